This design comes from an exercise in tuning for small area and a short achievable clock period on the open sky130 flow, not from production work. Where RTL was checked, it was by simulation tests only, not by an equivalence proof against the original. Runs are listed by start time; runs that overlapped did not see each other's results, and the first one shown may already differ from the original design. Some runs may be left out. An edit can pass the tests and still lose a function that they never use. Only the layout flow was run in runs 2, 5, 9, 14, 16, 21 and 22; the RTL was not checked for function there.

===== design/flow/design.v =====
module a_s(op_a, op_m, as, outp);
   parameter        NBITS = 6;
   input [NBITS:0]  op_a;
   input [NBITS:0]  op_m;
   input            as;
   output [NBITS:0] outp;
   reg [NBITS:0]    outp;
   always @(as or op_a or op_m)
   begin: adder_subt
      if (as == 1'b1)
         outp <= op_a + op_m;
      else
         outp <= op_a - op_m;
   end
endmodule
module div_nr_wsticky(A, B, Q, sticky);
   parameter             NBITS = 6;
   parameter             PBITS = 8;
   input [NBITS-1:0]     A;
   input [NBITS-1:0]     B;
   output [PBITS-1:0]    Q;
   output                sticky;
   parameter [NBITS-1:0] ZEROS = 0;
   reg [NBITS:0]         YY_in[0:PBITS];
   reg [PBITS-1:0]       QQ_in[0:PBITS];
   reg [NBITS:0]         m_cablesIn[0:PBITS];
   wire [NBITS:0]        m_cablesOut[0:PBITS];
   wire [PBITS:0]        a_or_s;
   wire [PBITS-1:0]      QQ;
   wire [NBITS-1:0]      YY;
   wire [NBITS-1:0]      XX;
   assign XX = A;
   assign YY = B;
   assign Q = QQ;
   assign a_or_s[0] = 1'b0;
   always @(*) m_cablesIn[0] <= {1'b0, XX};
   always @(*) YY_in[0] <= {1'b0, YY};
   generate
      begin : xhdl0
         genvar                I;
         for (I = 0; I <= PBITS - 1; I = I + 1)
         begin : divisor
            a_s #(NBITS) int_mod(.op_a(m_cablesIn[I]), .op_m(YY_in[I]), .as(a_or_s[I]), .outp(m_cablesOut[I]));
         end
      end
   endgenerate
   generate
      begin : xhdl1
         genvar                I;
         for (I = 0; I <= PBITS - 1; I = I + 1)
         begin : conex
            assign a_or_s[I + 1] = m_cablesOut[I][NBITS];
            always @(*) m_cablesIn[I + 1] <= {m_cablesOut[I][NBITS - 1:0], 1'b0};
            always @(*) YY_in[I + 1] <= YY_in[I];
            always @(*) QQ_in[I + 1][I] <= a_or_s[I + 1];
            if (I > 0)
            begin : rest
               always @(*) QQ_in[I + 1][I - 1:0] <= QQ_in[I][I - 1:0];
            end
         end
      end
   endgenerate
   generate
      begin : xhdl2
         genvar                I;
         for (I = 0; I <= PBITS - 1; I = I + 1)
         begin : quotient
            assign QQ[I] = (~QQ_in[PBITS][PBITS - 1 - I]);
         end
      end
   endgenerate
   assign sticky = (m_cablesOut[PBITS - 1] == ZEROS) ? 1'b0 : 
                   1'b1;
endmodule
module FP_div(FP_A, FP_B, clk, ce, FP_Z);
   parameter         K = 32;
   parameter         P = 24;
   parameter         E = 8;
   input [K-1:0]     FP_A;
   input [K-1:0]     FP_B;
   input             clk;
   input             ce;
   output [K-1:0]    FP_Z;
   reg [K-1:0]       FP_Z;
   parameter [K-1:0] ZEROS = 1'b0;
   parameter [K-1:0] ONES = 32'hffffffff;
   parameter [E-1:0] BIAS = {1'b0, ONES[E - 2:0]};
   parameter         PBITS = P + 3;
   reg [K-1:0]       A_int;
   reg [K-1:0]       B_int;
   reg [K-1:0]       FP_Z_int;
   wire [E-1:0]      exp_A;
   wire [E-1:0]      exp_B;
   wire [P-1:0]      frac_A;
   wire [P-1:0]      frac_B;
   wire              sign_A;
   wire              sign_B;
   wire              expA_FF;
   wire              expB_FF;
   wire              expA_Z;
   wire              expB_Z;
   wire              fracA_Z;
   wire              fracB_Z;
   wire [E:0]        exp_noBIAS;
   wire [E:0]        exp_Biased;
   wire [E:0]        exp_Biased_Norm;
   wire              isNaN_A;
   wire              isNaN_B;
   wire              isInf_A;
   wire              isInf_B;
   wire              isZero_A;
   wire              isZero_B;
   wire              isNaN;
   wire              isInf;
   wire              isZero;
   wire              sign;
   wire [PBITS-1:0]  frac_div;
   wire [PBITS-1:0]  frac_div_shifted;
   wire [PBITS-2:0]  fr_sh;
   wire [P-2:0]      frac_final;
   wire              underflow;
   wire              overflow;
   wire [E-1:0]      exp_final;
   wire              sticky_bit;
   wire              div_by_zero;
   always @(posedge clk)
      begin
         if (ce == 1'b1)
         begin
            A_int <= FP_A;
            B_int <= FP_B;
         end
      end
   assign sign_A = A_int[K - 1];
   assign sign_B = B_int[K - 1];
   assign exp_A = A_int[K - 2:K - E - 1];
   assign exp_B = B_int[K - 2:K - E - 1];
   assign frac_A = {1'b1, A_int[P - 2:0]};
   assign frac_B = {1'b1, B_int[P - 2:0]};
   assign expA_FF = (A_int[K - 2:K - E - 1] == ONES[K - 2:K - E - 1]) ? 1'b1 : 
                    1'b0;
   assign expB_FF = (B_int[K - 2:K - E - 1] == ONES[K - 2:K - E - 1]) ? 1'b1 : 
                    1'b0;
   assign expA_Z = (A_int[K - 2:K - E - 1] == ZEROS[K - 2:K - E - 1]) ? 1'b1 : 
                   1'b0;
   assign expB_Z = (B_int[K - 2:K - E - 1] == ZEROS[K - 2:K - E - 1]) ? 1'b1 : 
                   1'b0;
   assign fracA_Z = (A_int[P - 2:0] == ZEROS[P - 2:0]) ? 1'b1 : 
                    1'b0;
   assign fracB_Z = (B_int[P - 2:0] == ZEROS[P - 2:0]) ? 1'b1 : 
                    1'b0;
   assign isNaN_A = expA_FF & ((~fracA_Z));
   assign isNaN_B = expB_FF & ((~fracB_Z));
   assign isInf_A = expA_FF;
   assign isInf_B = expB_FF;
   assign isZero_A = expA_Z & fracA_Z;
   assign isZero_B = expB_Z & fracB_Z;
   assign div_by_zero = expB_Z;
   assign isNaN = isNaN_A | isNaN_B;
   assign isInf = isInf_A | isInf_B | div_by_zero;
   assign isZero = isZero_A & (~isZero_B);
   assign exp_noBIAS = ({1'b0, exp_A}) - ({1'b0, exp_B});
   assign exp_Biased = exp_noBIAS + ({1'b0, BIAS});
   assign sign = sign_A ^ sign_B;
   div_nr_wsticky #(P,PBITS) a_div(.A(frac_A), .B(frac_B), .Q(frac_div), .sticky(sticky_bit));
   assign frac_div_shifted = (frac_div[PBITS - 1] == 1'b0) ? {frac_div[PBITS - 2:0], 1'b0} : 
                             frac_div;
   assign exp_Biased_Norm = (frac_div[PBITS - 1] == 1'b0) ? exp_Biased - 1 : 
                            exp_Biased;
   assign exp_final = exp_Biased_Norm[E - 1:0];
   assign overflow = (((exp_Biased_Norm[E:E - 1] == 2'b10) | (exp_Biased_Norm[E:0] == {1'b0, ONES[E - 1:0]}))) ? 1'b1 : 
                     1'b0;
   assign underflow = (((exp_Biased_Norm[E:E - 1] == 2'b11) | (exp_Biased_Norm[E - 1:0] == ZEROS[E - 1:0]))) ? 1'b1 : 
                      1'b0;
   assign fr_sh = frac_div_shifted[PBITS - 2:0];
   assign frac_final = ((fr_sh[2] == 1'b1 & (sticky_bit == 1'b1 | fr_sh[0] == 1'b1 | fr_sh[1] == 1'b1))) ? fr_sh[PBITS - 2:PBITS - P] + 1 : 
                       (((sticky_bit == 1'b1) & (fr_sh[2:0] == 3'b100) & (fr_sh[3] == 1'b1))) ? fr_sh[PBITS - 2:PBITS - P] + 1 : 
                       fr_sh[PBITS - 2:PBITS - P];
   always @(sign or isNaN or isInf or isZero or exp_final or frac_final or underflow or overflow)
   begin: packing
      FP_Z_int[K - 1] <= sign;
      if (isNaN == 1'b1)
      begin
         FP_Z_int[K - 2:P - 1] <= ONES[E - 1:0];
         FP_Z_int[P - 2:0] <= {1'b1, ZEROS[P - 3:0]};
      end
      else if ((isInf == 1'b1) | (overflow == 1'b1))
      begin
         FP_Z_int[K - 2:P - 1] <= ONES[E - 1:0];
         FP_Z_int[P - 2:0] <= ZEROS[P - 2:0];
      end
      else if ((isZero == 1'b1) | (underflow == 1'b1))
      begin
         FP_Z_int[K - 2:P - 1] <= ZEROS[E - 1:0];
         FP_Z_int[P - 2:0] <= ZEROS[P - 2:0];
      end
      else
      begin
         FP_Z_int[K - 2:P - 1] <= exp_final;
         FP_Z_int[P - 2:0] <= frac_final;
      end
   end
   always @(posedge clk)
   begin: final_reg
      begin
         if (ce == 1'b1)
            FP_Z <= FP_Z_int;
      end
   end
endmodule

===== design/flow/run.sh =====
#!/bin/bash
# synth_recipe.tcl (not shown) runs the flow's synth.tcl, then flattens the netlist and writes it again
# the make line also repeats each setting of config.mk as NAME=value (left out here)
make -C /OpenROAD-flow-scripts/flow DESIGN_CONFIG=/design/flow/config.mk WORK_HOME=/design/flow/orfs CLKGATE_MAP_FILE= SYNTH_SCRIPT=/design/flow/synth_recipe.tcl finish

===== design/flow/config.mk =====
export PLATFORM = sky130hd
export DESIGN_NAME = FP_div
export DESIGN_NICKNAME = FP_div
export VERILOG_FILES = /design/flow/design.v
export SDC_FILE = /design/flow/constraint.sdc
export NUM_CORES = 4
export LEC_CHECK = 0
export CAP_MARGIN = 20
export CORE_MARGIN = 2
export CORE_UTILIZATION = 45
export PLACE_DENSITY = 0.6
export SLEW_MARGIN = 20

===== design/flow/constraint.sdc =====
create_clock -name core_clock -period 80.0 [get_ports {clk}]
set_input_delay 16.0000 -clock core_clock [delete_from_list [all_inputs] [get_ports {clk}]]
set_output_delay 16.0000 -clock core_clock [all_outputs]
set_load 0.01 [all_outputs]

==> results.py, run 1 <==
metrics = {
    "timing": {
        "finClkSkew_ns": 0.0317,
        "rsz0062_at_grt": "no",
        "final-hold-violation-count": 0,
        "slew_headroom_pct": 24.2,
        "setup_violations": 0,
        "fin_crit_ns": 68.63,
        "tightest_slew_ns": 1.14,
        "fmax_ghz": 0.0146,
        "fin_hold_ws_ns": 0.574,
        "finalCritPeriodShare_pct": 85.8,
        "fin_tns_setup_ns": 0,
        "slew_viol_final": 0,
    },
    "global_route": {
        "gr-total-overflow": 0,
        "grt_pass1_vias": 46800,
        "grt_max_degree": 55,
        "gr-usage-all-layers_pct": 27.4,
        "grt_pass1_wl_um": 257000,
        "antenna_found_initial": 8,
    },
    "detailed_routing": {
        "wl_um": 164000,
        "vias": 49100,
        "drt_first_pass_iters": 5,
        "first_iter_violations": 3444,
        "drcViolationCount": 0,
        "wl_per_cell_um": 19.3,
        "vias_per_cell": 5.79,
        "ant_nets": 0,
    },
    "synth": {
        "synth_compound_area_share_pct": 25.5,
        "synthMuxAreaShare_pct": 5.95,
        "synth_cell_types": 107,
        "yosys_register_bits": 96,
        "synth_xor_area_share_pct": 12.3,
        "seq_area_frac_synth_pct": 5.67,
        "synth_fa_ha_area_share_pct": 28.1,
        "syn_area_sq_um": 50900,
        "synth-warning-count": 9,
        "synth-main-ff-cell": "edfxtp_1",
        "avgSynthCellArea_sq_um": 7.37,
        "synth-simple-area-share_pct": 18.3,
        "synth-edff-count": 96,
        "ys_async_sr_fraction_pct": 0,
        "synthCells": 6906,
        "synth_top_family_by_area": "adder cells",
    },
    "finish": {
        "nNetsFinal": 8164,
        "final_cells": 8479,
        "layout_commonest_cell": "nor2_1",
        "fin_util_pct": 48.4,
        "area_growth_pct": 6.84,
        "final_layout_size_suffix_gt1_share_pct": 3.55,
        "layout_common_cells": "nor2_1 (1241), ha_1 (1100), a21oi_1 (793)",
    },
    "clocking": {
        "tritoncts": "built",
        "cts-resized-gates": 0,
        "cts_setup_buffers": 0,
        "cts_sinks": 96,
        "clockBufferDepth": 2,
        "clk_pin_slew_ns": 0.09,
        "cts-root-buf": "clkbuf_16",
        "htreeDepth": 3,
        "clk_latency_ns": 0.42,
        "holdBufCountCts": 0,
        "numCtsBuffers": 9,
    },
    "placed_design": {
        "gp_congestion": 0.932,
        "io_buffer_count": 97,
        "dpl.hpwl_um": 128000,
        "dp.cells": 8461,
    },
    "worst_setup_path": {
        "crit_type": "reg -> reg",
        "crit_slowest_cell": "a2111oi_0",
        "cp_data_arrival_time_ns": 68.89,
        "max_stage_delay_ns": 0.69,
        "required_ns": 80.26,
        "cp_max_fo": 42,
        "crit_path_end_kind": "flip-flop",
        "startpoint_type": "flip-flop",
        "cpMostUsedCell": "a21oi_1",
    },
    "floorplanning": {
        "io_pins": 98,
        "die_area_sq_um": 116000,
        "fp.dieH_um": 340,
        "start_util_pct": 45.3,
        "fp.dieW_um": 340,
        "coreArea_sq_um": 112000,
        "rows": 123,
    },
    "job": {
        "maxCapViolCount": 0,
    },
    "hold_path": {
        "min_path_type": "reg -> reg",
    },
    "status": {
        "status": "complete, no violations",
    },
}
## state kept, by name, summed over array words and instances, names as in the netlist
signal and cells:
B_int 32, FP_Z 32, A_int 32
## worst paths after layout
check | from | end | slack [ns] | depth (start not counted)
max | B_int[10] | FP_Z[16] | 11.37 | 367
max reg2reg | B_int[10] | FP_Z[16] | 11.37 | 367
min | A_int[31] | FP_Z[31] | 0.57 | 1
min reg2reg | A_int[31] | FP_Z[31] | 0.57 | 1
## cells by family after synthesis
family | Yosys count
xor gates and xnor gates | 693
DFF | 96
muxes | 288
buffers and inverters | 520
adders and majority gates | 1126
AOI/OAI and AO/OA | 2064
and+or+nand+nor | 2119
## layer usage
layer / track usage (%) / share of wire (%) / up-vias
met5: 0 / 0.0079 / -
met4: 7.52 / 2.8 / 2
met3: 3.03 / 5.4 / 217
met2: 46.6 / 46 / 1265
met1: 36.5 / 46 / 23000
li1: - / - / 24600
## per-stage QoR
step	worst slack, ns	area, sq um
2_1_floorplan	19.08	50900
3_3_place_gp	12.83	54000
3_5_place_dp	12.43	54000
4_1_cts	12.02	54300
5_1_grt	5.50	54300
6_report	11.37	54400
## cells in the mapped netlist (16+ instances only)
library cell     n  share of area [%]
or2_2           20               0.25
o21bai_1       312                4.6
a211oi_1        34               0.50
clkbuf_1        79               0.58
o21a_1          22               0.32
o22ai_1         26               0.32
edfxtp_1        96                5.7
nand3b_1        33               0.49
o211ai_1        20               0.30
nor3_1          90               0.89
nand2b_1       116                1.4
a21oi_1        794                7.8
buf_2           26               0.26
o31ai_1         32               0.47
nand4_1         18               0.22
fa_1            26                1.0
buf_1           21               0.15
a21o_1         260                3.8
buf_4           23               0.34
a221o_1         16               0.31
nor2b_1         69               0.85
nand3_1         55               0.54
and2_1          25               0.31
nor4_1          38               0.47
a221oi_1        23               0.40
nand2_1        320                2.4
ha_1          1100                 27
inv_1          360                2.7
mux2i_1        265                5.2
o21ai_0        332                3.3
a31oi_1         22               0.27
o21ba_2         16               0.31
or3_1           21               0.26
xor2_1         110                1.9
nor2_1        1243                9.2
xnor2_1        564                9.7
## cell type report
cell class	count	area (sq um)
Fill cell	11400	58000
Multi-Input combinational cell	6290	46100
Tap cell	1500	1880
Antenna cell	2	5.00
Clock inverter	7	95.1
Timing Repair Buffer	212	1840
Clock buffer	9	225
Sequential cell	96	2880
Inverter	363	1360
## worst max-delay path: cells and delay by family, from the launching register on
family | cells | cell delay, ns
buf+inv | 16 | 5.87
simple gates | 112 | 13.25
fa+ha+maj | 14 | 4.85
xor+xnor | 21 | 4.84
compound gates | 196 | 36.63
mux | 8 | 2.14
flops | 1 | 0.37
Power of run 1 is left out: the tool's default activity adds up to more than one toggle a clock period on the data nets, which glitch-free logic cannot reach.
==> inputs of run 2 (changes only) <==
==> design/flow/design.v (replaced) <==
module a_s(s_in, c_in, y, s_out, c_out, qp2, qp1, qn1, qn2);
   input  [26:0] s_in;
   input  [26:0] c_in;
   input  [22:0] y;
   output [26:0] s_out;
   output [26:0] c_out;
   output        qp2, qp1, qn1, qn2;
   wire [6:0] est = s_in[26:20] + c_in[26:20];
   div_nr_wsticky qds(.yt(y[22:20]), .est(est), .q({qp2, qp1, qn1, qn2}));
   wire [28:0] d1 = {3'b000, 1'b1, y, 2'b00};
   wire [28:0] d2 = {2'b00, 1'b1, y, 3'b000};
   wire [28:0] m = ({29{qp1}} & ~d1) | ({29{qp2}} & ~d2) | ({29{qn1}} & d1) | ({29{qn2}} & d2);
   wire [28:0] a = {s_in, 2'b00};
   wire [28:0] b = {c_in, 1'b0, qp1 | qp2};
   wire [28:0] sum = a ^ b ^ m;
   wire [28:0] cy  = (a & b) | (a & m) | (b & m);
   assign s_out = sum[26:0];
   assign c_out = {cy[25:0], 1'b0};
endmodule
module div_nr_wsticky(yt, est, q);
   input  [2:0] yt;
   input  [6:0] est;
   output reg [3:0] q;
   always @(*) begin
      case ({yt, est})
         10'd0: q = 4'b0000;
         10'd1: q = 4'b0000;
         10'd2: q = 4'b0000;
         10'd3: q = 4'b0000;
         10'd4: q = 4'b0100;
         10'd5: q = 4'b0100;
         10'd6: q = 4'b0100;
         10'd7: q = 4'b0100;
         10'd8: q = 4'b0100;
         10'd9: q = 4'b0100;
         10'd10: q = 4'b0100;
         10'd11: q = 4'b0100;
         10'd12: q = 4'b1000;
         10'd13: q = 4'b1000;
         10'd14: q = 4'b1000;
         10'd15: q = 4'b1000;
         10'd16: q = 4'b1000;
         10'd17: q = 4'b1000;
         10'd18: q = 4'b1000;
         10'd19: q = 4'b1000;
         10'd20: q = 4'b1000;
         10'd21: q = 4'b1000;
         10'd22: q = 4'b1000;
         10'd23: q = 4'b1000;
         10'd24: q = 4'b1000;
         10'd25: q = 4'b1000;
         10'd26: q = 4'b1000;
         10'd27: q = 4'b1000;
         10'd28: q = 4'b1000;
         10'd29: q = 4'b1000;
         10'd30: q = 4'b1000;
         10'd31: q = 4'b1000;
         10'd32: q = 4'b1000;
         10'd33: q = 4'b1000;
         10'd34: q = 4'b1000;
         10'd35: q = 4'b1000;
         10'd36: q = 4'b1000;
         10'd37: q = 4'b1000;
         10'd38: q = 4'b1000;
         10'd39: q = 4'b1000;
         10'd40: q = 4'b1000;
         10'd41: q = 4'b1000;
         10'd42: q = 4'b1000;
         10'd43: q = 4'b1000;
         10'd44: q = 4'b1000;
         10'd45: q = 4'b1000;
         10'd46: q = 4'b1000;
         10'd47: q = 4'b1000;
         10'd48: q = 4'b1000;
         10'd49: q = 4'b1000;
         10'd50: q = 4'b1000;
         10'd51: q = 4'b1000;
         10'd52: q = 4'b1000;
         10'd53: q = 4'b1000;
         10'd54: q = 4'b1000;
         10'd55: q = 4'b1000;
         10'd56: q = 4'b1000;
         10'd57: q = 4'b1000;
         10'd58: q = 4'b1000;
         10'd59: q = 4'b1000;
         10'd60: q = 4'b1000;
         10'd61: q = 4'b1000;
         10'd62: q = 4'b1000;
         10'd63: q = 4'b1000;
         10'd64: q = 4'b0001;
         10'd65: q = 4'b0001;
         10'd66: q = 4'b0001;
         10'd67: q = 4'b0001;
         10'd68: q = 4'b0001;
         10'd69: q = 4'b0001;
         10'd70: q = 4'b0001;
         10'd71: q = 4'b0001;
         10'd72: q = 4'b0001;
         10'd73: q = 4'b0001;
         10'd74: q = 4'b0001;
         10'd75: q = 4'b0001;
         10'd76: q = 4'b0001;
         10'd77: q = 4'b0001;
         10'd78: q = 4'b0001;
         10'd79: q = 4'b0001;
         10'd80: q = 4'b0001;
         10'd81: q = 4'b0001;
         10'd82: q = 4'b0001;
         10'd83: q = 4'b0001;
         10'd84: q = 4'b0001;
         10'd85: q = 4'b0001;
         10'd86: q = 4'b0001;
         10'd87: q = 4'b0001;
         10'd88: q = 4'b0001;
         10'd89: q = 4'b0001;
         10'd90: q = 4'b0001;
         10'd91: q = 4'b0001;
         10'd92: q = 4'b0001;
         10'd93: q = 4'b0001;
         10'd94: q = 4'b0001;
         10'd95: q = 4'b0001;
         10'd96: q = 4'b0001;
         10'd97: q = 4'b0001;
         10'd98: q = 4'b0001;
         10'd99: q = 4'b0001;
         10'd100: q = 4'b0001;
         10'd101: q = 4'b0001;
         10'd102: q = 4'b0001;
         10'd103: q = 4'b0001;
         10'd104: q = 4'b0001;
         10'd105: q = 4'b0001;
         10'd106: q = 4'b0001;
         10'd107: q = 4'b0001;
         10'd108: q = 4'b0001;
         10'd109: q = 4'b0001;
         10'd110: q = 4'b0001;
         10'd111: q = 4'b0001;
         10'd112: q = 4'b0001;
         10'd113: q = 4'b0001;
         10'd114: q = 4'b0001;
         10'd115: q = 4'b0010;
         10'd116: q = 4'b0010;
         10'd117: q = 4'b0010;
         10'd118: q = 4'b0010;
         10'd119: q = 4'b0010;
         10'd120: q = 4'b0010;
         10'd121: q = 4'b0010;
         10'd122: q = 4'b0010;
         10'd123: q = 4'b0010;
         10'd124: q = 4'b0000;
         10'd125: q = 4'b0000;
         10'd126: q = 4'b0000;
         10'd127: q = 4'b0000;
         10'd128: q = 4'b0000;
         10'd129: q = 4'b0000;
         10'd130: q = 4'b0000;
         10'd131: q = 4'b0000;
         10'd132: q = 4'b0100;
         10'd133: q = 4'b0100;
         10'd134: q = 4'b0100;
         10'd135: q = 4'b0100;
         10'd136: q = 4'b0100;
         10'd137: q = 4'b0100;
         10'd138: q = 4'b0100;
         10'd139: q = 4'b0100;
         10'd140: q = 4'b0100;
         10'd141: q = 4'b0100;
         10'd142: q = 4'b1000;
         10'd143: q = 4'b1000;
         10'd144: q = 4'b1000;
         10'd145: q = 4'b1000;
         10'd146: q = 4'b1000;
         10'd147: q = 4'b1000;
         10'd148: q = 4'b1000;
         10'd149: q = 4'b1000;
         10'd150: q = 4'b1000;
         10'd151: q = 4'b1000;
         10'd152: q = 4'b1000;
         10'd153: q = 4'b1000;
         10'd154: q = 4'b1000;
         10'd155: q = 4'b1000;
         10'd156: q = 4'b1000;
         10'd157: q = 4'b1000;
         10'd158: q = 4'b1000;
         10'd159: q = 4'b1000;
         10'd160: q = 4'b1000;
         10'd161: q = 4'b1000;
         10'd162: q = 4'b1000;
         10'd163: q = 4'b1000;
         10'd164: q = 4'b1000;
         10'd165: q = 4'b1000;
         10'd166: q = 4'b1000;
         10'd167: q = 4'b1000;
         10'd168: q = 4'b1000;
         10'd169: q = 4'b1000;
         10'd170: q = 4'b1000;
         10'd171: q = 4'b1000;
         10'd172: q = 4'b1000;
         10'd173: q = 4'b1000;
         10'd174: q = 4'b1000;
         10'd175: q = 4'b1000;
         10'd176: q = 4'b1000;
         10'd177: q = 4'b1000;
         10'd178: q = 4'b1000;
         10'd179: q = 4'b1000;
         10'd180: q = 4'b1000;
         10'd181: q = 4'b1000;
         10'd182: q = 4'b1000;
         10'd183: q = 4'b1000;
         10'd184: q = 4'b1000;
         10'd185: q = 4'b1000;
         10'd186: q = 4'b1000;
         10'd187: q = 4'b1000;
         10'd188: q = 4'b1000;
         10'd189: q = 4'b1000;
         10'd190: q = 4'b1000;
         10'd191: q = 4'b1000;
         10'd192: q = 4'b0001;
         10'd193: q = 4'b0001;
         10'd194: q = 4'b0001;
         10'd195: q = 4'b0001;
         10'd196: q = 4'b0001;
         10'd197: q = 4'b0001;
         10'd198: q = 4'b0001;
         10'd199: q = 4'b0001;
         10'd200: q = 4'b0001;
         10'd201: q = 4'b0001;
         10'd202: q = 4'b0001;
         10'd203: q = 4'b0001;
         10'd204: q = 4'b0001;
         10'd205: q = 4'b0001;
         10'd206: q = 4'b0001;
         10'd207: q = 4'b0001;
         10'd208: q = 4'b0001;
         10'd209: q = 4'b0001;
         10'd210: q = 4'b0001;
         10'd211: q = 4'b0001;
         10'd212: q = 4'b0001;
         10'd213: q = 4'b0001;
         10'd214: q = 4'b0001;
         10'd215: q = 4'b0001;
         10'd216: q = 4'b0001;
         10'd217: q = 4'b0001;
         10'd218: q = 4'b0001;
         10'd219: q = 4'b0001;
         10'd220: q = 4'b0001;
         10'd221: q = 4'b0001;
         10'd222: q = 4'b0001;
         10'd223: q = 4'b0001;
         10'd224: q = 4'b0001;
         10'd225: q = 4'b0001;
         10'd226: q = 4'b0001;
         10'd227: q = 4'b0001;
         10'd228: q = 4'b0001;
         10'd229: q = 4'b0001;
         10'd230: q = 4'b0001;
         10'd231: q = 4'b0001;
         10'd232: q = 4'b0001;
         10'd233: q = 4'b0001;
         10'd234: q = 4'b0001;
         10'd235: q = 4'b0001;
         10'd236: q = 4'b0001;
         10'd237: q = 4'b0001;
         10'd238: q = 4'b0001;
         10'd239: q = 4'b0001;
         10'd240: q = 4'b0001;
         10'd241: q = 4'b0010;
         10'd242: q = 4'b0010;
         10'd243: q = 4'b0010;
         10'd244: q = 4'b0010;
         10'd245: q = 4'b0010;
         10'd246: q = 4'b0010;
         10'd247: q = 4'b0010;
         10'd248: q = 4'b0010;
         10'd249: q = 4'b0010;
         10'd250: q = 4'b0000;
         10'd251: q = 4'b0000;
         10'd252: q = 4'b0000;
         10'd253: q = 4'b0000;
         10'd254: q = 4'b0000;
         10'd255: q = 4'b0000;
         10'd256: q = 4'b0000;
         10'd257: q = 4'b0000;
         10'd258: q = 4'b0000;
         10'd259: q = 4'b0000;
         10'd260: q = 4'b0100;
         10'd261: q = 4'b0100;
         10'd262: q = 4'b0100;
         10'd263: q = 4'b0100;
         10'd264: q = 4'b0100;
         10'd265: q = 4'b0100;
         10'd266: q = 4'b0100;
         10'd267: q = 4'b0100;
         10'd268: q = 4'b0100;
         10'd269: q = 4'b0100;
         10'd270: q = 4'b0100;
         10'd271: q = 4'b1000;
         10'd272: q = 4'b1000;
         10'd273: q = 4'b1000;
         10'd274: q = 4'b1000;
         10'd275: q = 4'b1000;
         10'd276: q = 4'b1000;
         10'd277: q = 4'b1000;
         10'd278: q = 4'b1000;
         10'd279: q = 4'b1000;
         10'd280: q = 4'b1000;
         10'd281: q = 4'b1000;
         10'd282: q = 4'b1000;
         10'd283: q = 4'b1000;
         10'd284: q = 4'b1000;
         10'd285: q = 4'b1000;
         10'd286: q = 4'b1000;
         10'd287: q = 4'b1000;
         10'd288: q = 4'b1000;
         10'd289: q = 4'b1000;
         10'd290: q = 4'b1000;
         10'd291: q = 4'b1000;
         10'd292: q = 4'b1000;
         10'd293: q = 4'b1000;
         10'd294: q = 4'b1000;
         10'd295: q = 4'b1000;
         10'd296: q = 4'b1000;
         10'd297: q = 4'b1000;
         10'd298: q = 4'b1000;
         10'd299: q = 4'b1000;
         10'd300: q = 4'b1000;
         10'd301: q = 4'b1000;
         10'd302: q = 4'b1000;
         10'd303: q = 4'b1000;
         10'd304: q = 4'b1000;
         10'd305: q = 4'b1000;
         10'd306: q = 4'b1000;
         10'd307: q = 4'b1000;
         10'd308: q = 4'b1000;
         10'd309: q = 4'b1000;
         10'd310: q = 4'b1000;
         10'd311: q = 4'b1000;
         10'd312: q = 4'b1000;
         10'd313: q = 4'b1000;
         10'd314: q = 4'b1000;
         10'd315: q = 4'b1000;
         10'd316: q = 4'b1000;
         10'd317: q = 4'b1000;
         10'd318: q = 4'b1000;
         10'd319: q = 4'b1000;
         10'd320: q = 4'b0001;
         10'd321: q = 4'b0001;
         10'd322: q = 4'b0001;
         10'd323: q = 4'b0001;
         10'd324: q = 4'b0001;
         10'd325: q = 4'b0001;
         10'd326: q = 4'b0001;
         10'd327: q = 4'b0001;
         10'd328: q = 4'b0001;
         10'd329: q = 4'b0001;
         10'd330: q = 4'b0001;
         10'd331: q = 4'b0001;
         10'd332: q = 4'b0001;
         10'd333: q = 4'b0001;
         10'd334: q = 4'b0001;
         10'd335: q = 4'b0001;
         10'd336: q = 4'b0001;
         10'd337: q = 4'b0001;
         10'd338: q = 4'b0001;
         10'd339: q = 4'b0001;
         10'd340: q = 4'b0001;
         10'd341: q = 4'b0001;
         10'd342: q = 4'b0001;
         10'd343: q = 4'b0001;
         10'd344: q = 4'b0001;
         10'd345: q = 4'b0001;
         10'd346: q = 4'b0001;
         10'd347: q = 4'b0001;
         10'd348: q = 4'b0001;
         10'd349: q = 4'b0001;
         10'd350: q = 4'b0001;
         10'd351: q = 4'b0001;
         10'd352: q = 4'b0001;
         10'd353: q = 4'b0001;
         10'd354: q = 4'b0001;
         10'd355: q = 4'b0001;
         10'd356: q = 4'b0001;
         10'd357: q = 4'b0001;
         10'd358: q = 4'b0001;
         10'd359: q = 4'b0001;
         10'd360: q = 4'b0001;
         10'd361: q = 4'b0001;
         10'd362: q = 4'b0001;
         10'd363: q = 4'b0001;
         10'd364: q = 4'b0001;
         10'd365: q = 4'b0001;
         10'd366: q = 4'b0001;
         10'd367: q = 4'b0001;
         10'd368: q = 4'b0010;
         10'd369: q = 4'b0010;
         10'd370: q = 4'b0010;
         10'd371: q = 4'b0010;
         10'd372: q = 4'b0010;
         10'd373: q = 4'b0010;
         10'd374: q = 4'b0010;
         10'd375: q = 4'b0010;
         10'd376: q = 4'b0010;
         10'd377: q = 4'b0010;
         10'd378: q = 4'b0000;
         10'd379: q = 4'b0000;
         10'd380: q = 4'b0000;
         10'd381: q = 4'b0000;
         10'd382: q = 4'b0000;
         10'd383: q = 4'b0000;
         10'd384: q = 4'b0000;
         10'd385: q = 4'b0000;
         10'd386: q = 4'b0000;
         10'd387: q = 4'b0000;
         10'd388: q = 4'b0100;
         10'd389: q = 4'b0100;
         10'd390: q = 4'b0100;
         10'd391: q = 4'b0100;
         10'd392: q = 4'b0100;
         10'd393: q = 4'b0100;
         10'd394: q = 4'b0100;
         10'd395: q = 4'b0100;
         10'd396: q = 4'b0100;
         10'd397: q = 4'b0100;
         10'd398: q = 4'b0100;
         10'd399: q = 4'b0100;
         10'd400: q = 4'b1000;
         10'd401: q = 4'b1000;
         10'd402: q = 4'b1000;
         10'd403: q = 4'b1000;
         10'd404: q = 4'b1000;
         10'd405: q = 4'b1000;
         10'd406: q = 4'b1000;
         10'd407: q = 4'b1000;
         10'd408: q = 4'b1000;
         10'd409: q = 4'b1000;
         10'd410: q = 4'b1000;
         10'd411: q = 4'b1000;
         10'd412: q = 4'b1000;
         10'd413: q = 4'b1000;
         10'd414: q = 4'b1000;
         10'd415: q = 4'b1000;
         10'd416: q = 4'b1000;
         10'd417: q = 4'b1000;
         10'd418: q = 4'b1000;
         10'd419: q = 4'b1000;
         10'd420: q = 4'b1000;
         10'd421: q = 4'b1000;
         10'd422: q = 4'b1000;
         10'd423: q = 4'b1000;
         10'd424: q = 4'b1000;
         10'd425: q = 4'b1000;
         10'd426: q = 4'b1000;
         10'd427: q = 4'b1000;
         10'd428: q = 4'b1000;
         10'd429: q = 4'b1000;
         10'd430: q = 4'b1000;
         10'd431: q = 4'b1000;
         10'd432: q = 4'b1000;
         10'd433: q = 4'b1000;
         10'd434: q = 4'b1000;
         10'd435: q = 4'b1000;
         10'd436: q = 4'b1000;
         10'd437: q = 4'b1000;
         10'd438: q = 4'b1000;
         10'd439: q = 4'b1000;
         10'd440: q = 4'b1000;
         10'd441: q = 4'b1000;
         10'd442: q = 4'b1000;
         10'd443: q = 4'b1000;
         10'd444: q = 4'b1000;
         10'd445: q = 4'b1000;
         10'd446: q = 4'b1000;
         10'd447: q = 4'b1000;
         10'd448: q = 4'b0001;
         10'd449: q = 4'b0001;
         10'd450: q = 4'b0001;
         10'd451: q = 4'b0001;
         10'd452: q = 4'b0001;
         10'd453: q = 4'b0001;
         10'd454: q = 4'b0001;
         10'd455: q = 4'b0001;
         10'd456: q = 4'b0001;
         10'd457: q = 4'b0001;
         10'd458: q = 4'b0001;
         10'd459: q = 4'b0001;
         10'd460: q = 4'b0001;
         10'd461: q = 4'b0001;
         10'd462: q = 4'b0001;
         10'd463: q = 4'b0001;
         10'd464: q = 4'b0001;
         10'd465: q = 4'b0001;
         10'd466: q = 4'b0001;
         10'd467: q = 4'b0001;
         10'd468: q = 4'b0001;
         10'd469: q = 4'b0001;
         10'd470: q = 4'b0001;
         10'd471: q = 4'b0001;
         10'd472: q = 4'b0001;
         10'd473: q = 4'b0001;
         10'd474: q = 4'b0001;
         10'd475: q = 4'b0001;
         10'd476: q = 4'b0001;
         10'd477: q = 4'b0001;
         10'd478: q = 4'b0001;
         10'd479: q = 4'b0001;
         10'd480: q = 4'b0001;
         10'd481: q = 4'b0001;
         10'd482: q = 4'b0001;
         10'd483: q = 4'b0001;
         10'd484: q = 4'b0001;
         10'd485: q = 4'b0001;
         10'd486: q = 4'b0001;
         10'd487: q = 4'b0001;
         10'd488: q = 4'b0001;
         10'd489: q = 4'b0001;
         10'd490: q = 4'b0001;
         10'd491: q = 4'b0001;
         10'd492: q = 4'b0001;
         10'd493: q = 4'b0001;
         10'd494: q = 4'b0010;
         10'd495: q = 4'b0010;
         10'd496: q = 4'b0010;
         10'd497: q = 4'b0010;
         10'd498: q = 4'b0010;
         10'd499: q = 4'b0010;
         10'd500: q = 4'b0010;
         10'd501: q = 4'b0010;
         10'd502: q = 4'b0010;
         10'd503: q = 4'b0010;
         10'd504: q = 4'b0010;
         10'd505: q = 4'b0010;
         10'd506: q = 4'b0000;
         10'd507: q = 4'b0000;
         10'd508: q = 4'b0000;
         10'd509: q = 4'b0000;
         10'd510: q = 4'b0000;
         10'd511: q = 4'b0000;
         10'd512: q = 4'b0000;
         10'd513: q = 4'b0000;
         10'd514: q = 4'b0000;
         10'd515: q = 4'b0000;
         10'd516: q = 4'b0000;
         10'd517: q = 4'b0000;
         10'd518: q = 4'b0100;
         10'd519: q = 4'b0100;
         10'd520: q = 4'b0100;
         10'd521: q = 4'b0100;
         10'd522: q = 4'b0100;
         10'd523: q = 4'b0100;
         10'd524: q = 4'b0100;
         10'd525: q = 4'b0100;
         10'd526: q = 4'b0100;
         10'd527: q = 4'b0100;
         10'd528: q = 4'b0100;
         10'd529: q = 4'b0100;
         10'd530: q = 4'b1000;
         10'd531: q = 4'b1000;
         10'd532: q = 4'b1000;
         10'd533: q = 4'b1000;
         10'd534: q = 4'b1000;
         10'd535: q = 4'b1000;
         10'd536: q = 4'b1000;
         10'd537: q = 4'b1000;
         10'd538: q = 4'b1000;
         10'd539: q = 4'b1000;
         10'd540: q = 4'b1000;
         10'd541: q = 4'b1000;
         10'd542: q = 4'b1000;
         10'd543: q = 4'b1000;
         10'd544: q = 4'b1000;
         10'd545: q = 4'b1000;
         10'd546: q = 4'b1000;
         10'd547: q = 4'b1000;
         10'd548: q = 4'b1000;
         10'd549: q = 4'b1000;
         10'd550: q = 4'b1000;
         10'd551: q = 4'b1000;
         10'd552: q = 4'b1000;
         10'd553: q = 4'b1000;
         10'd554: q = 4'b1000;
         10'd555: q = 4'b1000;
         10'd556: q = 4'b1000;
         10'd557: q = 4'b1000;
         10'd558: q = 4'b1000;
         10'd559: q = 4'b1000;
         10'd560: q = 4'b1000;
         10'd561: q = 4'b1000;
         10'd562: q = 4'b1000;
         10'd563: q = 4'b1000;
         10'd564: q = 4'b1000;
         10'd565: q = 4'b1000;
         10'd566: q = 4'b1000;
         10'd567: q = 4'b1000;
         10'd568: q = 4'b1000;
         10'd569: q = 4'b1000;
         10'd570: q = 4'b1000;
         10'd571: q = 4'b1000;
         10'd572: q = 4'b1000;
         10'd573: q = 4'b1000;
         10'd574: q = 4'b1000;
         10'd575: q = 4'b1000;
         10'd576: q = 4'b0001;
         10'd577: q = 4'b0001;
         10'd578: q = 4'b0001;
         10'd579: q = 4'b0001;
         10'd580: q = 4'b0001;
         10'd581: q = 4'b0001;
         10'd582: q = 4'b0001;
         10'd583: q = 4'b0001;
         10'd584: q = 4'b0001;
         10'd585: q = 4'b0001;
         10'd586: q = 4'b0001;
         10'd587: q = 4'b0001;
         10'd588: q = 4'b0001;
         10'd589: q = 4'b0001;
         10'd590: q = 4'b0001;
         10'd591: q = 4'b0001;
         10'd592: q = 4'b0001;
         10'd593: q = 4'b0001;
         10'd594: q = 4'b0001;
         10'd595: q = 4'b0001;
         10'd596: q = 4'b0001;
         10'd597: q = 4'b0001;
         10'd598: q = 4'b0001;
         10'd599: q = 4'b0001;
         10'd600: q = 4'b0001;
         10'd601: q = 4'b0001;
         10'd602: q = 4'b0001;
         10'd603: q = 4'b0001;
         10'd604: q = 4'b0001;
         10'd605: q = 4'b0001;
         10'd606: q = 4'b0001;
         10'd607: q = 4'b0001;
         10'd608: q = 4'b0001;
         10'd609: q = 4'b0001;
         10'd610: q = 4'b0001;
         10'd611: q = 4'b0001;
         10'd612: q = 4'b0001;
         10'd613: q = 4'b0001;
         10'd614: q = 4'b0001;
         10'd615: q = 4'b0001;
         10'd616: q = 4'b0001;
         10'd617: q = 4'b0001;
         10'd618: q = 4'b0001;
         10'd619: q = 4'b0001;
         10'd620: q = 4'b0010;
         10'd621: q = 4'b0010;
         10'd622: q = 4'b0010;
         10'd623: q = 4'b0010;
         10'd624: q = 4'b0010;
         10'd625: q = 4'b0010;
         10'd626: q = 4'b0010;
         10'd627: q = 4'b0010;
         10'd628: q = 4'b0010;
         10'd629: q = 4'b0010;
         10'd630: q = 4'b0010;
         10'd631: q = 4'b0010;
         10'd632: q = 4'b0000;
         10'd633: q = 4'b0000;
         10'd634: q = 4'b0000;
         10'd635: q = 4'b0000;
         10'd636: q = 4'b0000;
         10'd637: q = 4'b0000;
         10'd638: q = 4'b0000;
         10'd639: q = 4'b0000;
         10'd640: q = 4'b0000;
         10'd641: q = 4'b0000;
         10'd642: q = 4'b0000;
         10'd643: q = 4'b0000;
         10'd644: q = 4'b0000;
         10'd645: q = 4'b0000;
         10'd646: q = 4'b0100;
         10'd647: q = 4'b0100;
         10'd648: q = 4'b0100;
         10'd649: q = 4'b0100;
         10'd650: q = 4'b0100;
         10'd651: q = 4'b0100;
         10'd652: q = 4'b0100;
         10'd653: q = 4'b0100;
         10'd654: q = 4'b0100;
         10'd655: q = 4'b0100;
         10'd656: q = 4'b0100;
         10'd657: q = 4'b0100;
         10'd658: q = 4'b0100;
         10'd659: q = 4'b0100;
         10'd660: q = 4'b1000;
         10'd661: q = 4'b1000;
         10'd662: q = 4'b1000;
         10'd663: q = 4'b1000;
         10'd664: q = 4'b1000;
         10'd665: q = 4'b1000;
         10'd666: q = 4'b1000;
         10'd667: q = 4'b1000;
         10'd668: q = 4'b1000;
         10'd669: q = 4'b1000;
         10'd670: q = 4'b1000;
         10'd671: q = 4'b1000;
         10'd672: q = 4'b1000;
         10'd673: q = 4'b1000;
         10'd674: q = 4'b1000;
         10'd675: q = 4'b1000;
         10'd676: q = 4'b1000;
         10'd677: q = 4'b1000;
         10'd678: q = 4'b1000;
         10'd679: q = 4'b1000;
         10'd680: q = 4'b1000;
         10'd681: q = 4'b1000;
         10'd682: q = 4'b1000;
         10'd683: q = 4'b1000;
         10'd684: q = 4'b1000;
         10'd685: q = 4'b1000;
         10'd686: q = 4'b1000;
         10'd687: q = 4'b1000;
         10'd688: q = 4'b1000;
         10'd689: q = 4'b1000;
         10'd690: q = 4'b1000;
         10'd691: q = 4'b1000;
         10'd692: q = 4'b1000;
         10'd693: q = 4'b1000;
         10'd694: q = 4'b1000;
         10'd695: q = 4'b1000;
         10'd696: q = 4'b1000;
         10'd697: q = 4'b1000;
         10'd698: q = 4'b1000;
         10'd699: q = 4'b1000;
         10'd700: q = 4'b1000;
         10'd701: q = 4'b1000;
         10'd702: q = 4'b1000;
         10'd703: q = 4'b1000;
         10'd704: q = 4'b0001;
         10'd705: q = 4'b0001;
         10'd706: q = 4'b0001;
         10'd707: q = 4'b0001;
         10'd708: q = 4'b0001;
         10'd709: q = 4'b0001;
         10'd710: q = 4'b0001;
         10'd711: q = 4'b0001;
         10'd712: q = 4'b0001;
         10'd713: q = 4'b0001;
         10'd714: q = 4'b0001;
         10'd715: q = 4'b0001;
         10'd716: q = 4'b0001;
         10'd717: q = 4'b0001;
         10'd718: q = 4'b0001;
         10'd719: q = 4'b0001;
         10'd720: q = 4'b0001;
         10'd721: q = 4'b0001;
         10'd722: q = 4'b0001;
         10'd723: q = 4'b0001;
         10'd724: q = 4'b0001;
         10'd725: q = 4'b0001;
         10'd726: q = 4'b0001;
         10'd727: q = 4'b0001;
         10'd728: q = 4'b0001;
         10'd729: q = 4'b0001;
         10'd730: q = 4'b0001;
         10'd731: q = 4'b0001;
         10'd732: q = 4'b0001;
         10'd733: q = 4'b0001;
         10'd734: q = 4'b0001;
         10'd735: q = 4'b0001;
         10'd736: q = 4'b0001;
         10'd737: q = 4'b0001;
         10'd738: q = 4'b0001;
         10'd739: q = 4'b0001;
         10'd740: q = 4'b0001;
         10'd741: q = 4'b0001;
         10'd742: q = 4'b0001;
         10'd743: q = 4'b0001;
         10'd744: q = 4'b0001;
         10'd745: q = 4'b0001;
         10'd746: q = 4'b0001;
         10'd747: q = 4'b0001;
         10'd748: q = 4'b0010;
         10'd749: q = 4'b0010;
         10'd750: q = 4'b0010;
         10'd751: q = 4'b0010;
         10'd752: q = 4'b0010;
         10'd753: q = 4'b0010;
         10'd754: q = 4'b0010;
         10'd755: q = 4'b0010;
         10'd756: q = 4'b0010;
         10'd757: q = 4'b0010;
         10'd758: q = 4'b0010;
         10'd759: q = 4'b0010;
         10'd760: q = 4'b0000;
         10'd761: q = 4'b0000;
         10'd762: q = 4'b0000;
         10'd763: q = 4'b0000;
         10'd764: q = 4'b0000;
         10'd765: q = 4'b0000;
         10'd766: q = 4'b0000;
         10'd767: q = 4'b0000;
         10'd768: q = 4'b0000;
         10'd769: q = 4'b0000;
         10'd770: q = 4'b0000;
         10'd771: q = 4'b0000;
         10'd772: q = 4'b0000;
         10'd773: q = 4'b0000;
         10'd774: q = 4'b0000;
         10'd775: q = 4'b0000;
         10'd776: q = 4'b0100;
         10'd777: q = 4'b0100;
         10'd778: q = 4'b0100;
         10'd779: q = 4'b0100;
         10'd780: q = 4'b0100;
         10'd781: q = 4'b0100;
         10'd782: q = 4'b0100;
         10'd783: q = 4'b0100;
         10'd784: q = 4'b0100;
         10'd785: q = 4'b0100;
         10'd786: q = 4'b0100;
         10'd787: q = 4'b0100;
         10'd788: q = 4'b1000;
         10'd789: q = 4'b1000;
         10'd790: q = 4'b1000;
         10'd791: q = 4'b1000;
         10'd792: q = 4'b1000;
         10'd793: q = 4'b1000;
         10'd794: q = 4'b1000;
         10'd795: q = 4'b1000;
         10'd796: q = 4'b1000;
         10'd797: q = 4'b1000;
         10'd798: q = 4'b1000;
         10'd799: q = 4'b1000;
         10'd800: q = 4'b1000;
         10'd801: q = 4'b1000;
         10'd802: q = 4'b1000;
         10'd803: q = 4'b1000;
         10'd804: q = 4'b1000;
         10'd805: q = 4'b1000;
         10'd806: q = 4'b1000;
         10'd807: q = 4'b1000;
         10'd808: q = 4'b1000;
         10'd809: q = 4'b1000;
         10'd810: q = 4'b1000;
         10'd811: q = 4'b1000;
         10'd812: q = 4'b1000;
         10'd813: q = 4'b1000;
         10'd814: q = 4'b1000;
         10'd815: q = 4'b1000;
         10'd816: q = 4'b1000;
         10'd817: q = 4'b1000;
         10'd818: q = 4'b1000;
         10'd819: q = 4'b1000;
         10'd820: q = 4'b1000;
         10'd821: q = 4'b1000;
         10'd822: q = 4'b1000;
         10'd823: q = 4'b1000;
         10'd824: q = 4'b1000;
         10'd825: q = 4'b1000;
         10'd826: q = 4'b1000;
         10'd827: q = 4'b1000;
         10'd828: q = 4'b1000;
         10'd829: q = 4'b1000;
         10'd830: q = 4'b1000;
         10'd831: q = 4'b1000;
         10'd832: q = 4'b0001;
         10'd833: q = 4'b0001;
         10'd834: q = 4'b0001;
         10'd835: q = 4'b0001;
         10'd836: q = 4'b0001;
         10'd837: q = 4'b0001;
         10'd838: q = 4'b0001;
         10'd839: q = 4'b0001;
         10'd840: q = 4'b0001;
         10'd841: q = 4'b0001;
         10'd842: q = 4'b0001;
         10'd843: q = 4'b0001;
         10'd844: q = 4'b0001;
         10'd845: q = 4'b0001;
         10'd846: q = 4'b0001;
         10'd847: q = 4'b0001;
         10'd848: q = 4'b0001;
         10'd849: q = 4'b0001;
         10'd850: q = 4'b0001;
         10'd851: q = 4'b0001;
         10'd852: q = 4'b0001;
         10'd853: q = 4'b0001;
         10'd854: q = 4'b0001;
         10'd855: q = 4'b0001;
         10'd856: q = 4'b0001;
         10'd857: q = 4'b0001;
         10'd858: q = 4'b0001;
         10'd859: q = 4'b0001;
         10'd860: q = 4'b0001;
         10'd861: q = 4'b0001;
         10'd862: q = 4'b0001;
         10'd863: q = 4'b0001;
         10'd864: q = 4'b0001;
         10'd865: q = 4'b0001;
         10'd866: q = 4'b0001;
         10'd867: q = 4'b0001;
         10'd868: q = 4'b0001;
         10'd869: q = 4'b0001;
         10'd870: q = 4'b0001;
         10'd871: q = 4'b0001;
         10'd872: q = 4'b0001;
         10'd873: q = 4'b0001;
         10'd874: q = 4'b0010;
         10'd875: q = 4'b0010;
         10'd876: q = 4'b0010;
         10'd877: q = 4'b0010;
         10'd878: q = 4'b0010;
         10'd879: q = 4'b0010;
         10'd880: q = 4'b0010;
         10'd881: q = 4'b0010;
         10'd882: q = 4'b0010;
         10'd883: q = 4'b0010;
         10'd884: q = 4'b0010;
         10'd885: q = 4'b0010;
         10'd886: q = 4'b0010;
         10'd887: q = 4'b0010;
         10'd888: q = 4'b0000;
         10'd889: q = 4'b0000;
         10'd890: q = 4'b0000;
         10'd891: q = 4'b0000;
         10'd892: q = 4'b0000;
         10'd893: q = 4'b0000;
         10'd894: q = 4'b0000;
         10'd895: q = 4'b0000;
         10'd896: q = 4'b0000;
         10'd897: q = 4'b0000;
         10'd898: q = 4'b0000;
         10'd899: q = 4'b0000;
         10'd900: q = 4'b0000;
         10'd901: q = 4'b0000;
         10'd902: q = 4'b0000;
         10'd903: q = 4'b0000;
         10'd904: q = 4'b0100;
         10'd905: q = 4'b0100;
         10'd906: q = 4'b0100;
         10'd907: q = 4'b0100;
         10'd908: q = 4'b0100;
         10'd909: q = 4'b0100;
         10'd910: q = 4'b0100;
         10'd911: q = 4'b0100;
         10'd912: q = 4'b0100;
         10'd913: q = 4'b0100;
         10'd914: q = 4'b0100;
         10'd915: q = 4'b0100;
         10'd916: q = 4'b0100;
         10'd917: q = 4'b0100;
         10'd918: q = 4'b0100;
         10'd919: q = 4'b0100;
         10'd920: q = 4'b1000;
         10'd921: q = 4'b1000;
         10'd922: q = 4'b1000;
         10'd923: q = 4'b1000;
         10'd924: q = 4'b1000;
         10'd925: q = 4'b1000;
         10'd926: q = 4'b1000;
         10'd927: q = 4'b1000;
         10'd928: q = 4'b1000;
         10'd929: q = 4'b1000;
         10'd930: q = 4'b1000;
         10'd931: q = 4'b1000;
         10'd932: q = 4'b1000;
         10'd933: q = 4'b1000;
         10'd934: q = 4'b1000;
         10'd935: q = 4'b1000;
         10'd936: q = 4'b1000;
         10'd937: q = 4'b1000;
         10'd938: q = 4'b1000;
         10'd939: q = 4'b1000;
         10'd940: q = 4'b1000;
         10'd941: q = 4'b1000;
         10'd942: q = 4'b1000;
         10'd943: q = 4'b1000;
         10'd944: q = 4'b1000;
         10'd945: q = 4'b1000;
         10'd946: q = 4'b1000;
         10'd947: q = 4'b1000;
         10'd948: q = 4'b1000;
         10'd949: q = 4'b1000;
         10'd950: q = 4'b1000;
         10'd951: q = 4'b1000;
         10'd952: q = 4'b1000;
         10'd953: q = 4'b1000;
         10'd954: q = 4'b1000;
         10'd955: q = 4'b1000;
         10'd956: q = 4'b1000;
         10'd957: q = 4'b1000;
         10'd958: q = 4'b1000;
         10'd959: q = 4'b1000;
         10'd960: q = 4'b0001;
         10'd961: q = 4'b0001;
         10'd962: q = 4'b0001;
         10'd963: q = 4'b0001;
         10'd964: q = 4'b0001;
         10'd965: q = 4'b0001;
         10'd966: q = 4'b0001;
         10'd967: q = 4'b0001;
         10'd968: q = 4'b0001;
         10'd969: q = 4'b0001;
         10'd970: q = 4'b0001;
         10'd971: q = 4'b0001;
         10'd972: q = 4'b0001;
         10'd973: q = 4'b0001;
         10'd974: q = 4'b0001;
         10'd975: q = 4'b0001;
         10'd976: q = 4'b0001;
         10'd977: q = 4'b0001;
         10'd978: q = 4'b0001;
         10'd979: q = 4'b0001;
         10'd980: q = 4'b0001;
         10'd981: q = 4'b0001;
         10'd982: q = 4'b0001;
         10'd983: q = 4'b0001;
         10'd984: q = 4'b0001;
         10'd985: q = 4'b0001;
         10'd986: q = 4'b0001;
         10'd987: q = 4'b0001;
         10'd988: q = 4'b0001;
         10'd989: q = 4'b0001;
         10'd990: q = 4'b0001;
         10'd991: q = 4'b0001;
         10'd992: q = 4'b0001;
         10'd993: q = 4'b0001;
         10'd994: q = 4'b0001;
         10'd995: q = 4'b0001;
         10'd996: q = 4'b0001;
         10'd997: q = 4'b0001;
         10'd998: q = 4'b0001;
         10'd999: q = 4'b0001;
         10'd1000: q = 4'b0010;
         10'd1001: q = 4'b0010;
         10'd1002: q = 4'b0010;
         10'd1003: q = 4'b0010;
         10'd1004: q = 4'b0010;
         10'd1005: q = 4'b0010;
         10'd1006: q = 4'b0010;
         10'd1007: q = 4'b0010;
         10'd1008: q = 4'b0010;
         10'd1009: q = 4'b0010;
         10'd1010: q = 4'b0010;
         10'd1011: q = 4'b0010;
         10'd1012: q = 4'b0010;
         10'd1013: q = 4'b0010;
         10'd1014: q = 4'b0010;
         10'd1015: q = 4'b0010;
         10'd1016: q = 4'b0000;
         10'd1017: q = 4'b0000;
         10'd1018: q = 4'b0000;
         10'd1019: q = 4'b0000;
         10'd1020: q = 4'b0000;
         10'd1021: q = 4'b0000;
         10'd1022: q = 4'b0000;
         10'd1023: q = 4'b0000;
         default: q = 4'b0000;
      endcase
   end
endmodule
module FP_div(FP_A, FP_B, clk, ce, FP_Z);
   parameter K = 5;
   input  [31:0] FP_A;
   input  [31:0] FP_B;
   input         clk;
   input         ce;
   output [31:0] FP_Z;
   reg    [31:0] FP_Z;
   wire [7:0] ea = FP_A[30:23];
   wire [7:0] eb = FP_B[30:23];
   wire fa_z = (FP_A[22:0] == 23'd0);
   wire fb_z = (FP_B[22:0] == 23'd0);
   wire nan1  = (&ea & ~fa_z) | (&eb & ~fb_z);
   wire inf1  = (&ea) | (&eb) | (eb == 8'd0);
   wire zero1 = (ea == 8'd0) & fa_z;
   wire hi = (FP_A[22:0] >= FP_B[22:0]);
   wire [8:0] en = {1'b0, ea} - {1'b0, eb} + 9'd126 + {8'd0, hi};
   wire ovf = (en[8:7] == 2'b10) | (en == 9'd255);
   wire unf = (en[8:7] == 2'b11) | (en[7:0] == 8'd0);
   wire [1:0] cls1 = nan1 ? 2'd3 : (inf1 | ovf) ? 2'd2 : (zero1 | unf) ? 2'd1 : 2'd0;
   wire [26:0] s1 [0:K];
   wire [26:0] c1 [0:K];
   wire [K-1:0] p2_1, p1_1, n1_1, n2_1;
   assign s1[0] = hi ? {3'b000, 1'b1, FP_A[22:0]} : {2'b00, 1'b1, FP_A[22:0], 1'b0};
   assign c1[0] = 27'd0;
   genvar i;
   generate
      for (i = 0; i < K; i = i + 1) begin : st1
         a_s row(.s_in(s1[i]), .c_in(c1[i]), .y(FP_B[22:0]),
                 .s_out(s1[i+1]), .c_out(c1[i+1]),
                 .qp2(p2_1[K-1-i]), .qp1(p1_1[K-1-i]), .qn1(n1_1[K-1-i]), .qn2(n2_1[K-1-i]));
      end
   endgenerate
   reg [26:0]  s_r, c_r;
   reg [22:0]  y_r;
   reg [K-1:0] p2_r, p1_r, n1_r, n2_r;
   reg [1:0]   cls_r;
   reg         sign_r;
   reg [7:0]   exp_r;
   always @(posedge clk) begin
      if (ce) begin
         s_r <= s1[K];
         c_r <= c1[K];
         y_r <= FP_B[22:0];
         p2_r <= p2_1;
         p1_r <= p1_1;
         n1_r <= n1_1;
         n2_r <= n2_1;
         cls_r <= cls1;
         sign_r <= FP_A[31] ^ FP_B[31];
         exp_r <= en[7:0];
      end
   end
   wire [26:0] s2 [0:13-K];
   wire [26:0] c2 [0:13-K];
   wire [12-K:0] p2_2, p1_2, n1_2, n2_2;
   assign s2[0] = s_r;
   assign c2[0] = c_r;
   generate
      for (i = 0; i < 13 - K; i = i + 1) begin : st2
         a_s row(.s_in(s2[i]), .c_in(c2[i]), .y(y_r),
                 .s_out(s2[i+1]), .c_out(c2[i+1]),
                 .qp2(p2_2[12-K-i]), .qp1(p1_2[12-K-i]), .qn1(n1_2[12-K-i]), .qn2(n2_2[12-K-i]));
      end
   endgenerate
   wire [12:0] p2 = {p2_r, p2_2}, p1 = {p1_r, p1_2}, n1 = {n1_r, n1_2}, n2 = {n2_r, n2_2};
   wire [25:0] qp, qn;
   generate
      for (i = 0; i < 13; i = i + 1) begin : dig
         assign qp[2*i+1:2*i] = {p2[i], p1[i]};
         assign qn[2*i+1:2*i] = {n2[i], n1[i]};
      end
   endgenerate
   wire [26:0] w = s2[13-K] + c2[13-K];
   wire [25:0] f = qp - qn - {25'd0, w[26]};
   wire [22:0] man = f[23:1] + {22'd0, f[0]};
   reg [30:0] z;
   always @(*) begin
      case (cls_r)
         2'd3: z = {8'hff, 23'h400000};
         2'd2: z = {8'hff, 23'd0};
         2'd1: z = 31'd0;
         default: z = {exp_r, man};
      endcase
   end
   always @(posedge clk)
      if (ce)
         FP_Z <= {sign_r, z};
endmodule
==> run 2 against run 1 <==
Worst setup slack better by 29 ns. Maximum frequency is 74% higher. Final area is 41% lower. Clock-buffer cell count is 8 higher. Non-clock buffer count is 30 lower. Sequential cell count is 35 higher. Global-route usage is 0.56 points higher. Core utilization is 0.48 points higher. Die area is 41% lower. Still clean on timing, DRC and antenna. Clock skew is 0.017 ns lower. Cell count is 44% lower.
==> results.py, run 2 <==
metrics = {
    "status": {
        "status": "complete, no violations",
    },
    "placed_design": {
        "io_buffer_count": 97,
        "dpl.hpwl_um": 74600,
        "gp_congestion": 0.944,
        "placedInstanceArea_sq_um": 31500,
    },
    "worst_setup_path": {
        "crit_start": "s_r[20]",
        "rrSetupSlack_ns": 40.54,
        "crit_path_end_kind": "flip-flop",
        "cp_data_arrival_time_ns": 39.66,
        "reg2reg_from": "s_r[20]",
        "crit_end": "FP_Z[22]",
        "startpoint_type": "flip-flop",
        "r2r_cells": 158,
        "crit_type": "reg -> reg",
        "timing.rr.end": "FP_Z[22]",
        "max_stage_delay_ns": 0.83,
        "cp_max_fo": 25,
        "cpMostUsedCell": "nor2_1",
        "required_ns": 80.20,
        "crit_slowest_cell": "xnor2_1",
    },
    "synth": {
        "seq_area_frac_synth_pct": 13.2,
        "synth_xor_area_share_pct": 4.06,
        "syn_area_sq_um": 29900,
        "ys_async_sr_fraction_pct": 0,
        "synthMuxAreaShare_pct": 1.52,
        "avgSynthCellArea_sq_um": 7.60,
        "synth_top_area_cell": "fa_1",
        "synth_most_common_cell": "nor2_1",
        "synth-warning-count": 2,
        "synth_top_family_by_area": "adder cells",
        "synthTopCellsByCount": "nor2_1 (469), inv_1 (435), nand2_1 (428)",
        "synth-edff-count": 131,
        "synth_top_area_share_pct": 17.2,
        "synth.area.top_cells": "fa_1 (17%), edfxtp_1 (13%), ha_1 (11%)",
        "synth-simple-area-share_pct": 16.9,
        "yosys_register_bits": 131,
        "synth_compound_area_share_pct": 26.7,
        "synth-main-ff-cell": "edfxtp_1",
        "synth_fa_ha_area_share_pct": 28.2,
        "synthCells": 3935,
        "synth_cell_types": 104,
    },
    "timing": {
        "slew_headroom_pct": 24.7,
        "fin_crit_ns": 39.46,
        "setup_violations": 0,
        "tightest_slew_ns": 1.13,
        "finClkSkew_ns": 0.0143,
        "fin_tns_setup_ns": 0,
        "final-hold-violation-count": 0,
        "rsz0062_at_grt": "no",
        "fin_hold_ws_ns": 0.428,
        "finalCritPeriodShare_pct": 49.3,
        "slew_viol_final": 0,
        "fmax_ghz": 0.0253,
    },
    "floorplanning": {
        "start_util_pct": 45.5,
        "die_area_sq_um": 68500,
        "rows": 94,
        "fp.dieW_um": 262,
        "io_pins": 98,
        "fp.dieH_um": 262,
        "coreArea_sq_um": 65700,
    },
    "detailed_routing": {
        "wl_um": 95900,
        "first_iter_violations": 3162,
        "drt_first_pass_iters": 6,
        "vias": 28100,
        "wl_per_cell_um": 20.3,
        "ant_nets": 0,
        "vias_per_cell": 5.95,
        "drcViolationCount": 0,
    },
    "clocking": {
        "cts-root-buf": "clkbuf_16",
        "holdBufCountCts": 0,
        "tritoncts": "built",
        "cts_sinks": 131,
        "numCtsBuffers": 17,
        "cts_setup_buffers": 0,
        "clockBufferDepth": 2,
        "clk_latency_ns": 0.47,
        "clk_pin_slew_ns": 0.08,
        "cts-resized-gates": 0,
        "htreeDepth": 4,
    },
    "finish": {
        "final_cell_area_sq_um": 32100,
        "largest_reg_flops": 32,
        "reg_top3": "FP_Z (32), s_r (26)",
        "area_growth_pct": 7.40,
        "diodes": 0,
        "layout_commonest_cell": "nor2_1",
        "multi_input_area_sq_um": 23200,
        "regMostFlops": "FP_Z",
        "final_layout_size_suffix_gt1_share_pct": 4.96,
        "nNetsFinal": 4423,
        "num-fill-cells": 6472,
        "layout_common_cells": "nor2_1 (469), inv_1 (435), nand2_1 (428)",
        "seq_area_sq_um": 3930,
    },
    "global_route": {
        "grt_pass1_wl_um": 151000,
        "gr-total-overflow": 0,
        "antenna_found_initial": 2,
        "gr-usage-all-layers_pct": 27.9,
        "grt_pass1_vias": 26500,
        "grt_max_degree": 68,
    },
    "hold_path": {
        "min_path_type": "reg -> reg",
        "min_path_cells": 0,
    },
    "job": {
        "maxCapViolCount": 0,
    },
}
[run 2: per-stage QoR]
stage | setup WS [ns] | cells | util, %
after floorplan | 45.08 | 3935 | -
after global placement | 41.89 | 4685 | 47.9
after detailed placement | 41.05 | 4685 | 47.9
after CTS | 40.98 | 4717 | 48.9
after global routing | 37.15 | 4717 | 48.9
final | 40.54 | 4717 | 48.9
[run 2: how the worst min path moves through the flow]
stage | start | to | slack [ns]
2_1_floorplan | sign_r | FP_Z[31] | 0.40
3_3_place_gp | sign_r | FP_Z[31] | 0.40
3_5_place_dp | sign_r | FP_Z[31] | 0.42
4_1_cts | sign_r | FP_Z[31] | 0.43
5_1_grt | sign_r | FP_Z[31] | 0.44
6_report | sign_r | FP_Z[31] | 0.43
[run 2: cell type report]
type | count | area share (%)
clock buffers | 17 | 1.32
clock inverters | 15 | 0.565
inverters | 449 | 5.25
multi-input cells | 3059 | 72.3
flip-flops and latches | 131 | 12.2
well taps | 864 | 3.37
repair buffers | 182 | 5.00
[run 2: critical path: cells and delay by family, from the launching register on]
kind            cells  cell delay (ns)
simple gates       42             8.31
flops               1             0.38
buf+inv            15             2.51
fa+ha+maj          32            12.30
xor+xnor            9             2.80
compound gates     60            12.84
[run 2: logic make-up (layout without fill, tap and decap cells)]
kind of cell    Yosys count  count (layout)
flops                   131             131
compound gates         1180            1180
simple gates           1180            1180
other cells               2               2
fa+ha+maj               520             520
mux                      44              44
buf+inv                 745             663
xor+xnor                133             133
[run 2: metal layers]
layer  vias up  part of all wire (%)  track usage (%)  wire (um)
li1      13500                     -                -          -
met1     13300                    43             37.1      41600
met2      1091                    47             47.1      45300
met3       149                   5.7             2.99       5480
met4         0                   3.6             10.2       3480
met5         -                     0                0          0
Power of run 2 is left out for the same reason.
==> inputs of run 3 (changes only) <==
--- a/design/flow/design.v
+++ b/design/flow/design.v
@@ -1126,6 +1126,7 @@
    endgenerate
    wire [26:0] w = s2[13-K] + c2[13-K];
-   wire [25:0] f = qp - qn - {25'd0, w[26]};
-   wire [22:0] man = f[23:1] + {22'd0, f[0]};
+   wire [25:0] q0 = qp - qn;
+   wire [25:0] q1 = qp - qn + 26'd1;
+   wire [22:0] man = w[26] ? q0[23:1] : q1[23:1];
    reg [30:0] z;
    always @(*) begin
--- a/design/flow/config.mk
+++ b/design/flow/config.mk
@@ -6,4 +6,5 @@
 export NUM_CORES = 4
 export LEC_CHECK = 0
+export ABC_AREA = 1
 export CAP_MARGIN = 20
 export CORE_MARGIN = 2
==> run 3 against run 2 <==
Non-clock buffer count down 48. Still clean. Critical path depth down 64. First-iteration DRC count up 4.5%. Core utilization up 0.087 points. Register-to-register slack better by 3.2 ns. Area after synthesis down 5.4%. Synthesized cell count down 2.3%. Global-route usage up 1.6 points.
==> results.py, run 3 <==
metrics = {
    "status": {
        "status": "complete, no violations",
    },
    "worst_setup_path": {
        "required_ns": 80.30,
        "crit_slowest_cell": "clkdlybuf4s50_1",
        "cp_max_fo": 43,
        "cp_data_arrival_time_ns": 38.18,
        "crit_type": "in -> reg",
        "startpoint_type": "input pin",
        "crit_path_end_kind": "flip-flop",
        "rrSetupSlack_ns": 43.76,
        "max_stage_delay_ns": 0.97,
    },
    "finish": {
        "regMostFlops": "FP_Z",
        "fin_util_pct": 48.9,
        "final_cell_area_sq_um": 30300,
        "largest_reg_flops": 32,
        "layout_commonest_cell": "nand2_1",
        "seq_area_sq_um": 3930,
        "reg_top3": "FP_Z (32), s_r (26)",
        "area_growth_pct": 7.11,
        "layout_common_cells": "nand2_1 (657), inv_1 (586), o21ai_0 (275)",
        "multi_input_area_sq_um": 21100,
        "final_layout_size_suffix_gt1_share_pct": 3.86,
        "num-fill-cells": 6357,
        "nNetsFinal": 4331,
    },
    "synth": {
        "seq_area_frac_synth_pct": 13.9,
        "synthCells": 3846,
        "synthTopCellsByCount": "nand2_1 (658), inv_1 (588), o21ai_0 (275)",
        "synth.area.top_cells": "fa_1 (18%), edfxtp_1 (14%), ha_1 (11%)",
        "synth_cell_types": 65,
        "synth-warning-count": 2,
        "synth-edff-count": 131,
        "synth_most_common_cell": "nand2_1",
        "ys_async_sr_fraction_pct": 0,
        "yosys_register_bits": 131,
        "synth_top_area_cell": "fa_1",
        "synth-main-ff-cell": "edfxtp_1",
        "synth_top_area_share_pct": 18.1,
        "avgSynthCellArea_sq_um": 7.36,
        "syn_area_sq_um": 28300,
    },
    "timing": {
        "finClkSkew_ns": 0.0213,
        "rsz0062_at_grt": "no",
        "setup_violations": 0,
        "finalCritPeriodShare_pct": 47.4,
        "fmax_ghz": 0.0264,
        "slew_headroom_pct": 19.1,
        "fin_crit_ns": 37.88,
        "tightest_slew_ns": 1.21,
        "layout_setup_ws_ns": 42.12,
        "slew_viol_final": 0,
        "fin_tns_setup_ns": 0,
        "final-hold-violation-count": 0,
    },
    "placed_design": {
        "gp_congestion": 0.970,
        "dpl.hpwl_um": 76000,
        "placedInstanceArea_sq_um": 29700,
        "io_buffer_count": 97,
        "place_ws_ns": 41.73,
    },
    "hold_path": {
        "min_path_type": "reg -> reg",
    },
    "detailed_routing": {
        "wl_per_cell_um": 21.0,
        "highest_layer": "met4",
        "vias_per_cell": 6.10,
        "vias": 28200,
        "met1_length_um": 39900,
        "first_iter_violations": 3303,
        "wl_um": 96800,
        "drt_first_pass_iters": 6,
        "dr_wl_met2_um": 44800,
        "drcViolationCount": 0,
        "wl_met3_um": 7020,
        "ant_nets": 0,
    },
    "floorplanning": {
        "die_area_sq_um": 64900,
        "rows": 91,
        "io_pins": 98,
        "fp.dieW_um": 255,
        "coreArea_sq_um": 61900,
        "start_util_pct": 45.7,
        "fp.dieH_um": 255,
    },
    "clocking": {
        "cts-root-buf": "clkbuf_16",
        "holdBufCountCts": 0,
        "clk_pin_slew_ns": 0.07,
        "htreeDepth": 4,
        "cts_sinks": 131,
        "clk_latency_ns": 0.44,
        "tritoncts": "built",
        "cts-resized-gates": 0,
        "cts_setup_buffers": 0,
        "clockBufferDepth": 2,
        "numCtsBuffers": 17,
    },
    "global_route": {
        "antenna_found_initial": 1,
        "grt_pass1_vias": 26600,
        "gr-total-overflow": 0,
        "gr-usage-all-layers_pct": 29.6,
        "grt_pass1_wl_um": 151000,
        "grt_max_degree": 81,
    },
    "job": {
        "maxCapViolCount": 0,
    },
}
run 3: final cells by class:
class / count / share of cell area [%]
Inverter: 630 / 7.80
Timing Repair Buffer: 134 / 4.11
Clock buffer: 17 / 1.40
Tap cell: 837 / 3.45
Sequential cell: 131 / 13.0
Antenna cell: 1 / 0.00825
Clock inverter: 15 / 0.598
Multi-Input combinational cell: 2855 / 69.6
run 3: layer usage:
| layer | vias up | GRT usage, % |
|---|---|---|
| li1 | 13200 | - |
| met1 | 13400 | 38.5 |
| met2 | 1324 | 48.8 |
| met3 | 244 | 3.39 |
| met4 | 0 | 14.7 |
| met5 | - | 0 |
run 3: worst paths after layout:
check | from | end | depth (start not counted)
setup reg to reg | y_r[21] | FP_Z[20] | 148
hold reg to reg | sign_r | FP_Z[31] | 0
hold / removal | sign_r | FP_Z[31] | 0
setup / recovery | FP_B[16] | s_r[8] | 94
run 3: worst max-delay path, delay by kind of cell:
kind                     cells  cell delay, ns
AND/OR/NAND/NOR             29            3.84
AO/OA/AOI/OAI               33            7.59
buffers and inverters       18            4.99
adder cells (fa/ha/maj)     10            4.03
XOR/XNOR                     4            1.70
run 3: kinds of logic after synthesis:
group | Yosys count | share of synthesized area [%]
xor gates and xnor gates | 105 | 3.30
buffers and inverters | 860 | 11.5
and+or+nand+nor | 1180 | 18.2
AOI/OAI and AO/OA | 1072 | 24.3
other | 2 | 0.0265
DFF | 131 | 13.9
adders and majority gates | 496 | 28.7
run 3: stage by stage:
stage | instances | hold WS, ns
2_1_floorplan | 3846 | 0.400
3_3_place_gp | 4587 | 0.402
3_5_place_dp | 4587 | 0.405
4_1_cts | 4619 | 0.421
5_1_grt | 4620 | 0.441
6_report | 4620 | 0.419
Power of run 3 is left out for the same reason.
==> inputs of run 4 (changes only) <==
--- a/design/flow/config.mk
+++ b/design/flow/config.mk
@@ -9,5 +9,5 @@
 export CAP_MARGIN = 20
 export CORE_MARGIN = 2
-export CORE_UTILIZATION = 45
-export PLACE_DENSITY = 0.6
+export CORE_UTILIZATION = 60
+export PLACE_DENSITY = 0.75
 export SLEW_MARGIN = 20
==> run 4 against run 3 <==
Area after synthesis did not move. Hold slack improved by 0.025 ns. Synthesized cell count did not move. Non-clock buffer count fell by 4. Sequential share of layout area rose by 0.14 points. Register-to-register slack got worse by 0.83 ns. Highest routed layer unchanged.
==> results.py, run 4 <==
metrics = {
    "clocking": {
        "numCtsBuffers": 17,
        "htreeDepth": 4,
        "clk_latency_ns": 0.44,
        "cts_sinks": 131,
        "cts_setup_buffers": 0,
        "cts-resized-gates": 0,
        "cts-root-buf": "clkbuf_16",
        "clk_pin_slew_ns": 0.07,
        "clockBufferDepth": 2,
        "holdBufCountCts": 0,
        "tritoncts": "built",
    },
    "finish": {
        "final_cells": 4385,
        "layout_commonest_cell": "nand2_1",
        "regMostFlops": "FP_Z",
        "final_cell_area_sq_um": 30000,
        "largest_reg_flops": 32,
        "nNetsFinal": 4327,
        "diodes": 0,
        "area_growth_pct": 5.94,
        "final_layout_size_suffix_gt1_share_pct": 3.68,
        "layout_common_cells": "nand2_1 (658), inv_1 (586), o21ai_0 (275)",
        "reg_top3": "FP_Z (32), s_r (26)",
    },
    "hold_path": {
        "min_path_type": "reg -> reg",
    },
    "floorplanning": {
        "fp.dieH_um": 221,
        "io_pins": 98,
        "fp.dieW_um": 221,
        "start_util_pct": 60.8,
        "rows": 79,
        "coreArea_sq_um": 46600,
        "die_area_sq_um": 48900,
    },
    "worst_setup_path": {
        "cp_max_fo": 43,
        "crit_slowest_cell": "clkdlybuf4s50_1",
        "cpMostUsedCell": "nand2_1",
        "startpoint_type": "input pin",
        "crit_start": "FP_B[19]",
        "max_stage_delay_ns": 0.93,
        "cp_data_arrival_time_ns": 39.37,
        "required_ns": 80.29,
        "crit_type": "in -> reg",
        "r2r_cells": 154,
        "reg2reg_from": "s_r[20]",
        "crit_path_end_kind": "flip-flop",
        "crit_end": "s_r[7]",
        "timing.rr.end": "FP_Z[21]",
        "rrSetupSlack_ns": 42.93,
    },
    "synth": {
        "synth-edff-count": 131,
        "synth_top_area_share_pct": 18.1,
        "synth_most_common_cell": "nand2_1",
        "yosys_register_bits": 131,
        "ys_async_sr_fraction_pct": 0,
        "synth.area.top_cells": "fa_1 (18%), edfxtp_1 (14%), ha_1 (11%)",
        "synth-warning-count": 2,
        "synthCells": 3846,
        "syn_area_sq_um": 28300,
        "avgSynthCellArea_sq_um": 7.36,
        "synthTopCellsByCount": "nand2_1 (658), inv_1 (588), o21ai_0 (275)",
        "synth-main-ff-cell": "edfxtp_1",
        "seq_area_frac_synth_pct": 13.9,
        "synth_top_area_cell": "fa_1",
        "synth_cell_types": 65,
    },
    "timing": {
        "fin_hold_ws_ns": 0.445,
        "rsz0062_at_grt": "no",
        "finClkSkew_ns": 0.0220,
        "fmax_ghz": 0.0256,
        "fin_tns_setup_ns": 0,
        "tightest_slew_ns": 1.09,
        "slew_headroom_pct": 27.5,
        "finalCritPeriodShare_pct": 48.9,
        "fin_crit_ns": 39.08,
        "slew_viol_final": 0,
        "setup_violations": 0,
        "final-hold-violation-count": 0,
    },
    "detailed_routing": {
        "ant_nets": 0,
        "vias_per_cell": 6.69,
        "drt_first_pass_iters": 7,
        "vias": 29400,
        "wl_per_cell_um": 21.7,
        "drcViolationCount": 0,
        "wl_um": 95300,
        "first_iter_violations": 3573,
    },
    "global_route": {
        "grt_pass1_vias": 28100,
        "grt_max_degree": 89,
        "gr-total-overflow": 0,
        "grt_pass1_wl_um": 151000,
        "gr-usage-all-layers_pct": 37.9,
        "antenna_found_initial": 0,
    },
    "status": {
        "status": "complete, no violations",
    },
    "placed_design": {
        "dp.cells": 4353,
        "gp_congestion": 1.05,
        "io_buffer_count": 97,
        "placedInstanceArea_sq_um": 29400,
        "dpl.hpwl_um": 73700,
    },
    "job": {
        "maxCapViolCount": 0,
    },
}
## run 4: cell counts after synthesis
Identical to the previous run, type by type.
## run 4: kinds of logic after synthesis
logic type	synth area share, %
AOI/OAI and AO/OA	24.3
xor gates and xnor gates	3.30
adders and majority gates	28.7
buffers and inverters	11.5
DFF	13.9
other	0.0265
and+or+nand+nor	18.2
## run 4: through the flow
step / utilization, % / worst slack [ns]
floorplan: - / 46.94
global placement: 63.1 / 41.58
detailed placement: 63.1 / 41.20
CTS: 64.4 / 41.57
global route: 64.4 / 39.45
finish: 64.4 / 40.92
## run 4: worst min-delay path by stage
stage | startpoint | to | slack [ns] | cells after the start
finish | sign_r | FP_Z[31] | 0.44 | 0
floorplan | sign_r | FP_Z[31] | 0.40 | 0
global route | sign_r | FP_Z[31] | 0.46 | 0
detailed placement | sign_r | FP_Z[31] | 0.43 | 0
global placement | sign_r | FP_Z[31] | 0.40 | 0
CTS | sign_r | FP_Z[31] | 0.45 | 0
## run 4: cell type report
type                    count  area (sq um)
clock buffers              17           425
clock inverters            15           173
fillers                  4101         16600
inverters                 630          2360
multi-input cells        2855         21100
flip-flops and latches    131          3930
well taps                 607           759
repair buffers            130          1220
## run 4: critical path: cells and delay by family
kind,cells,cell delay [ns]
XOR/XNOR,3,1.53
AO/OA/AOI/OAI,28,7.26
AND/OR/NAND/NOR,30,4.07
adder cells (fa/ha/maj),11,4.37
buffers and inverters,21,6.08
## run 4: routing by layer
layer,vias up,GRT usage (%),wire [um]
li1,13200,-,-
met1,13800,47.8,36200
met2,1941,62.2,43600
met3,397,5.03,8990
met4,0,23.0,6570
met5,-,0,0
Power of run 4 is left out for the same reason.
==> inputs of run 5 (changes only) <==
--- a/design/flow/design.v
+++ b/design/flow/design.v
@@ -1053,5 +1053,5 @@
 endmodule
 module FP_div(FP_A, FP_B, clk, ce, FP_Z);
-   parameter K = 5;
+   parameter K = 1;
    input  [31:0] FP_A;
    input  [31:0] FP_B;
@@ -1060,29 +1060,12 @@
    output [31:0] FP_Z;
    reg    [31:0] FP_Z;
-   wire [7:0] ea = FP_A[30:23];
-   wire [7:0] eb = FP_B[30:23];
-   wire fa_z = (FP_A[22:0] == 23'd0);
-   wire fb_z = (FP_B[22:0] == 23'd0);
-   wire nan1  = (&ea & ~fa_z) | (&eb & ~fb_z);
-   wire inf1  = (&ea) | (&eb) | (eb == 8'd0);
-   wire zero1 = (ea == 8'd0) & fa_z;
-   wire hi = (FP_A[22:0] >= FP_B[22:0]);
-   wire [8:0] en = {1'b0, ea} - {1'b0, eb} + 9'd126 + {8'd0, hi};
-   wire ovf = (en[8:7] == 2'b10) | (en == 9'd255);
-   wire unf = (en[8:7] == 2'b11) | (en[7:0] == 8'd0);
-   wire [1:0] cls1 = nan1 ? 2'd3 : (inf1 | ovf) ? 2'd2 : (zero1 | unf) ? 2'd1 : 2'd0;
-   wire [26:0] s1 [0:K];
-   wire [26:0] c1 [0:K];
+   wire [26:0]  s1, c1;
    wire [K-1:0] p2_1, p1_1, n1_1, n2_1;
-   assign s1[0] = hi ? {3'b000, 1'b1, FP_A[22:0]} : {2'b00, 1'b1, FP_A[22:0], 1'b0};
-   assign c1[0] = 27'd0;
-   genvar i;
-   generate
-      for (i = 0; i < K; i = i + 1) begin : st1
-         a_s row(.s_in(s1[i]), .c_in(c1[i]), .y(FP_B[22:0]),
-                 .s_out(s1[i+1]), .c_out(c1[i+1]),
-                 .qp2(p2_1[K-1-i]), .qp1(p1_1[K-1-i]), .qn1(n1_1[K-1-i]), .qn2(n2_1[K-1-i]));
-      end
-   endgenerate
+   wire [1:0]   cls1;
+   wire         sign1;
+   wire [7:0]   exp1;
+   fp_div_s1 #(K) st1(.FP_A(FP_A), .FP_B(FP_B), .s(s1), .c(c1),
+                      .p2(p2_1), .p1(p1_1), .n1(n1_1), .n2(n2_1),
+                      .cls(cls1), .sign(sign1), .expo(exp1));
    reg [26:0]  s_r, c_r;
    reg [22:0]  y_r;
@@ -1093,6 +1076,6 @@
    always @(posedge clk) begin
       if (ce) begin
-         s_r <= s1[K];
-         c_r <= c1[K];
+         s_r <= s1;
+         c_r <= c1;
          y_r <= FP_B[22:0];
          p2_r <= p2_1;
@@ -1101,43 +1084,96 @@
          n2_r <= n2_1;
          cls_r <= cls1;
-         sign_r <= FP_A[31] ^ FP_B[31];
-         exp_r <= en[7:0];
+         sign_r <= sign1;
+         exp_r <= exp1;
       end
    end
-   wire [26:0] s2 [0:13-K];
-   wire [26:0] c2 [0:13-K];
+   wire [31:0] z;
+   fp_div_s2 #(K) st2(.s(s_r), .c(c_r), .y(y_r), .p2(p2_r), .p1(p1_r), .n1(n1_r), .n2(n2_r),
+                      .cls(cls_r), .sign(sign_r), .expo(exp_r), .z(z));
+   always @(posedge clk)
+      if (ce)
+         FP_Z <= z;
+endmodule
+module fp_div_s1(FP_A, FP_B, s, c, p2, p1, n1, n2, cls, sign, expo);
+   parameter K = 1;
+   input  [31:0]  FP_A;
+   input  [31:0]  FP_B;
+   output [26:0]  s, c;
+   output [K-1:0] p2, p1, n1, n2;
+   output [1:0]   cls;
+   output         sign;
+   output [7:0]   expo;
+   wire [7:0] ea = FP_A[30:23];
+   wire [7:0] eb = FP_B[30:23];
+   wire fa_z = (FP_A[22:0] == 23'd0);
+   wire fb_z = (FP_B[22:0] == 23'd0);
+   wire nan1  = (&ea & ~fa_z) | (&eb & ~fb_z);
+   wire inf1  = (&ea) | (&eb) | (eb == 8'd0);
+   wire zero1 = (ea == 8'd0) & fa_z;
+   wire hi = (FP_A[22:0] >= FP_B[22:0]);
+   wire [8:0] en = {1'b0, ea} - {1'b0, eb} + 9'd126 + {8'd0, hi};
+   wire ovf = (en[8:7] == 2'b10) | (en == 9'd255);
+   wire unf = (en[8:7] == 2'b11) | (en[7:0] == 8'd0);
+   assign cls = nan1 ? 2'd3 : (inf1 | ovf) ? 2'd2 : (zero1 | unf) ? 2'd1 : 2'd0;
+   assign sign = FP_A[31] ^ FP_B[31];
+   assign expo = en[7:0];
+   wire [26:0] sr [0:K];
+   wire [26:0] cr [0:K];
+   assign sr[0] = hi ? {3'b000, 1'b1, FP_A[22:0]} : {2'b00, 1'b1, FP_A[22:0], 1'b0};
+   assign cr[0] = 27'd0;
+   genvar i;
+   generate
+      for (i = 0; i < K; i = i + 1) begin : row
+         a_s r(.s_in(sr[i]), .c_in(cr[i]), .y(FP_B[22:0]),
+               .s_out(sr[i+1]), .c_out(cr[i+1]),
+               .qp2(p2[K-1-i]), .qp1(p1[K-1-i]), .qn1(n1[K-1-i]), .qn2(n2[K-1-i]));
+      end
+   endgenerate
+   assign s = sr[K];
+   assign c = cr[K];
+endmodule
+module fp_div_s2(s, c, y, p2, p1, n1, n2, cls, sign, expo, z);
+   parameter K = 1;
+   input  [26:0]  s, c;
+   input  [22:0]  y;
+   input  [K-1:0] p2, p1, n1, n2;
+   input  [1:0]   cls;
+   input          sign;
+   input  [7:0]   expo;
+   output [31:0]  z;
+   wire [26:0] sr [0:13-K];
+   wire [26:0] cr [0:13-K];
    wire [12-K:0] p2_2, p1_2, n1_2, n2_2;
-   assign s2[0] = s_r;
-   assign c2[0] = c_r;
+   assign sr[0] = s;
+   assign cr[0] = c;
+   genvar i;
    generate
-      for (i = 0; i < 13 - K; i = i + 1) begin : st2
-         a_s row(.s_in(s2[i]), .c_in(c2[i]), .y(y_r),
-                 .s_out(s2[i+1]), .c_out(c2[i+1]),
-                 .qp2(p2_2[12-K-i]), .qp1(p1_2[12-K-i]), .qn1(n1_2[12-K-i]), .qn2(n2_2[12-K-i]));
+      for (i = 0; i < 13 - K; i = i + 1) begin : row
+         a_s r(.s_in(sr[i]), .c_in(cr[i]), .y(y),
+               .s_out(sr[i+1]), .c_out(cr[i+1]),
+               .qp2(p2_2[12-K-i]), .qp1(p1_2[12-K-i]), .qn1(n1_2[12-K-i]), .qn2(n2_2[12-K-i]));
       end
    endgenerate
-   wire [12:0] p2 = {p2_r, p2_2}, p1 = {p1_r, p1_2}, n1 = {n1_r, n1_2}, n2 = {n2_r, n2_2};
+   wire [12:0] a2 = {p2, p2_2}, a1 = {p1, p1_2}, b1 = {n1, n1_2}, b2 = {n2, n2_2};
    wire [25:0] qp, qn;
    generate
       for (i = 0; i < 13; i = i + 1) begin : dig
-         assign qp[2*i+1:2*i] = {p2[i], p1[i]};
-         assign qn[2*i+1:2*i] = {n2[i], n1[i]};
+         assign qp[2*i+1:2*i] = {a2[i], a1[i]};
+         assign qn[2*i+1:2*i] = {b2[i], b1[i]};
       end
    endgenerate
-   wire [26:0] w = s2[13-K] + c2[13-K];
+   wire [26:0] w = sr[13-K] + cr[13-K];
    wire [25:0] q0 = qp - qn;
    wire [25:0] q1 = qp - qn + 26'd1;
    wire [22:0] man = w[26] ? q0[23:1] : q1[23:1];
-   reg [30:0] z;
+   reg [30:0] zz;
    always @(*) begin
-      case (cls_r)
-         2'd3: z = {8'hff, 23'h400000};
-         2'd2: z = {8'hff, 23'd0};
-         2'd1: z = 31'd0;
-         default: z = {exp_r, man};
+      case (cls)
+         2'd3: zz = {8'hff, 23'h400000};
+         2'd2: zz = {8'hff, 23'd0};
+         2'd1: zz = 31'd0;
+         default: zz = {expo, man};
       endcase
    end
-   always @(posedge clk)
-      if (ce)
-         FP_Z <= {sign_r, z};
+   assign z = {sign, zz};
 endmodule
==> design/flow/flow/run.sh (new file) <==
#!/bin/bash
# The standard layout, except that synthesis does not extract full and half
# adders into the library's adder cells (ADDER_MAP_FILE empty): the adder
# cells are slow, and they cut the logic into pieces that ABC maps one by one,
# so ABC can not see the real critical paths.  Everything else, including the
# synthesis script, is the standard flow's own.  make's output goes to standard.log; the
# ORFS tools keep their own logs under orfs/logs.
set -euo pipefail
bash standard.sh ADDER_MAP_FILE= finish > standard.log 2>&1
==> design/flow/standard.sh (new file) <==
#!/bin/bash
# synth_recipe.tcl (not shown) runs the flow's synth.tcl, then flattens the netlist and writes it again
# the make line also repeats each setting of config.mk as NAME=value (left out here)
make -C /OpenROAD-flow-scripts/flow DESIGN_CONFIG=/design/flow/config.mk WORK_HOME=/design/flow/orfs CLKGATE_MAP_FILE= SYNTH_SCRIPT=/design/flow/synth_recipe.tcl "${@:-finish}"
--- a/design/flow/config.mk
+++ b/design/flow/config.mk
@@ -7,7 +7,7 @@
 export LEC_CHECK = 0
 export ABC_AREA = 1
-export CAP_MARGIN = 20
+export CAP_MARGIN = 60
 export CORE_MARGIN = 2
-export CORE_UTILIZATION = 60
-export PLACE_DENSITY = 0.75
-export SLEW_MARGIN = 20
+export CORE_UTILIZATION = 45
+export PLACE_DENSITY = 0.6
+export SLEW_MARGIN = 60
removed: design/flow/run.sh
==> run 5 against run 4 <==
Still clean. Die area up 75%. Sequential cell count decreased by 15. Final area rose by 29%. Synthesized cell count is 64% higher. Sequential share of layout area down 4.1 points. Critical path depth grew 127. Area after synthesis up 33%. First-iteration DRC count down 16%. Worst setup slack gained 11 ns. Clock skew shrank 0.015 ns.
==> results.py, run 5 <==
metrics = {
    "placed_design": {
        "io_buffer_count": 97,
        "gp_congestion": 0.951,
        "dpl.hpwl_um": 100000,
        "place_ws_ns": 52.19,
        "dp.cells": 7305,
    },
    "clocking": {
        "tritoncts": "built",
        "clockBufferDepth": 2,
        "clk_latency_ns": 0.43,
        "htreeDepth": 4,
        "holdBufCountCts": 0,
        "clk_pin_slew_ns": 0.06,
        "cts-resized-gates": 0,
        "cts_sinks": 116,
        "cts-root-buf": "clkbuf_16",
        "cts_setup_buffers": 0,
        "numCtsBuffers": 17,
    },
    "worst_setup_path": {
        "cp_max_fo": 25,
        "startpoint_type": "flip-flop",
        "crit_slowest_cell": "nand3_2",
        "cp_data_arrival_time_ns": 28.15,
        "rrSetupSlack_ns": 52.03,
        "timing.rr.end": "FP_Z[21]",
        "cpMostUsedCell": "nand2_1",
        "crit_start": "s_r[22]",
        "crit_type": "reg -> reg",
        "crit_path_end_kind": "flip-flop",
        "max_stage_delay_ns": 0.48,
        "required_ns": 80.19,
        "reg2reg_from": "s_r[22]",
        "r2r_cells": 220,
    },
    "timing": {
        "setup_violations": 0,
        "layout_setup_ws_ns": 52.03,
        "rsz0062_at_grt": "no",
        "tightest_slew_ns": 0.622,
        "slew_viol_final": 0,
        "fin_crit_ns": 27.97,
        "slew_headroom_pct": 58.5,
        "finalCritPeriodShare_pct": 35.0,
        "final-hold-violation-count": 0,
        "fin_tns_setup_ns": 0,
        "finClkSkew_ns": 0.00752,
        "fmax_ghz": 0.0358,
    },
    "job": {
        "maxCapViolCount": 0,
    },
    "finish": {
        "layout_commonest_cell": "nand2_1",
        "largest_reg_flops": 32,
        "nNetsFinal": 6322,
        "regMostFlops": "FP_Z",
        "area_growth_pct": 2.98,
        "final_layout_size_suffix_gt1_share_pct": 21.3,
        "reg_top3": "FP_Z (32), c_r (25), s_r (25)",
        "final_cells": 7341,
        "layout_common_cells": "nand2_1 (1693), nor2_1 (647), inv_1 (634)",
    },
    "hold_path": {
        "min_from": "sign_r",
        "min_path_type": "reg -> reg",
        "holdPathEnd": "FP_Z[31]",
        "min_path_cells": 0,
    },
    "detailed_routing": {
        "vias": 40200,
        "first_iter_violations": 2991,
        "highest_layer": "met4",
        "drt_first_pass_iters": 6,
        "dr_wl_met2_um": 59400,
        "wl_per_cell_um": 17.4,
        "vias_per_cell": 5.47,
        "wl_met3_um": 7980,
        "wl_um": 127000,
        "ant_nets": 0,
        "met1_length_um": 56000,
        "drcViolationCount": 0,
    },
    "global_route": {
        "gr-usage-all-layers_pct": 28.8,
        "antenna_found_initial": 0,
        "grt_max_degree": 66,
        "grt_pass1_wl_um": 199000,
        "grt_pass1_vias": 36200,
        "gr-total-overflow": 0,
    },
    "synth": {
        "synthMuxAreaShare_pct": 0,
        "seq_area_frac_synth_pct": 9.28,
        "synth_compound_area_share_pct": 14.6,
        "synth_most_common_cell": "nand2_1",
        "synth_top_family_by_area": "simple AND/OR/NAND/NOR gates",
        "synth-simple-area-share_pct": 55.6,
        "synth_fa_ha_area_share_pct": 0.0533,
        "syn_area_sq_um": 37500,
        "synth-edff-count": 116,
        "synthTopCellsByCount": "nand2_1 (1694), nor2_1 (649), inv_1 (637)",
        "synth-warning-count": 4,
        "synth.area.top_cells": "nand2_1 (17%), edfxtp_1 (9.3%), nand2_2 (7.5%)",
        "ys_async_sr_fraction_pct": 0,
        "synth_top_area_share_pct": 16.9,
        "yosys_register_bits": 116,
        "synth_top_area_cell": "nand2_1",
        "synth-main-ff-cell": "edfxtp_1",
        "avgSynthCellArea_sq_um": 5.95,
        "synth_xor_area_share_pct": 5.94,
        "synth_cell_types": 89,
        "synthCells": 6307,
    },
    "floorplanning": {
        "fp.dieH_um": 293,
        "coreArea_sq_um": 82400,
        "io_pins": 98,
        "start_util_pct": 45.6,
        "die_area_sq_um": 85700,
        "fp.dieW_um": 293,
        "rows": 105,
    },
    "status": {
        "status": "complete, no violations",
    },
}
## run 5: cell types whose count changed after synthesis, moves of 143 or more
cell / before / now
nand2_1: 658 / 1694
nor2_1: 195 / 649
ha_1: 240 / 0
nand2_2: 20 / 451
nand3_1: 148 / 492
clkbuf_1: 202 / 59
fa_1: 256 / 0
nand2_4: 4 / 159
## run 5: worst max path at each step
stage                           to  slack [ns]  cells after the start
final                     FP_Z[21]       52.03                    220
after global routing      FP_Z[21]       48.84                    216
after CTS                 FP_Z[21]       52.09                    215
after detailed placement  FP_Z[21]       52.19                    215
after global placement    FP_Z[19]       52.03                    217
after floorplan           FP_Z[14]       59.48                    226
## run 5: cell families (layout without fill, tap and decap cells)
logic type      Yosys count  after routing
compound gates          858            858
xor+xnor                244            244
fa+ha+maj                 2              2
buf+inv                 998            960
flops                   116            116
other cells               1              3
simple gates           4088           4088
## run 5: worst max-delay path: cells and delay by family (launching register included)
| kind | cells | cell delay, ns |
|---|---|---|
| AO/OA/AOI/OAI | 10 | 2.02 |
| XOR/XNOR | 3 | 1.07 |
| buffers and inverters | 10 | 0.81 |
| flip-flops | 1 | 0.45 |
| AND/OR/NAND/NOR | 197 | 23.17 |
## run 5: per-layer routing
layer / global-route usage (%) / vias to the layer above
met5: 0 / -
met4: 9.44 / 0
met3: 2.99 / 212
met2: 49.1 / 1358
met1: 38.0 / 18200
li1: - / 20400
## run 5: through the flow
step                hold slack (ns)  utilization (%)  area (sq um)
global route                  0.441             46.9         38600
CTS                           0.418             46.9         38600
floorplan                     0.400                -         37500
global placement              0.402             45.9         37800
detailed placement            0.405             46.1         38000
finish                        0.421             46.9         38600
## run 5: final cells by class
type,count,area (sq um)
repair buffers,166,1540
diodes,2,5.00
inverters,762,3010
clock inverters,15,179
fillers,8731,43700
well taps,1070,1340
clock buffers,17,425
multi-input cells,5193,28700
flip-flops and latches,116,3480
Power of run 5 is left out for the same reason.
==> inputs of run 6 (changes only) <==
==> design/flow/design.v: back to that of run 3 <==
==> design/flow/run.sh (new file) <==
#!/bin/bash
# synth_recipe.tcl (not shown) runs the flow's synth.tcl, then flattens the netlist and writes it again
# the make line also repeats each setting of config.mk as NAME=value (left out here)
make -C /OpenROAD-flow-scripts/flow DESIGN_CONFIG=/design/flow/config.mk WORK_HOME=/design/flow/orfs CLKGATE_MAP_FILE= SYNTH_SCRIPT=/design/flow/synth_recipe.tcl finish
removed: design/flow/flow/run.sh
removed: design/flow/standard.sh
==> run 6 against run 5 <==
Still clean. Non-clock buffer count fell by 4. Register-to-register slack got worse by 5.9 ns. Cell count fell by 37%. Worst setup slack got worse by 8.1 ns. Critical path depth fell by 127. First-iteration DRC count rose by 9.7%. Hold slack got worse by 0.00095 ns.
==> results.py, run 6 <==
metrics = {
    "timing": {
        "slew_headroom_pct": 58.3,
        "rsz0062_at_grt": "no",
        "finalCritPeriodShare_pct": 45.1,
        "slew_viol_final": 0,
        "fin_crit_ns": 36.08,
        "setup_violations": 0,
        "fin_hold_ws_ns": 0.420,
        "fmax_ghz": 0.0277,
        "final-hold-violation-count": 0,
        "fin_tns_setup_ns": 0,
        "finClkSkew_ns": 0.0179,
        "tightest_slew_ns": 0.621,
    },
    "hold_path": {
        "min_path_type": "reg -> reg",
        "min_from": "sign_r",
        "min_path_cells": 0,
        "holdPathEnd": "FP_Z[31]",
    },
    "finish": {
        "seq_area_sq_um": 3930,
        "reg_top3": "FP_Z (32), s_r (26)",
        "diodes": 0,
        "layout_commonest_cell": "nand2_1",
        "num-fill-cells": 6290,
        "area_growth_pct": 8.42,
        "layout_common_cells": "nand2_1 (650), inv_1 (568), o21ai_0 (275)",
        "regMostFlops": "FP_Z",
        "multi_input_area_sq_um": 21300,
        "final_layout_size_suffix_gt1_share_pct": 6.38,
        "nNetsFinal": 4359,
        "largest_reg_flops": 32,
    },
    "detailed_routing": {
        "drt_first_pass_iters": 7,
        "drcViolationCount": 0,
        "vias_per_cell": 6.04,
        "first_iter_violations": 3281,
        "wl_um": 97300,
        "vias": 28100,
        "wl_per_cell_um": 20.9,
        "ant_nets": 0,
    },
    "synth": {
        "ys_async_sr_fraction_pct": 0,
        "synth_top_area_share_pct": 18.1,
        "synthCells": 3846,
        "syn_area_sq_um": 28300,
        "synth_top_area_cell": "fa_1",
        "synth-edff-count": 131,
        "synth_cell_types": 65,
        "yosys_register_bits": 131,
        "seq_area_frac_synth_pct": 13.9,
        "synth_most_common_cell": "nand2_1",
        "synth-main-ff-cell": "edfxtp_1",
        "synth-warning-count": 2,
        "synthTopCellsByCount": "nand2_1 (658), inv_1 (588), o21ai_0 (275)",
        "avgSynthCellArea_sq_um": 7.36,
        "synth.area.top_cells": "fa_1 (18%), edfxtp_1 (14%), ha_1 (11%)",
    },
    "clocking": {
        "holdBufCountCts": 0,
        "numCtsBuffers": 17,
        "cts-root-buf": "clkbuf_16",
        "cts_sinks": 131,
        "tritoncts": "built",
        "cts_setup_buffers": 0,
        "cts-resized-gates": 0,
        "clockBufferDepth": 2,
        "clk_pin_slew_ns": 0.07,
        "htreeDepth": 4,
        "clk_latency_ns": 0.43,
    },
    "floorplanning": {
        "fp.dieW_um": 255,
        "die_area_sq_um": 64900,
        "fp.dieH_um": 255,
        "start_util_pct": 45.7,
        "io_pins": 98,
        "rows": 91,
        "coreArea_sq_um": 61900,
    },
    "status": {
        "status": "complete, no violations",
    },
    "global_route": {
        "antenna_found_initial": 0,
        "grt_max_degree": 81,
        "grt_pass1_vias": 26700,
        "gr-total-overflow": 0,
        "grt_pass1_wl_um": 150000,
        "gr-usage-all-layers_pct": 29.5,
    },
    "worst_setup_path": {
        "crit_type": "in -> reg",
        "reg2reg_from": "s_r[21]",
        "timing.rr.end": "FP_Z[19]",
        "required_ns": 80.30,
        "crit_start": "FP_B[20]",
        "crit_path_end_kind": "flip-flop",
        "startpoint_type": "input pin",
        "r2r_cells": 163,
        "max_stage_delay_ns": 0.56,
        "cpMostUsedCell": "nand2_1",
        "cp_data_arrival_time_ns": 36.38,
        "rrSetupSlack_ns": 46.17,
        "crit_slowest_cell": "fa_1",
        "cp_max_fo": 44,
    },
    "placed_design": {
        "gp_congestion": 0.970,
        "io_buffer_count": 97,
        "dpl.hpwl_um": 76900,
    },
    "job": {
        "maxCapViolCount": 0,
    },
}
[run 6: cell count changes after synthesis, sizes merged, moves of 38 or more]
cell and change:
fa +256, ha +240, o22ai +141, nand4 -107
xnor2 -100, nor2 -605, inv -135, or2 -87
nand3 -479, o21ai -59, xor2 -39, a211oi -38
nand2 -1625, a221oi +96
[run 6: cells by family after synthesis]
logic type	share of synthesized area, %
adders and majority gates	28.7
other	0.0265
DFF	13.9
AOI/OAI and AO/OA	24.3
xor gates and xnor gates	3.30
buffers and inverters	11.5
and+or+nand+nor	18.2
[run 6: worst max path at each step]
stage | slack [ns] | endpoint | cells after the start
finish | 43.92 | s_r[8] | 93
floorplan | 46.94 | s_r[23] | 99
global route | 42.06 | s_r[8] | 95
detailed placement | 43.45 | s_r[8] | 92
CTS | 43.90 | s_r[8] | 92
global placement | 41.66 | s_r[6] | 97
[run 6: cell type report]
cell class / instances / share of cell area [%]
clock buffer: 17 / 1.39
timing repair buffer: 162 / 4.68
multi-input combinational: 2855 / 69.4
inverter: 630 / 7.71
clock inverter: 15 / 0.583
tap: 837 / 3.41
sequential: 131 / 12.8
[run 6: critical path: cells and delay by family]
kind / cells / cell delay (ns)
AOI/OAI and AO/OA: 25 / 5.64
and+or+nand+nor: 28 / 3.61
adders and majority gates: 14 / 5.03
buffers and inverters: 23 / 4.91
xor gates and xnor gates: 3 / 1.09
[run 6: metrics by stage]
step	instance area, sq um	utilization, %	instances	setup slack [ns]
floorplan	28300	-	3846	46.94
global placement	29700	48.0	4587	41.66
detailed placement	29900	48.3	4608	43.45
CTS	30500	49.3	4640	43.90
global route	30700	49.5	4647	42.06
finish	30700	49.5	4647	43.92
[run 6: metal layers]
metal	GRT usage, %	vias up	wire length (um)
li1	-	13300	-
met1	38.4	13200	39800
met3	3.09	225	7460
met4	13.5	0	4520
met2	49.5	1360	45500
met5	0	-	0
Power of run 6 is left out for the same reason.
==> inputs of run 7 (changes only) <==
--- a/design/flow/design.v
+++ b/design/flow/design.v
@@ -1053,5 +1053,5 @@
 endmodule
 module FP_div(FP_A, FP_B, clk, ce, FP_Z);
-   parameter K = 5;
+   parameter K = 2;
    input  [31:0] FP_A;
    input  [31:0] FP_B;
@@ -1060,29 +1060,12 @@
    output [31:0] FP_Z;
    reg    [31:0] FP_Z;
-   wire [7:0] ea = FP_A[30:23];
-   wire [7:0] eb = FP_B[30:23];
-   wire fa_z = (FP_A[22:0] == 23'd0);
-   wire fb_z = (FP_B[22:0] == 23'd0);
-   wire nan1  = (&ea & ~fa_z) | (&eb & ~fb_z);
-   wire inf1  = (&ea) | (&eb) | (eb == 8'd0);
-   wire zero1 = (ea == 8'd0) & fa_z;
-   wire hi = (FP_A[22:0] >= FP_B[22:0]);
-   wire [8:0] en = {1'b0, ea} - {1'b0, eb} + 9'd126 + {8'd0, hi};
-   wire ovf = (en[8:7] == 2'b10) | (en == 9'd255);
-   wire unf = (en[8:7] == 2'b11) | (en[7:0] == 8'd0);
-   wire [1:0] cls1 = nan1 ? 2'd3 : (inf1 | ovf) ? 2'd2 : (zero1 | unf) ? 2'd1 : 2'd0;
-   wire [26:0] s1 [0:K];
-   wire [26:0] c1 [0:K];
+   wire [26:0]  s1, c1;
    wire [K-1:0] p2_1, p1_1, n1_1, n2_1;
-   assign s1[0] = hi ? {3'b000, 1'b1, FP_A[22:0]} : {2'b00, 1'b1, FP_A[22:0], 1'b0};
-   assign c1[0] = 27'd0;
-   genvar i;
-   generate
-      for (i = 0; i < K; i = i + 1) begin : st1
-         a_s row(.s_in(s1[i]), .c_in(c1[i]), .y(FP_B[22:0]),
-                 .s_out(s1[i+1]), .c_out(c1[i+1]),
-                 .qp2(p2_1[K-1-i]), .qp1(p1_1[K-1-i]), .qn1(n1_1[K-1-i]), .qn2(n2_1[K-1-i]));
-      end
-   endgenerate
+   wire [1:0]   cls1;
+   wire         sign1;
+   wire [7:0]   exp1;
+   fp_div_s1 #(K) st1(.FP_A(FP_A), .FP_B(FP_B), .s(s1), .c(c1),
+                      .p2(p2_1), .p1(p1_1), .n1(n1_1), .n2(n2_1),
+                      .cls(cls1), .sign(sign1), .expo(exp1));
    reg [26:0]  s_r, c_r;
    reg [22:0]  y_r;
@@ -1093,6 +1076,6 @@
    always @(posedge clk) begin
       if (ce) begin
-         s_r <= s1[K];
-         c_r <= c1[K];
+         s_r <= s1;
+         c_r <= c1;
          y_r <= FP_B[22:0];
          p2_r <= p2_1;
@@ -1101,43 +1084,96 @@
          n2_r <= n2_1;
          cls_r <= cls1;
-         sign_r <= FP_A[31] ^ FP_B[31];
-         exp_r <= en[7:0];
+         sign_r <= sign1;
+         exp_r <= exp1;
       end
    end
-   wire [26:0] s2 [0:13-K];
-   wire [26:0] c2 [0:13-K];
+   wire [31:0] z;
+   fp_div_s2 #(K) st2(.s(s_r), .c(c_r), .y(y_r), .p2(p2_r), .p1(p1_r), .n1(n1_r), .n2(n2_r),
+                      .cls(cls_r), .sign(sign_r), .expo(exp_r), .z(z));
+   always @(posedge clk)
+      if (ce)
+         FP_Z <= z;
+endmodule
+module fp_div_s1(FP_A, FP_B, s, c, p2, p1, n1, n2, cls, sign, expo);
+   parameter K = 2;
+   input  [31:0]  FP_A;
+   input  [31:0]  FP_B;
+   output [26:0]  s, c;
+   output [K-1:0] p2, p1, n1, n2;
+   output [1:0]   cls;
+   output         sign;
+   output [7:0]   expo;
+   wire [7:0] ea = FP_A[30:23];
+   wire [7:0] eb = FP_B[30:23];
+   wire fa_z = (FP_A[22:0] == 23'd0);
+   wire fb_z = (FP_B[22:0] == 23'd0);
+   wire nan1  = (&ea & ~fa_z) | (&eb & ~fb_z);
+   wire inf1  = (&ea) | (&eb) | (eb == 8'd0);
+   wire zero1 = (ea == 8'd0) & fa_z;
+   wire hi = (FP_A[22:0] >= FP_B[22:0]);
+   wire [8:0] en = {1'b0, ea} - {1'b0, eb} + 9'd126 + {8'd0, hi};
+   wire ovf = (en[8:7] == 2'b10) | (en == 9'd255);
+   wire unf = (en[8:7] == 2'b11) | (en[7:0] == 8'd0);
+   assign cls = nan1 ? 2'd3 : (inf1 | ovf) ? 2'd2 : (zero1 | unf) ? 2'd1 : 2'd0;
+   assign sign = FP_A[31] ^ FP_B[31];
+   assign expo = en[7:0];
+   wire [26:0] sr [0:K];
+   wire [26:0] cr [0:K];
+   assign sr[0] = hi ? {3'b000, 1'b1, FP_A[22:0]} : {2'b00, 1'b1, FP_A[22:0], 1'b0};
+   assign cr[0] = 27'd0;
+   genvar i;
+   generate
+      for (i = 0; i < K; i = i + 1) begin : row
+         a_s r(.s_in(sr[i]), .c_in(cr[i]), .y(FP_B[22:0]),
+               .s_out(sr[i+1]), .c_out(cr[i+1]),
+               .qp2(p2[K-1-i]), .qp1(p1[K-1-i]), .qn1(n1[K-1-i]), .qn2(n2[K-1-i]));
+      end
+   endgenerate
+   assign s = sr[K];
+   assign c = cr[K];
+endmodule
+module fp_div_s2(s, c, y, p2, p1, n1, n2, cls, sign, expo, z);
+   parameter K = 2;
+   input  [26:0]  s, c;
+   input  [22:0]  y;
+   input  [K-1:0] p2, p1, n1, n2;
+   input  [1:0]   cls;
+   input          sign;
+   input  [7:0]   expo;
+   output [31:0]  z;
+   wire [26:0] sr [0:13-K];
+   wire [26:0] cr [0:13-K];
    wire [12-K:0] p2_2, p1_2, n1_2, n2_2;
-   assign s2[0] = s_r;
-   assign c2[0] = c_r;
+   assign sr[0] = s;
+   assign cr[0] = c;
+   genvar i;
    generate
-      for (i = 0; i < 13 - K; i = i + 1) begin : st2
-         a_s row(.s_in(s2[i]), .c_in(c2[i]), .y(y_r),
-                 .s_out(s2[i+1]), .c_out(c2[i+1]),
-                 .qp2(p2_2[12-K-i]), .qp1(p1_2[12-K-i]), .qn1(n1_2[12-K-i]), .qn2(n2_2[12-K-i]));
+      for (i = 0; i < 13 - K; i = i + 1) begin : row
+         a_s r(.s_in(sr[i]), .c_in(cr[i]), .y(y),
+               .s_out(sr[i+1]), .c_out(cr[i+1]),
+               .qp2(p2_2[12-K-i]), .qp1(p1_2[12-K-i]), .qn1(n1_2[12-K-i]), .qn2(n2_2[12-K-i]));
       end
    endgenerate
-   wire [12:0] p2 = {p2_r, p2_2}, p1 = {p1_r, p1_2}, n1 = {n1_r, n1_2}, n2 = {n2_r, n2_2};
+   wire [12:0] a2 = {p2, p2_2}, a1 = {p1, p1_2}, b1 = {n1, n1_2}, b2 = {n2, n2_2};
    wire [25:0] qp, qn;
    generate
       for (i = 0; i < 13; i = i + 1) begin : dig
-         assign qp[2*i+1:2*i] = {p2[i], p1[i]};
-         assign qn[2*i+1:2*i] = {n2[i], n1[i]};
+         assign qp[2*i+1:2*i] = {a2[i], a1[i]};
+         assign qn[2*i+1:2*i] = {b2[i], b1[i]};
       end
    endgenerate
-   wire [26:0] w = s2[13-K] + c2[13-K];
+   wire [26:0] w = sr[13-K] + cr[13-K];
    wire [25:0] q0 = qp - qn;
    wire [25:0] q1 = qp - qn + 26'd1;
    wire [22:0] man = w[26] ? q0[23:1] : q1[23:1];
-   reg [30:0] z;
+   reg [30:0] zz;
    always @(*) begin
-      case (cls_r)
-         2'd3: z = {8'hff, 23'h400000};
-         2'd2: z = {8'hff, 23'd0};
-         2'd1: z = 31'd0;
-         default: z = {exp_r, man};
+      case (cls)
+         2'd3: zz = {8'hff, 23'h400000};
+         2'd2: zz = {8'hff, 23'd0};
+         2'd1: zz = 31'd0;
+         default: zz = {expo, man};
       endcase
    end
-   always @(posedge clk)
-      if (ce)
-         FP_Z <= {sign_r, z};
+   assign z = {sign, zz};
 endmodule
==> design/flow/flow/run.sh (new file) <==
#!/bin/bash
# The standard layout, except that synthesis does not extract full and half
# adders into the library's adder cells (ADDER_MAP_FILE empty): the adder
# cells are slow, and they cut the logic into pieces that ABC maps one by one,
# so ABC can not see the real critical paths.  Everything else, including the
# synthesis script, is the standard flow's own.  make's output goes to standard.log; the
# ORFS tools keep their own logs under orfs/logs.
set -euo pipefail
bash standard.sh ADDER_MAP_FILE= finish > standard.log 2>&1
==> design/flow/standard.sh (new file) <==
#!/bin/bash
# synth_recipe.tcl (not shown) runs the flow's synth.tcl, then flattens the netlist and writes it again
# the make line also repeats each setting of config.mk as NAME=value (left out here)
make -C /OpenROAD-flow-scripts/flow DESIGN_CONFIG=/design/flow/config.mk WORK_HOME=/design/flow/orfs CLKGATE_MAP_FILE= SYNTH_SCRIPT=/design/flow/synth_recipe.tcl "${@:-finish}"
--- a/design/flow/config.mk
+++ b/design/flow/config.mk
@@ -10,4 +10,4 @@
 export CORE_MARGIN = 2
 export CORE_UTILIZATION = 45
-export PLACE_DENSITY = 0.6
+export PLACE_DENSITY = 0.8
 export SLEW_MARGIN = 60
removed: design/flow/run.sh
==> run 7 against run 6 <==
Still clean. Global-route usage shrank 2.0 points. Via count grew 49%. Cell count up 59%. Area after synthesis up 32%. Clock skew down 0.0040 ns. Clock-buffer cell count up 2. Register-to-register slack gained 8.2 ns. First-iteration DRC count up 38%. Highest routed layer is now met5.
==> results.py, run 7 <==
metrics = {
    "global_route": {
        "grt_max_degree": 82,
        "grt_pass1_vias": 37800,
        "antenna_found_initial": 3,
        "gr-usage-all-layers_pct": 27.6,
        "grt_pass1_wl_um": 195000,
        "gr-total-overflow": 0,
    },
    "worst_setup_path": {
        "rrSetupSlack_ns": 54.37,
        "r2r_cells": 185,
        "reg2reg_from": "y_r[21]",
        "startpoint_type": "flip-flop",
        "timing.rr.end": "FP_Z[19]",
        "cpMostUsedCell": "nand2_2",
        "crit_path_end_kind": "flip-flop",
        "cp_max_fo": 37,
        "cp_data_arrival_time_ns": 25.80,
        "crit_slowest_cell": "nand2_4",
        "crit_type": "reg -> reg",
        "max_stage_delay_ns": 0.47,
        "required_ns": 80.18,
    },
    "detailed_routing": {
        "vias": 41800,
        "vias_per_cell": 5.66,
        "ant_nets": 0,
        "first_iter_violations": 4531,
        "wl_um": 122000,
        "wl_per_cell_um": 16.5,
        "drt_first_pass_iters": 6,
        "drcViolationCount": 0,
    },
    "floorplanning": {
        "io_pins": 98,
        "start_util_pct": 45.5,
        "coreArea_sq_um": 82200,
        "fp.dieH_um": 292,
        "fp.dieW_um": 292,
        "die_area_sq_um": 85500,
        "rows": 105,
    },
    "synth": {
        "synth_most_common_cell": "nand2_1",
        "synth_cell_types": 90,
        "syn_area_sq_um": 37400,
        "ys_async_sr_fraction_pct": 0,
        "yosys_register_bits": 119,
        "synth_top_area_share_pct": 17.0,
        "synth-warning-count": 4,
        "synth-edff-count": 119,
        "synth-main-ff-cell": "edfxtp_1",
        "synth.area.top_cells": "nand2_1 (17%), edfxtp_1 (9.6%), nand2_2 (7.9%)",
        "avgSynthCellArea_sq_um": 5.90,
        "synthTopCellsByCount": "nand2_1 (1697), inv_1 (713), nor2_1 (685)",
        "synthCells": 6343,
        "seq_area_frac_synth_pct": 9.55,
        "synth_top_area_cell": "nand2_1",
    },
    "hold_path": {
        "min_path_cells": 0,
        "min_path_type": "reg -> reg",
        "holdPathEnd": "FP_Z[31]",
        "min_from": "sign_r",
    },
    "finish": {
        "regMostFlops": "FP_Z",
        "largest_reg_flops": 32,
        "final_cells": 7388,
        "nNetsFinal": 6372,
        "reg_top3": "FP_Z (32), s_r (25), c_r (24)",
        "final_layout_size_suffix_gt1_share_pct": 19.9,
        "layout_common_cells": "nand2_1 (1696), inv_1 (701), nor2_1 (682)",
        "layout_commonest_cell": "nand2_1",
        "area_growth_pct": 2.89,
        "num-fill-cells": 8449,
        "final_cell_area_sq_um": 38500,
    },
    "clocking": {
        "htreeDepth": 4,
        "cts_sinks": 119,
        "cts-resized-gates": 0,
        "cts-root-buf": "clkbuf_16",
        "tritoncts": "built",
        "clk_pin_slew_ns": 0.06,
        "cts_setup_buffers": 0,
        "numCtsBuffers": 17,
        "holdBufCountCts": 0,
        "clockBufferDepth": 2,
        "clk_latency_ns": 0.43,
    },
    "placed_design": {
        "place_ws_ns": 54.76,
        "io_buffer_count": 97,
        "gp_congestion": 1.01,
        "dpl.hpwl_um": 94400,
        "dp.cells": 7353,
        "placedInstanceArea_sq_um": 37900,
    },
    "job": {
        "maxCapViolCount": 0,
    },
    "timing": {
        "layout_setup_ws_ns": 54.37,
        "final-hold-violation-count": 0,
        "fin_tns_setup_ns": 0,
        "finClkSkew_ns": 0.0139,
        "fmax_ghz": 0.0390,
        "tightest_slew_ns": 0.639,
        "slew_viol_final": 0,
        "fin_crit_ns": 25.63,
        "slew_headroom_pct": 57.0,
        "rsz0062_at_grt": "no",
        "setup_violations": 0,
        "finalCritPeriodShare_pct": 32.0,
    },
    "status": {
        "status": "complete, no violations",
    },
}
==> run 7: cells by family after synthesis <==
| kind of cell | synth area share (%) |
|---|---|
| simple gates | 53.9 |
| buf+inv | 14.7 |
| compound gates | 16.2 |
| xor+xnor | 5.65 |
| flops | 9.55 |
| other cells | 0.0100 |
==> run 7: through the flow <==
step	util, %	hold WS [ns]
after floorplan	-	0.400
after global placement	46.0	0.403
after detailed placement	46.1	0.410
after CTS	46.7	0.424
after global routing	46.8	0.439
final	46.8	0.423
==> run 7: layout make-up <==
class	count	area, sq um	share of cell area (%)
multi-input combinational	5185	28400	73.7
inverter	821	3180	8.27
clock buffer	19	433	1.12
sequential	119	3570	9.28
timing repair buffer	162	1500	3.90
tap	1070	1340	3.48
clock inverter	11	110	0.286
antenna	1	2.50	0.00650
==> run 7: worst max-delay path by stage <==
stage	from	end	slack, ns
after floorplan	FP_B[20]	c_r[24]	58.62
after global placement	y_r[21]	FP_Z[19]	55.12
after detailed placement	y_r[21]	FP_Z[19]	54.76
after CTS	y_r[21]	FP_Z[19]	54.68
after global routing	y_r[21]	FP_Z[19]	51.95
final	y_r[21]	FP_Z[19]	54.37
==> run 7: routing by layer <==
layer / vias up / track usage (%) / share of wire, %
li1: 20500 / - / -
met1: 18800 / 37.2 / 42
met2: 2142 / 44.2 / 43
met3: 325 / 4.12 / 11
met4: 2 / 10.8 / 4.1
met5: - / 0 / 0.011
==> run 7: critical path, delay by kind of cell, from the launching register on <==
kind | cells | cell delay (ns)
and+or+nand+nor | 157 | 19.45
AOI/OAI and AO/OA | 15 | 2.59
buffers and inverters | 10 | 2.23
xor gates and xnor gates | 3 | 0.60
DFF | 1 | 0.32
Power of run 7 is left out for the same reason.
==> inputs of run 8 (changes only) <==
--- a/design/flow/config.mk
+++ b/design/flow/config.mk
@@ -10,4 +10,4 @@
 export CORE_MARGIN = 2
 export CORE_UTILIZATION = 45
-export PLACE_DENSITY = 0.8
+export PLACE_DENSITY = 0.6
 export SLEW_MARGIN = 60
==> run 8 against run 7 <==
Still clean on timing, DRC and antenna. Clock-buffer cell count unchanged. Wire length increased by 3.0%. Sequential share of layout area about the same. Global-route usage increased by 0.90 points. Worst setup slack improved by 0.12 ns. Final area about the same. Sequential cell count unchanged. Cell count about the same. Largest cell class unchanged. Highest routed layer unchanged.
==> results.py, run 8 <==
metrics = {
    "floorplanning": {
        "fp.dieH_um": 292,
        "io_pins": 98,
        "die_area_sq_um": 85500,
        "start_util_pct": 45.5,
        "coreArea_sq_um": 82200,
        "fp.dieW_um": 292,
        "rows": 105,
    },
    "synth": {
        "synth.area.top_cells": "nand2_1 (17%), edfxtp_1 (9.6%), nand2_2 (7.9%)",
        "seq_area_frac_synth_pct": 9.55,
        "yosys_register_bits": 119,
        "synth_cell_types": 90,
        "synthTopCellsByCount": "nand2_1 (1697), inv_1 (713), nor2_1 (685)",
        "synth_top_area_cell": "nand2_1",
        "syn_area_sq_um": 37400,
        "synth_most_common_cell": "nand2_1",
        "avgSynthCellArea_sq_um": 5.90,
        "synth-edff-count": 119,
        "synth-main-ff-cell": "edfxtp_1",
        "synth-warning-count": 4,
        "synthCells": 6343,
        "ys_async_sr_fraction_pct": 0,
        "synth_top_area_share_pct": 17.0,
    },
    "finish": {
        "seq_area_sq_um": 3570,
        "largest_reg_flops": 32,
        "layout_commonest_cell": "nand2_1",
        "diodes": 0,
        "num-fill-cells": 8887,
        "regMostFlops": "FP_Z",
        "layout_common_cells": "nand2_1 (1695), inv_1 (706), nor2_1 (682)",
        "reg_top3": "FP_Z (32), s_r (25), c_r (24)",
        "nNetsFinal": 6374,
        "area_growth_pct": 2.99,
        "multi_input_area_sq_um": 28400,
        "final_layout_size_suffix_gt1_share_pct": 19.9,
    },
    "timing": {
        "tightest_slew_ns": 0.589,
        "final-hold-violation-count": 0,
        "finClkSkew_ns": 0.0129,
        "slew_viol_final": 0,
        "rsz0062_at_grt": "no",
        "fmax_ghz": 0.0392,
        "fin_tns_setup_ns": 0,
        "fin_crit_ns": 25.51,
        "slew_headroom_pct": 60.7,
        "setup_violations": 0,
        "finalCritPeriodShare_pct": 31.9,
        "layout_setup_ws_ns": 54.49,
    },
    "hold_path": {
        "min_path_cells": 0,
        "holdPathEnd": "FP_Z[31]",
        "min_from": "sign_r",
        "min_path_type": "reg -> reg",
    },
    "placed_design": {
        "io_buffer_count": 97,
        "dpl.hpwl_um": 99000,
        "gp_congestion": 0.931,
        "place_ws_ns": 54.84,
    },
    "worst_setup_path": {
        "startpoint_type": "flip-flop",
        "crit_type": "reg -> reg",
        "crit_path_end_kind": "flip-flop",
        "cp_data_arrival_time_ns": 25.68,
        "max_stage_delay_ns": 0.45,
        "cpMostUsedCell": "nand2_1",
        "required_ns": 80.16,
        "reg2reg_from": "y_r[20]",
        "crit_start": "y_r[20]",
        "r2r_cells": 181,
        "crit_slowest_cell": "xor2_1",
        "rrSetupSlack_ns": 54.49,
        "cp_max_fo": 37,
        "timing.rr.end": "FP_Z[19]",
    },
    "global_route": {
        "grt_pass1_vias": 36900,
        "antenna_found_initial": 1,
        "grt_pass1_wl_um": 198000,
        "grt_max_degree": 64,
        "gr-usage-all-layers_pct": 28.5,
        "gr-total-overflow": 0,
    },
    "clocking": {
        "clk_latency_ns": 0.42,
        "cts-resized-gates": 0,
        "clk_pin_slew_ns": 0.05,
        "tritoncts": "built",
        "numCtsBuffers": 17,
        "cts-root-buf": "clkbuf_16",
        "cts_setup_buffers": 0,
        "cts_sinks": 119,
        "htreeDepth": 4,
        "clockBufferDepth": 2,
        "holdBufCountCts": 0,
    },
    "detailed_routing": {
        "ant_nets": 0,
        "wl_um": 126000,
        "drt_first_pass_iters": 9,
        "vias": 40400,
        "wl_per_cell_um": 17.0,
        "first_iter_violations": 3099,
        "vias_per_cell": 5.47,
        "drcViolationCount": 0,
    },
    "job": {
        "maxCapViolCount": 0,
    },
    "status": {
        "status": "complete, no violations",
    },
}
-- run 8: cell counts after synthesis --
Identical to the previous run, type by type.
-- run 8: stage by stage --
step | hold slack (ns) | util, % | cells | cell area (sq um)
final | 0.424 | 46.9 | 7389 | 38500
after global routing | 0.437 | 46.9 | 7389 | 38500
after CTS | 0.428 | 46.8 | 7386 | 38500
after detailed placement | 0.415 | 46.1 | 7356 | 37900
after global placement | 0.401 | 46.0 | 7353 | 37800
after floorplan | 0.400 | - | 6343 | 37400
-- run 8: layout make-up --
type,instances,area share (%)
tap,1070,3.47
clock inverter,11,0.286
sequential,119,9.27
inverter,821,8.27
timing repair buffer,164,3.94
multi-input combinational,5185,73.6
clock buffer,19,1.12
-- run 8: worst max-delay path: cells and delay by family (launching register included) --
family                 cells  cell delay (ns)
flip-flops                 1             0.35
AO/OA/AOI/OAI             12             2.22
AND/OR/NAND/NOR          154            19.45
XOR/XNOR                   4             1.00
buffers and inverters     11             2.03
-- run 8: how the worst max path moves through the flow --
stage	to	slack, ns	cells after the start
after floorplan	c_r[24]	58.62	39
after global placement	FP_Z[19]	54.64	186
after detailed placement	FP_Z[19]	54.84	186
after CTS	FP_Z[19]	54.75	186
after global routing	FP_Z[19]	51.88	196
final	FP_Z[19]	54.49	181
-- run 8: cell families after synthesis --
kind of cell	after synthesis	share of synthesized area, %
other cells	1	0.0100
compound gates	989	16.2
xor+xnor	225	5.65
simple gates	3970	53.9
flops	119	9.55
buf+inv	1039	14.7
-- run 8: per-layer routing --
| layer | vias to the layer above | global-route usage, % | wire length (um) |
|---|---|---|---|
| met3 | 175 | 2.12 | 8040 |
| met1 | 18400 | 38.2 | 56000 |
| met2 | 1363 | 48.6 | 58000 |
| met4 | 2 | 8.64 | 3480 |
| li1 | 20500 | - | - |
| met5 | - | 0 | 13 |
Power of run 8 is left out for the same reason.
==> inputs of run 9 (changes only) <==
--- a/design/flow/design.v
+++ b/design/flow/design.v
@@ -6,9 +6,27 @@
    output [26:0] c_out;
    output        qp2, qp1, qn1, qn2;
+   a_s_sel sel(.s_in(s_in), .c_in(c_in), .y(y), .q({qp2, qp1, qn1, qn2}));
+   a_s_csa csa(.s_in(s_in), .c_in(c_in), .y(y), .q({qp2, qp1, qn1, qn2}),
+               .s_out(s_out), .c_out(c_out));
+endmodule
+module a_s_sel(s_in, c_in, y, q);
+   input  [26:0] s_in;
+   input  [26:0] c_in;
+   input  [22:0] y;
+   output [3:0]  q;
    wire [6:0] est = s_in[26:20] + c_in[26:20];
-   div_nr_wsticky qds(.yt(y[22:20]), .est(est), .q({qp2, qp1, qn1, qn2}));
+   div_nr_wsticky qds(.yt(y[22:20]), .est(est), .q(q));
+endmodule
+module a_s_csa(s_in, c_in, y, q, s_out, c_out);
+   input  [26:0] s_in;
+   input  [26:0] c_in;
+   input  [22:0] y;
+   input  [3:0]  q;
+   output [26:0] s_out;
+   output [26:0] c_out;
+   wire qp2 = q[3], qp1 = q[2], qn1 = q[1], qn2 = q[0];
    wire [28:0] d1 = {3'b000, 1'b1, y, 2'b00};
    wire [28:0] d2 = {2'b00, 1'b1, y, 3'b000};
-   wire [28:0] m = ({29{qp1}} & ~d1) | ({29{qp2}} & ~d2) | ({29{qn1}} & d1) | ({29{qn2}} & d2);
+   wire [28:0] m = ({29{qp1 | qn1}} & d1 | {29{qp2 | qn2}} & d2) ^ {29{qp1 | qp2}};
    wire [28:0] a = {s_in, 2'b00};
    wire [28:0] b = {c_in, 1'b0, qp1 | qp2};
@@ -1065,5 +1083,6 @@
    wire         sign1;
    wire [7:0]   exp1;
-   fp_div_s1 #(K) st1(.FP_A(FP_A), .FP_B(FP_B), .s(s1), .c(c1),
+   wire [3:0]   qk1;
+   fp_div_s1 #(K) st1(.FP_A(FP_A), .FP_B(FP_B), .s(s1), .c(c1), .qk(qk1),
                       .p2(p2_1), .p1(p1_1), .n1(n1_1), .n2(n2_1),
                       .cls(cls1), .sign(sign1), .expo(exp1));
@@ -1074,6 +1093,8 @@
    reg         sign_r;
    reg [7:0]   exp_r;
+   reg [3:0]   qk_r;
    always @(posedge clk) begin
       if (ce) begin
+         qk_r <= qk1;
          s_r <= s1;
          c_r <= c1;
@@ -1089,5 +1110,5 @@
    end
    wire [31:0] z;
-   fp_div_s2 #(K) st2(.s(s_r), .c(c_r), .y(y_r), .p2(p2_r), .p1(p1_r), .n1(n1_r), .n2(n2_r),
+   fp_div_s2 #(K) st2(.s(s_r), .c(c_r), .qk(qk_r), .y(y_r), .p2(p2_r), .p1(p1_r), .n1(n1_r), .n2(n2_r),
                       .cls(cls_r), .sign(sign_r), .expo(exp_r), .z(z));
    always @(posedge clk)
@@ -1095,9 +1116,10 @@
          FP_Z <= z;
 endmodule
-module fp_div_s1(FP_A, FP_B, s, c, p2, p1, n1, n2, cls, sign, expo);
+module fp_div_s1(FP_A, FP_B, s, c, qk, p2, p1, n1, n2, cls, sign, expo);
    parameter K = 2;
    input  [31:0]  FP_A;
    input  [31:0]  FP_B;
    output [26:0]  s, c;
+   output [3:0]   qk;
    output [K-1:0] p2, p1, n1, n2;
    output [1:0]   cls;
@@ -1132,8 +1154,10 @@
    assign s = sr[K];
    assign c = cr[K];
+   a_s_sel selk(.s_in(sr[K]), .c_in(cr[K]), .y(FP_B[22:0]), .q(qk));
 endmodule
-module fp_div_s2(s, c, y, p2, p1, n1, n2, cls, sign, expo, z);
+module fp_div_s2(s, c, qk, y, p2, p1, n1, n2, cls, sign, expo, z);
    parameter K = 2;
    input  [26:0]  s, c;
+   input  [3:0]   qk;
    input  [22:0]  y;
    input  [K-1:0] p2, p1, n1, n2;
@@ -1148,6 +1172,8 @@
    assign cr[0] = c;
    genvar i;
+   assign {p2_2[12-K], p1_2[12-K], n1_2[12-K], n2_2[12-K]} = qk;
+   a_s_csa r0(.s_in(sr[0]), .c_in(cr[0]), .y(y), .q(qk), .s_out(sr[1]), .c_out(cr[1]));
    generate
-      for (i = 0; i < 13 - K; i = i + 1) begin : row
+      for (i = 1; i < 13 - K; i = i + 1) begin : row
          a_s r(.s_in(sr[i]), .c_in(cr[i]), .y(y),
                .s_out(sr[i+1]), .c_out(cr[i+1]),
==> run 9 against run 8 <==
Area after synthesis down 6.9%. Core utilization up 0.29 points. Global-route usage down 2.2 points. Via count down 11%. Hold slack better by 0.00098 ns. Clock skew up 0.0051 ns. Non-clock buffer count down 22. Final area down 5.7%. First-iteration DRC count down 21%. Sequential share of layout area up 0.56 points. Worst setup slack worse by 1.3 ns. Sequential cell count unchanged.
==> results.py, run 9 <==
metrics = {
    "timing": {
        "tightest_slew_ns": 0.588,
        "fin_hold_ws_ns": 0.425,
        "final-hold-violation-count": 0,
        "slew_headroom_pct": 60.8,
        "fin_tns_setup_ns": 0,
        "setup_violations": 0,
        "rsz0062_at_grt": "no",
        "fin_crit_ns": 26.83,
        "slew_viol_final": 0,
        "layout_setup_ws_ns": 53.17,
        "finalCritPeriodShare_pct": 33.5,
        "fmax_ghz": 0.0373,
        "finClkSkew_ns": 0.0181,
    },
    "detailed_routing": {
        "drcViolationCount": 0,
        "first_iter_violations": 2445,
        "wl_per_cell_um": 15.7,
        "ant_nets": 0,
        "vias_per_cell": 5.26,
        "wl_um": 107000,
        "vias": 35800,
        "drt_first_pass_iters": 6,
    },
    "finish": {
        "diodes": 0,
        "seq_area_sq_um": 3570,
        "nNetsFinal": 5823,
        "layout_common_cells": "nand2_1 (1677), nand3_1 (589), inv_1 (539)",
        "final_layout_size_suffix_gt1_share_pct": 20.0,
        "num-fill-cells": 8216,
        "final_cell_area_sq_um": 36300,
        "largest_reg_flops": 32,
        "regMostFlops": "FP_Z",
        "area_growth_pct": 4.36,
        "layout_commonest_cell": "nand2_1",
        "reg_top3": "FP_Z (32), s_r (24), y_r (23)",
        "multi_input_area_sq_um": 27000,
    },
    "synth": {
        "synthTopCellsByCount": "nand2_1 (1678), nand3_1 (590), inv_1 (543)",
        "ys_async_sr_fraction_pct": 0,
        "synth-edff-count": 119,
        "synth-main-ff-cell": "edfxtp_1",
        "synth_most_common_cell": "nand2_1",
        "synth_top_family_by_area": "simple AND/OR/NAND/NOR gates",
        "synth.area.top_cells": "nand2_1 (18%), edfxtp_1 (10%), xor2_1 (8.8%)",
        "avgSynthCellArea_sq_um": 6.04,
        "yosys_register_bits": 119,
        "syn_area_sq_um": 34800,
        "synth_xor_area_share_pct": 12.0,
        "synth_top_area_cell": "nand2_1",
        "synthCells": 5767,
        "synth_cell_types": 86,
        "seq_area_frac_synth_pct": 10.3,
        "synth-simple-area-share_pct": 55.0,
        "synth_top_area_share_pct": 18.1,
        "synth_fa_ha_area_share_pct": 0.0287,
        "synthMuxAreaShare_pct": 0,
        "synth_compound_area_share_pct": 10.4,
        "synth-warning-count": 4,
    },
    "worst_setup_path": {
        "max_stage_delay_ns": 0.50,
        "crit_path_end_kind": "flip-flop",
        "startpoint_type": "flip-flop",
        "crit_type": "reg -> reg",
        "required_ns": 80.25,
        "crit_buf_inv": 19,
        "cpMostUsedCell": "nand2_1",
        "path_delay_family": "simple AND/OR/NAND/NOR gates",
        "crit_slowest_cell": "edfxtp_1",
        "cp_max_fo": 29,
        "cp_data_arrival_time_ns": 27.08,
    },
    "global_route": {
        "gr-usage-all-layers_pct": 26.3,
        "grt_max_degree": 66,
        "gr-total-overflow": 0,
        "antenna_found_initial": 0,
        "grt_pass1_wl_um": 170000,
        "grt_pass1_vias": 32800,
    },
    "clocking": {
        "htreeDepth": 4,
        "clockBufferDepth": 2,
        "cts_sinks": 119,
        "tritoncts": "built",
        "cts-root-buf": "clkbuf_16",
        "cts-resized-gates": 0,
        "clk_pin_slew_ns": 0.06,
        "holdBufCountCts": 0,
        "numCtsBuffers": 17,
        "clk_latency_ns": 0.42,
        "cts_setup_buffers": 0,
    },
    "placed_design": {
        "dpl.hpwl_um": 85300,
        "placedInstanceArea_sq_um": 35700,
        "place_ws_ns": 53.26,
        "io_buffer_count": 97,
        "gp_congestion": 0.930,
    },
    "hold_path": {
        "min_path_type": "reg -> reg",
    },
    "floorplanning": {
        "coreArea_sq_um": 77100,
        "start_util_pct": 45.2,
        "io_pins": 98,
        "fp.dieH_um": 282,
        "rows": 102,
        "fp.dieW_um": 282,
        "die_area_sq_um": 79600,
    },
    "status": {
        "status": "complete, no violations",
    },
    "job": {
        "maxCapViolCount": 0,
    },
}
==> run 9: final timing paths <==
| path | start | endpoint | slack [ns] | cells after the start |
|---|---|---|---|---|
| setup / recovery | qk_r[3] | FP_Z[21] | 53.17 | 192 |
| hold / removal | sign_r | FP_Z[31] | 0.42 | 0 |
| setup reg to reg | qk_r[3] | FP_Z[21] | 53.17 | 192 |
| hold reg to reg | sign_r | FP_Z[31] | 0.42 | 0 |
==> run 9: cells by family (layout without fill, tap and decap cells) <==
group                    count (synthesis)  count (layout)
AO/OA/AOI/OAI                          601             601
flip-flops                             119             119
buffers and inverters                  814             817
other                                    1               1
AND/OR/NAND/NOR                       3778            3778
XOR/XNOR                               453             453
adder cells (fa/ha/maj)                  1               1
==> run 9: layout make-up <==
class	instances	share of cell area, %
Multi-Input combinational cell	4834	74.3
Clock buffer	17	1.17
Timing Repair Buffer	142	3.68
Sequential cell	119	9.83
Tap cell	1040	3.58
Clock inverter	15	0.489
Inverter	643	6.94
==> run 9: per-layer routing <==
layer | track usage (%) | routed length (um)
met5 | 0 | 0
met4 | 6.69 | 2730
met3 | 1.45 | 3990
met2 | 48.3 | 52400
met1 | 33.4 | 47400
==> run 9: metrics by stage <==
step,cells,utilization [%]
final,6810,47.1
after global placement,6774,46.3
after floorplan,5767,-
after CTS,6806,47.1
after global routing,6810,47.1
after detailed placement,6774,46.3
Power of run 9 is left out for the same reason.
==> inputs of run 10 (changes only) <==
--- a/design/flow/design.v
+++ b/design/flow/design.v
@@ -28,5 +28,5 @@
    wire [28:0] d1 = {3'b000, 1'b1, y, 2'b00};
    wire [28:0] d2 = {2'b00, 1'b1, y, 3'b000};
-   wire [28:0] m = ({29{qp1 | qn1}} & d1 | {29{qp2 | qn2}} & d2) ^ {29{qp1 | qp2}};
+   wire [28:0] m = ({29{qp1}} & ~d1) | ({29{qp2}} & ~d2) | ({29{qn1}} & d1) | ({29{qn2}} & d2);
    wire [28:0] a = {s_in, 2'b00};
    wire [28:0] b = {c_in, 1'b0, qp1 | qp2};
--- a/design/flow/config.mk
+++ b/design/flow/config.mk
@@ -7,7 +7,7 @@
 export LEC_CHECK = 0
 export ABC_AREA = 1
-export CAP_MARGIN = 60
+export CAP_MARGIN = 85
 export CORE_MARGIN = 2
 export CORE_UTILIZATION = 45
 export PLACE_DENSITY = 0.6
-export SLEW_MARGIN = 60
+export SLEW_MARGIN = 85
==> run 10 against run 9 <==
Critical endpoint is now qk_r[2]. Still clean on timing, DRC and antenna. First-iteration DRC count is 34% higher. Global-route usage is 4.2 points higher. Sequential cell count stayed put. Maximum frequency is 3.8% higher. Register-to-register slack better by 2.0 ns.
==> results.py, run 10 <==
metrics = {
    "status": {
        "status": "complete, no violations",
    },
    "finish": {
        "final_layout_size_suffix_gt1_share_pct": 33.9,
        "nNetsFinal": 6612,
        "layout_common_cells": "nand2_1 (1739), inv_1 (659), nand2_2 (480)",
        "largest_reg_flops": 32,
        "fin_util_pct": 59.9,
        "regMostFlops": "FP_Z",
        "area_growth_pct": 31.4,
        "layout_commonest_cell": "nand2_1",
        "diodes": 0,
        "reg_top3": "FP_Z (32), s_r (24), y_r (23)",
    },
    "hold_path": {
        "min_path_type": "reg -> reg",
        "min_path_cells": 0,
        "min_from": "sign_r",
        "holdPathEnd": "FP_Z[31]",
    },
    "clocking": {
        "cts_setup_buffers": 0,
        "clk_latency_ns": 0.43,
        "clk_pin_slew_ns": 0.06,
        "clockBufferDepth": 2,
        "numCtsBuffers": 17,
        "cts_sinks": 119,
        "cts-resized-gates": 0,
        "cts-root-buf": "clkbuf_16",
        "holdBufCountCts": 0,
        "htreeDepth": 4,
        "tritoncts": "built",
    },
    "worst_setup_path": {
        "startpoint_type": "input pin",
        "max_stage_delay_ns": 0.56,
        "cpMostUsedCell": "nand2_1",
        "required_ns": 80.16,
        "cp_data_arrival_time_ns": 26.02,
        "timing.rr.end": "FP_Z[21]",
        "crit_slowest_cell": "clkdlybuf4s50_1",
        "crit_type": "in -> reg",
        "crit_buf_inv": 21,
        "rrSetupSlack_ns": 55.20,
        "crit_path_end_kind": "flip-flop",
        "cp_max_fo": 23,
        "reg2reg_from": "qk_r[3]",
        "path_delay_family": "buffers and inverters",
        "r2r_cells": 193,
    },
    "timing": {
        "finClkSkew_ns": 0.0176,
        "fin_crit_ns": 25.86,
        "setup_violations": 0,
        "final-hold-violation-count": 0,
        "rsz0062_at_grt": "no",
        "fmax_ghz": 0.0387,
        "slew_viol_final": 0,
        "finalCritPeriodShare_pct": 32.3,
        "layout_setup_ws_ns": 54.14,
        "fin_tns_setup_ns": 0,
    },
    "synth": {
        "yosys_register_bits": 119,
        "synth.area.top_cells": "nand2_1 (18%), edfxtp_1 (9.7%), nand2_2 (8.2%)",
        "synthTopCellsByCount": "nand2_1 (1768), inv_1 (710), nor2_1 (578)",
        "synth-warning-count": 4,
        "synth_cell_types": 81,
        "synth_most_common_cell": "nand2_1",
        "synth-main-ff-cell": "edfxtp_1",
        "syn_area_sq_um": 36800,
        "synthCells": 6312,
        "seq_area_frac_synth_pct": 9.72,
        "synth_top_area_cell": "nand2_1",
        "synth-edff-count": 119,
        "ys_async_sr_fraction_pct": 0,
        "synth_top_area_share_pct": 18.1,
        "avgSynthCellArea_sq_um": 5.82,
    },
    "detailed_routing": {
        "wl_um": 134000,
        "dr_wl_met2_um": 62600,
        "met1_length_um": 58000,
        "wl_met3_um": 8320,
        "vias": 42600,
        "vias_per_cell": 5.60,
        "drt_first_pass_iters": 6,
        "first_iter_violations": 3269,
        "ant_nets": 0,
        "wl_per_cell_um": 17.6,
        "drcViolationCount": 0,
        "highest_layer": "met4",
    },
    "floorplanning": {
        "rows": 104,
        "io_pins": 98,
        "die_area_sq_um": 84000,
        "coreArea_sq_um": 80700,
        "fp.dieW_um": 290,
        "start_util_pct": 45.6,
        "fp.dieH_um": 290,
    },
    "global_route": {
        "gr-usage-all-layers_pct": 30.5,
        "gr-total-overflow": 0,
        "grt_pass1_wl_um": 212000,
        "grt_max_degree": 25,
        "antenna_found_initial": 0,
        "grt_pass1_vias": 39800,
    },
    "placed_design": {
        "place_ws_ns": 54.30,
        "gp_congestion": 0.934,
        "io_buffer_count": 97,
        "dpl.hpwl_um": 109000,
    },
    "job": {
        "maxCapViolCount": 0,
    },
}
## run 10: per-stage QoR
step	instances	hold WS, ns	instance area, sq um
floorplan	6312	0.400	36800
global placement	7287	0.402	37400
detailed placement	7527	0.407	45600
CTS	7559	0.416	46200
global route	7619	0.431	48300
finish	7619	0.416	48300
## run 10: how the worst max path moves through the flow
stage	slack [ns]	cells after the start	startpoint	endpoint
floorplan	57.15	53	FP_B[21]	qk_r[0]
finish	54.14	64	FP_A[9]	qk_r[2]
global route	52.98	190	qk_r[3]	FP_Z[21]
CTS	54.70	61	FP_A[10]	qk_r[0]
detailed placement	54.30	61	FP_A[10]	qk_r[0]
global placement	54.08	60	FP_B[20]	qk_r[0]
## run 10: layout make-up
class	instances	area, sq um
clock buffer	17	425
clock inverter	15	165
fill	7455	32400
inverter	813	3440
multi-input combinational	5148	34600
sequential	119	3570
tap	1060	1330
timing repair buffer	447	4820
## run 10: cells by family (layout without fill, tap and decap cells)
kind of cell / count (synthesis) / in the layout / share of synthesized area [%]
and+or+nand+nor: 3959 / 3959 / 54.1
AOI/OAI and AO/OA: 939 / 939 / 15.9
DFF: 119 / 119 / 9.72
xor gates and xnor gates: 249 / 249 / 6.12
other: 1 / 1 / 0.0102
buffers and inverters: 1045 / 1292 / 14.1
## run 10: metal layers
layer / vias up / GRT usage [%]
li1: 21100 / -
met1: 19900 / 40.2
met2: 1354 / 51.7
met3: 308 / 3.35
met4: 0 / 10.4
met5: - / 0
Power of run 10 is left out for the same reason.
==> inputs of run 11 (changes only) <==
--- a/design/flow/config.mk
+++ b/design/flow/config.mk
@@ -7,7 +7,7 @@
 export LEC_CHECK = 0
 export ABC_AREA = 1
-export CAP_MARGIN = 85
+export CAP_MARGIN = 60
 export CORE_MARGIN = 2
 export CORE_UTILIZATION = 45
 export PLACE_DENSITY = 0.6
-export SLEW_MARGIN = 85
+export SLEW_MARGIN = 60
==> run 11 against run 10 <==
Sequential share of layout area is 2.0 points higher. Clock-buffer cell count is 1 higher. Via count fell by 5.6%. Still clean on timing, DRC and antenna. Critical path type unchanged. First-iteration DRC count grew 3.0%.
==> results.py, run 11 <==
metrics = {
    "synth": {
        "ys_async_sr_fraction_pct": 0,
        "synthCells": 6312,
        "avgSynthCellArea_sq_um": 5.82,
        "synth-warning-count": 4,
        "synth-edff-count": 119,
        "synth-main-ff-cell": "edfxtp_1",
        "synth.area.top_cells": "nand2_1 (18%), edfxtp_1 (9.7%), nand2_2 (8.2%)",
        "seq_area_frac_synth_pct": 9.72,
        "synth_cell_types": 81,
        "syn_area_sq_um": 36800,
        "synth_most_common_cell": "nand2_1",
        "synth_top_area_cell": "nand2_1",
        "synth_top_area_share_pct": 18.1,
        "yosys_register_bits": 119,
        "synthTopCellsByCount": "nand2_1 (1768), inv_1 (710), nor2_1 (578)",
    },
    "floorplanning": {
        "coreArea_sq_um": 80700,
        "fp.dieW_um": 290,
        "die_area_sq_um": 84000,
        "start_util_pct": 45.6,
        "fp.dieH_um": 290,
        "rows": 104,
        "io_pins": 98,
    },
    "finish": {
        "area_growth_pct": 3.78,
        "diodes": 0,
        "layout_commonest_cell": "nand2_1",
        "final_layout_size_suffix_gt1_share_pct": 19.9,
        "seq_area_sq_um": 3570,
        "layout_common_cells": "nand2_1 (1767), inv_1 (693), nor2_1 (571)",
        "multi_input_area_sq_um": 28000,
        "num-fill-cells": 8838,
        "nNetsFinal": 6326,
        "regMostFlops": "FP_Z",
        "largest_reg_flops": 32,
        "final_cell_area_sq_um": 38100,
        "reg_top3": "FP_Z (32), s_r (24), y_r (23)",
    },
    "worst_setup_path": {
        "crit_path_end_kind": "flip-flop",
        "cp_data_arrival_time_ns": 25.45,
        "crit_slowest_cell": "inv_1",
        "startpoint_type": "input pin",
        "required_ns": 80.24,
        "cpMostUsedCell": "nand2_1",
        "cp_max_fo": 45,
        "max_stage_delay_ns": 0.42,
        "crit_type": "in -> reg",
    },
    "detailed_routing": {
        "drt_first_pass_iters": 6,
        "ant_nets": 0,
        "wl_um": 125000,
        "first_iter_violations": 3366,
        "vias_per_cell": 5.49,
        "drcViolationCount": 0,
        "wl_per_cell_um": 17.0,
        "vias": 40200,
    },
    "clocking": {
        "clk_pin_slew_ns": 0.06,
        "cts-root-buf": "clkbuf_16",
        "clk_latency_ns": 0.42,
        "cts-resized-gates": 0,
        "numCtsBuffers": 17,
        "cts_sinks": 119,
        "htreeDepth": 4,
        "clockBufferDepth": 2,
        "tritoncts": "built",
        "holdBufCountCts": 0,
        "cts_setup_buffers": 0,
    },
    "global_route": {
        "gr-usage-all-layers_pct": 28.7,
        "grt_pass1_vias": 36600,
        "grt_max_degree": 77,
        "antenna_found_initial": 2,
        "grt_pass1_wl_um": 199000,
        "gr-total-overflow": 0,
    },
    "timing": {
        "fin_hold_ws_ns": 0.424,
        "tightest_slew_ns": 0.584,
        "finalCritPeriodShare_pct": 31.5,
        "rsz0062_at_grt": "no",
        "fin_tns_setup_ns": 0,
        "layout_setup_ws_ns": 54.80,
        "slew_viol_final": 0,
        "fin_crit_ns": 25.20,
        "slew_headroom_pct": 61.0,
        "fmax_ghz": 0.0397,
        "setup_violations": 0,
        "final-hold-violation-count": 0,
        "finClkSkew_ns": 0.00882,
    },
    "job": {
        "maxCapViolCount": 0,
    },
    "hold_path": {
        "min_path_type": "reg -> reg",
    },
    "placed_design": {
        "gp_congestion": 0.934,
        "io_buffer_count": 97,
        "placedInstanceArea_sq_um": 37500,
        "dpl.hpwl_um": 98700,
        "place_ws_ns": 54.47,
    },
    "status": {
        "status": "complete, no violations",
    },
}
==> run 11: final timing paths <==
path              end      from  slack [ns]  depth (start not counted)
max           qk_r[1]  FP_B[21]       54.80                         61
min          FP_Z[31]    sign_r        0.42                          0
max reg2reg  FP_Z[20]   y_r[21]       55.24                        179
min reg2reg  FP_Z[31]    sign_r        0.42                          0
==> run 11: cells by family (layout without fill, tap and decap cells) <==
| kind of cell | after synthesis | count (layout) | share of synthesized area, % |
|---|---|---|---|
| other | 1 | 1 | 0.0102 |
| AOI/OAI and AO/OA | 939 | 939 | 15.9 |
| xor gates and xnor gates | 249 | 249 | 6.12 |
| buffers and inverters | 1045 | 1006 | 14.1 |
| DFF | 119 | 119 | 9.72 |
| and+or+nand+nor | 3959 | 3959 | 54.1 |
==> run 11: critical path, delay by kind of cell <==
family	cells	cell delay (ns)
simple gates	37	4.82
buf+inv	12	2.42
compound gates	11	1.90
xor+xnor	1	0.30
==> run 11: cell type report <==
cell class | instances | share of cell area, %
multi-input cells | 5148 | 73.5
flip-flops and latches | 119 | 9.37
inverters | 813 | 8.18
repair buffers | 161 | 3.96
well taps | 1060 | 3.48
clock buffers | 18 | 1.13
clock inverters | 14 | 0.394
==> run 11: per-layer routing <==
metal | GRT usage [%] | part of all wire, % | vias to the layer above
met5 | 0 | 0.025 | -
met3 | 2.93 | 6.6 | 182
met1 | 39.0 | 46 | 18300
li1 | - | - | 20400
met4 | 8.24 | 2.7 | 4
met2 | 48.0 | 45 | 1337
==> run 11: per-stage QoR <==
| stage | std cells | util, % |
|---|---|---|
| floorplan | 6312 | - |
| global placement | 7287 | 46.3 |
| detailed placement | 7294 | 46.4 |
| CTS | 7326 | 47.1 |
| global route | 7333 | 47.3 |
| finish | 7333 | 47.3 |
Power of run 11 is left out for the same reason.
==> inputs of run 12 (changes only) <==
--- a/design/flow/config.mk
+++ b/design/flow/config.mk
@@ -7,7 +7,7 @@
 export LEC_CHECK = 0
 export ABC_AREA = 1
-export CAP_MARGIN = 60
+export CAP_MARGIN = 20
 export CORE_MARGIN = 2
 export CORE_UTILIZATION = 45
 export PLACE_DENSITY = 0.6
-export SLEW_MARGIN = 60
+export SLEW_MARGIN = 20
==> run 12 against run 11 <==
Still clean. Die area unchanged. Sequential share of layout area barely moved. Clock skew rose by 0.0035 ns. Wire length is 0.41% lower. Global-route usage rose by 0.071 points. Via count down 0.18%.
==> results.py, run 12 <==
metrics = {
    "finish": {
        "layout_commonest_cell": "nand2_1",
        "regMostFlops": "FP_Z",
        "layout_common_cells": "nand2_1 (1768), inv_1 (708), nor2_1 (578)",
        "largest_reg_flops": 32,
        "final_layout_size_suffix_gt1_share_pct": 19.4,
        "reg_top3": "FP_Z (32), s_r (24), y_r (23)",
        "nNetsFinal": 6312,
        "area_growth_pct": 3.39,
        "diodes": 0,
    },
    "floorplanning": {
        "io_pins": 98,
        "rows": 104,
        "fp.dieH_um": 290,
        "start_util_pct": 45.6,
        "coreArea_sq_um": 80700,
        "die_area_sq_um": 84000,
        "fp.dieW_um": 290,
    },
    "detailed_routing": {
        "ant_nets": 0,
        "vias_per_cell": 5.49,
        "wl_um": 124000,
        "drt_first_pass_iters": 6,
        "wl_per_cell_um": 17.0,
        "first_iter_violations": 3431,
        "vias": 40200,
        "drcViolationCount": 0,
    },
    "synth": {
        "synth_top_area_share_pct": 18.1,
        "synth_most_common_cell": "nand2_1",
        "synth-edff-count": 119,
        "seq_area_frac_synth_pct": 9.72,
        "avgSynthCellArea_sq_um": 5.82,
        "yosys_register_bits": 119,
        "synthCells": 6312,
        "synth.area.top_cells": "nand2_1 (18%), edfxtp_1 (9.7%), nand2_2 (8.2%)",
        "syn_area_sq_um": 36800,
        "ys_async_sr_fraction_pct": 0,
        "synthTopCellsByCount": "nand2_1 (1768), inv_1 (710), nor2_1 (578)",
        "synth_cell_types": 81,
        "synth_top_area_cell": "nand2_1",
        "synth-main-ff-cell": "edfxtp_1",
        "synth-warning-count": 4,
    },
    "timing": {
        "tightest_slew_ns": 0.999,
        "fmax_ghz": 0.0391,
        "finClkSkew_ns": 0.0124,
        "setup_violations": 0,
        "fin_tns_setup_ns": 0,
        "slew_viol_final": 0,
        "finalCritPeriodShare_pct": 32.0,
        "slew_headroom_pct": 33.4,
        "rsz0062_at_grt": "no",
        "final-hold-violation-count": 0,
        "fin_crit_ns": 25.57,
    },
    "clocking": {
        "htreeDepth": 4,
        "cts-root-buf": "clkbuf_16",
        "clockBufferDepth": 2,
        "numCtsBuffers": 17,
        "cts-resized-gates": 0,
        "clk_pin_slew_ns": 0.06,
        "cts_setup_buffers": 0,
        "tritoncts": "built",
        "clk_latency_ns": 0.43,
        "cts_sinks": 119,
        "holdBufCountCts": 0,
    },
    "job": {
        "maxCapViolCount": 0,
    },
    "worst_setup_path": {
        "timing.rr.end": "FP_Z[13]",
        "max_stage_delay_ns": 0.59,
        "cp_max_fo": 45,
        "cp_data_arrival_time_ns": 25.72,
        "startpoint_type": "input pin",
        "reg2reg_from": "y_r[18]",
        "crit_slowest_cell": "inv_1",
        "r2r_cells": 176,
        "cpMostUsedCell": "nand2_1",
        "crit_type": "in -> reg",
        "required_ns": 80.15,
        "crit_path_end_kind": "flip-flop",
        "rrSetupSlack_ns": 54.87,
        "crit_start": "FP_B[20]",
    },
    "global_route": {
        "gr-total-overflow": 0,
        "grt_max_degree": 77,
        "gr-usage-all-layers_pct": 28.8,
        "grt_pass1_vias": 36700,
        "grt_pass1_wl_um": 200000,
        "antenna_found_initial": 3,
    },
    "placed_design": {
        "gp_congestion": 0.934,
        "dpl.hpwl_um": 98600,
        "io_buffer_count": 97,
    },
    "hold_path": {
        "min_from": "sign_r",
        "min_path_type": "reg -> reg",
        "min_path_cells": 0,
        "holdPathEnd": "FP_Z[31]",
    },
    "status": {
        "status": "complete, no violations",
    },
}
run 12: per-stage QoR:
stage / setup slack (ns) / util (%) / area, sq um / instances / hold WS, ns
2_1_floorplan: 57.15 / - / 36800 / 6312 / 0.400
3_3_place_gp: 54.08 / 46.3 / 37400 / 7287 / 0.402
3_5_place_dp: 54.24 / 46.3 / 37400 / 7287 / 0.413
4_1_cts: 54.66 / 47.1 / 38000 / 7319 / 0.428
5_1_grt: 52.10 / 47.1 / 38000 / 7319 / 0.457
6_report: 54.43 / 47.1 / 38000 / 7319 / 0.423
run 12: metal layers:
| layer | routed length (um) | global-route usage, % | vias to the layer above |
|---|---|---|---|
| li1 | - | - | 20400 |
| met1 | 56700 | 38.9 | 18300 |
| met2 | 56400 | 48.6 | 1328 |
| met3 | 7860 | 3.16 | 186 |
| met4 | 3120 | 7.62 | 6 |
| met5 | 45 | 0 | - |
run 12: final cells by class:
cell class,instances,area (sq um)
clock buffer,17,425
clock inverter,15,214
fill,8850,42700
inverter,813,3120
multi-input combinational,5148,28000
sequential,119,3570
tap,1060,1330
timing repair buffer,147,1340
run 12: cells by family after synthesis:
kind of cell	count (synthesis)	synth area share, %
simple gates	3959	54.1
compound gates	939	15.9
xor+xnor	249	6.12
flops	119	9.72
buf+inv	1045	14.1
other cells	1	0.0102
run 12: worst max path at each step:
stage | slack [ns] | endpoint
after floorplan | 57.15 | qk_r[0]
after global placement | 54.08 | qk_r[0]
after detailed placement | 54.24 | qk_r[0]
after CTS | 54.66 | qk_r[0]
after global routing | 52.10 | FP_Z[13]
final | 54.43 | qk_r[0]
run 12: worst max-delay path, delay by kind of cell:
| kind | cells | cell delay, ns |
|---|---|---|
| and+or+nand+nor | 36 | 4.83 |
| AOI/OAI and AO/OA | 11 | 1.93 |
| buffers and inverters | 12 | 2.62 |
| xor gates and xnor gates | 1 | 0.31 |
Power of run 12 is left out for the same reason.
==> inputs of run 13 (changes only) <==
--- a/design/flow/design.v
+++ b/design/flow/design.v
@@ -1,38 +1,39 @@
 module a_s(s_in, c_in, y, s_out, c_out, qp2, qp1, qn1, qn2);
-   input  [26:0] s_in;
-   input  [26:0] c_in;
+   input  [24:0] s_in;
+   input  [24:0] c_in;
    input  [22:0] y;
-   output [26:0] s_out;
-   output [26:0] c_out;
+   output [24:0] s_out;
+   output [24:0] c_out;
    output        qp2, qp1, qn1, qn2;
-   a_s_sel sel(.s_in(s_in), .c_in(c_in), .y(y), .q({qp2, qp1, qn1, qn2}));
-   a_s_csa csa(.s_in(s_in), .c_in(c_in), .y(y), .q({qp2, qp1, qn1, qn2}),
+   wire [26:0] a = {s_in, 2'b00};
+   wire [26:0] b = {c_in, 2'b00};
+   a_s_sel sel(.a(a), .b(b), .y(y), .q({qp2, qp1, qn1, qn2}));
+   a_s_csa csa(.a(a), .b(b), .y(y), .q({qp2, qp1, qn1, qn2}),
                .s_out(s_out), .c_out(c_out));
 endmodule
-module a_s_sel(s_in, c_in, y, q);
-   input  [26:0] s_in;
-   input  [26:0] c_in;
+module a_s_sel(a, b, y, q);
+   input  [26:0] a;
+   input  [26:0] b;
    input  [22:0] y;
    output [3:0]  q;
-   wire [6:0] est = s_in[26:20] + c_in[26:20];
+   wire [6:0] est = a[26:20] + b[26:20];
    div_nr_wsticky qds(.yt(y[22:20]), .est(est), .q(q));
 endmodule
-module a_s_csa(s_in, c_in, y, q, s_out, c_out);
-   input  [26:0] s_in;
-   input  [26:0] c_in;
+module a_s_csa(a, b, y, q, s_out, c_out);
+   input  [26:0] a;
+   input  [26:0] b;
    input  [22:0] y;
    input  [3:0]  q;
-   output [26:0] s_out;
-   output [26:0] c_out;
+   output [24:0] s_out;
+   output [24:0] c_out;
    wire qp2 = q[3], qp1 = q[2], qn1 = q[1], qn2 = q[0];
-   wire [28:0] d1 = {3'b000, 1'b1, y, 2'b00};
-   wire [28:0] d2 = {2'b00, 1'b1, y, 3'b000};
-   wire [28:0] m = ({29{qp1}} & ~d1) | ({29{qp2}} & ~d2) | ({29{qn1}} & d1) | ({29{qn2}} & d2);
-   wire [28:0] a = {s_in, 2'b00};
-   wire [28:0] b = {c_in, 1'b0, qp1 | qp2};
-   wire [28:0] sum = a ^ b ^ m;
-   wire [28:0] cy  = (a & b) | (a & m) | (b & m);
-   assign s_out = sum[26:0];
-   assign c_out = {cy[25:0], 1'b0};
+   wire [26:0] d1 = {3'b000, 1'b1, y};
+   wire [26:0] d2 = {2'b00, 1'b1, y, 1'b0};
+   wire [26:0] m = ({27{qp1}} & ~d1) | ({27{qp2}} & ~d2) | ({27{qn1}} & d1) | ({27{qn2}} & d2);
+   wire [26:0] bb = {b[26:1], qp1 | qp2};
+   wire [26:0] sum = a ^ bb ^ m;
+   wire [26:0] cy  = (a & bb) | (a & m) | (bb & m);
+   assign s_out = sum[24:0];
+   assign c_out = {cy[23:0], 1'b0};
 endmodule
 module div_nr_wsticky(yt, est, q);
@@ -1078,5 +1079,5 @@
    output [31:0] FP_Z;
    reg    [31:0] FP_Z;
-   wire [26:0]  s1, c1;
+   wire [24:0]  s1, c1;
    wire [K-1:0] p2_1, p1_1, n1_1, n2_1;
    wire [1:0]   cls1;
@@ -1087,5 +1088,5 @@
                       .p2(p2_1), .p1(p1_1), .n1(n1_1), .n2(n2_1),
                       .cls(cls1), .sign(sign1), .expo(exp1));
-   reg [26:0]  s_r, c_r;
+   reg [24:0]  s_r, c_r;
    reg [22:0]  y_r;
    reg [K-1:0] p2_r, p1_r, n1_r, n2_r;
@@ -1120,5 +1121,5 @@
    input  [31:0]  FP_A;
    input  [31:0]  FP_B;
-   output [26:0]  s, c;
+   output [24:0]  s, c;
    output [3:0]   qk;
    output [K-1:0] p2, p1, n1, n2;
@@ -1140,11 +1141,14 @@
    assign sign = FP_A[31] ^ FP_B[31];
    assign expo = en[7:0];
-   wire [26:0] sr [0:K];
-   wire [26:0] cr [0:K];
-   assign sr[0] = hi ? {3'b000, 1'b1, FP_A[22:0]} : {2'b00, 1'b1, FP_A[22:0], 1'b0};
-   assign cr[0] = 27'd0;
+   wire [24:0] sr [1:K];
+   wire [24:0] cr [1:K];
+   wire [26:0] x4 = hi ? {3'b000, 1'b1, FP_A[22:0]} : {2'b00, 1'b1, FP_A[22:0], 1'b0};
+   wire [3:0]  q0;
+   a_s_sel sel0(.a(x4), .b(27'd0), .y(FP_B[22:0]), .q(q0));
+   a_s_csa csa0(.a(x4), .b(27'd0), .y(FP_B[22:0]), .q(q0), .s_out(sr[1]), .c_out(cr[1]));
+   assign {p2[K-1], p1[K-1], n1[K-1], n2[K-1]} = q0;
    genvar i;
    generate
-      for (i = 0; i < K; i = i + 1) begin : row
+      for (i = 1; i < K; i = i + 1) begin : row
          a_s r(.s_in(sr[i]), .c_in(cr[i]), .y(FP_B[22:0]),
                .s_out(sr[i+1]), .c_out(cr[i+1]),
@@ -1154,9 +1158,9 @@
    assign s = sr[K];
    assign c = cr[K];
-   a_s_sel selk(.s_in(sr[K]), .c_in(cr[K]), .y(FP_B[22:0]), .q(qk));
+   a_s_sel selk(.a({sr[K], 2'b00}), .b({cr[K], 2'b00}), .y(FP_B[22:0]), .q(qk));
 endmodule
 module fp_div_s2(s, c, qk, y, p2, p1, n1, n2, cls, sign, expo, z);
    parameter K = 2;
-   input  [26:0]  s, c;
+   input  [24:0]  s, c;
    input  [3:0]   qk;
    input  [22:0]  y;
@@ -1166,6 +1170,6 @@
    input  [7:0]   expo;
    output [31:0]  z;
-   wire [26:0] sr [0:13-K];
-   wire [26:0] cr [0:13-K];
+   wire [24:0] sr [0:13-K];
+   wire [24:0] cr [0:13-K];
    wire [12-K:0] p2_2, p1_2, n1_2, n2_2;
    assign sr[0] = s;
@@ -1173,5 +1177,5 @@
    genvar i;
    assign {p2_2[12-K], p1_2[12-K], n1_2[12-K], n2_2[12-K]} = qk;
-   a_s_csa r0(.s_in(sr[0]), .c_in(cr[0]), .y(y), .q(qk), .s_out(sr[1]), .c_out(cr[1]));
+   a_s_csa r0(.a({sr[0], 2'b00}), .b({cr[0], 2'b00}), .y(y), .q(qk), .s_out(sr[1]), .c_out(cr[1]));
    generate
       for (i = 1; i < 13 - K; i = i + 1) begin : row
@@ -1189,8 +1193,8 @@
       end
    endgenerate
-   wire [26:0] w = sr[13-K] + cr[13-K];
+   wire [24:0] w = sr[13-K] + cr[13-K];
    wire [25:0] q0 = qp - qn;
    wire [25:0] q1 = qp - qn + 26'd1;
-   wire [22:0] man = w[26] ? q0[23:1] : q1[23:1];
+   wire [22:0] man = w[24] ? q0[23:1] : q1[23:1];
    reg [30:0] zz;
    always @(*) begin
--- a/design/flow/config.mk
+++ b/design/flow/config.mk
@@ -7,7 +7,7 @@
 export LEC_CHECK = 0
 export ABC_AREA = 1
-export CAP_MARGIN = 20
+export CAP_MARGIN = 60
 export CORE_MARGIN = 2
 export CORE_UTILIZATION = 45
 export PLACE_DENSITY = 0.6
-export SLEW_MARGIN = 20
+export SLEW_MARGIN = 60
==> run 13 against run 12 <==
First-iteration DRC count shrank 11%. Worst setup slack gained 0.45 ns. Sequential share of layout area grew 0.081 points. Global-route usage shrank 1.2 points. Non-clock buffer count grew 10. Core utilization grew 0.27 points. Register-to-register slack gained 0.09 ns. Cell count shrank 0.74%. Via count shrank 2.6%. Maximum frequency grew 1.8%. Die area shrank 2.4%. Critical path type unchanged. Largest cell class unchanged. Highest routed layer is now met4.
==> results.py, run 13 <==
metrics = {
    "status": {
        "status": "complete, no violations",
    },
    "floorplanning": {
        "fp.dieW_um": 286,
        "io_pins": 98,
        "rows": 103,
        "fp.dieH_um": 286,
        "start_util_pct": 45.5,
        "die_area_sq_um": 81900,
        "coreArea_sq_um": 78900,
    },
    "synth": {
        "synth_most_common_cell": "nand2_1",
        "synth-main-ff-cell": "edfxtp_1",
        "seq_area_frac_synth_pct": 9.88,
        "syn_area_sq_um": 35900,
        "synth-edff-count": 118,
        "synth_top_area_share_pct": 18.1,
        "synthCells": 6248,
        "avgSynthCellArea_sq_um": 5.74,
        "synth_top_area_cell": "nand2_1",
        "synthTopCellsByCount": "nand2_1 (1726), inv_1 (708), nor2_1 (668)",
        "synth-warning-count": 4,
        "synth_cell_types": 77,
        "synth.area.top_cells": "nand2_1 (18%), edfxtp_1 (9.9%), nand2_2 (8.1%)",
        "ys_async_sr_fraction_pct": 0,
        "yosys_register_bits": 118,
    },
    "worst_setup_path": {
        "crit_end": "qk_r[2]",
        "crit_type": "in -> reg",
        "crit_start": "FP_B[20]",
        "reg2reg_from": "y_r[17]",
        "max_stage_delay_ns": 0.49,
        "timing.rr.end": "FP_Z[22]",
        "crit_slowest_cell": "clkinv_1",
        "rrSetupSlack_ns": 54.96,
        "cpMostUsedCell": "nand2_1",
        "r2r_cells": 187,
        "required_ns": 80.17,
        "startpoint_type": "input pin",
        "crit_path_end_kind": "flip-flop",
        "cp_max_fo": 42,
        "cp_data_arrival_time_ns": 25.29,
    },
    "hold_path": {
        "min_path_cells": 0,
        "min_from": "sign_r",
        "min_path_type": "reg -> reg",
    },
    "placed_design": {
        "dpl.hpwl_um": 92700,
        "gp_congestion": 0.913,
        "io_buffer_count": 97,
    },
    "global_route": {
        "gr-total-overflow": 0,
        "grt_pass1_wl_um": 186000,
        "gr-usage-all-layers_pct": 27.6,
        "grt_max_degree": 64,
        "antenna_found_initial": 1,
        "grt_pass1_vias": 35400,
    },
    "timing": {
        "slew_viol_final": 0,
        "fin_tns_setup_ns": 0,
        "slew_headroom_pct": 60.5,
        "tightest_slew_ns": 0.593,
        "rsz0062_at_grt": "no",
        "fin_crit_ns": 25.12,
        "fmax_ghz": 0.0398,
        "final-hold-violation-count": 0,
        "finClkSkew_ns": 0.0139,
        "setup_violations": 0,
        "finalCritPeriodShare_pct": 31.4,
    },
    "clocking": {
        "tritoncts": "built",
        "cts_sinks": 118,
        "clk_latency_ns": 0.43,
        "clk_pin_slew_ns": 0.06,
        "numCtsBuffers": 17,
        "cts-resized-gates": 0,
        "cts_setup_buffers": 0,
        "clockBufferDepth": 2,
        "holdBufCountCts": 0,
        "htreeDepth": 4,
        "cts-root-buf": "clkbuf_16",
    },
    "detailed_routing": {
        "ant_nets": 0,
        "wl_per_cell_um": 15.9,
        "vias": 39100,
        "drt_first_pass_iters": 6,
        "wl_um": 116000,
        "first_iter_violations": 3066,
        "drcViolationCount": 0,
        "vias_per_cell": 5.38,
    },
    "finish": {
        "seq_area_sq_um": 3540,
        "final_layout_size_suffix_gt1_share_pct": 18.8,
        "layout_commonest_cell": "nand2_1",
        "regMostFlops": "FP_Z",
        "layout_common_cells": "nand2_1 (1723), inv_1 (699), nor2_1 (665)",
        "multi_input_area_sq_um": 27100,
        "area_growth_pct": 4.21,
        "nNetsFinal": 6267,
        "reg_top3": "FP_Z (32), s_r (23), y_r (23)",
        "num-fill-cells": 8573,
        "largest_reg_flops": 32,
    },
    "job": {
        "maxCapViolCount": 0,
    },
}
-- run 13: cell count changes in the layout (fill, tap and decap cells not counted), sizes merged, moves of 11 or more --
cell / change
clkinv: +17
o22ai: +20
o221ai: -11
o21ai: -19
or2: -14
a221oi: -28
nor3: +18
nor2: +55
xor2: -18
nand4: -17
nand3: +21
nand2: -82
-- run 13: worst min-delay path by stage --
stage                           to  slack, ns
after global placement    FP_Z[31]       0.41
after global routing      FP_Z[31]       0.43
after floorplan           FP_Z[31]       0.40
after CTS                 FP_Z[31]       0.43
final                     FP_Z[31]       0.43
after detailed placement  FP_Z[31]       0.41
-- run 13: metrics by stage --
stage               cell area [sq um]  worst slack, ns  utilization, %  hold WS (ns)  std cells
floorplan                       35900            56.96               -         0.400       6248
global placement                36500            54.22            46.3         0.405       7223
detailed placement              36700            54.58            46.5         0.414       7231
CTS                             37300            55.01            47.3         0.427       7263
global route                    37400            52.60            47.4         0.433       7265
finish                          37400            54.88            47.4         0.426       7265
-- run 13: logic make-up after synthesis --
| family | count (synthesis) | share of synthesized area (%) |
|---|---|---|
| simple gates | 3951 | 54.4 |
| buf+inv | 1051 | 14.5 |
| flops | 118 | 9.88 |
| compound gates | 904 | 15.5 |
| xor+xnor | 222 | 5.55 |
| fa+ha+maj | 2 | 0.0558 |
-- run 13: final cells by class --
class / instances / area share, %
multi-input combinational: 5079 / 72.7
sequential: 118 / 9.48
inverter: 828 / 8.55
timing repair buffer: 157 / 4.01
tap: 1050 / 3.52
clock buffer: 17 / 1.14
clock inverter: 15 / 0.643
antenna: 1 / 0.00670
-- run 13: per-layer routing --
layer | global-route usage, % | up-vias | wire length, um
li1 | - | 20100 | -
met1 | 36.7 | 17700 | 52900
met2 | 47.7 | 1113 | 54400
met3 | 1.78 | 146 | 5700
met4 | 8.01 | 0 | 2880
met5 | 0 | - | 0
-- run 13: worst max-delay path: cells and delay by family --
| family | cells | cell delay [ns] |
|---|---|---|
| buffers and inverters | 14 | 2.66 |
| AO/OA/AOI/OAI | 12 | 2.31 |
| XOR/XNOR | 3 | 0.99 |
| AND/OR/NAND/NOR | 30 | 3.31 |
Power of run 13 is left out for the same reason.
==> inputs of run 14 (changes only) <==
--- a/design/flow/design.v
+++ b/design/flow/design.v
@@ -1194,7 +1194,8 @@
    endgenerate
    wire [24:0] w = sr[13-K] + cr[13-K];
-   wire [25:0] q0 = qp - qn;
-   wire [25:0] q1 = qp - qn + 26'd1;
-   wire [22:0] man = w[24] ? q0[23:1] : q1[23:1];
+   wire [25:0] q = qp - qn;
+   wire [22:0] qh = q[23:1];
+   wire [22:0] qh1 = q[23:1] + 23'd1;
+   wire [22:0] man = (q[0] & ~w[24]) ? qh1 : qh;
    reg [30:0] zz;
    always @(*) begin
==> run 14 against run 13 <==
Core utilization is 0.35 points higher. Critical path type is now reg -> reg. Via count increased by 0.51%. Sequential cell count unchanged. Die area shrank 1.8%. Area after synthesis fell by 1.8%. Wire length grew 0.25%. Worst setup slack worse by 0.39 ns. Highest routed layer unchanged. Maximum frequency shrank 1.5%.
==> results.py, run 14 <==
metrics = {
    "placed_design": {
        "place_ws_ns": 53.88,
        "io_buffer_count": 97,
        "dpl.hpwl_um": 91200,
        "gp_congestion": 0.919,
    },
    "worst_setup_path": {
        "cpMostUsedCell": "nand2_1",
        "crit_path_end_kind": "flip-flop",
        "required_ns": 80.16,
        "cp_data_arrival_time_ns": 25.67,
        "cp_max_fo": 23,
        "r2r_cells": 186,
        "max_stage_delay_ns": 0.50,
        "timing.rr.end": "FP_Z[22]",
        "startpoint_type": "flip-flop",
        "crit_slowest_cell": "o21ai_4",
        "crit_type": "reg -> reg",
        "crit_start": "y_r[19]",
        "rrSetupSlack_ns": 54.49,
        "reg2reg_from": "y_r[19]",
    },
    "timing": {
        "finClkSkew_ns": 0.0133,
        "rsz0062_at_grt": "no",
        "final-hold-violation-count": 0,
        "fin_crit_ns": 25.51,
        "fin_tns_setup_ns": 0,
        "slew_viol_final": 0,
        "fmax_ghz": 0.0392,
        "setup_violations": 0,
        "layout_setup_ws_ns": 54.49,
        "finalCritPeriodShare_pct": 31.9,
        "slew_headroom_pct": 59.7,
        "tightest_slew_ns": 0.605,
    },
    "hold_path": {
        "min_path_type": "reg -> reg",
        "holdPathEnd": "FP_Z[31]",
        "min_from": "sign_r",
        "min_path_cells": 0,
    },
    "clocking": {
        "cts_setup_buffers": 0,
        "cts-root-buf": "clkbuf_16",
        "clk_pin_slew_ns": 0.06,
        "cts-resized-gates": 0,
        "holdBufCountCts": 0,
        "tritoncts": "built",
        "htreeDepth": 4,
        "numCtsBuffers": 17,
        "cts_sinks": 118,
        "clockBufferDepth": 2,
        "clk_latency_ns": 0.42,
    },
    "global_route": {
        "antenna_found_initial": 0,
        "gr-total-overflow": 0,
        "grt_pass1_wl_um": 185000,
        "grt_pass1_vias": 35100,
        "grt_max_degree": 75,
        "gr-usage-all-layers_pct": 27.7,
    },
    "finish": {
        "reg_top3": "FP_Z (32), s_r (23), y_r (23)",
        "largest_reg_flops": 32,
        "diodes": 0,
        "fin_util_pct": 47.7,
        "regMostFlops": "FP_Z",
        "nNetsFinal": 6305,
        "final_layout_size_suffix_gt1_share_pct": 16.9,
        "num-fill-cells": 8428,
        "layout_common_cells": "nand2_1 (1935), inv_1 (654), nor2_1 (628)",
        "area_growth_pct": 4.99,
        "layout_commonest_cell": "nand2_1",
    },
    "synth": {
        "synth-edff-count": 118,
        "synth_most_common_cell": "nand2_1",
        "avgSynthCellArea_sq_um": 5.60,
        "syn_area_sq_um": 35200,
        "synth.area.top_cells": "nand2_1 (21%), edfxtp_1 (10%), inv_1 (7.1%)",
        "synthTopCellsByCount": "nand2_1 (1940), inv_1 (670), nor2_1 (631)",
        "synthCells": 6288,
        "synth_top_area_share_pct": 20.7,
        "ys_async_sr_fraction_pct": 0,
        "seq_area_frac_synth_pct": 10.1,
        "yosys_register_bits": 118,
        "synth-warning-count": 4,
        "synth-main-ff-cell": "edfxtp_1",
        "synth_cell_types": 74,
        "synth_top_area_cell": "nand2_1",
    },
    "floorplanning": {
        "fp.dieH_um": 284,
        "rows": 102,
        "io_pins": 98,
        "die_area_sq_um": 80500,
        "fp.dieW_um": 284,
        "coreArea_sq_um": 77500,
        "start_util_pct": 45.4,
    },
    "detailed_routing": {
        "vias": 39300,
        "first_iter_violations": 2994,
        "drcViolationCount": 0,
        "drt_first_pass_iters": 8,
        "wl_um": 116000,
        "ant_nets": 0,
        "wl_per_cell_um": 15.9,
        "vias_per_cell": 5.39,
    },
    "status": {
        "status": "complete, no violations",
    },
    "job": {
        "maxCapViolCount": 0,
    },
}
-- run 14: cell count changes in the layout (fill, tap and decap cells not counted), sizes merged, moves of 10 or more --
cell and delta:
nand2 +89, inv -48, or2 +38, a211oi +35, nand3 +30, nor2 -27, a221oi -19, nand4 -18
a21oi -16, nor3 -16, xnor2 +14, o211ai -11, o21bai -10
-- run 14: how the worst max path moves through the flow --
stage | end | slack (ns) | cells after the start
after floorplan | qk_r[1] | 56.75 | 56
after global placement | qk_r[1] | 53.54 | 60
after detailed placement | qk_r[1] | 53.88 | 59
final | FP_Z[22] | 54.49 | 186
after global routing | FP_Z[17] | 51.70 | 191
after CTS | qk_r[1] | 54.30 | 59
-- run 14: area by class of cell --
class | instances | area (sq um) | area share, %
Multi-Input combinational cell | 5174 | 27100 | 73.4
Sequential cell | 118 | 3540 | 9.59
Inverter | 778 | 3010 | 8.15
Timing Repair Buffer | 150 | 1430 | 3.86
Tap cell | 1040 | 1300 | 3.52
Clock buffer | 17 | 425 | 1.15
Clock inverter | 15 | 121 | 0.328
-- run 14: layer usage --
metal	GRT usage [%]	vias up	share of wire, %
li1	-	20300	-
met1	38.7	17600	47
met2	45.7	1243	44
met3	2.01	169	6.0
met4	7.87	0	2.7
met5	0	-	0
-- run 14: cells by family (layout without fill, tap and decap cells) --
kind of cell	Yosys count	after routing	share of synthesized area, %
XOR/XNOR	243	243	6.10
flip-flops	118	118	10.1
AO/OA/AOI/OAI	884	884	15.5
buffers and inverters	996	960	13.0
AND/OR/NAND/NOR	4047	4047	55.3
-- run 14: worst max-delay path: cells and delay by family, from the launching register on --
kind	cells	cell delay, ns
AND/OR/NAND/NOR	162	20.21
AO/OA/AOI/OAI	12	2.73
buffers and inverters	11	1.62
flip-flops	1	0.34
XOR/XNOR	1	0.16
-- run 14: stage by stage --
| step | std cells | cell area (sq um) | hold slack (ns) |
|---|---|---|---|
| after floorplan | 6288 | 35200 | 0.400 |
| after global placement | 7251 | 36200 | 0.402 |
| after detailed placement | 7257 | 36400 | 0.408 |
| after CTS | 7289 | 36900 | 0.425 |
| after global routing | 7292 | 37000 | 0.431 |
| final | 7292 | 37000 | 0.424 |
Power of run 14 is left out for the same reason.
==> inputs of run 15 (changes only) <==
--- a/design/flow/design.v
+++ b/design/flow/design.v
@@ -1194,8 +1194,7 @@
    endgenerate
    wire [24:0] w = sr[13-K] + cr[13-K];
-   wire [25:0] q = qp - qn;
-   wire [22:0] qh = q[23:1];
-   wire [22:0] qh1 = q[23:1] + 23'd1;
-   wire [22:0] man = (q[0] & ~w[24]) ? qh1 : qh;
+   wire [25:0] q0 = qp - qn;
+   wire [25:0] q1 = qp - qn + 26'd1;
+   wire [22:0] man = w[24] ? q0[23:1] : q1[23:1];
    reg [30:0] zz;
    always @(*) begin
--- a/design/flow/config.mk
+++ b/design/flow/config.mk
@@ -9,5 +9,5 @@
 export CAP_MARGIN = 60
 export CORE_MARGIN = 2
-export CORE_UTILIZATION = 45
-export PLACE_DENSITY = 0.6
+export CORE_UTILIZATION = 55
+export PLACE_DENSITY = 0.7
 export SLEW_MARGIN = 60
==> run 15 against run 14 <==
Final area hardly changed. Hold slack better by 0.012 ns. Maximum frequency is 1.1% higher. Core utilization is 9.6 points higher. Via count is 0.58% higher. Register-to-register slack better by 0.63 ns. Sequential cell count stayed put. Cell count is 3.1% lower. Area after synthesis is 1.8% higher. Sequential share of layout area hardly changed. Critical path type is now in -> reg. Critical endpoint is now qk_r[2]. Highest routed layer unchanged.
==> results.py, run 15 <==
metrics = {
    "worst_setup_path": {
        "cp_max_fo": 47,
        "crit_path_end_kind": "flip-flop",
        "worst-path-stages": 58,
        "cp_data_arrival_time_ns": 25.43,
        "max_stage_delay_ns": 0.47,
        "crit_slowest_cell": "o21ai_0",
        "crit_type": "in -> reg",
        "required_ns": 80.18,
        "startpoint_type": "input pin",
        "r2r_cells": 185,
        "crit_buf_inv": 14,
        "path_delay_family": "simple AND/OR/NAND/NOR gates",
        "cpMostUsedCell": "nand2_1",
    },
    "synth": {
        "synth_top_area_cell": "nand2_1",
        "synthCells": 6248,
        "synth-main-ff-cell": "edfxtp_1",
        "synthTopCellsByCount": "nand2_1 (1726), inv_1 (708), nor2_1 (668)",
        "syn_area_sq_um": 35900,
        "synth_top_area_share_pct": 18.1,
        "synth-warning-count": 4,
        "synth_cell_types": 77,
        "avgSynthCellArea_sq_um": 5.74,
        "seq_area_frac_synth_pct": 9.88,
        "synth.area.top_cells": "nand2_1 (18%), edfxtp_1 (9.9%), nand2_2 (8.1%)",
        "synth_most_common_cell": "nand2_1",
        "synth-edff-count": 118,
        "ys_async_sr_fraction_pct": 0,
        "yosys_register_bits": 118,
    },
    "finish": {
        "reg_top3": "FP_Z (32), s_r (23), y_r (23)",
        "area_growth_pct": 3.15,
        "layout_commonest_cell": "nand2_1",
        "regMostFlops": "FP_Z",
        "layout_common_cells": "nand2_1 (1724), inv_1 (697), nor2_1 (665)",
        "nNetsFinal": 6263,
        "final_layout_size_suffix_gt1_share_pct": 18.8,
        "fin_util_pct": 57.4,
        "diodes": 0,
        "largest_reg_flops": 32,
    },
    "clocking": {
        "clockBufferDepth": 2,
        "numCtsBuffers": 17,
        "cts_sinks": 118,
        "holdBufCountCts": 0,
        "cts-root-buf": "clkbuf_16",
        "clk_pin_slew_ns": 0.07,
        "htreeDepth": 4,
        "cts-resized-gates": 0,
        "tritoncts": "built",
        "clk_latency_ns": 0.42,
        "cts_setup_buffers": 0,
    },
    "placed_design": {
        "io_buffer_count": 97,
        "gp_congestion": 0.924,
        "dpl.hpwl_um": 87600,
    },
    "floorplanning": {
        "fp.dieW_um": 259,
        "io_pins": 98,
        "fp.dieH_um": 259,
        "start_util_pct": 55.6,
        "rows": 93,
        "coreArea_sq_um": 64500,
        "die_area_sq_um": 67200,
    },
    "global_route": {
        "grt_max_degree": 77,
        "antenna_found_initial": 0,
        "grt_pass1_wl_um": 178000,
        "gr-total-overflow": 0,
        "grt_pass1_vias": 35000,
        "gr-usage-all-layers_pct": 31.9,
    },
    "detailed_routing": {
        "drcViolationCount": 0,
        "wl_um": 110000,
        "vias_per_cell": 5.60,
        "ant_nets": 0,
        "wl_per_cell_um": 15.6,
        "first_iter_violations": 3520,
        "vias": 39500,
        "drt_first_pass_iters": 6,
    },
    "timing": {
        "final-hold-violation-count": 0,
        "finalCritPeriodShare_pct": 31.6,
        "finClkSkew_ns": 0.0121,
        "fin_tns_setup_ns": 0,
        "fmax_ghz": 0.0396,
        "rsz0062_at_grt": "no",
        "slew_viol_final": 0,
        "tightest_slew_ns": 0.577,
        "slew_headroom_pct": 61.5,
        "fin_hold_ws_ns": 0.437,
        "setup_violations": 0,
        "fin_crit_ns": 25.25,
    },
    "status": {
        "status": "complete, no violations",
    },
    "hold_path": {
        "min_path_cells": 0,
        "min_path_type": "reg -> reg",
    },
    "job": {
        "maxCapViolCount": 0,
    },
}
[run 15: cell types whose count changed after synthesis, sizes merged, moves of 14 or more]
cell / previous run / this run
a211oi: 53 / 18
nor2: 746 / 773
clkbuf: 144 / 169
nor3: 45 / 61
nand2: 2406 / 2317
nand3: 572 / 542
xnor2: 80 / 66
a221oi: 68 / 87
buf: 74 / 54
inv: 747 / 795
or2: 101 / 63
a21oi: 228 / 244
nand4: 127 / 145
[run 15: cell families after synthesis]
group,share of synthesized area (%)
adders and majority gates,0.0558
AOI/OAI and AO/OA,15.5
xor gates and xnor gates,5.55
buffers and inverters,14.5
DFF,9.88
and+or+nand+nor,54.4
[run 15: worst reg2reg max path: cells and delay by family (launching register included)]
kind	cells	cell delay, ns
and+or+nand+nor	159	19.76
buffers and inverters	17	2.57
AOI/OAI and AO/OA	8	1.84
DFF	1	0.32
xor gates and xnor gates	1	0.12
[run 15: per-layer routing]
metal,wire length (um),GRT usage (%)
met5,0,0
met4,3430,10.2
met3,7090,2.07
met2,50700,54.2
met1,49000,42.9
[run 15: worst paths after layout]
kind,startpoint,end,slack [ns]
setup / recovery,FP_B[20],qk_r[2],54.75
hold / removal,sign_r,FP_Z[31],0.44
setup reg to reg,y_r[19],FP_Z[22],55.12
hold reg to reg,sign_r,FP_Z[31],0.44
[run 15: cell type report]
cell class | instances | area, sq um
flip-flops and latches | 118 | 3540
fillers | 6659 | 27500
multi-input cells | 5079 | 27100
well taps | 855 | 1070
clock buffers | 17 | 425
clock inverters | 15 | 169
repair buffers | 153 | 1450
inverters | 828 | 3190
[run 15: through the flow]
| stage | setup slack (ns) | instance area (sq um) | std cells |
|---|---|---|---|
| after floorplan | 56.96 | 35900 | 6248 |
| after global placement | 53.73 | 36200 | 7026 |
| after detailed placement | 54.40 | 36300 | 7032 |
| after CTS | 54.84 | 36900 | 7064 |
| after global routing | 52.75 | 37000 | 7065 |
| final | 54.75 | 37000 | 7065 |
Power of run 15 is left out for the same reason.
==> inputs of run 16 (changes only) <==
--- a/design/flow/design.v
+++ b/design/flow/design.v
@@ -1072,5 +1072,5 @@
 endmodule
 module FP_div(FP_A, FP_B, clk, ce, FP_Z);
-   parameter K = 2;
+   localparam K = 3;
    input  [31:0] FP_A;
    input  [31:0] FP_B;
@@ -1084,6 +1084,5 @@
    wire         sign1;
    wire [7:0]   exp1;
-   wire [3:0]   qk1;
-   fp_div_s1 #(K) st1(.FP_A(FP_A), .FP_B(FP_B), .s(s1), .c(c1), .qk(qk1),
+   fp_div_s1 st1(.FP_A(FP_A), .FP_B(FP_B), .s(s1), .c(c1),
                       .p2(p2_1), .p1(p1_1), .n1(n1_1), .n2(n2_1),
                       .cls(cls1), .sign(sign1), .expo(exp1));
@@ -1094,8 +1093,6 @@
    reg         sign_r;
    reg [7:0]   exp_r;
-   reg [3:0]   qk_r;
    always @(posedge clk) begin
       if (ce) begin
-         qk_r <= qk1;
          s_r <= s1;
          c_r <= c1;
@@ -1111,5 +1108,5 @@
    end
    wire [31:0] z;
-   fp_div_s2 #(K) st2(.s(s_r), .c(c_r), .qk(qk_r), .y(y_r), .p2(p2_r), .p1(p1_r), .n1(n1_r), .n2(n2_r),
+   fp_div_s2 st2(.s(s_r), .c(c_r), .y(y_r), .p2(p2_r), .p1(p1_r), .n1(n1_r), .n2(n2_r),
                       .cls(cls_r), .sign(sign_r), .expo(exp_r), .z(z));
    always @(posedge clk)
@@ -1117,10 +1114,9 @@
          FP_Z <= z;
 endmodule
-module fp_div_s1(FP_A, FP_B, s, c, qk, p2, p1, n1, n2, cls, sign, expo);
-   parameter K = 2;
+module fp_div_s1(FP_A, FP_B, s, c, p2, p1, n1, n2, cls, sign, expo);
+   localparam K = 3;
    input  [31:0]  FP_A;
    input  [31:0]  FP_B;
    output [24:0]  s, c;
-   output [3:0]   qk;
    output [K-1:0] p2, p1, n1, n2;
    output [1:0]   cls;
@@ -1158,10 +1154,8 @@
    assign s = sr[K];
    assign c = cr[K];
-   a_s_sel selk(.a({sr[K], 2'b00}), .b({cr[K], 2'b00}), .y(FP_B[22:0]), .q(qk));
 endmodule
-module fp_div_s2(s, c, qk, y, p2, p1, n1, n2, cls, sign, expo, z);
-   parameter K = 2;
+module fp_div_s2(s, c, y, p2, p1, n1, n2, cls, sign, expo, z);
+   localparam K = 3;
    input  [24:0]  s, c;
-   input  [3:0]   qk;
    input  [22:0]  y;
    input  [K-1:0] p2, p1, n1, n2;
@@ -1176,8 +1170,6 @@
    assign cr[0] = c;
    genvar i;
-   assign {p2_2[12-K], p1_2[12-K], n1_2[12-K], n2_2[12-K]} = qk;
-   a_s_csa r0(.a({sr[0], 2'b00}), .b({cr[0], 2'b00}), .y(y), .q(qk), .s_out(sr[1]), .c_out(cr[1]));
    generate
-      for (i = 1; i < 13 - K; i = i + 1) begin : row
+      for (i = 0; i < 13 - K; i = i + 1) begin : row
          a_s r(.s_in(sr[i]), .c_in(cr[i]), .y(y),
                .s_out(sr[i+1]), .c_out(cr[i+1]),
==> design/flow/flow/run.sh (replaced) <==
#!/bin/bash
# The standard layout (standard.sh, with the standard flow's own synthesis script) with
# two synthesis settings changed:
#  - ADDER_MAP_FILE empty: no full and half adders are extracted into the
#    library's adder cells.  Those cells are slow, and they cut the logic into
#    pieces that abc maps one by one without seeing the real critical paths.
#  - SYNTH_KEEP_MODULES=fp_div_s1: the logic in front of the first registers
#    is kept as a module until the end of synthesis (the standard flow's script flattens
#    it then), so abc maps it on its own for its own critical path instead
#    of slowing it down to the longer register-to-register logic; abc does
#    not know that the inputs arrive late.
# make's output goes to standard.log; each ORFS tool keeps its own log under
# orfs/logs.
set -euo pipefail
bash standard.sh ADDER_MAP_FILE= SYNTH_KEEP_MODULES=fp_div_s1 finish > standard.log 2>&1
--- a/design/flow/config.mk
+++ b/design/flow/config.mk
@@ -9,5 +9,5 @@
 export CAP_MARGIN = 60
 export CORE_MARGIN = 2
-export CORE_UTILIZATION = 55
-export PLACE_DENSITY = 0.7
+export CORE_UTILIZATION = 45
+export PLACE_DENSITY = 0.6
 export SLEW_MARGIN = 60
==> run 16 against run 15 <==
Critical path depth is 117 higher. Final area up 6.3%. Sequential share of layout area fell by 0.11 points. Hold slack worse by 0.013 ns. Synthesized cell count rose by 6.3%. Cell count grew 8.5%. Global-route usage down 3.4 points. Area after synthesis grew 5.8%. Worst setup slack gained 0.70 ns. Non-clock buffer count is 6 lower.
==> results.py, run 16 <==
metrics = {
    "status": {
        "status": "complete, no violations",
    },
    "placed_design": {
        "dpl.hpwl_um": 99400,
        "dp.cells": 7630,
        "io_buffer_count": 97,
        "gp_congestion": 0.916,
    },
    "clocking": {
        "clk_pin_slew_ns": 0.07,
        "cts-resized-gates": 0,
        "clk_latency_ns": 0.44,
        "cts_sinks": 124,
        "htreeDepth": 4,
        "cts_setup_buffers": 0,
        "numCtsBuffers": 17,
        "tritoncts": "built",
        "cts-root-buf": "clkbuf_16",
        "clockBufferDepth": 2,
        "holdBufCountCts": 0,
    },
    "floorplanning": {
        "die_area_sq_um": 86600,
        "fp.dieW_um": 294,
        "start_util_pct": 45.4,
        "fp.dieH_um": 294,
        "rows": 106,
        "io_pins": 98,
        "coreArea_sq_um": 83600,
    },
    "timing": {
        "finalCritPeriodShare_pct": 30.7,
        "tightest_slew_ns": 0.597,
        "setup_violations": 0,
        "slew_viol_final": 0,
        "rsz0062_at_grt": "no",
        "final-hold-violation-count": 0,
        "fin_crit_ns": 24.55,
        "fmax_ghz": 0.0407,
        "fin_tns_setup_ns": 0,
        "slew_headroom_pct": 59.9,
        "finClkSkew_ns": 0.0115,
    },
    "global_route": {
        "gr-usage-all-layers_pct": 28.5,
        "gr-total-overflow": 0,
        "grt_max_degree": 69,
        "grt_pass1_wl_um": 201000,
        "antenna_found_initial": 0,
        "grt_pass1_vias": 37600,
    },
    "finish": {
        "final_layout_size_suffix_gt1_share_pct": 19.2,
        "area_growth_pct": 3.60,
        "nNetsFinal": 6640,
        "diodes": 0,
        "largest_reg_flops": 32,
        "layout_commonest_cell": "nand2_1",
        "layout_common_cells": "nand2_1 (2142), inv_1 (689), nor2_1 (560)",
        "final_cells": 7667,
        "reg_top3": "FP_Z (32), c_r (25), s_r (25)",
        "regMostFlops": "FP_Z",
    },
    "detailed_routing": {
        "wl_per_cell_um": 16.4,
        "wl_um": 125000,
        "ant_nets": 0,
        "drcViolationCount": 0,
        "first_iter_violations": 3819,
        "vias_per_cell": 5.43,
        "vias": 41600,
        "drt_first_pass_iters": 6,
    },
    "hold_path": {
        "min_path_type": "reg -> reg",
    },
    "synth": {
        "synth-warning-count": 4,
        "synthCells": 6640,
        "syn_area_sq_um": 37900,
        "avgSynthCellArea_sq_um": 5.71,
    },
    "worst_setup_path": {
        "crit_path_end_kind": "flip-flop",
        "crit_type": "reg -> reg",
        "startpoint_type": "flip-flop",
        "max_stage_delay_ns": 0.49,
        "required_ns": 80.27,
        "cpMostUsedCell": "nand2_1",
        "crit_slowest_cell": "buf_4",
        "cp_data_arrival_time_ns": 24.82,
        "cp_max_fo": 41,
    },
    "job": {
        "maxCapViolCount": 0,
    },
}
run 16: changes by cell type in the layout (fill, tap and decap cells not counted), moves of 45 or more:
cell	delta
nand3_1	+140
nor2_1	-105
xor2_1	-53
a21oi_1	-45
nand2_1	+418
o21ai_0	-59
run 16: final timing paths:
path                              start        to  slack (ns)  depth (start not counted)
worst max-delay path            y_r[20]  FP_Z[18]       55.45                        175
worst min-delay path             sign_r  FP_Z[31]        0.42                          0
worst max register to register  y_r[20]  FP_Z[18]       55.45                        175
worst min register to register   sign_r  FP_Z[31]        0.42                          0
run 16: critical path: cells and delay by family, from the launching register on:
family / cells / cell delay, ns
buf+inv: 17 / 2.84
xor+xnor: 1 / 0.42
compound gates: 11 / 2.62
simple gates: 146 / 18.01
flops: 1 / 0.34
run 16: metrics by stage:
step	area [sq um]	hold WS, ns	setup WS (ns)	util, %
after detailed placement	38600	0.406	55.69	46.2
after floorplan	37900	0.400	59.06	-
final	39300	0.424	55.45	47.0
after CTS	39200	0.423	55.67	47.0
after global routing	39300	0.434	53.27	47.0
after global placement	38500	0.403	55.21	46.1
run 16: cell type report:
cell class                      instances  area (sq um)
Clock buffer                           17           425
Timing Repair Buffer                  147          1400
Clock inverter                         15           195
Multi-Input combinational cell       5443         29000
Fill cell                            8905         44200
Inverter                              841          3250
Sequential cell                       124          3720
Tap cell                             1080          1350
run 16: per-layer routing:
| metal | GRT usage (%) | part of all wire (%) | vias up |
|---|---|---|---|
| met5 | 0 | 0 | - |
| met4 | 7.22 | 2.3 | 0 |
| met3 | 1.97 | 6.3 | 176 |
| met2 | 47.1 | 45 | 1439 |
| met1 | 39.9 | 46 | 18800 |
| li1 | - | - | 21200 |
Power of run 16 is left out for the same reason.
==> inputs of run 17 (changes only) <==
--- a/design/flow/design.v
+++ b/design/flow/design.v
@@ -1072,5 +1072,5 @@
 endmodule
 module FP_div(FP_A, FP_B, clk, ce, FP_Z);
-   localparam K = 3;
+   localparam K = 2;
    input  [31:0] FP_A;
    input  [31:0] FP_B;
@@ -1084,5 +1084,6 @@
    wire         sign1;
    wire [7:0]   exp1;
-   fp_div_s1 st1(.FP_A(FP_A), .FP_B(FP_B), .s(s1), .c(c1),
+   wire [3:0]   qk1;
+   fp_div_s1 #(K) st1(.FP_A(FP_A), .FP_B(FP_B), .s(s1), .c(c1), .qk(qk1),
                       .p2(p2_1), .p1(p1_1), .n1(n1_1), .n2(n2_1),
                       .cls(cls1), .sign(sign1), .expo(exp1));
@@ -1093,6 +1094,8 @@
    reg         sign_r;
    reg [7:0]   exp_r;
+   reg [3:0]   qk_r;
    always @(posedge clk) begin
       if (ce) begin
+         qk_r <= qk1;
          s_r <= s1;
          c_r <= c1;
@@ -1108,5 +1111,5 @@
    end
    wire [31:0] z;
-   fp_div_s2 st2(.s(s_r), .c(c_r), .y(y_r), .p2(p2_r), .p1(p1_r), .n1(n1_r), .n2(n2_r),
+   fp_div_s2 #(K) st2(.s(s_r), .c(c_r), .qk(qk_r), .y(y_r), .p2(p2_r), .p1(p1_r), .n1(n1_r), .n2(n2_r),
                       .cls(cls_r), .sign(sign_r), .expo(exp_r), .z(z));
    always @(posedge clk)
@@ -1114,9 +1117,10 @@
          FP_Z <= z;
 endmodule
-module fp_div_s1(FP_A, FP_B, s, c, p2, p1, n1, n2, cls, sign, expo);
-   localparam K = 3;
+module fp_div_s1(FP_A, FP_B, s, c, qk, p2, p1, n1, n2, cls, sign, expo);
+   parameter K = 2;
    input  [31:0]  FP_A;
    input  [31:0]  FP_B;
    output [24:0]  s, c;
+   output [3:0]   qk;
    output [K-1:0] p2, p1, n1, n2;
    output [1:0]   cls;
@@ -1154,8 +1158,10 @@
    assign s = sr[K];
    assign c = cr[K];
+   a_s_sel selk(.a({sr[K], 2'b00}), .b({cr[K], 2'b00}), .y(FP_B[22:0]), .q(qk));
 endmodule
-module fp_div_s2(s, c, y, p2, p1, n1, n2, cls, sign, expo, z);
-   localparam K = 3;
+module fp_div_s2(s, c, qk, y, p2, p1, n1, n2, cls, sign, expo, z);
+   parameter K = 2;
    input  [24:0]  s, c;
+   input  [3:0]   qk;
    input  [22:0]  y;
    input  [K-1:0] p2, p1, n1, n2;
@@ -1170,6 +1176,8 @@
    assign cr[0] = c;
    genvar i;
+   assign {p2_2[12-K], p1_2[12-K], n1_2[12-K], n2_2[12-K]} = qk;
+   a_s_csa r0(.a({sr[0], 2'b00}), .b({cr[0], 2'b00}), .y(y), .q(qk), .s_out(sr[1]), .c_out(cr[1]));
    generate
-      for (i = 0; i < 13 - K; i = i + 1) begin : row
+      for (i = 1; i < 13 - K; i = i + 1) begin : row
          a_s r(.s_in(sr[i]), .c_in(cr[i]), .y(y),
                .s_out(sr[i+1]), .c_out(cr[i+1]),
==> design/flow/flow/run.sh (replaced) <==
#!/bin/bash
# The standard layout, except that synthesis does not extract full and half
# adders into the library's adder cells (ADDER_MAP_FILE empty): the adder
# cells are slow, and they cut the logic into pieces that ABC maps one by one,
# so ABC can not see the real critical paths.  Everything else, including the
# synthesis script, is the standard flow's own.  make's output goes to standard.log; the
# ORFS tools keep their own logs under orfs/logs.
set -euo pipefail
bash standard.sh ADDER_MAP_FILE= finish > standard.log 2>&1
--- a/design/flow/config.mk
+++ b/design/flow/config.mk
@@ -9,5 +9,5 @@
 export CAP_MARGIN = 60
 export CORE_MARGIN = 2
-export CORE_UTILIZATION = 45
-export PLACE_DENSITY = 0.6
+export CORE_UTILIZATION = 55
+export PLACE_DENSITY = 0.7
 export SLEW_MARGIN = 60
==> run 17 against run 16 <==
Register-to-register slack lost 0.33 ns. Via count decreased by 5.0%. Critical endpoint is now qk_r[2]. Area after synthesis down 5.5%. Critical path depth decreased by 117. Synthesized cell count down 5.9%. Hold slack improved by 0.013 ns. Final area shrank 5.9%. Critical path type is now in -> reg. Clock-buffer cell count stayed put. Sequential cell count fell by 6. Maximum frequency is 2.8% lower.
==> results.py, run 17 <==
metrics = {
    "status": {
        "status": "complete, no violations",
    },
    "synth": {
        "synth.area.top_cells": "nand2_1 (18%), edfxtp_1 (9.9%), nand2_2 (8.1%)",
        "yosys_register_bits": 118,
        "ys_async_sr_fraction_pct": 0,
        "synthCells": 6248,
        "synth_top_area_cell": "nand2_1",
        "avgSynthCellArea_sq_um": 5.74,
        "synth-edff-count": 118,
        "synth-warning-count": 4,
        "syn_area_sq_um": 35900,
        "synth_most_common_cell": "nand2_1",
        "seq_area_frac_synth_pct": 9.88,
        "synth_cell_types": 77,
        "synthTopCellsByCount": "nand2_1 (1726), inv_1 (708), nor2_1 (668)",
        "synth-main-ff-cell": "edfxtp_1",
        "synth_top_area_share_pct": 18.1,
    },
    "floorplanning": {
        "io_pins": 98,
        "start_util_pct": 55.6,
        "die_area_sq_um": 67200,
        "rows": 93,
        "fp.dieW_um": 259,
        "fp.dieH_um": 259,
        "coreArea_sq_um": 64500,
    },
    "detailed_routing": {
        "first_iter_violations": 3520,
        "vias": 39500,
        "drcViolationCount": 0,
        "wl_per_cell_um": 15.6,
        "wl_um": 110000,
        "vias_per_cell": 5.60,
        "drt_first_pass_iters": 6,
        "ant_nets": 0,
    },
    "clocking": {
        "numCtsBuffers": 17,
        "clockBufferDepth": 2,
        "cts_sinks": 118,
        "holdBufCountCts": 0,
        "cts-resized-gates": 0,
        "cts_setup_buffers": 0,
        "clk_latency_ns": 0.42,
        "htreeDepth": 4,
        "cts-root-buf": "clkbuf_16",
        "tritoncts": "built",
        "clk_pin_slew_ns": 0.07,
    },
    "worst_setup_path": {
        "cpMostUsedCell": "nand2_1",
        "max_stage_delay_ns": 0.47,
        "crit_slowest_cell": "o21ai_0",
        "crit_type": "in -> reg",
        "crit_path_end_kind": "flip-flop",
        "required_ns": 80.18,
        "startpoint_type": "input pin",
        "cp_max_fo": 47,
        "cp_data_arrival_time_ns": 25.43,
    },
    "timing": {
        "fmax_ghz": 0.0396,
        "fin_crit_ns": 25.25,
        "final-hold-violation-count": 0,
        "rsz0062_at_grt": "no",
        "slew_headroom_pct": 61.5,
        "layout_setup_ws_ns": 54.75,
        "fin_tns_setup_ns": 0,
        "finClkSkew_ns": 0.0121,
        "slew_viol_final": 0,
        "setup_violations": 0,
        "finalCritPeriodShare_pct": 31.6,
        "tightest_slew_ns": 0.577,
        "fin_hold_ws_ns": 0.437,
    },
    "finish": {
        "num-fill-cells": 6659,
        "largest_reg_flops": 32,
        "area_growth_pct": 3.15,
        "nNetsFinal": 6263,
        "diodes": 0,
        "final_cell_area_sq_um": 37000,
        "layout_commonest_cell": "nand2_1",
        "reg_top3": "FP_Z (32), s_r (23), y_r (23)",
        "layout_common_cells": "nand2_1 (1724), inv_1 (697), nor2_1 (665)",
        "final_layout_size_suffix_gt1_share_pct": 18.8,
        "regMostFlops": "FP_Z",
    },
    "global_route": {
        "grt_pass1_vias": 35000,
        "gr-total-overflow": 0,
        "gr-usage-all-layers_pct": 31.9,
        "grt_pass1_wl_um": 178000,
        "grt_max_degree": 77,
        "antenna_found_initial": 0,
    },
    "placed_design": {
        "placedInstanceArea_sq_um": 36300,
        "place_ws_ns": 54.40,
        "gp_congestion": 0.924,
        "io_buffer_count": 97,
        "dpl.hpwl_um": 87600,
    },
    "job": {
        "maxCapViolCount": 0,
    },
    "hold_path": {
        "min_path_type": "reg -> reg",
    },
}
## run 17: final cells by class
| cell class | count | area (sq um) | share of cell area [%] |
|---|---|---|---|
| well taps | 855 | 1070 | 2.89 |
| clock buffers | 17 | 425 | 1.15 |
| flip-flops and latches | 118 | 3540 | 9.58 |
| repair buffers | 153 | 1450 | 3.92 |
| inverters | 828 | 3190 | 8.63 |
| multi-input cells | 5079 | 27100 | 73.4 |
| clock inverters | 15 | 169 | 0.457 |
## run 17: final timing paths
path / slack [ns] / to / start / cells after the start
max reg2reg: 55.12 / FP_Z[22] / y_r[19] / 185
min: 0.44 / FP_Z[31] / sign_r / 0
min reg2reg: 0.44 / FP_Z[31] / sign_r / 0
max: 54.75 / qk_r[2] / FP_B[20] / 58
## run 17: critical path, delay by kind of cell
kind | cells | cell delay, ns
compound gates | 13 | 3.05
simple gates | 29 | 3.36
xor+xnor | 2 | 0.53
buf+inv | 14 | 2.44
## run 17: through the flow
step	utilization, %	std cells
finish	57.4	7065
global route	57.4	7065
CTS	57.3	7064
detailed placement	56.4	7032
global placement	56.2	7026
floorplan	-	6248
## run 17: layer usage
metal  up-vias  global-route usage (%)  wire length [um]
met5         -                       0                 0
met4         0                    10.2              3430
met3       203                    2.07              7090
met2      1386                    54.2             50700
met1     17800                    42.9             49000
li1      20100                       -                 -
## run 17: logic make-up after synthesis
group	after synthesis	synth area share (%)
adder cells (fa/ha/maj)	2	0.0558
buffers and inverters	1051	14.5
XOR/XNOR	222	5.55
AND/OR/NAND/NOR	3951	54.4
flip-flops	118	9.88
AO/OA/AOI/OAI	904	15.5
Power of run 17 is left out for the same reason.
==> inputs of run 18 (changes only) <==
--- a/design/flow/config.mk
+++ b/design/flow/config.mk
@@ -10,4 +10,5 @@
 export CORE_MARGIN = 2
 export CORE_UTILIZATION = 55
+export GPL_ROUTABILITY_DRIVEN = 0
 export PLACE_DENSITY = 0.7
 export SLEW_MARGIN = 60
==> run 18 against run 17 <==
Still clean. Area after synthesis did not move. Register-to-register slack better by 0.18 ns. Sequential cell count stayed put. Non-clock buffer count up 4. Worst setup slack got worse by 0.40 ns. Sequential share of layout area is essentially flat. Global-route usage decreased by 0.11 points. Via count is essentially flat. Highest routed layer unchanged.
==> results.py, run 18 <==
metrics = {
    "detailed_routing": {
        "vias_per_cell": 5.59,
        "drcViolationCount": 0,
        "vias": 39500,
        "wl_per_cell_um": 15.5,
        "ant_nets": 0,
        "first_iter_violations": 3521,
        "drt_first_pass_iters": 8,
        "wl_um": 110000,
    },
    "clocking": {
        "numCtsBuffers": 17,
        "cts_setup_buffers": 0,
        "clk_latency_ns": 0.42,
        "holdBufCountCts": 0,
        "htreeDepth": 4,
        "clk_pin_slew_ns": 0.06,
        "cts_sinks": 118,
        "clockBufferDepth": 2,
        "cts-resized-gates": 0,
        "tritoncts": "built",
        "cts-root-buf": "clkbuf_16",
    },
    "synth": {
        "ys_async_sr_fraction_pct": 0,
        "synthTopCellsByCount": "nand2_1 (1726), inv_1 (708), nor2_1 (668)",
        "synth.area.top_cells": "nand2_1 (18%), edfxtp_1 (9.9%), nand2_2 (8.1%)",
        "syn_area_sq_um": 35900,
        "yosys_register_bits": 118,
        "synth-warning-count": 4,
        "synth-main-ff-cell": "edfxtp_1",
        "avgSynthCellArea_sq_um": 5.74,
        "synthCells": 6248,
        "seq_area_frac_synth_pct": 9.88,
        "synth_top_area_cell": "nand2_1",
        "synth_top_area_share_pct": 18.1,
        "synth_most_common_cell": "nand2_1",
        "synth-edff-count": 118,
        "synth_cell_types": 77,
    },
    "job": {
        "maxCapViolCount": 0,
    },
    "worst_setup_path": {
        "cp_max_fo": 48,
        "startpoint_type": "input pin",
        "crit_type": "in -> reg",
        "max_stage_delay_ns": 0.51,
        "required_ns": 80.17,
        "rrSetupSlack_ns": 55.30,
        "crit_buf_inv": 15,
        "cp_data_arrival_time_ns": 25.81,
        "path_delay_family": "simple AND/OR/NAND/NOR gates",
        "crit_slowest_cell": "xnor2_1",
        "cpMostUsedCell": "nand2_1",
        "crit_path_end_kind": "flip-flop",
    },
    "floorplanning": {
        "fp.dieH_um": 259,
        "rows": 93,
        "start_util_pct": 55.6,
        "die_area_sq_um": 67200,
        "coreArea_sq_um": 64500,
        "fp.dieW_um": 259,
        "io_pins": 98,
    },
    "timing": {
        "slew_headroom_pct": 58.2,
        "final-hold-violation-count": 0,
        "slew_viol_final": 0,
        "layout_setup_ws_ns": 54.36,
        "fin_crit_ns": 25.64,
        "tightest_slew_ns": 0.622,
        "fmax_ghz": 0.0390,
        "fin_hold_ws_ns": 0.426,
        "rsz0062_at_grt": "no",
        "finClkSkew_ns": 0.00785,
        "setup_violations": 0,
        "finalCritPeriodShare_pct": 32.1,
        "fin_tns_setup_ns": 0,
    },
    "global_route": {
        "grt_pass1_wl_um": 178000,
        "antenna_found_initial": 0,
        "grt_max_degree": 80,
        "grt_pass1_vias": 35300,
        "gr-total-overflow": 0,
        "gr-usage-all-layers_pct": 31.8,
    },
    "finish": {
        "area_growth_pct": 3.20,
        "layout_commonest_cell": "nand2_1",
        "final_cell_area_sq_um": 37000,
        "largest_reg_flops": 32,
        "num-fill-cells": 6602,
        "final_layout_size_suffix_gt1_share_pct": 18.8,
        "nNetsFinal": 6267,
        "regMostFlops": "FP_Z",
        "reg_top3": "FP_Z (32), s_r (23), y_r (23)",
        "diodes": 0,
        "layout_common_cells": "nand2_1 (1724), inv_1 (697), nor2_1 (666)",
    },
    "hold_path": {
        "min_path_type": "reg -> reg",
    },
    "placed_design": {
        "io_buffer_count": 97,
        "dpl.hpwl_um": 87100,
        "placedInstanceArea_sq_um": 36300,
        "place_ws_ns": 54.28,
    },
    "status": {
        "status": "complete, no violations",
    },
}
[run 18: changes by cell type in the layout (fill, tap and decap cells not counted), sizes merged]
cell,delta
inv,-2
clkinvlp,-3
buf,+4
clkinv,+5
[run 18: routing by layer]
layer	vias to the layer above	part of all wire [%]	track usage (%)	wire length, um
met1	17600	44	42.0	48100
met5	-	0	0	0
met2	1530	46	54.3	50400
li1	20200	-	-	-
met4	0	3.3	10.6	3680
met3	237	7.0	2.57	7720
[run 18: stage by stage]
step	utilization (%)	instances
2_1_floorplan	-	6248
3_3_place_gp	56.2	7028
3_5_place_dp	56.4	7033
4_1_cts	57.3	7065
5_1_grt	57.4	7069
6_report	57.4	7069
[run 18: kinds of logic after synthesis]
| kind of cell | share of synthesized area, % |
|---|---|
| AOI/OAI and AO/OA | 15.5 |
| xor gates and xnor gates | 5.55 |
| adders and majority gates | 0.0558 |
| buffers and inverters | 14.5 |
| DFF | 9.88 |
| and+or+nand+nor | 54.4 |
[run 18: final timing paths]
check,startpoint,to,depth (start not counted)
worst max register to register,y_r[18],FP_Z[22],188
worst min register to register,sign_r,FP_Z[31],0
worst min-delay path,sign_r,FP_Z[31],0
worst max-delay path,FP_B[20],qk_r[2],60
[run 18: cell type report]
class	instances	area, sq um	share of cell area [%]
multi-input cells	5079	27100	73.3
flip-flops and latches	118	3540	9.58
inverters	828	3190	8.62
repair buffers	157	1480	4.00
well taps	855	1070	2.89
clock buffers	17	425	1.15
clock inverters	15	168	0.453
[run 18: worst reg2reg max path: cells and delay by family (launching register included)]
family	cells	cell delay [ns]
and+or+nand+nor	160	19.01
AOI/OAI and AO/OA	11	2.41
DFF	1	0.37
buffers and inverters	17	2.72
Power of run 18 is left out for the same reason.
==> inputs of run 19 (changes only) <==
--- a/design/flow/config.mk
+++ b/design/flow/config.mk
@@ -9,6 +9,5 @@
 export CAP_MARGIN = 60
 export CORE_MARGIN = 2
-export CORE_UTILIZATION = 55
-export GPL_ROUTABILITY_DRIVEN = 0
-export PLACE_DENSITY = 0.7
+export CORE_UTILIZATION = 62
+export PLACE_DENSITY = 0.75
 export SLEW_MARGIN = 60
==> run 19 against run 18 <==
Wire length fell by 0.14%. Core utilization up 6.8 points. Register-to-register slack lost 0.30 ns. Non-clock buffer count down 6. Clock-buffer cell count increased by 1. Maximum frequency is 2.1% higher. Area after synthesis unchanged. Sequential cell count is the same. Critical path type unchanged.
==> results.py, run 19 <==
metrics = {
    "status": {
        "status": "complete, no violations",
    },
    "worst_setup_path": {
        "cp_max_fo": 48,
        "cp_data_arrival_time_ns": 25.30,
        "startpoint_type": "input pin",
        "timing.rr.end": "FP_Z[22]",
        "crit_path_end_kind": "flip-flop",
        "crit_type": "in -> reg",
        "cpMostUsedCell": "nand2_1",
        "max_stage_delay_ns": 0.45,
        "crit_slowest_cell": "clkdlybuf4s50_1",
        "required_ns": 80.18,
        "r2r_cells": 189,
        "reg2reg_from": "y_r[18]",
        "rrSetupSlack_ns": 55.00,
    },
    "floorplanning": {
        "rows": 88,
        "coreArea_sq_um": 57500,
        "start_util_pct": 62.4,
        "die_area_sq_um": 59800,
        "fp.dieH_um": 244,
        "fp.dieW_um": 244,
        "io_pins": 98,
    },
    "timing": {
        "fin_crit_ns": 25.12,
        "fin_tns_setup_ns": 0,
        "final-hold-violation-count": 0,
        "fmax_ghz": 0.0398,
        "rsz0062_at_grt": "no",
        "finalCritPeriodShare_pct": 31.4,
        "setup_violations": 0,
        "finClkSkew_ns": 0.0156,
        "slew_headroom_pct": 58.5,
        "tightest_slew_ns": 0.620,
        "slew_viol_final": 0,
    },
    "finish": {
        "num-fill-cells": 5691,
        "largest_reg_flops": 32,
        "regMostFlops": "FP_Z",
        "nNetsFinal": 6261,
        "area_growth_pct": 2.87,
        "reg_top3": "FP_Z (32), s_r (23), y_r (23)",
        "layout_common_cells": "nand2_1 (1724), inv_1 (694), nor2_1 (666)",
        "layout_commonest_cell": "nand2_1",
        "final_layout_size_suffix_gt1_share_pct": 18.8,
        "diodes": 0,
    },
    "clocking": {
        "cts_setup_buffers": 0,
        "cts-root-buf": "clkbuf_16",
        "cts-resized-gates": 0,
        "clk_pin_slew_ns": 0.06,
        "clockBufferDepth": 2,
        "numCtsBuffers": 17,
        "tritoncts": "built",
        "clk_latency_ns": 0.43,
        "htreeDepth": 4,
        "cts_sinks": 118,
        "holdBufCountCts": 0,
    },
    "detailed_routing": {
        "drt_first_pass_iters": 8,
        "first_iter_violations": 3632,
        "ant_nets": 0,
        "wl_um": 110000,
        "vias_per_cell": 5.71,
        "vias": 39800,
        "drcViolationCount": 0,
        "wl_per_cell_um": 15.7,
    },
    "synth": {
        "ys_async_sr_fraction_pct": 0,
        "synth-edff-count": 118,
        "seq_area_frac_synth_pct": 9.88,
        "synth_most_common_cell": "nand2_1",
        "synthTopCellsByCount": "nand2_1 (1726), inv_1 (708), nor2_1 (668)",
        "synth-warning-count": 4,
        "syn_area_sq_um": 35900,
        "synth-main-ff-cell": "edfxtp_1",
        "synthCells": 6248,
        "synth_top_area_share_pct": 18.1,
        "yosys_register_bits": 118,
        "synth_cell_types": 77,
        "synth_top_area_cell": "nand2_1",
        "synth.area.top_cells": "nand2_1 (18%), edfxtp_1 (9.9%), nand2_2 (8.1%)",
        "avgSynthCellArea_sq_um": 5.74,
    },
    "hold_path": {
        "holdPathEnd": "FP_Z[31]",
        "min_path_type": "reg -> reg",
        "min_path_cells": 0,
        "min_from": "sign_r",
    },
    "global_route": {
        "grt_pass1_wl_um": 177000,
        "gr-total-overflow": 0,
        "antenna_found_initial": 0,
        "gr-usage-all-layers_pct": 35.6,
        "grt_pass1_vias": 35400,
        "grt_max_degree": 78,
    },
    "placed_design": {
        "io_buffer_count": 97,
        "dpl.hpwl_um": 86000,
        "gp_congestion": 0.949,
    },
    "job": {
        "maxCapViolCount": 0,
    },
}
run 19: cell count changes in the layout (fill, tap and decap cells not counted), sizes merged:
cell,delta
buf,-6
clkbuf,+1
bufinv,+2
clkinv,-1
inv,-5
clkinvlp,+2
run 19: layer usage:
metal  wire, um  track usage, %
met5          0               0
met4       4170            14.5
met3       8840            3.50
met2      49900            60.1
met1      46800            46.5
run 19: final cells by class:
class	instances	area (sq um)	share of cell area (%)
Sequential cell	118	3540	9.61
Tap cell	765	957	2.60
Clock buffer	18	429	1.16
Inverter	828	3190	8.65
Timing Repair Buffer	151	1450	3.93
Clock inverter	13	183	0.495
Multi-Input combinational cell	5079	27100	73.6
run 19: critical path, delay by kind of cell:
kind                      cells  cell delay (ns)
and+or+nand+nor              30             3.45
buffers and inverters        15             2.69
AOI/OAI and AO/OA            13             2.52
xor gates and xnor gates      2             0.59
run 19: kinds of logic (layout without fill, tap and decap cells):
kind of cell	Yosys count	in the layout	share of synthesized area, %
AOI/OAI and AO/OA	904	904	15.5
buffers and inverters	1051	1010	14.5
and+or+nand+nor	3951	3951	54.4
adders and majority gates	2	2	0.0558
DFF	118	118	9.88
xor gates and xnor gates	222	222	5.55
run 19: stage by stage:
step | hold WS (ns) | util [%] | instances | setup slack, ns | cell area [sq um]
CTS | 0.417 | 64.0 | 6968 | 54.80 | 36800
detailed placement | 0.405 | 63.0 | 6937 | 54.36 | 36200
global placement | 0.401 | 62.8 | 6930 | 54.07 | 36100
global route | 0.439 | 64.2 | 6972 | 52.69 | 36900
finish | 0.423 | 64.2 | 6972 | 54.88 | 36900
floorplan | 0.400 | - | 6248 | 56.96 | 35900
run 19: worst max-delay path by stage:
stage | start | end | slack (ns) | depth (start not counted)
5_1_grt | y_r[18] | FP_Z[22] | 52.69 | 187
3_5_place_dp | FP_B[20] | qk_r[2] | 54.36 | 60
4_1_cts | FP_B[20] | qk_r[2] | 54.80 | 60
2_1_floorplan | FP_B[20] | qk_r[2] | 56.96 | 54
6_report | FP_B[20] | qk_r[2] | 54.88 | 60
3_3_place_gp | FP_B[20] | qk_r[2] | 54.07 | 60
Power of run 19 is left out for the same reason.
==> inputs of run 20 (changes only) <==
--- a/design/flow/config.mk
+++ b/design/flow/config.mk
@@ -7,7 +7,7 @@
 export LEC_CHECK = 0
 export ABC_AREA = 1
-export CAP_MARGIN = 60
+export CAP_MARGIN = 40
 export CORE_MARGIN = 2
-export CORE_UTILIZATION = 62
-export PLACE_DENSITY = 0.75
-export SLEW_MARGIN = 60
+export CORE_UTILIZATION = 55
+export PLACE_DENSITY = 0.7
+export SLEW_MARGIN = 40
==> run 20 against run 19 <==
Wire length is 0.32% higher. Maximum frequency is 2.5% lower. Non-clock buffer count is 5 lower. Area after synthesis stayed put. Worst setup slack worse by 0.65 ns. Sequential cell count stayed put. Die area is 13% higher. Register-to-register slack worse by 0.22 ns. Clock skew is 0.0079 ns lower. Highest routed layer is now met5.
==> results.py, run 20 <==
metrics = {
    "worst_setup_path": {
        "crit_path_end_kind": "flip-flop",
        "startpoint_type": "input pin",
        "cp_data_arrival_time_ns": 25.96,
        "required_ns": 80.19,
        "cp_max_fo": 47,
        "crit_type": "in -> reg",
        "cpMostUsedCell": "nand2_1",
        "max_stage_delay_ns": 0.62,
        "crit_slowest_cell": "inv_1",
    },
    "finish": {
        "layout_commonest_cell": "nand2_1",
        "nNetsFinal": 6256,
        "area_growth_pct": 2.74,
        "seq_area_sq_um": 3540,
        "final_layout_size_suffix_gt1_share_pct": 18.3,
        "layout_common_cells": "nand2_1 (1726), inv_1 (708), nor2_1 (667)",
        "multi_input_area_sq_um": 27100,
        "final_cell_area_sq_um": 36800,
        "reg_top3": "FP_Z (32), s_r (23), y_r (23)",
        "num-fill-cells": 6745,
        "regMostFlops": "FP_Z",
        "largest_reg_flops": 32,
        "diodes": 0,
        "fin_util_pct": 57.1,
    },
    "floorplanning": {
        "fp.dieH_um": 259,
        "fp.dieW_um": 259,
        "io_pins": 98,
        "start_util_pct": 55.6,
        "die_area_sq_um": 67200,
        "coreArea_sq_um": 64500,
        "rows": 93,
    },
    "job": {
        "maxCapViolCount": 0,
    },
    "clocking": {
        "cts-root-buf": "clkbuf_16",
        "clk_pin_slew_ns": 0.07,
        "numCtsBuffers": 17,
        "holdBufCountCts": 0,
        "cts_setup_buffers": 0,
        "htreeDepth": 4,
        "clk_latency_ns": 0.43,
        "clockBufferDepth": 2,
        "tritoncts": "built",
        "cts_sinks": 118,
        "cts-resized-gates": 0,
    },
    "timing": {
        "slew_viol_final": 0,
        "final-hold-violation-count": 0,
        "fmax_ghz": 0.0388,
        "setup_violations": 0,
        "fin_tns_setup_ns": 0,
        "tightest_slew_ns": 0.872,
        "slew_headroom_pct": 41.6,
        "rsz0062_at_grt": "no",
        "fin_crit_ns": 25.77,
        "finalCritPeriodShare_pct": 32.2,
        "finClkSkew_ns": 0.00771,
    },
    "detailed_routing": {
        "ant_nets": 0,
        "wl_um": 110000,
        "vias_per_cell": 5.57,
        "drcViolationCount": 0,
        "wl_per_cell_um": 15.6,
        "vias": 39300,
        "drt_first_pass_iters": 6,
        "first_iter_violations": 3642,
    },
    "synth": {
        "synth_top_area_share_pct": 18.1,
        "ys_async_sr_fraction_pct": 0,
        "synth_top_area_cell": "nand2_1",
        "synth_most_common_cell": "nand2_1",
        "synthTopCellsByCount": "nand2_1 (1726), inv_1 (708), nor2_1 (668)",
        "synth-edff-count": 118,
        "synth.area.top_cells": "nand2_1 (18%), edfxtp_1 (9.9%), nand2_2 (8.1%)",
        "synth-main-ff-cell": "edfxtp_1",
        "avgSynthCellArea_sq_um": 5.74,
        "yosys_register_bits": 118,
        "synthCells": 6248,
        "synth-warning-count": 4,
        "seq_area_frac_synth_pct": 9.88,
        "synth_cell_types": 77,
        "syn_area_sq_um": 35900,
    },
    "placed_design": {
        "placedInstanceArea_sq_um": 36200,
        "io_buffer_count": 97,
        "dpl.hpwl_um": 87600,
        "gp_congestion": 0.924,
    },
    "global_route": {
        "gr-total-overflow": 0,
        "antenna_found_initial": 1,
        "grt_max_degree": 77,
        "grt_pass1_wl_um": 179000,
        "grt_pass1_vias": 35100,
        "gr-usage-all-layers_pct": 31.9,
    },
    "hold_path": {
        "min_path_type": "reg -> reg",
    },
    "status": {
        "status": "complete, no violations",
    },
}
==> run 20: cell counts after synthesis <==
Identical to the previous run, type by type.
==> run 20: worst max-delay path: cells and delay by family <==
family / cells / cell delay [ns]
and+or+nand+nor: 28 / 2.95
AOI/OAI and AO/OA: 14 / 3.03
xor gates and xnor gates: 2 / 0.75
buffers and inverters: 16 / 3.24
==> run 20: final cells by class <==
type / instances / area share [%]
inverters: 828 / 8.66
clock buffers: 17 / 1.15
repair buffers: 146 / 3.64
multi-input cells: 5079 / 73.6
flip-flops and latches: 118 / 9.62
well taps: 855 / 2.90
clock inverters: 15 / 0.455
==> run 20: metal layers <==
metal / vias up / routed length (um) / share of wire (%) / GRT usage, %
met2: 1336 / 50300 / 46 / 54.2
met5: - / 13 / 0.012 / 0
li1: 20100 / - / - / -
met3: 200 / 7170 / 6.5 / 2.44
met1: 17700 / 49100 / 45 / 42.9
met4: 2 / 3470 / 3.1 / 10.2
==> run 20: kinds of logic after synthesis <==
group	share of synthesized area [%]
simple gates	54.4
buf+inv	14.5
compound gates	15.5
xor+xnor	5.55
flops	9.88
fa+ha+maj	0.0558
==> run 20: per-stage QoR <==
stage | instances | hold WS [ns] | setup WS [ns]
finish | 7058 | 0.431 | 54.23
CTS | 7058 | 0.439 | 54.21
global placement | 7026 | 0.405 | 53.73
floorplan | 6248 | 0.400 | 56.96
global route | 7058 | 0.440 | 52.30
detailed placement | 7026 | 0.424 | 53.75
==> run 20: path summary, 6_finish.rpt <==
check	start	end	slack [ns]	cells past startpoint
worst max-delay path	FP_B[20]	qk_r[2]	54.23	60
worst min-delay path	sign_r	FP_Z[31]	0.43	0
worst max register to register	y_r[19]	FP_Z[7]	54.78	186
worst min register to register	sign_r	FP_Z[31]	0.43	0
Power of run 20 is left out for the same reason.
==> inputs of run 21 (changes only) <==
--- a/design/flow/design.v
+++ b/design/flow/design.v
@@ -1170,31 +1170,35 @@
    input  [7:0]   expo;
    output [31:0]  z;
-   wire [24:0] sr [0:13-K];
-   wire [24:0] cr [0:13-K];
-   wire [12-K:0] p2_2, p1_2, n1_2, n2_2;
+   wire [24:0] sr [0:12-K];
+   wire [24:0] cr [0:12-K];
+   wire [11-K:0] p2_2, p1_2, n1_2, n2_2;
    assign sr[0] = s;
    assign cr[0] = c;
    genvar i;
-   assign {p2_2[12-K], p1_2[12-K], n1_2[12-K], n2_2[12-K]} = qk;
+   assign {p2_2[11-K], p1_2[11-K], n1_2[11-K], n2_2[11-K]} = qk;
    a_s_csa r0(.a({sr[0], 2'b00}), .b({cr[0], 2'b00}), .y(y), .q(qk), .s_out(sr[1]), .c_out(cr[1]));
    generate
-      for (i = 1; i < 13 - K; i = i + 1) begin : row
+      for (i = 1; i < 12 - K; i = i + 1) begin : row
          a_s r(.s_in(sr[i]), .c_in(cr[i]), .y(y),
                .s_out(sr[i+1]), .c_out(cr[i+1]),
-               .qp2(p2_2[12-K-i]), .qp1(p1_2[12-K-i]), .qn1(n1_2[12-K-i]), .qn2(n2_2[12-K-i]));
+               .qp2(p2_2[11-K-i]), .qp1(p1_2[11-K-i]), .qn1(n1_2[11-K-i]), .qn2(n2_2[11-K-i]));
       end
    endgenerate
-   wire [12:0] a2 = {p2, p2_2}, a1 = {p1, p1_2}, b1 = {n1, n1_2}, b2 = {n2, n2_2};
-   wire [25:0] qp, qn;
+   wire [11:0] a2 = {p2, p2_2}, a1 = {p1, p1_2}, b1 = {n1, n1_2}, b2 = {n2, n2_2};
+   wire [23:0] qp, qn;
    generate
-      for (i = 0; i < 13; i = i + 1) begin : dig
+      for (i = 0; i < 12; i = i + 1) begin : dig
          assign qp[2*i+1:2*i] = {a2[i], a1[i]};
          assign qn[2*i+1:2*i] = {b2[i], b1[i]};
       end
    endgenerate
-   wire [24:0] w = sr[13-K] + cr[13-K];
-   wire [25:0] q0 = qp - qn;
-   wire [25:0] q1 = qp - qn + 26'd1;
-   wire [22:0] man = w[24] ? q0[23:1] : q1[23:1];
+   wire [21:0] q0 = qp[21:0] - qn[21:0];
+   wire [21:0] qm = qp[21:0] - qn[21:0] - 22'd1;
+   wire [26:0] d1 = {3'b000, 1'b1, y};
+   wire [26:0] wmd = {sr[12-K], 2'b00} + {cr[12-K], 2'b00} - d1;
+   wire [26:0] wpd = {sr[12-K], 2'b00} + {cr[12-K], 2'b00} + d1;
+   wire up = ~wmd[26];
+   wire dn = wpd[26];
+   wire [22:0] man = up ? {q0, 1'b1} : dn ? {qm, 1'b1} : {q0, 1'b0};
    reg [30:0] zz;
    always @(*) begin
--- a/design/flow/config.mk
+++ b/design/flow/config.mk
@@ -7,7 +7,7 @@
 export LEC_CHECK = 0
 export ABC_AREA = 1
-export CAP_MARGIN = 40
+export CAP_MARGIN = 60
 export CORE_MARGIN = 2
 export CORE_UTILIZATION = 55
 export PLACE_DENSITY = 0.7
-export SLEW_MARGIN = 40
+export SLEW_MARGIN = 60
==> run 21 against run 20 <==
Final area barely moved. Cell count rose by 0.95%. Critical path depth fell by 3. First-iteration DRC count rose by 2.2%. Wire length rose by 4.6%. Clock-buffer cell count rose by 2. Critical endpoint is now qk_r[1].
==> results.py, run 21 <==
metrics = {
    "status": {
        "status": "complete, no violations",
    },
    "detailed_routing": {
        "first_iter_violations": 3721,
        "vias": 40000,
        "drt_first_pass_iters": 6,
        "ant_nets": 0,
        "wl_um": 115000,
        "drcViolationCount": 0,
        "vias_per_cell": 5.62,
        "wl_per_cell_um": 16.2,
    },
    "worst_setup_path": {
        "required_ns": 80.26,
        "max_stage_delay_ns": 0.59,
        "crit_path_end_kind": "flip-flop",
        "cp_max_fo": 44,
        "crit_slowest_cell": "a221oi_1",
        "cp_data_arrival_time_ns": 26.07,
        "crit_type": "in -> reg",
        "cpMostUsedCell": "nand2_1",
        "startpoint_type": "input pin",
    },
    "synth": {
        "syn_area_sq_um": 35500,
        "ys_async_sr_fraction_pct": 0,
        "seq_area_frac_synth_pct": 9.97,
        "avgSynthCellArea_sq_um": 5.65,
        "synth_top_area_cell": "nand2_1",
        "synthTopCellsByCount": "nand2_1 (1814), inv_1 (699), nor2_1 (606)",
        "synth.area.top_cells": "nand2_1 (19%), edfxtp_1 (10%), nand2_2 (7.8%)",
        "yosys_register_bits": 118,
        "synth_top_area_share_pct": 19.2,
        "synth-edff-count": 118,
        "synthCells": 6289,
        "synth_most_common_cell": "nand2_1",
        "synth-warning-count": 4,
        "synth_cell_types": 75,
        "synth-main-ff-cell": "edfxtp_1",
    },
    "placed_design": {
        "gp_congestion": 0.958,
        "io_buffer_count": 97,
        "place_ws_ns": 53.99,
        "dpl.hpwl_um": 91800,
    },
    "global_route": {
        "gr-usage-all-layers_pct": 33.6,
        "grt_pass1_wl_um": 185000,
        "grtUsageMet2_pct": 56.8,
        "antenna_found_initial": 0,
        "gr-total-overflow": 0,
        "grt_use_met3_pct": 2.91,
        "grt_pass1_vias": 35700,
        "use_met1_pct": 44.1,
        "grt.busiest_layer": "met2",
        "grt_max_degree": 67,
    },
    "timing": {
        "rsz0062_at_grt": "no",
        "layout_setup_ws_ns": 54.19,
        "slew_headroom_pct": 56.5,
        "final-hold-violation-count": 0,
        "fin_tns_setup_ns": 0,
        "finClkSkew_ns": 0.00983,
        "finalCritPeriodShare_pct": 32.3,
        "setup_violations": 0,
        "slew_viol_final": 0,
        "fin_crit_ns": 25.81,
        "fmax_ghz": 0.0387,
        "tightest_slew_ns": 0.645,
    },
    "job": {
        "maxCapViolCount": 0,
    },
    "clocking": {
        "cts-resized-gates": 0,
        "clockBufferDepth": 2,
        "holdBufCountCts": 0,
        "clk_latency_ns": 0.42,
        "htreeDepth": 4,
        "cts-root-buf": "clkbuf_16",
        "cts_setup_buffers": 0,
        "numCtsBuffers": 17,
        "clk_pin_slew_ns": 0.06,
        "cts_sinks": 118,
        "tritoncts": "built",
    },
    "finish": {
        "regMostFlops": "FP_Z",
        "nNetsFinal": 6323,
        "reg_top3": "FP_Z (32), s_r (23), y_r (23)",
        "layout_commonest_cell": "nand2_1",
        "layout_common_cells": "nand2_1 (1813), inv_1 (688), nor2_1 (604)",
        "num-fill-cells": 6731,
        "area_growth_pct": 3.66,
        "largest_reg_flops": 32,
        "diodes": 0,
        "final_layout_size_suffix_gt1_share_pct": 18.1,
    },
    "floorplanning": {
        "coreArea_sq_um": 64100,
        "fp.dieH_um": 258,
        "fp.dieW_um": 258,
        "die_area_sq_um": 66700,
        "start_util_pct": 55.4,
        "rows": 93,
        "io_pins": 98,
    },
    "hold_path": {
        "min_path_type": "reg -> reg",
    },
}
-- run 21: cell count changes after synthesis, sizes merged, moves of 15 or more --
cell	delta
clkbuf	-18
nand2	+37
o21ai	-19
nand4	-16
clkinv	+20
inv	-25
xnor2	-22
a221oi	-25
a21oi	+21
nand3	+68
o22ai	+15
-- run 21: layout make-up --
cell class	count	area, sq um	share of cell area [%]
Inverter	823	3130	8.50
Tap cell	855	1070	2.90
Timing Repair Buffer	166	1520	4.13
Clock buffer	19	433	1.18
Sequential cell	118	3540	9.62
Multi-Input combinational cell	5131	27000	73.2
Clock inverter	13	156	0.425
-- run 21: worst max-delay path: cells and delay by family --
kind / cells / cell delay [ns]
AO/OA/AOI/OAI: 10 / 2.51
XOR/XNOR: 1 / 0.29
buffers and inverters: 15 / 3.12
AND/OR/NAND/NOR: 31 / 4.13
-- run 21: final timing paths --
path                            startpoint  endpoint  cells after the start  slack (ns)
worst min register to register      sign_r  FP_Z[31]                      0        0.45
worst max register to register     y_r[21]   FP_Z[5]                    172       56.21
worst max-delay path              FP_B[22]   qk_r[1]                     57       54.19
worst min-delay path                sign_r  FP_Z[31]                      0        0.45
-- run 21: layer usage --
| layer | wire [um] | vias to the layer above |
|---|---|---|
| met2 | 52600 | 1490 |
| met1 | 49700 | 18000 |
| met5 | 0 | - |
| li1 | - | 20300 |
| met3 | 7860 | 262 |
| met4 | 4910 | 0 |
-- run 21: logic make-up after synthesis --
logic type             count (synthesis)  synth area share [%]
XOR/XNOR                             213                  5.27
multiplexers                           1                0.0282
flip-flops                           118                  9.97
buffers and inverters               1040                  14.2
AO/OA/AOI/OAI                        896                  15.5
AND/OR/NAND/NOR                     4021                  55.1
-- run 21: per-stage QoR --
| stage | util, % | hold WS (ns) | area (sq um) | std cells |
|---|---|---|---|---|
| after CTS | 57.4 | 0.448 | 36800 | 7120 |
| final | 57.5 | 0.450 | 36800 | 7125 |
| after global routing | 57.5 | 0.454 | 36800 | 7125 |
| after floorplan | - | 0.400 | 35500 | 6289 |
| after detailed placement | 56.5 | 0.422 | 36200 | 7088 |
| after global placement | 56.2 | 0.403 | 36100 | 7076 |
Power of run 21 is left out for the same reason.
==> inputs of run 22 (changes only) <==
--- a/design/flow/design.v
+++ b/design/flow/design.v
@@ -1071,4 +1071,22 @@
    end
 endmodule
+module qds_cmp(yt, est, q);
+   input  [2:0] yt;
+   input  [6:0] est;
+   output [3:0] q;
+   wire [6:0] t_m1 = (yt == 3'd0) ? -7'sd13 : (yt == 3'd1) ? -7'sd15 : (yt == 3'd2) ? -7'sd16 :
+                     (yt == 3'd3) ? -7'sd18 : (yt == 3'd4) ? -7'sd20 : (yt == 3'd5) ? -7'sd20 :
+                     (yt == 3'd6) ? -7'sd22 : -7'sd24;
+   wire [6:0] t_0  = (yt == 3'd0) ? -7'sd4 : (yt[2] == 1'b0) ? -7'sd6 : -7'sd8;
+   wire [6:0] t_1  = (yt[2] == 1'b0) ? 7'sd4 : (yt[1] == 1'b0) ? 7'sd6 : 7'sd8;
+   wire [6:0] t_2  = (yt == 3'd0) ? 7'sd12 : (yt == 3'd1) ? 7'sd14 : (yt == 3'd2) ? 7'sd15 :
+                     (yt == 3'd3) ? 7'sd16 : (yt == 3'd4) ? 7'sd18 : (yt == 3'd5) ? 7'sd20 :
+                     (yt == 3'd6) ? 7'sd20 : 7'sd24;
+   wire ge_m1 = $signed(est) >= $signed(t_m1);
+   wire ge_0  = $signed(est) >= $signed(t_0);
+   wire ge_1  = $signed(est) >= $signed(t_1);
+   wire ge_2  = $signed(est) >= $signed(t_2);
+   assign q = {ge_2, ge_1 & ~ge_2, ge_m1 & ~ge_0, ~ge_m1};
+endmodule
 module FP_div(FP_A, FP_B, clk, ce, FP_Z);
    localparam K = 2;
@@ -1084,6 +1102,6 @@
    wire         sign1;
    wire [7:0]   exp1;
-   wire [3:0]   qk1;
-   fp_div_s1 #(K) st1(.FP_A(FP_A), .FP_B(FP_B), .s(s1), .c(c1), .qk(qk1),
+   wire [6:0]   ek1;
+   fp_div_s1 #(K) st1(.FP_A(FP_A), .FP_B(FP_B), .s(s1), .c(c1), .ek(ek1),
                       .p2(p2_1), .p1(p1_1), .n1(n1_1), .n2(n2_1),
                       .cls(cls1), .sign(sign1), .expo(exp1));
@@ -1094,8 +1112,8 @@
    reg         sign_r;
    reg [7:0]   exp_r;
-   reg [3:0]   qk_r;
+   reg [6:0]   ek_r;
    always @(posedge clk) begin
       if (ce) begin
-         qk_r <= qk1;
+         ek_r <= ek1;
          s_r <= s1;
          c_r <= c1;
@@ -1111,5 +1129,5 @@
    end
    wire [31:0] z;
-   fp_div_s2 #(K) st2(.s(s_r), .c(c_r), .qk(qk_r), .y(y_r), .p2(p2_r), .p1(p1_r), .n1(n1_r), .n2(n2_r),
+   fp_div_s2 #(K) st2(.s(s_r), .c(c_r), .ek(ek_r), .y(y_r), .p2(p2_r), .p1(p1_r), .n1(n1_r), .n2(n2_r),
                       .cls(cls_r), .sign(sign_r), .expo(exp_r), .z(z));
    always @(posedge clk)
@@ -1117,10 +1135,10 @@
          FP_Z <= z;
 endmodule
-module fp_div_s1(FP_A, FP_B, s, c, qk, p2, p1, n1, n2, cls, sign, expo);
+module fp_div_s1(FP_A, FP_B, s, c, ek, p2, p1, n1, n2, cls, sign, expo);
    parameter K = 2;
    input  [31:0]  FP_A;
    input  [31:0]  FP_B;
    output [24:0]  s, c;
-   output [3:0]   qk;
+   output [6:0]   ek;
    output [K-1:0] p2, p1, n1, n2;
    output [1:0]   cls;
@@ -1158,10 +1176,10 @@
    assign s = sr[K];
    assign c = cr[K];
-   a_s_sel selk(.a({sr[K], 2'b00}), .b({cr[K], 2'b00}), .y(FP_B[22:0]), .q(qk));
+   assign ek = sr[K][24:18] + cr[K][24:18];
 endmodule
-module fp_div_s2(s, c, qk, y, p2, p1, n1, n2, cls, sign, expo, z);
+module fp_div_s2(s, c, ek, y, p2, p1, n1, n2, cls, sign, expo, z);
    parameter K = 2;
    input  [24:0]  s, c;
-   input  [3:0]   qk;
+   input  [6:0]   ek;
    input  [22:0]  y;
    input  [K-1:0] p2, p1, n1, n2;
@@ -1176,4 +1194,6 @@
    assign cr[0] = c;
    genvar i;
+   wire [3:0] qk;
+   qds_cmp qdsk(.yt(y[22:20]), .est(ek), .q(qk));
    assign {p2_2[11-K], p1_2[11-K], n1_2[11-K], n2_2[11-K]} = qk;
    a_s_csa r0(.a({sr[0], 2'b00}), .b({cr[0], 2'b00}), .y(y), .q(qk), .s_out(sr[1]), .c_out(cr[1]));
==> run 22 against run 21 <==
Core utilization is 0.10 points lower. Maximum frequency down 1.8%. Critical path depth up 132. Cell count up 2.0%. Via count grew 3.9%. Final area is 1.8% higher. Sequential share of layout area increased by 0.069 points. Sequential cell count is 3 higher. Critical path type is now reg -> reg. Largest cell class unchanged. Highest routed layer is now met5.
==> results.py, run 22 <==
metrics = {
    "clocking": {
        "clockBufferDepth": 2,
        "cts_setup_buffers": 0,
        "holdBufCountCts": 0,
        "clk_latency_ns": 0.44,
        "clk_pin_slew_ns": 0.06,
        "cts-resized-gates": 0,
        "cts_sinks": 121,
        "numCtsBuffers": 17,
        "tritoncts": "built",
        "cts-root-buf": "clkbuf_16",
        "htreeDepth": 4,
    },
    "synth": {
        "syn_area_sq_um": 36200,
        "synth_top_area_cell": "nand2_1",
        "avgSynthCellArea_sq_um": 5.64,
        "synthCells": 6416,
        "synth_top_area_share_pct": 20.3,
        "synth.area.top_cells": "nand2_1 (20%), edfxtp_1 (10%), nand2_2 (7.6%)",
        "synth-main-ff-cell": "edfxtp_1",
        "ys_async_sr_fraction_pct": 0,
        "synth_most_common_cell": "nand2_1",
        "seq_area_frac_synth_pct": 10.0,
        "synth-edff-count": 121,
        "synth-warning-count": 4,
        "synthTopCellsByCount": "nand2_1 (1960), inv_1 (695), nor2_1 (625)",
        "synth_cell_types": 78,
        "yosys_register_bits": 121,
    },
    "hold_path": {
        "min_path_type": "reg -> reg",
        "min_from": "sign_r",
    },
    "floorplanning": {
        "fp.dieW_um": 260,
        "rows": 94,
        "fp.dieH_um": 260,
        "io_pins": 98,
        "die_area_sq_um": 67800,
        "coreArea_sq_um": 65400,
        "start_util_pct": 55.3,
    },
    "worst_setup_path": {
        "cp_max_fo": 29,
        "cpMostUsedCell": "nand2_1",
        "cp_data_arrival_time_ns": 26.48,
        "crit_start": "y_r[21]",
        "startpoint_type": "flip-flop",
        "crit_path_end_kind": "flip-flop",
        "crit_type": "reg -> reg",
        "max_stage_delay_ns": 0.54,
        "crit_slowest_cell": "buf_4",
        "reg2reg_from": "y_r[21]",
        "required_ns": 80.19,
    },
    "finish": {
        "largest_reg_flops": 32,
        "area_growth_pct": 3.73,
        "diodes": 0,
        "final_layout_size_suffix_gt1_share_pct": 16.8,
        "layout_common_cells": "nand2_1 (1956), inv_1 (690), nor2_1 (624)",
        "layout_commonest_cell": "nand2_1",
        "nNetsFinal": 6454,
        "reg_top3": "FP_Z (32), s_r (23), y_r (23)",
        "regMostFlops": "FP_Z",
    },
    "timing": {
        "finClkSkew_ns": 0.0249,
        "fin_tns_setup_ns": 0,
        "rsz0062_at_grt": "no",
        "setup_violations": 0,
        "fmax_ghz": 0.0380,
        "slew_headroom_pct": 60.1,
        "tightest_slew_ns": 0.599,
        "finalCritPeriodShare_pct": 32.9,
        "final-hold-violation-count": 0,
        "slew_viol_final": 0,
        "fin_crit_ns": 26.29,
    },
    "detailed_routing": {
        "wl_um": 125000,
        "vias": 41600,
        "ant_nets": 0,
        "drt_first_pass_iters": 6,
        "first_iter_violations": 4402,
        "vias_per_cell": 5.73,
        "dr_wl_met2_um": 57600,
        "wl_met3_um": 9800,
        "drcViolationCount": 0,
        "highest_layer": "met5",
        "met1_length_um": 51800,
        "wl_per_cell_um": 17.2,
    },
    "global_route": {
        "grt_pass1_wl_um": 195000,
        "gr-usage-all-layers_pct": 35.5,
        "grt_pass1_vias": 37200,
        "antenna_found_initial": 1,
        "grt_max_degree": 75,
        "gr-total-overflow": 0,
    },
    "placed_design": {
        "dpl.hpwl_um": 99000,
        "gp_congestion": 0.989,
        "io_buffer_count": 97,
    },
    "status": {
        "status": "complete, no violations",
    },
    "job": {
        "maxCapViolCount": 0,
    },
}
==> run 22: area by class of cell <==
cell class / count / area (sq um)
clock buffers: 17 / 425
repair buffers: 165 / 1540
clock inverters: 15 / 164
well taps: 864 / 1080
multi-input cells: 5286 / 27600
inverters: 797 / 3020
fillers: 6810 / 27900
flip-flops and latches: 121 / 3630
==> run 22: final timing paths <==
path                            endpoint  slack, ns  cells after the start
worst min-delay path            FP_Z[31]       0.43                      0
worst min register to register  FP_Z[31]       0.43                      0
worst max-delay path            FP_Z[20]      53.71                    189
worst max register to register  FP_Z[20]      53.71                    189
==> run 22: critical path: cells and delay by family, from the launching register on <==
family,cells,cell delay (ns)
simple gates,159,20.34
compound gates,11,2.71
buf+inv,19,2.42
flops,1,0.37
==> run 22: cell families (layout without fill, tap and decap cells) <==
| kind of cell | after synthesis | in the layout | share of synthesized area, % |
|---|---|---|---|
| simple gates | 4166 | 4166 | 55.1 |
| buf+inv | 1009 | 994 | 13.7 |
| compound gates | 863 | 863 | 14.7 |
| xor+xnor | 256 | 256 | 6.34 |
| flops | 121 | 121 | 10.0 |
| fa+ha+maj | 1 | 1 | 0.0277 |
==> run 22: routing by layer <==
layer / track usage, % / vias to the layer above
met5: 0 / -
met4: 16.0 / 2
met3: 3.71 / 383
met2: 60.6 / 1876
met1: 45.1 / 18600
li1: - / 20800
==> run 22: stage by stage <==
stage	setup slack (ns)	hold slack (ns)	std cells	utilization, %	area, sq um
3_3_place_gp	53.80	0.423	7208	56.0	36600
6_report	53.71	0.434	7265	57.4	37500
3_5_place_dp	54.23	0.408	7230	56.3	36800
4_1_cts	54.15	0.437	7262	57.2	37400
5_1_grt	50.93	0.450	7265	57.4	37500
2_1_floorplan	56.85	0.400	6416	-	36200
Power of run 22 is left out for the same reason.

-- re-timing with driven ports --
Ports are ideal in the flow. The routed layouts listed here were re-timed in OpenROAD. Step 1, drivers: a clkbuf_16 drives clk and a buf_2 each remaining input, both assumed. Step 2, shift: input delay + t, output delay - t, t = (earliest + latest rising clock arrival at the registers) / 2. This alone moves slack from input paths to output paths. Three values: ideal, step 1, step 2; two values: the first two.
| run | t, ns | setup slack, ns | clock arrival spread, ns |
|---|---|---|---|
| run 1 | 0.468 | 11.368 / 11.368 / 11.368 | 0.031 / 0.031 |
| run 2 | 0.518 | 40.543 / 40.543 / 40.543 | 0.016 / 0.015 |
| run 3 | 0.489 | 42.119 / 42.151 / 41.662 | 0.023 / 0.022 |
| run 4 | 0.477 | 40.917 / 40.946 / 40.469 | 0.022 / 0.022 |
| run 5 | 0.478 | 52.034 / 52.034 / 52.034 | 0.010 / 0.010 |
| run 6 | 0.479 | 43.917 / 43.940 / 43.461 | 0.018 / 0.018 |
| run 7 | 0.467 | 54.374 / 54.374 / 54.374 | 0.014 / 0.014 |
| run 8 | 0.456 | 54.489 / 54.489 / 54.489 | 0.013 / 0.013 |
| run 9 | 0.460 | 53.166 / 53.166 / 53.166 | 0.018 / 0.018 |
| run 10 | 0.475 | 54.139 / 54.170 / 53.696 | 0.017 / 0.017 |
| run 11 | 0.470 | 54.797 / 54.828 / 54.358 | 0.009 / 0.009 |
| run 12 | 0.475 | 54.431 / 54.462 / 53.987 | 0.012 / 0.012 |
| run 13 | 0.472 | 54.879 / 54.907 / 54.435 | 0.014 / 0.014 |
| run 14 | 0.462 | 54.485 / 54.485 / 54.485 | 0.017 / 0.017 |
| run 15 | 0.463 | 54.754 / 54.776 / 54.313 | 0.018 / 0.018 |
| run 16 | 0.492 | 55.452 / 55.452 / 55.452 | 0.012 / 0.012 |
| run 17 | 0.463 | 54.754 / 54.776 / 54.313 | 0.018 / 0.018 |
| run 18 | 0.466 | 54.356 / 54.382 / 53.916 | 0.010 / 0.010 |
| run 19 | 0.464 | 54.882 / 54.906 / 54.442 | 0.020 / 0.020 |
| run 20 | 0.476 | 54.234 / 54.259 / 53.783 | 0.011 / 0.012 |
| run 21 | 0.474 | 54.186 / 54.219 / 53.745 | 0.014 / 0.014 |
| run 22 | 0.473 | 53.706 / 53.706 / 53.706 | 0.025 / 0.025 |
After both steps setup and hold are still met in every run listed. For run 3, which loses most, drivers alone change the setup slack by +0.032 ns; drivers and shift together by -0.457 ns.
